From an optimization exercise on the open Yosys and OpenROAD flow, aimed at small area; shortcuts taken in it are not production practice.
At most, simulation tests tie the RTL to the original design; equivalence was not proved.
Runs are listed by start time; runs that overlapped did not see each other's results, and the first one shown may already differ from the original design.
Some runs may be left out. An edit can pass the tests and still lose a function that they never use.
No functional check of the RTL was part of runs 3 and 4.
Power and IR drop assume default switching activity.

==> design/flow/design.v <==
`timescale 1ns / 1ps
module clk_divider(
    input clk_ht,
    input rst,
    input reset,
    input en,
    output reg clk_di);
    reg [27:0] counter;
    localparam CLK = 28'd2000;
    parameter DIV = 28'd1;
    always @(posedge clk_ht)
    begin
        if (rst == 1'b1 || reset == 1'b1) begin
            clk_di <= 1'b0;
            counter <= 28'd0;
        end
        else if (en == 1'b1) begin
            counter <= counter + 28'd1;
            if(counter >= CLK/DIV - 1)
            begin
                counter <= 28'd0;
            end
            clk_di <= (counter == 28'd0) ? 1'b1 : 1'b0;
        end
        else begin
            clk_di <= 1'b0;
        end
    end
endmodule
`timescale 1ns / 1ps
module button_push(
    input clk_in, rst, button_in,
    output reg button_out
);
reg [27:0] counter;
wire clk_1000hz;
clk_divider #(.DIV(28'd1000)) clk_1ms(clk_in, rst, 1'b0, 1'b1, clk_1000hz);
always @(posedge clk_in) begin
    if (rst) begin
        counter <= 28'd0;
        button_out <= 1'd0;
    end
    else if (clk_1000hz) begin
        if (button_in) begin
            counter <= counter + 28'd1;
            if (counter >= 28'd50) begin
                button_out <= 1'd1;
            end
            if (counter >= 28'd1000) begin
                button_out <= 1'd0;
            end
        end
        else begin
            counter <=28'd0;
            button_out <= 1'd0;
        end
    end
end
endmodule
module button_push_v1(
    input clk_in, rst, button_in,
    output reg button_out
);
reg [27:0] counter;
reg tog;
wire clk_1000hz;
clk_divider #(.DIV(28'd1000)) clk_1ms(clk_in, rst, 1'b0, 1'b1, clk_1000hz);
always @(posedge clk_in) begin
    if (rst) begin
        counter <= 28'd0;
        tog <= 1'b0;
        button_out <= 1'b0;
    end
    else if (clk_1000hz) begin
        if (!button_in && !tog) begin
            button_out <= 1'b1;
        end
        else if (!button_in && tog) begin
            counter <= counter + 1'b1;
            if (counter >= 'd0 && counter <= 'd20) begin
                button_out <= 1'b0;
            end
            else if (counter > 'd20) begin
                tog <= 'b0;
                counter <= 'd0;
            end
        end
        else begin
            tog <= 1'b1;
        end
    end
end
endmodule
module button_press(
    input clk_in, rst, button_in,
    output reg button_out
);
reg [27:0] counter;
wire clk_1000hz;
clk_divider #(.DIV(28'd1000)) clk_1ms(clk_in, rst, 1'b0, 1'b1, clk_1000hz);
always @(posedge clk_in) begin
    if (rst) begin
        counter <= 28'd0;
        button_out <= 1'd0;
    end
    else if (clk_1000hz) begin
        if (button_in) begin
            counter <= counter + 28'd1;
            if (counter >= 28'd3000) begin
                button_out <= 1'd1;
                if (counter > 28'd3020) begin
                    button_out <= 1'd0;
                end
            end
        end
        else begin
            counter <=28'd0;
            button_out <= 1'd0;
        end
    end
end
endmodule
`timescale 1ns / 1ps
module a_checking_pass(
    input [15:0] pw_16bit,
    input [15:0] password,
    input disable_cnt,
    input enough,
    input reset,
    input clk,
    input rst,
    output reg enb_lock,
    output reg gen_rst
);
    always @(posedge clk) begin
        if (rst || reset) begin
            enb_lock <= 1'd0;
            gen_rst <= 1'd0;
        end
        else begin
            if (enough == 1'b1 && !disable_cnt && !enb_lock && !gen_rst) begin
                gen_rst <= 1'b1;
                if(pw_16bit == password)
                    enb_lock <= 1'd1;
                else
                    enb_lock <= 1'd0;
            end
            else begin
                gen_rst <= 1'b0;
            end
        end
    end
endmodule
`timescale 1ns / 1ps
module a_error_processer(
input clk,
input rst,
input gen_rst,
input rst_in,
input rst_out,
output reg gen_stop,
output reg [2:0] error_counter
);
    always @(posedge clk) begin
        if (rst || rst_in) begin
            gen_stop <= 1'd0;
            error_counter <= 'd0;
        end
        else begin
            if (rst_out == 1'b1) begin
                gen_stop <= 1'd0;
            end
            else if (gen_rst == 1'b1) begin
                error_counter <= (error_counter + 1'b1 > 'd7)? 'd7 : (error_counter + 1'b1);
                gen_stop <= 1'd1;
            end
        end
    end
endmodule
`timescale 1ns / 1ps
module a_main(
    input clk,
    input rst,
    input [15:0] pw_16bit,
    input [15:0] password,
    input disable_cnt,
    input enough,
    input reset,
    output enb_lock,
    output gen_stop,
    output [2:0] error_counter,
    output gen_rst
    );
    a_checking_pass cp (
        .pw_16bit(pw_16bit),
        .password(password),
        .disable_cnt(disable_cnt),
        .enough(enough),
        .reset(reset),
        .clk(clk),
        .rst(rst),
        .enb_lock(enb_lock),
        .gen_rst(gen_rst)
    );
    a_error_processer ep (
        .clk(clk),
        .rst(rst),
        .gen_rst(gen_rst),
        .rst_in(enb_lock),
        .rst_out(reset),
        .gen_stop(gen_stop),
        .error_counter(error_counter)
    );
endmodule
`timescale 1ns / 1ps
module d_module_timer(
    input enb_lock,
    input disable_cnt,
    input enb_cnt,
    input ignore,
    input gen_stop,
    input [2:0] error_counter,
    input clk_in,
    input rst,
    output reg enb_set,
    output reg enb_inp,
    output reg reset,
    output reg [9:0] led_cnt,
    output reg [2:0] led_rgb,
    output reg rgb_toggle,
    output reg idle,
    output reg eval
    ,output reg evcp
    ,output reg [2:0] state
    );
    localparam IDLE = 3'b000;
    localparam WAIT = 3'b001;
    localparam OPEN = 3'b010;
    localparam CLOSE = 3'b011;
    localparam NEW = 3'b100;
    localparam EXIT = 3'b101;
    localparam WRONG = 3'b110;
    localparam WARNING = 3'b111;
    localparam OFF = 3'b000;
    localparam RED = 3'b100;
    localparam GREEN = 3'b010;
    localparam YELLOW = 3'b110;
    localparam WHITE = 3'b111;
    localparam BLUE = 3'b001;
    reg evop;
    reg evig;
    reg [4:0] cw10;
    reg [4:0] cl10;
    reg [4:0] co30;
    reg [2:0] exittime;
    reg [2:0] pre_state;
    reg flash;
    reg pulse_count;
    reg [9:0] wrong_timer_minus;
    reg enb_cnt_q;
    reg disable_cnt_q;
    wire ignore_sta;
    wire clk_1hz, clk_1hz_ns;
    button_push B2 (clk_in, rst, ignore, ignore_sta);
    always @(posedge clk_in) begin
        if (rst) begin
            enb_cnt_q <= 1'b0;
            disable_cnt_q <= 1'b0;
        end
        else begin
            enb_cnt_q <= enb_cnt;
            disable_cnt_q <= disable_cnt;
        end
    end
    always @(posedge clk_in) begin
        if (rst || idle) begin
            evop <= 'd0;
        end
        else if (enb_cnt && !enb_cnt_q) begin
            if (enb_lock == 1'b1 && enb_cnt == 1'b1 && disable_cnt == 1'b0 && evop == 1'b0 && evcp == 1'b0 && state == WAIT) evop <= 1'b1;
        end
    end
    always @(posedge clk_in) begin
        if (rst || idle) begin
            evcp <= 'd0;
        end
        else if (disable_cnt && !disable_cnt_q) begin
            if (enb_lock == 1'b1 && enb_cnt == 1'b0 && disable_cnt == 1'b1 && evop == 1'b0 && evcp == 1'b0 && state == WAIT) evcp <= 1'b1;
        end
    end
    always @(posedge clk_in) begin
        if (rst) begin
            state <= IDLE;
            pre_state <= IDLE;
            reset <= 1'b0;
            pulse_count <= 1'b0;
        end
        else begin
            if (idle == 1'b1) begin
                state <= IDLE;
                pre_state <= state;
                reset <= 1'b1;
            end
            else begin
                if (reset) begin
                    reset <=1'b0;
                end
                if (enb_lock == 1'b1) begin
                    if (!evop && !evcp ) begin
                        state <= WAIT;
                        pre_state <= state;
                    end
                    else if (!evop && evcp && !disable_cnt) begin
                        state <= EXIT;
                        pre_state <= state;
                    end
                    else if (!evop && evcp && disable_cnt) begin
                        state <= NEW;
                        pre_state <= state;
                    end
                    else if (evop && !evcp && !disable_cnt) begin
                        if (enb_cnt == 1'b0) begin
                            state <= CLOSE;
                            pre_state <= state;
                        end
                        else begin
                            state <= OPEN;
                            pre_state <= state;
                        end
                    end
                end
                else begin
                    if (gen_stop == 1'b1 && (error_counter == 'd1 || error_counter == 'd2)) begin
                        state <= WARNING;
                        pre_state <= state;
                    end
                    else if (gen_stop == 1'b1 && error_counter > 'd2) begin
                        state <= WRONG;
                        pre_state <= state;
                    end
                end
            end
            if (pulse_count) pulse_count <= 'd0;
            if (pre_state != state) begin
                pulse_count <= 1'b1;
            end
        end
    end
    clk_divider #(.DIV(28'd1)) clock_1hz (clk_in, rst, pulse_count, 1'b1, clk_1hz);
    clk_divider #(.DIV(28'd1)) clock_1hz_ns (clk_in, rst, 1'b0, evop, clk_1hz_ns);
    wire clocked_1hz = clk_1hz_ns & !eval & !evig;
    always @(posedge clk_in) begin
        if (rst || idle == 1'd1) begin
            co30 <= 'd30;
        end
        else if (clocked_1hz) begin
            if (co30 > 'd0 && evop == 'd1) begin
                co30 <= (co30 == 'd0) ? co30 : co30 - 1;
            end
        end
    end
    always @(posedge clk_in) begin
        if (rst) begin
            eval <= 1'b0;
            evig <= 1'b0;
        end
        else if (ignore_sta == 'd1 && eval == 'd1) begin
            eval <= 1'b0;
            evig <= 1'b1;
        end
        else if (co30 == 'd0 && state == OPEN && !eval && !evig) begin
            eval <= 1'b1;
        end
        else if (co30 == 'd0 && state == OPEN && !eval && evig && pre_state == CLOSE) begin
            evig <= 1'b0;
        end
        else if (state == IDLE) begin
            eval <= 1'b0;
            evig <= 1'b0;
        end
    end
    always @(posedge clk_in) begin
        if (rst) begin
            enb_set <= 1'b0;
            enb_inp <= 1'b0;
            led_cnt <= 'd0;
            led_rgb <= OFF;
            rgb_toggle <= 1'b0;
            idle <= 1'b0;
            flash <= 1'b1;
            cw10 <= 'd10;
            cl10 <= 'd10;
            exittime <= 'd2;
            wrong_timer_minus <= 'd0;
        end
        else if (clk_1hz) begin
        case(state)
            IDLE: begin
                enb_set <= 0;
                enb_inp <= 0;
                led_rgb <= OFF;
                rgb_toggle <= 1'b0;
                flash <= 1'b1;
                cw10 <= 'd10;
                cl10 <= 'd10;
                exittime <= 'd2;
                idle <= 1'd0;
                wrong_timer_minus <= 'd0;
            end
            WAIT: begin
                enb_set <= 1'b1;
                enb_inp <= 1'b1;
                led_rgb <= GREEN;
                rgb_toggle <= 1'b0;
                led_cnt <= cw10;
                cw10 <= cw10 - 1'b1;
                if (cw10 == 'd0) begin
                    idle <= 1'b1;
                end
            end
            OPEN: begin
                cl10 <= 5'd10;       
                enb_set <= 0;
                enb_inp <= 1;
                led_rgb <= BLUE;
                rgb_toggle <= 1'b0;
                led_cnt <= co30;
                if (co30 == 'd0 && eval == 1'b1) begin
                    rgb_toggle <= 1'b1;
                end
            end
            CLOSE: begin
                enb_set <= 0;
                enb_inp <= 1;
                led_rgb <= GREEN;
                rgb_toggle <= 1'b1;
                led_cnt <= cl10;
                cl10 <= cl10 - 1'b1;
                if (cl10 == 'd0) begin
                    idle <= 1'b1;
                end
            end
            NEW: begin
                enb_set <= 1;
                enb_inp <= 0;
                led_rgb <= WHITE;
                rgb_toggle <= 1'b0;
            end
            EXIT: begin
                enb_set <= 0;
                enb_inp <= 0;
                exittime <= exittime - 1'b1;
                if (exittime == 'd0) begin
                    idle <= 1'b1;
                    led_rgb <= OFF;
                end
            end
            WRONG: begin
                enb_set <= 0;
                enb_inp <= 1;
                led_rgb <= RED;
                rgb_toggle <= 1'b1;
                led_cnt <= (((error_counter - 'd3)*(error_counter - 'd3) + 1'd1)*'d60) - wrong_timer_minus;
                wrong_timer_minus <= wrong_timer_minus + 1'b1;
                if (wrong_timer_minus == (((error_counter - 'd3)*(error_counter - 'd3) + 1)*'d60)) begin
                    idle <= 1'b1;
                end
            end
            WARNING: begin
                enb_set <= 0;
                enb_inp <= 1;
                led_rgb <= RED;
                rgb_toggle <= 1'b0;
                flash <= flash - 1'b1;
                if (flash == 1'b0) begin
                    idle <= 1'b1;
                end
            end
        endcase
        end
    end
endmodule
`timescale 1ns / 1ps
module d_module_led_rgb(
    input rgb_toggle,
    input [2:0] led_rgb,
    input clk_in,
    input rst,
    input idle,
    output reg [2:0] rgb_out
    );
    localparam OFF = 3'b000;
    localparam RED = 3'b001;
    localparam GREEN = 3'b010;
    localparam YELLOW = 3'b011;
    localparam WHITE = 3'b111;
    localparam BLUE = 3'b100;
    wire clk_1hz;
    clk_divider #(.DIV(28'd4)) clock_1HZ (clk_in, rst, idle, 1'b1, clk_1hz);
    always @(posedge clk_in) begin
        if (rst) begin
            rgb_out <= OFF;
        end
        else if (clk_1hz) begin
            if (rgb_toggle == 1'b1) begin
                if (rgb_out == OFF) begin
                    rgb_out <= led_rgb;
                end
                else begin
                    rgb_out <= OFF;
                end
            end
            else begin
                rgb_out <= led_rgb;
            end
        end
    end
endmodule
`timescale 1ns / 1ps
module d_main(
    input enb_lock,
    input disable_cnt,
    input enb_cnt,
    input ignore,
    input gen_stop,
    input [2:0] error_counter,
    input clk_in,
    input rst,
    output enb_set,
    output enb_inp,
    output reset,
    output [9:0] led_cnt,
    output [2:0] rgb_out,
    output eval
    ,output evcp
    ,output [2:0] state
    );
    wire [2:0] led_rgb;
    wire rgb_toggle, idle;
    d_module_timer D1 (
    .enb_lock(enb_lock)
    ,.disable_cnt(disable_cnt)
    ,.enb_cnt(enb_cnt)
    ,.ignore(ignore)
    ,.gen_stop(gen_stop)
    ,.error_counter(error_counter)
    ,.clk_in(clk_in)
    ,.rst(rst)
    ,.enb_set(enb_set)
    ,.enb_inp(enb_inp)
    ,.reset(reset)
    ,.led_cnt(led_cnt)
    ,.led_rgb(led_rgb)
    ,.rgb_toggle(rgb_toggle)
    ,.idle(idle)
    ,.eval(eval)
    ,.evcp(evcp)
    ,.state(state)
    );
    d_module_led_rgb D2 (
    .rgb_toggle(rgb_toggle)
    ,.led_rgb(led_rgb)
    ,.clk_in(clk_in)
    ,.rst(rst)
    ,.idle(idle)
    ,.rgb_out(rgb_out)
    );
endmodule
`timescale 1ns / 1ps
module h_newlock_v2(
        input   enb_inp,
                enb_set,
                exit_button,
                enough,
        input   [15:0] value_16bit,
        input   confirm_button,
                clk_in,
                rst,
        output  reg disable_cnt,
        output  reg [15:0] password,
        output  reg success
    );
    reg[3:0] three_time_counter;
    wire button_push_confirm, button_push_exit, button_push_3s_exit;
    button_push B0(clk_in, rst, confirm_button, button_push_confirm);
    button_push_v1 B1(clk_in, rst, exit_button,button_push_exit);
    button_press B2(clk_in, rst, exit_button,button_push_3s_exit);
    reg [30:0] counter;
    reg dis_1;
    reg dis_2;
    reg dis_3;
    reg confirm_q, exit_q, exit3s_q;
    always @(posedge clk_in) begin
        if (rst) begin
            confirm_q <= 1'b0;
            exit_q <= 1'b0;
            exit3s_q <= 1'b0;
        end
        else begin
            confirm_q <= button_push_confirm;
            exit_q <= button_push_exit;
            exit3s_q <= button_push_3s_exit;
        end
    end
    always @(posedge clk_in) begin
        if (rst) begin
            success <= 1'b0;
            counter <= 'd0;
        end
        else if (disable_cnt == 1 && enough == 1 && button_push_3s_exit && success == 0) begin
            success <= 1'b1;
            counter <= 'd0;
        end
        else if (success == 1) begin
            counter <= counter + 1'b1;
            if (counter >= 'd4000) begin
                success <= 0;
                counter <= 0;
            end
        end
    end
    always @(posedge clk_in) begin
        if (rst) begin
            three_time_counter <= 4'd0;
            dis_1 <= 1'd0;
        end
        else if (button_push_confirm && !confirm_q) begin
            if (enb_set == 1'd1 && enb_inp == 1'd1) begin
                three_time_counter <= three_time_counter + 4'd1;
                if(three_time_counter >= 4'd2) begin
                    dis_1 <= ~dis_1;
                    three_time_counter <= 4'd0;
                end
            end
        end
    end
    always @(posedge clk_in) begin
        if (rst) begin
            password <= 16'd0;
            dis_2 <= 1'd0;
        end
        else if (button_push_3s_exit && !exit3s_q) begin
            if(enough) begin
                if(disable_cnt == 1'd1) begin
                    password <= value_16bit;
                    dis_2 <= ~dis_2;
                end
                else dis_2<= ~dis_2;
            end
        end
    end
    always @(posedge clk_in) begin
        if (rst) begin
            dis_3 <= 1'd0;
        end
        else if (!button_push_exit && exit_q) begin
            if(disable_cnt == 1'd1) begin
                dis_3 <= ~dis_3;
            end
        end
    end
    always @(posedge clk_in) begin
        if (rst) disable_cnt <= 1'd0;
        else if(dis_1 == 1'd1 && dis_2 == 1'd0 && dis_3 == 1'd0) disable_cnt <= 1'd1;
        else if(dis_1 == 1'd0 && dis_2 == 1'd0 && dis_3 == 1'd1) disable_cnt <= 1'd1;
        else if(dis_1 == 1'd0 && dis_2 == 1'd1 && dis_3 == 1'd0) disable_cnt <= 1'd1;
        else if(dis_1 == 1'd1 && dis_2 == 1'd1 && dis_3 == 1'd1) disable_cnt <= 1'd1;
        else  disable_cnt <= 1'd0;
    end
endmodule
`timescale 1ns / 1ps
module h_un_lock(
    input clk_in,
          rst,
          enb_lock,
          disable_cnt,
          button,
    output reg enb_cnt
    );
    wire d_button;
    reg d_button_q;
    button_push B1 (clk_in, rst, button, d_button);
    always @(posedge clk_in) begin
        if (rst) begin
            d_button_q <= 1'b0;
            enb_cnt <= 1'd0;
        end
        else begin
            d_button_q <= d_button;
            if (d_button && !d_button_q) begin
                if (enb_lock && !disable_cnt) begin
                    enb_cnt <= ~enb_cnt;
                end
            end
        end
    end
endmodule
`timescale 1ns / 1ps
module l_10_to_16bit(
    input [9:0] led_cnt,  
    output reg [15:0] led_cnt16    
);
    reg [3:0] reg0;
    reg [3:0] reg1;   
    reg [3:0] reg2;   
    reg [3:0] reg3;
    integer temp;  
    always @(*) begin
        reg0 = 'd0;
        reg1 = 'd0;   
        reg2 = 'd0;   
        reg3 = 'd0;
        temp = led_cnt;             
        if (temp >= 1000) begin
            reg0 = temp / 1000;     
            temp = temp % 1000;     
        end
        if (temp >= 100) begin      
            reg1 = temp / 100;      
            temp = temp % 100;      
        end
        if (temp >= 10) begin       
            reg2 = temp / 10;       
            temp = temp % 10;       
        end
        reg3 = temp;    
        led_cnt16 = {reg0, reg1, reg2, reg3};
    end
endmodule
`timescale 1ns / 1ps
module l_seg_display(
    input clk_in, rst, confirm, reset, enb_count,
    input [15:0] led_cnt16,
    input [3:0] value_4bit,
    output reg [15:0] led7_out,
    output reg [15:0] pw_16bit,
    output reg enough
);
    reg [27:0] blink_counter;
    reg [3:0] reg0;
    reg [3:0] reg1;
    reg [3:0] reg2;
    reg [3:0] reg3;
    reg toggle_display;
    reg [3:0] count;
    reg button_q;
    wire clk_1000hz, button;
    button_push bt(clk_in, rst, confirm, button);
    clk_divider #(.DIV(28'd1000)) clk_out2(clk_in, rst, 1'b0, 1'b1, clk_1000hz);
    always @(posedge clk_in) begin
        if (rst) begin
            led7_out <= 16'hFFFF;
            reg3 <= 4'b1111;
            blink_counter <= 28'd0;
            toggle_display <= 1'b1;
        end
        else if (clk_1000hz) begin
            if (enb_count) begin
                led7_out <= led_cnt16;
            end else begin
                reg3 <= value_4bit;
                blink_counter <= blink_counter + 1;
                if (blink_counter == 28'd1000) begin
                    toggle_display <= ~toggle_display;
                    blink_counter <= 28'd0;
                end
                if (button == 1'd1) begin
                    led7_out <= {reg0, reg1, reg2, reg3};
                    toggle_display <= 1'd1;
                end
                else if (toggle_display == 1'b0 && count <= 4'd3) begin
                    led7_out <= {reg0, reg1, reg2, 4'b1111};
                end
                else if (toggle_display == 1'b1 && count <= 4'd3)
                    led7_out <= {reg0, reg1, reg2, reg3};
            end
        end
    end
    always @(posedge clk_in) begin
        if (rst) begin
            button_q <= 1'b0;
            pw_16bit <= 16'd0;
        end
        else begin
            button_q <= button;
        end
        if (rst || reset) begin
            reg2 <= 4'b1111;
            reg1 <= 4'b1111;
            reg0 <= 4'b1111;
            count <= 0;
            enough <= 1'b0;
        end
        else if (button && !button_q && !enb_count) begin
            case (count)
                4'd0: begin
                    reg2 <= reg3;
                    reg1 <= 4'b1111;
                    reg0 <= 4'b1111;
                    count <= count + 4'd1;
                end
                4'd1: begin
                    reg2 <= reg3;
                    reg1 <= reg2;
                    reg0 <= 4'b1111;
                    count <= count + 4'd1;
                end
                4'd2: begin
                    reg2 <= reg3;
                    reg1 <= reg2;
                    reg0 <= reg1;
                    count <= count + 4'd1;
                end
                4'd3: begin
                    count <= count + 4'd1;
                    pw_16bit <= {reg0, reg1, reg2, reg3};
                    enough <= 1'b1;
                end
                default: begin end
            endcase
        end
    end
endmodule
`timescale 1ns / 1ps
module matkey(
    input clk,                 
    input rst,
    input [3:0] row,           
    output reg [3:0] col,      
    output reg [3:0] value_4bit  
    );
wire clk_1000hz;
clk_divider #(.DIV(28'd1000)) clk_1ms(clk, rst, 1'b0, 1'b1, clk_1000hz);
always @(posedge clk) begin
  if (rst) begin
    col <= 4'b0001;
    value_4bit <= 4'd0;
  end
  else if (clk_1000hz) begin
    if (col == 4'b0001) begin  
        if (row[0] == 1) value_4bit <= 4'd1;  
        else if (row[1] == 1) value_4bit <= 4'd4;  
        else if (row[2] == 1) value_4bit <= 4'd7;  
        else if (row[3] == 1) value_4bit <= 4'd13;  
        col <= 4'b0010;
    end else if (col == 4'b0010) begin  
        if (row[0] == 1) value_4bit <= 4'd2;  
        else if (row[1] == 1) value_4bit <= 4'd5;  
        else if (row[2] == 1) value_4bit <= 4'd8;  
        else if (row[3] == 1) value_4bit <= 4'd0;  
        col <= 4'b0100;
    end else if (col == 4'b0100) begin  
        if (row[0] == 1) value_4bit <= 4'd3;  
        else if (row[1] == 1) value_4bit <= 4'd6;  
        else if (row[2] == 1) value_4bit <= 4'd9;  
        else if (row[3] == 1) value_4bit <= 4'd14;  
        col <= 4'b1000;
    end else if (col == 4'b1000) begin  
        if (row[0] == 1) value_4bit <= 4'd15;  
        else if (row[1] == 1) value_4bit <= 4'd15;  
        else if (row[2] == 1) value_4bit <= 4'd15;  
        else if (row[3] == 1) value_4bit <= 4'd15;  
        col <= 4'b0001;
    end
  end
end
endmodule
`timescale 1ns / 1ps
module h_gandata(
input [2:0] state,
input eval,
input success,
output reg [127:0] lcd_h0,
output reg [127:0] lcd_h1
    );
localparam IDLE = 3'b000;
localparam WAIT = 3'b001;
localparam OPEN = 3'b010;
localparam CLOSE = 3'b011;
localparam NEW = 3'b100;
localparam EXIT = 3'b101;
localparam WRONG = 3'b110;
localparam WARNING = 3'b111;
always @(*) begin
    if (state == IDLE) begin
        lcd_h0="Enter password  ";
        lcd_h1="    to open     ";
    end
    else if (state == WAIT) begin
        lcd_h0="Correct, press #";
        lcd_h1="open or 3* new  ";
    end
    else if (state == NEW) begin
        lcd_h0="Enter new pass  ";
        lcd_h1="Save press # 3s ";
    end
    else if (state == EXIT && success == 1) begin
        lcd_h0="Successfully sav";
        lcd_h1="e new pass, EXIT";
    end
    else if (state == EXIT && success == 0) begin
        lcd_h0="Fail to save new";
        lcd_h1="pass, EXIT      ";
    end
    else if (state == OPEN && eval == 0) begin
        lcd_h0="Door opening    ";
        lcd_h1="To close press #";
    end
    else if (state == OPEN && eval == 1) begin
        lcd_h0="Open over 30s   ";
        lcd_h1="Please press #,*";
    end
    else if (state == CLOSE) begin
        lcd_h0="Door close in 10";
        lcd_h1="To open press # ";
    end
    else if (state == WARNING) begin
        lcd_h0="Wrong pass!     ";
        lcd_h1="Try again       ";
    end
    else if (state == WRONG) begin
        lcd_h0="Wrong pass!     ";
        lcd_h1="Wait after:     ";
    end
    else begin
        lcd_h0="                ";
        lcd_h1="      ^.^       ";
    end
end
endmodule
`timescale 1ns / 1ps
module h_khoitao_ht(
input clk,
input rst,
input tick,
input [127:0] lcd_h0,
input [127:0] lcd_h1,
output rs,
output e,
output [7:0] data
    );
     parameter [3:0] 
        LCD_INIT = 4'b0000,
        LCD_ADDR_L0 = 4'b0001,
        LCD_DATA_L0 = 4'b0010,
        LCD_ADDR_L1 = 4'b0011,
        LCD_DATA_L1 = 4'b0100,
        LCD_IDLE = 4'b1001,
        LCD_PRE = 4'b1010;
     wire[7:0] lcd_h0b[0:15];
     wire[7:0] lcd_h1b[0:15];
     reg [3:0] state;
     reg [15:0] slx;
     reg [3:0] ptr;
     reg rsr;
     reg er;
     reg [7:0] datar;
     wire [7:0] cmd [0:5];
     assign e = er;
     assign rs = rsr;
     assign data= datar;
     assign cmd[0]=8'h30;  
     assign cmd[1]=8'h38;  
     assign cmd[2]=8'h0C;  
     assign cmd[3]=8'h01;  
     assign cmd[4]=8'h06;  
     assign cmd[5]=8'h0F;  
     generate
     genvar i;
     for(i=1;i<17;i=i+1)
     begin:for_name
        assign lcd_h0b[16-i] = lcd_h0[i*8-1: i*8-8];
        assign lcd_h1b[16-i] = lcd_h1[i*8-1: i*8-8];
    end
    endgenerate
    always@(posedge clk) begin
    if (rst) begin
      state <= LCD_INIT;
      slx <= 15'd0;
      ptr <= 4'd0;
      rsr <= 1'b0;
      er <= 1'b0;
      datar <= 8'd0;
    end
    else if (tick) begin
    case(state)
      LCD_PRE:
      begin  
        slx <= slx + 15'd1;
        if(slx == 15'd2000) begin
        slx <= 15'd0;
        state <= LCD_INIT;
        end
      end
      LCD_INIT:
        begin  
        slx <= slx + 15'd1;
        case (slx)
        15'd16: begin
            rsr <= 1'b0;  
            datar <= cmd[0];  
        end
        15'd20: er <= 1'b1;  
        15'd40: er <= 1'b0;  
        15'd46: begin
            rsr <= 1'b0;
            datar <= cmd[0];  
        end
        15'd50: er <= 1'b1;  
        15'd70: er <= 1'b0;  
        15'd96: begin
            rsr <= 1'b0;
            datar <= cmd[1];  
        end
        15'd100: er <= 1'b1;
        15'd120: er <= 1'b0;
        15'd140: begin
            rsr <= 1'b0;
            datar <= cmd[2];  
        end
        15'd145: er <= 1'b1;
        15'd165: er <= 1'b0;
        15'd185: begin
            rsr <= 1'b0;
            datar <= cmd[3];  
        end
        15'd190: er <= 1'b1;
        15'd195: er <= 1'b0;
        15'd510: begin
            rsr <= 1'b0;
            datar <= cmd[4];  
        end
        15'd515: er <= 1'b1;
        15'd535: er <= 1'b0;
        15'd600: begin
            slx <= 15'd0;
            state <= LCD_ADDR_L0;  
          end
          endcase
          end
        LCD_ADDR_L0:
        begin
            slx <= slx+15'd1;
            datar <= 8'h80;  
            rsr <= 1'b0;
            if(slx==15'd10) er <= 1'b1;  
            else if(slx==15'd11) er <= 1'b0;  
            else if(slx==15'd12) begin
                slx <= 15'd0;
                ptr <= 4'd0;
                state <= LCD_DATA_L0;
            end
        end
        LCD_DATA_L0:
        begin
            slx <= slx+15'd1;
            datar <= lcd_h0b[ptr];
            rsr <= 1'b1;
            if(slx==15'd10) er <= 1'b1;  
            else if(slx==15'd11) er <= 1'b0;  
            else if(slx==15'd12) begin
                slx <= 15'd0;
                if(ptr==4'd15) state <= LCD_ADDR_L1;
                else ptr <= ptr+4'd1;
                end
        end
        LCD_ADDR_L1:
        begin
            slx <= slx+15'd1;
            datar <= 8'hc0;  
            rsr <= 1'b0;
            if(slx==15'd10) er <= 1'b1;  
            else if(slx==15'd11) er <= 1'b0;  
            else if(slx==15'd12) begin
                slx <= 15'd0;
                ptr <= 4'd0;
                state <= LCD_DATA_L1;
            end
        end
        LCD_DATA_L1:
        begin
            slx <= slx+15'd1;
            datar <= lcd_h1b[ptr];
            rsr <= 1'b1;
            if(slx==15'd10) er <= 1'b1;  
            else if(slx==15'd11) er <= 1'b0;  
            else if(slx==15'd12) begin
                slx <= 15'd0;
                if(ptr==4'd15) state <= LCD_IDLE;
                else ptr <= ptr+4'd1;
                end
        end
        LCD_IDLE:
        begin
        slx <= slx+15'd1;
        if(slx == 15'd5) begin
            slx <= 15'd0;
            state <= LCD_ADDR_L0;
            end
        end  
        endcase
    end
    end
endmodule
`timescale 1ns / 1ps
module h_lcd(
input [2:0] state,
input eval,
input success,
input clk_in,
input rst,
output rs,
output e,
output [7:0] data
    );
wire [127:0] lcd_h0;
wire [127:0] lcd_h1;
wire clk;
clk_divider #(.DIV(28'd1000)) clk_1ms(clk_in, rst, 1'b0, 1'b1, clk);
h_gandata IC1 (
        .state(state),
        .eval(eval),
        .success(success),
        .lcd_h0(lcd_h0),
        .lcd_h1(lcd_h1)
        );
h_khoitao_ht IC2(
        .clk(clk_in),
        .rst(rst),
        .tick(clk),
        .lcd_h0(lcd_h0),
        .lcd_h1(lcd_h1),
        .rs(rs),
        .e(e),
        .data(data)
        );
endmodule
`timescale 1ns / 1ps
module mergeALL(
    input btn0,
    input btn1,
    input [3:0] row,
    output [3:0] col,
    input clk,
    input rst,
    output [15:0] led7_out,
    output [2:0] rgb,
    output lock_status,
    output eval,
    output success,
    output [2:0] state
    );
    wire [2:0] error_counter;
    wire [15:0] led_cnt16;
    wire [9:0] led_cnt;
    wire reset;
    wire [15:0] value_16bit;
    wire [15:0] password;
    wire enough;
    wire [3:0] value_4bit;
    wire clear, enb_lock, enb_inp, enb_set, gen_rst, gen_stop, disable_cnt, evcp;
    assign clear = btn1 & !enb_lock & !enb_inp;
     l_seg_display L0(.clk_in (clk)
                    ,.rst(rst)
                    ,.confirm(btn0)
                    ,.reset(gen_rst | reset | clear)
                    ,.enb_count(enb_inp)
                    ,.led_cnt16(led_cnt16)
                    ,.value_4bit(value_4bit)
                    ,.led7_out(led7_out)
                    ,.pw_16bit(value_16bit)
                    ,.enough(enough)
                    );
    a_main M1(
                .clk(clk)
                ,.rst(rst)
                ,.pw_16bit(value_16bit)
                ,.password(password)
                ,.disable_cnt(disable_cnt)
                ,.enough(enough)
                ,.reset(reset)
                ,.enb_lock(enb_lock)
                ,.gen_stop(gen_stop)
                ,.error_counter(error_counter)
                ,.gen_rst(gen_rst)
                );
    d_main M2 (
                .enb_lock(enb_lock)
                ,.disable_cnt(disable_cnt)
                ,.enb_cnt(lock_status)
                ,.ignore(btn0)
                ,.gen_stop(gen_stop)
                ,.error_counter(error_counter)
                ,.clk_in(clk)
                ,.rst(rst)
                ,.enb_set(enb_set)
                ,.enb_inp(enb_inp)
                ,.reset(reset)
                ,.led_cnt(led_cnt)
                ,.rgb_out(rgb)
                ,.eval(eval)
                ,.evcp(evcp)
                ,.state(state)
                );
    l_10_to_16bit L1(.led_cnt(led_cnt)
                    ,.led_cnt16(led_cnt16)
                    );
    h_newlock_v2 H0(.enb_inp(enb_inp)
                    ,.enb_set(enb_set)
                    ,.exit_button(btn1)
                    ,.enough(enough)
                    ,.value_16bit(value_16bit)
                    ,.confirm_button(btn0)
                    ,.clk_in(clk)
                    ,.rst(rst)
                    ,.disable_cnt(disable_cnt)
                    ,.password(password)
                    ,.success(success)
                    );
    h_un_lock H1(.clk_in(clk)
                    ,.rst(rst)
                    ,.enb_lock(enb_lock)
                    ,.disable_cnt(evcp)
                    ,.button(btn1)
                    ,.enb_cnt(lock_status)
                    );
    matkey mat_key (
        .clk(clk),
        .rst(rst),
        .row(row),
        .col(col),
        .value_4bit(value_4bit)
    );
endmodule
`timescale 1ns / 1ps
module lock(
    input clk,
    input rst,
    input btn0,
    input btn1,
    input [3:0] row,
    output [3:0] col,
    output rs,
    output e,
    output [7:0] data,
    output [15:0] led7_out,
    output [2:0] rgb,
    output lock_status,
    output eval
    );
    wire [2:0] state;
    wire success;
    mergeALL M0 (
    .btn0(btn0),
    .btn1(btn1),
    .row(row),
    .col(col),
    .clk(clk),
    .rst(rst),
    .led7_out(led7_out),
     .rgb(rgb),
     .lock_status(lock_status),
     .eval(eval),
     .success(success)
     ,.state(state)
     );
    h_lcd LCD0 (
    .state(state),
    .eval(eval),
    .success(success),
    .clk_in(clk),
    .rst(rst),
    .rs(rs),
    .e(e),
    .data(data));
endmodule
==> design/flow/run.sh <==
#!/bin/bash
# synth_recipe.tcl (not shown) runs the flow's synth.tcl, then flattens the netlist and writes it again
# the make line also repeats each setting of config.mk as NAME=value (left out here)
make -C /OpenROAD-flow-scripts/flow DESIGN_CONFIG=/design/flow/config.mk WORK_HOME=/design/flow/orfs CLKGATE_MAP_FILE= SYNTH_SCRIPT=/design/flow/synth_recipe.tcl finish
==> design/flow/config.mk <==
export PLATFORM = sky130hd
export DESIGN_NAME = lock
export DESIGN_NICKNAME = lock
export VERILOG_FILES = /design/flow/design.v
export SDC_FILE = /design/flow/constraint.sdc
export NUM_CORES = 4
export LEC_CHECK = 0
export CAP_MARGIN = 20
export CORE_MARGIN = 2
export CORE_UTILIZATION = 40
export SLEW_MARGIN = 20
==> design/flow/constraint.sdc <==
create_clock -name core_clock -period 15.0 [get_ports {clk}]
set_input_delay 3.0000 -clock core_clock [delete_from_list [all_inputs] [get_ports {clk}]]
set_output_delay 3.0000 -clock core_clock [all_outputs]
set_load 0.01 [all_outputs]
==> flow_metrics.py, run 1 <==
metrics = {
    "setup_path": {
        "reg2reg_from": "M0.M1.ep.error_counter[0]",
        "max_stage_delay_ns": 1.03,
        "worstSetupPathType": "flop to flop",
        "worst-path-stages": 40,
        "cp_top_family": "adder cells",
        "ff2ff_path_depth": 40,
        "start_kind": "flop",
        "path_buf_inv": 8,
        "crit_slowest_cell": "fa_1",
        "crit_arrival_ns": 12.35,
        "timing.critical_path.mode_cell": "inv_1",
        "cp.required_ns": 15.55,
        "crit_path_end_kind": "flop",
        "rrSetupSlack_ns": 3.20,
        "cp-startpoint": "M0.M1.ep.error_counter[0]",
        "r2r_end": "M0.M2.D1.idle",
        "cp_max_fo": 34,
        "cp-endpoint": "M0.M2.D1.idle",
    },
    "floorplanning": {
        "boundaryPins": 43,
        "fp.dieW_um": 322,
        "die_height_um": 322,
        "rows": 116,
        "start_util_pct": 40.4,
        "dieArea_um2": 104000,
        "coreArea_um2": 100000,
    },
    "timing": {
        "timing_worst_slew_pin_value_ns": 1.11,
        "setup_viol": 0,
        "fin_crit_sh_pct": 78.6,
        "drv_slew": 0,
        "slew_headroom_pct": 25.8,
        "finalHoldViolCount": 0,
        "max_freq_mhz": 84.8,
        "rsz0062_at_grt": "false",
        "fin_crit_ns": 11.80,
        "setup_slack_ns": 3.20,
        "skew_ns": 0.0373,
        "tns_ns": 0,
    },
    "yosys": {
        "ys_seq_elements": 778,
        "synth_seq_area_share_pct": 38.5,
        "syn_area_per_cell_um2": 8.54,
        "syn_inst": 4742,
        "synth_edf_count": 0,
        "synth_cell_types": 122,
        "syn_area_um2": 40500,
        "ys.flop_type": "dfxtp_1",
        "ys_async_sr_fraction_pct": 0,
        "yosys_warnings": 17,
    },
    "drt": {
        "highest_layer": "met5",
        "num_vias": 33077,
        "ant_nets": 0,
        "drt_iter0_drc": 2598,
        "routed_via_density": 5.18,
        "wl_met1_mm": 44.5,
        "wl_met3_mm": 5.24,
        "wire_per_inst_um": 14.9,
        "wl_met2_mm": 42.2,
        "drc_errors": 0,
        "routed_wl_mm": 94.9,
        "drtPass1Iterations": 6,
    },
    "placement": {
        "routabilityCongestion": 0.971,
        "hpwl_mm": 66.5,
        "port_buffers": 42,
        "place_ws_ns": 3.33,
    },
    "clock_tree": {
        "clock_path_buffers": 3,
        "cts_max_level": 3,
        "cts_made_buffers": 85,
        "clk_pin_slew_ns": 0.06,
        "ctsHoldBuffers": 0,
        "cts_sinks": 778,
        "clock_latency_ns": 0.66,
        "root_buffer": "clkbuf_16",
        "cts_setup_buffers": 0,
        "cts_tree": "yes",
        "cts_resized": 0,
    },
    "layout": {
        "drive_gt1_share_pct": 5.29,
        "largest_reg_flops": 31,
        "layout.nets": 5262,
        "largest-register": "M0.H0.counter",
        "diodes": 0,
        "syn2layout_area_growth_pct": 13.6,
    },
    "grt": {
        "grt_first_pass_wirelength_mm": 159,
        "grt_max_degree": 89,
        "antenna_found_initial": 1,
        "gr-usage-all-layers_pct": 18.2,
        "grt_pass1_vias": 31318,
        "overflow": 0,
    },
    "flow_run": {
        "drv_cap": 0,
    },
    "min_path": {
        "min_path_type": "flop to flop",
    },
    "run_status": {
        "status": "no timing/DRC/antenna violations",
    },
}
-- synth_stat cells (16+ instances only) --
master    instances  share of area (%)
clkbuf_1        168                1.6
xor2_1          177                3.8
inv_1           294                2.7
or3_1            44               0.68
fa_1             99                4.9
and3_1           74                1.1
a22oi_1          32               0.59
nor2_1          564                5.2
nor4b_1          29               0.63
a211oi_1         46               0.85
nor2b_1          45               0.70
o21ai_1          16               0.20
ha_1            196                6.1
a21oi_1         259                3.2
nand2_1         432                4.0
nand2b_1         26               0.40
o21bai_1         18               0.33
nor4_1          130                2.0
nand4_1          89                1.4
o22ai_1          41               0.63
o21ai_0         224                2.8
nand3_1         150                1.9
o31ai_1          16               0.30
xnor2_1         142                3.1
or2_2            18               0.28
and2_1           67                1.0
buf_1            23               0.21
mux2i_1          37               0.91
a31oi_1          40               0.62
nor3_1           96                1.2
dfxtp_1         778                 38
a21o_1           36               0.67
o21a_1           20               0.37
o211ai_1         31               0.57
-- area by class of cell --
class	count	area, µm²
Fill cell	9810	54300
Multi-Input combinational cell	3723	24000
Sequential cell	778	15600
Clock buffer	118	2410
Tap cell	1357	1700
Inverter	298	1120
Timing Repair Buffer	73	654
Clock inverter	34	534
-- layout by cell type (no fill, tap or decap), drive strengths merged, types with 16 or more instances in the layout --
| master | synthesis | routed |
|---|---|---|
| xor2 | 177 | 177 |
| a31oi | 41 | 41 |
| fa | 99 | 99 |
| a21o | 38 | 38 |
| and3 | 75 | 75 |
| nand4 | 90 | 90 |
| nand3 | 151 | 151 |
| o21bai | 18 | 18 |
| or3 | 44 | 44 |
| clkinv | 3 | 18 |
| clkbuf | 168 | 118 |
| dfxtp | 778 | 778 |
| or2 | 20 | 20 |
| nand2b | 26 | 26 |
| o21a | 22 | 22 |
| and2 | 68 | 68 |
| nand2 | 435 | 435 |
| o31ai | 19 | 19 |
| xnor2 | 142 | 142 |
| a21oi | 265 | 265 |
| o211ai | 36 | 36 |
| conb | 1 | 265 |
| clkdlybuf4s50 | 0 | 41 |
| inv | 295 | 300 |
| nor4b | 29 | 29 |
| nor2 | 568 | 568 |
| mux2i | 38 | 38 |
| a211oi | 46 | 46 |
| nor4 | 132 | 132 |
| o21ai | 244 | 244 |
| buf | 39 | 32 |
| a221oi | 16 | 16 |
| nor2b | 45 | 45 |
| nor3 | 99 | 99 |
| ha | 196 | 196 |
| a22oi | 35 | 35 |
| o22ai | 41 | 41 |
-- kinds of logic (layout without fill, tap and decap cells) --
logic type | count (synthesis) | in the layout | share of synthesized area [%]
AO/OA/AOI/OAI | 951 | 951 | 15.4
XOR/XNOR | 319 | 319 | 6.90
other | 1 | 265 | 0.00926
adder cells (fa/ha/maj) | 296 | 296 | 11.0
buffers and inverters | 505 | 523 | 4.80
flip-flops | 778 | 778 | 38.5
AND/OR/NAND/NOR | 1849 | 1849 | 22.4
multiplexers | 43 | 43 | 1.11
-- metal layers --
metal	GRT usage, %	up-vias
met5	0	-
met4	6.38	2
met3	3.00	222
met2	29.3	817
met1	24.6	15352
li1	-	16684
-- metrics by stage --
step	utilization (%)	area [µm²]	instances	hold slack, ns
2_1_floorplan	-	41500	5006	0.430
3_3_place_gp	42.9	43000	6228	0.443
3_5_place_dp	42.9	43100	6229	0.446
4_1_cts	45.9	46000	6381	0.463
5_1_grt	45.9	46000	6381	0.473
6_report	45.9	46000	6381	0.459
-- worst min path at each step --
stage                                  from           endpoint  slack [ns]  depth (start not counted)
after floorplan           M0.H0.counter[12]  M0.H0.counter[12]        0.43                          1
after global placement    M0.H0.counter[27]  M0.H0.counter[27]        0.44                          1
after detailed placement  M0.H0.counter[28]  M0.H0.counter[28]        0.45                          1
after CTS                 M0.H0.counter[27]  M0.H0.counter[27]        0.46                          1
after global routing      M0.H0.counter[23]  M0.H0.counter[23]        0.47                          1
final                     M0.H0.counter[23]  M0.H0.counter[23]        0.46                          1
Power of run 1 is not shown: the default activity estimate is doubtful for this run.
==> inputs of run 2 (changes only) <==
==> design/flow/design.v (replaced) <==
`timescale 1ns / 1ps
module lock(
    input clk,
    input rst,
    input btn0,
    input btn1,
    input [3:0] row,
    output [3:0] col,
    output rs,
    output e,
    output [7:0] data,
    output [15:0] led7_out,
    output [2:0] rgb,
    output lock_status,
    output eval
    );
    reg tick;
    always @(posedge clk)
        if (rst) tick <= 1'b0;
        else     tick <= ~tick;
    reg [27:0] c0, c1;
    always @(posedge clk) begin
        if (rst) begin
            c0 <= 28'd0;
            c1 <= 28'd0;
        end
        else if (tick) begin
            c0 <= btn0 ? c0 + 28'd1 : 28'd0;
            c1 <= btn1 ? c1 + 28'd1 : 28'd0;
        end
    end
    wire c0_hi0 = (c0[27:12] == 16'd0);
    wire c1_hi0 = (c1[27:12] == 16'd0);
    wire b0      = c0_hi0 && c0[11:0] >= 12'd51 && c0[11:0] <= 12'd1000;
    wire b0_rise = c0_hi0 && c0[11:0] == 12'd51 && !tick;
    wire b1_rise = c1_hi0 && c1[11:0] == 12'd51 && !tick;
    wire b1l      = c1_hi0 && c1[11:0] >= 12'd3001 && c1[11:0] <= 12'd3021;
    wire b1l_rise = c1_hi0 && c1[11:0] == 12'd3001 && !tick;
    reg       v1_tog, v1_out, v1_q;
    reg [4:0] v1_cnt;
    always @(posedge clk) begin
        if (rst) begin
            v1_cnt <= 5'd0;
            v1_tog <= 1'b0;
            v1_out <= 1'b0;
        end
        else if (tick) begin
            if (!btn1 && !v1_tog)
                v1_out <= 1'b1;
            else if (!btn1 && v1_tog) begin
                if (v1_cnt <= 5'd20) begin
                    v1_cnt <= v1_cnt + 5'd1;
                    v1_out <= 1'b0;
                end
                else begin
                    v1_tog <= 1'b0;
                    v1_cnt <= 5'd0;
                end
            end
            else
                v1_tog <= 1'b1;
        end
    end
    always @(posedge clk)
        if (rst) v1_q <= 1'b0;
        else     v1_q <= v1_out;
    wire v1_fall = !v1_out && v1_q;
    reg [1:0] cidx;
    reg [3:0] value_4bit;
    assign col = {cidx == 2'd3, cidx == 2'd2, cidx == 2'd1, cidx == 2'd0};
    always @(posedge clk) begin
        if (rst) begin
            cidx <= 2'd0;
            value_4bit <= 4'd0;
        end
        else if (tick) begin
            cidx <= cidx + 2'd1;
            if (row != 4'd0) begin
                case (cidx)
                    2'd0: value_4bit <= row[0] ? 4'd1 : row[1] ? 4'd4 : row[2] ? 4'd7 : 4'd13;
                    2'd1: value_4bit <= row[0] ? 4'd2 : row[1] ? 4'd5 : row[2] ? 4'd8 : 4'd0;
                    2'd2: value_4bit <= row[0] ? 4'd3 : row[1] ? 4'd6 : row[2] ? 4'd9 : 4'd14;
                    default: value_4bit <= 4'd15;
                endcase
            end
        end
    end
    reg        enb_lock, gen_rst, gen_stop;
    reg [2:0]  error_counter;
    reg        enb_set, enb_inp, t_reset, idle;
    reg [2:0]  state, pre_state;
    reg        disable_cnt, dis_p;
    reg        success;
    reg [15:0] password;
    reg        enb_cnt;
    reg        eval_r;
    reg        evop, evcp;
    reg [9:0]  led_cnt;
    assign lock_status = enb_cnt;
    assign eval = eval_r;
    reg [15:0] led7_r;
    reg [3:0]  reg0, reg1, reg2, reg3;
    reg [9:0]  blink_counter;
    reg        toggle_display;
    reg [2:0]  count;
    reg        enough;
    reg [3:0]  pw_lo;
    wire [15:0] pw_16bit = {reg0, reg1, reg2, pw_lo};
    wire [15:0] led_cnt16;
    assign led7_out = led7_r;
    wire clear = btn1 & !enb_lock & !enb_inp;
    wire seg_reset = gen_rst | t_reset | clear;
    always @(posedge clk) begin
        if (rst) begin
            led7_r <= 16'hFFFF;
            reg3 <= 4'b1111;
            blink_counter <= 10'd0;
            toggle_display <= 1'b1;
        end
        else if (tick) begin
            if (enb_inp) begin
                led7_r <= led_cnt16;
            end else begin
                reg3 <= value_4bit;
                blink_counter <= blink_counter + 10'd1;
                if (blink_counter == 10'd1000) begin
                    toggle_display <= ~toggle_display;
                    blink_counter <= 10'd0;
                end
                if (b0) begin
                    led7_r <= {reg0, reg1, reg2, reg3};
                    toggle_display <= 1'd1;
                end
                else if (count <= 3'd3)
                    led7_r <= {reg0, reg1, reg2, toggle_display ? reg3 : 4'b1111};
            end
        end
    end
    always @(posedge clk) begin
        if (rst)
            pw_lo <= 4'd0;
        else if (!seg_reset && b0_rise && !enb_inp && count == 3'd3)
            pw_lo <= reg3;
        if (rst || seg_reset) begin
            reg2 <= 4'b1111;
            reg1 <= 4'b1111;
            reg0 <= 4'b1111;
            count <= 3'd0;
            enough <= 1'b0;
        end
        else if (b0_rise && !enb_inp) begin
            case (count)
                3'd0: begin
                    reg2 <= reg3;
                    count <= 3'd1;
                end
                3'd1: begin
                    reg2 <= reg3;
                    reg1 <= reg2;
                    count <= 3'd2;
                end
                3'd2: begin
                    reg2 <= reg3;
                    reg1 <= reg2;
                    reg0 <= reg1;
                    count <= 3'd3;
                end
                3'd3: begin
                    count <= 3'd4;
                    enough <= 1'b1;
                end
                default: begin end
            endcase
        end
    end
    lock_bcd10 bcd (.bin(led_cnt), .bcd(led_cnt16));
    always @(posedge clk) begin
        if (rst || t_reset) begin
            enb_lock <= 1'd0;
            gen_rst <= 1'd0;
        end
        else if (enough && !disable_cnt && !enb_lock && !gen_rst) begin
            gen_rst <= 1'b1;
            enb_lock <= (pw_16bit == password);
        end
        else
            gen_rst <= 1'b0;
    end
    always @(posedge clk) begin
        if (rst || enb_lock) begin
            gen_stop <= 1'd0;
            error_counter <= 3'd0;
        end
        else if (t_reset)
            gen_stop <= 1'd0;
        else if (gen_rst) begin
            if (error_counter != 3'd7) error_counter <= error_counter + 3'd1;
            gen_stop <= 1'd1;
        end
    end
    reg [11:0] succ_cnt;
    reg [1:0]  three_time_counter;
    always @(posedge clk) begin
        if (rst) begin
            success <= 1'b0;
            succ_cnt <= 12'd0;
        end
        else if (disable_cnt && enough && b1l && !success) begin
            success <= 1'b1;
            succ_cnt <= 12'd0;
        end
        else if (success) begin
            if (succ_cnt == 12'd4000) begin
                success <= 1'b0;
                succ_cnt <= 12'd0;
            end
            else
                succ_cnt <= succ_cnt + 12'd1;
        end
    end
    wire ev1 = b0_rise && enb_set && enb_inp && three_time_counter == 2'd2;
    always @(posedge clk) begin
        if (rst)
            three_time_counter <= 2'd0;
        else if (b0_rise && enb_set && enb_inp)
            three_time_counter <= (three_time_counter == 2'd2) ? 2'd0 : three_time_counter + 2'd1;
    end
    wire ev2 = b1l_rise && enough;
    always @(posedge clk) begin
        if (rst)
            password <= 16'd0;
        else if (ev2 && disable_cnt)
            password <= pw_16bit;
    end
    wire ev3 = v1_fall && disable_cnt;
    always @(posedge clk) begin
        if (rst) begin
            dis_p <= 1'b0;
            disable_cnt <= 1'b0;
        end
        else begin
            dis_p <= dis_p ^ ev1 ^ ev2 ^ ev3;
            disable_cnt <= dis_p;
        end
    end
    always @(posedge clk) begin
        if (rst)
            enb_cnt <= 1'd0;
        else if (b1_rise && enb_lock && !evcp)
            enb_cnt <= ~enb_cnt;
    end
    localparam IDLE = 3'b000;
    localparam WAIT = 3'b001;
    localparam OPEN = 3'b010;
    localparam CLOSE = 3'b011;
    localparam NEW = 3'b100;
    localparam EXIT = 3'b101;
    localparam WRONG = 3'b110;
    localparam WARNING = 3'b111;
    localparam OFF = 3'b000;
    localparam RED = 3'b100;
    localparam GREEN = 3'b010;
    localparam WHITE = 3'b111;
    localparam BLUE = 3'b001;
    reg        evig;
    reg [4:0]  cw10, cl10, co30;
    reg [2:0]  exittime;
    reg        flash;
    reg        pulse_count;
    reg [9:0]  wrong_timer_minus;
    reg        enb_cnt_q, disable_cnt_q;
    reg [2:0]  led_rgb;
    reg        rgb_toggle;
    always @(posedge clk) begin
        if (rst) begin
            enb_cnt_q <= 1'b0;
            disable_cnt_q <= 1'b0;
        end
        else begin
            enb_cnt_q <= enb_cnt;
            disable_cnt_q <= disable_cnt;
        end
    end
    always @(posedge clk) begin
        if (rst || idle)
            evop <= 1'b0;
        else if (enb_cnt && !enb_cnt_q && enb_lock && !disable_cnt && !evop && !evcp && state == WAIT)
            evop <= 1'b1;
    end
    always @(posedge clk) begin
        if (rst || idle)
            evcp <= 1'b0;
        else if (disable_cnt && !disable_cnt_q && enb_lock && !enb_cnt && !evop && !evcp && state == WAIT)
            evcp <= 1'b1;
    end
    always @(posedge clk) begin
        if (rst) begin
            state <= IDLE;
            pre_state <= IDLE;
            t_reset <= 1'b0;
            pulse_count <= 1'b0;
        end
        else begin
            if (idle) begin
                state <= IDLE;
                pre_state <= state;
                t_reset <= 1'b1;
            end
            else begin
                if (t_reset)
                    t_reset <= 1'b0;
                if (enb_lock) begin
                    if (!evop && !evcp) begin
                        state <= WAIT;
                        pre_state <= state;
                    end
                    else if (!evop && evcp && !disable_cnt) begin
                        state <= EXIT;
                        pre_state <= state;
                    end
                    else if (!evop && evcp && disable_cnt) begin
                        state <= NEW;
                        pre_state <= state;
                    end
                    else if (evop && !evcp && !disable_cnt) begin
                        state <= enb_cnt ? OPEN : CLOSE;
                        pre_state <= state;
                    end
                end
                else if (gen_stop) begin
                    if (error_counter == 3'd1 || error_counter == 3'd2) begin
                        state <= WARNING;
                        pre_state <= state;
                    end
                    else if (error_counter > 3'd2) begin
                        state <= WRONG;
                        pre_state <= state;
                    end
                end
            end
            pulse_count <= (pre_state != state);
        end
    end
    reg [10:0] hz_cnt;
    reg        clk_1hz;
    always @(posedge clk) begin
        if (rst || pulse_count) begin
            clk_1hz <= 1'b0;
            hz_cnt <= 11'd0;
        end
        else begin
            hz_cnt <= (hz_cnt == 11'd1999) ? 11'd0 : hz_cnt + 11'd1;
            clk_1hz <= (hz_cnt == 11'd0);
        end
    end
    reg [10:0] ns_cnt;
    reg        clk_1hz_ns;
    always @(posedge clk) begin
        if (rst) begin
            clk_1hz_ns <= 1'b0;
            ns_cnt <= 11'd0;
        end
        else if (evop) begin
            ns_cnt <= (ns_cnt == 11'd1999) ? 11'd0 : ns_cnt + 11'd1;
            clk_1hz_ns <= (ns_cnt == 11'd0);
        end
        else
            clk_1hz_ns <= 1'b0;
    end
    always @(posedge clk) begin
        if (rst || idle)
            co30 <= 5'd30;
        else if (clk_1hz_ns && !eval_r && !evig && co30 != 5'd0 && evop)
            co30 <= co30 - 5'd1;
    end
    always @(posedge clk) begin
        if (rst) begin
            eval_r <= 1'b0;
            evig <= 1'b0;
        end
        else if (b0 && eval_r) begin
            eval_r <= 1'b0;
            evig <= 1'b1;
        end
        else if (co30 == 5'd0 && state == OPEN && !eval_r && !evig)
            eval_r <= 1'b1;
        else if (co30 == 5'd0 && state == OPEN && !eval_r && evig && pre_state == CLOSE)
            evig <= 1'b0;
        else if (state == IDLE) begin
            eval_r <= 1'b0;
            evig <= 1'b0;
        end
    end
    reg [9:0] wrong_limit;
    always @(*) begin
        case (error_counter)
            3'd0: wrong_limit = 10'd600;
            3'd1: wrong_limit = 10'd300;
            3'd2: wrong_limit = 10'd120;
            3'd3: wrong_limit = 10'd60;
            3'd4: wrong_limit = 10'd120;
            3'd5: wrong_limit = 10'd300;
            3'd6: wrong_limit = 10'd600;
            default: wrong_limit = 10'd1020;
        endcase
    end
    always @(posedge clk) begin
        if (rst) begin
            enb_set <= 1'b0;
            enb_inp <= 1'b0;
            led_cnt <= 10'd0;
            led_rgb <= OFF;
            rgb_toggle <= 1'b0;
            idle <= 1'b0;
            flash <= 1'b1;
            cw10 <= 5'd10;
            cl10 <= 5'd10;
            exittime <= 3'd2;
            wrong_timer_minus <= 10'd0;
        end
        else if (clk_1hz) begin
        case (state)
            IDLE: begin
                enb_set <= 1'b0;
                enb_inp <= 1'b0;
                led_rgb <= OFF;
                rgb_toggle <= 1'b0;
                flash <= 1'b1;
                cw10 <= 5'd10;
                cl10 <= 5'd10;
                exittime <= 3'd2;
                idle <= 1'd0;
                wrong_timer_minus <= 10'd0;
            end
            WAIT: begin
                enb_set <= 1'b1;
                enb_inp <= 1'b1;
                led_rgb <= GREEN;
                rgb_toggle <= 1'b0;
                led_cnt <= {5'd0, cw10};
                cw10 <= cw10 - 5'd1;
                if (cw10 == 5'd0)
                    idle <= 1'b1;
            end
            OPEN: begin
                cl10 <= 5'd10;
                enb_set <= 1'b0;
                enb_inp <= 1'b1;
                led_rgb <= BLUE;
                rgb_toggle <= (co30 == 5'd0 && eval_r);
                led_cnt <= {5'd0, co30};
            end
            CLOSE: begin
                enb_set <= 1'b0;
                enb_inp <= 1'b1;
                led_rgb <= GREEN;
                rgb_toggle <= 1'b1;
                led_cnt <= {5'd0, cl10};
                cl10 <= cl10 - 5'd1;
                if (cl10 == 5'd0)
                    idle <= 1'b1;
            end
            NEW: begin
                enb_set <= 1'b1;
                enb_inp <= 1'b0;
                led_rgb <= WHITE;
                rgb_toggle <= 1'b0;
            end
            EXIT: begin
                enb_set <= 1'b0;
                enb_inp <= 1'b0;
                exittime <= exittime - 3'd1;
                if (exittime == 3'd0) begin
                    idle <= 1'b1;
                    led_rgb <= OFF;
                end
            end
            WRONG: begin
                enb_set <= 1'b0;
                enb_inp <= 1'b1;
                led_rgb <= RED;
                rgb_toggle <= 1'b1;
                led_cnt <= wrong_limit - wrong_timer_minus;
                wrong_timer_minus <= wrong_timer_minus + 10'd1;
                if (wrong_timer_minus == wrong_limit)
                    idle <= 1'b1;
            end
            WARNING: begin
                enb_set <= 1'b0;
                enb_inp <= 1'b1;
                led_rgb <= RED;
                rgb_toggle <= 1'b0;
                flash <= ~flash;
                if (flash == 1'b0)
                    idle <= 1'b1;
            end
        endcase
        end
    end
    reg [8:0] rgb_cnt;
    reg       rgb_tick;
    reg [2:0] rgb_out;
    assign rgb = rgb_out;
    always @(posedge clk) begin
        if (rst || idle) begin
            rgb_tick <= 1'b0;
            rgb_cnt <= 9'd0;
        end
        else begin
            rgb_cnt <= (rgb_cnt == 9'd499) ? 9'd0 : rgb_cnt + 9'd1;
            rgb_tick <= (rgb_cnt == 9'd0);
        end
    end
    always @(posedge clk) begin
        if (rst)
            rgb_out <= OFF;
        else if (rgb_tick) begin
            if (rgb_toggle)
                rgb_out <= (rgb_out == OFF) ? led_rgb : OFF;
            else
                rgb_out <= led_rgb;
        end
    end
    localparam LCD_INIT    = 3'd0,
               LCD_ADDR_L0 = 3'd1,
               LCD_DATA_L0 = 3'd2,
               LCD_ADDR_L1 = 3'd3,
               LCD_DATA_L1 = 3'd4,
               LCD_IDLE    = 3'd5;
    reg [2:0] lstate;
    reg [9:0] slx;
    reg [3:0] ptr;
    reg       rsr, er;
    reg [7:0] datar;
    assign rs = rsr;
    assign e = er;
    assign data = datar;
    wire [7:0] lcd_char;
    lock_lcd_text txt (.state(state), .eval(eval_r), .success(success),
                       .line(lstate == LCD_DATA_L1), .ptr(ptr), .char(lcd_char));
    always @(posedge clk) begin
        if (rst) begin
            lstate <= LCD_INIT;
            slx <= 10'd0;
            ptr <= 4'd0;
            rsr <= 1'b0;
            er <= 1'b0;
            datar <= 8'd0;
        end
        else if (tick) begin
            slx <= slx + 10'd1;
            case (lstate)
                LCD_INIT: begin
                    case (slx)
                        10'd16, 10'd46: begin rsr <= 1'b0; datar <= 8'h30; end
                        10'd96:  begin rsr <= 1'b0; datar <= 8'h38; end
                        10'd140: begin rsr <= 1'b0; datar <= 8'h0C; end
                        10'd185: begin rsr <= 1'b0; datar <= 8'h01; end
                        10'd510: begin rsr <= 1'b0; datar <= 8'h06; end
                        10'd20, 10'd50, 10'd100, 10'd145, 10'd190, 10'd515: er <= 1'b1;
                        10'd40, 10'd70, 10'd120, 10'd165, 10'd195, 10'd535: er <= 1'b0;
                        10'd600: begin slx <= 10'd0; lstate <= LCD_ADDR_L0; end
                        default: begin end
                    endcase
                end
                LCD_ADDR_L0, LCD_ADDR_L1, LCD_DATA_L0, LCD_DATA_L1: begin
                    rsr <= (lstate == LCD_DATA_L0 || lstate == LCD_DATA_L1);
                    datar <= (lstate == LCD_ADDR_L0) ? 8'h80 :
                             (lstate == LCD_ADDR_L1) ? 8'hC0 : lcd_char;
                    if (slx == 10'd10) er <= 1'b1;
                    else if (slx == 10'd11) er <= 1'b0;
                    else if (slx == 10'd12) begin
                        slx <= 10'd0;
                        case (lstate)
                            LCD_ADDR_L0: begin ptr <= 4'd0; lstate <= LCD_DATA_L0; end
                            LCD_DATA_L0: if (ptr == 4'd15) lstate <= LCD_ADDR_L1; else ptr <= ptr + 4'd1;
                            LCD_ADDR_L1: begin ptr <= 4'd0; lstate <= LCD_DATA_L1; end
                            default:     if (ptr == 4'd15) lstate <= LCD_IDLE; else ptr <= ptr + 4'd1;
                        endcase
                    end
                end
                default: begin  
                    if (slx == 10'd5) begin
                        slx <= 10'd0;
                        lstate <= LCD_ADDR_L0;
                    end
                end
            endcase
        end
    end
endmodule
module lock_bcd10(
    input [9:0] bin,
    output [15:0] bcd
    );
    reg [3:0] d0, d1, d2, d3;
    integer temp;
    always @(*) begin
        d0 = 4'd0;
        d1 = 4'd0;
        d2 = 4'd0;
        temp = bin;
        if (temp >= 1000) begin
            d0 = temp / 1000;
            temp = temp % 1000;
        end
        if (temp >= 100) begin
            d1 = temp / 100;
            temp = temp % 100;
        end
        if (temp >= 10) begin
            d2 = temp / 10;
            temp = temp % 10;
        end
        d3 = temp;
    end
    assign bcd = {d0, d1, d2, d3};
endmodule
module lock_lcd_text(
    input [2:0] state,
    input eval,
    input success,
    input line,
    input [3:0] ptr,
    output [7:0] char
    );
    reg [127:0] h0, h1;
    always @(*) begin
        case (state)
            3'b000: begin h0 = "Enter password  "; h1 = "    to open     "; end
            3'b001: begin h0 = "Correct, press #"; h1 = "open or 3* new  "; end
            3'b100: begin h0 = "Enter new pass  "; h1 = "Save press # 3s "; end
            3'b101: if (success) begin h0 = "Successfully sav"; h1 = "e new pass, EXIT"; end
                    else         begin h0 = "Fail to save new"; h1 = "pass, EXIT      "; end
            3'b010: if (!eval) begin h0 = "Door opening    "; h1 = "To close press #"; end
                    else       begin h0 = "Open over 30s   "; h1 = "Please press #,*"; end
            3'b011: begin h0 = "Door close in 10"; h1 = "To open press # "; end
            3'b111: begin h0 = "Wrong pass!     "; h1 = "Try again       "; end
            default: begin h0 = "Wrong pass!     "; h1 = "Wait after:     "; end
        endcase
    end
    wire [127:0] h = line ? h1 : h0;
    assign char = h[(15 - ptr) * 8 +: 8];
endmodule
--- a/design/flow/config.mk
+++ b/design/flow/config.mk
@@ -6,6 +6,7 @@
 export NUM_CORES = 4
 export LEC_CHECK = 0
+export ABC_AREA = 1
 export CAP_MARGIN = 20
 export CORE_MARGIN = 2
-export CORE_UTILIZATION = 40
+export CORE_UTILIZATION = 60
 export SLEW_MARGIN = 20
==> run 2 against run 1 <==
Critical endpoint is now col[2]. Worst setup slack improved by 7.0 ns. Synthesized area decreased by 58%. Still clean. Worst hold slack got worse by 0.030 ns. Cell area decreased by 59%. Clock skew decreased by 0.0016 ns.
==> flow_metrics.py, run 2 <==
metrics = {
    "run_status": {
        "status": "no timing/DRC/antenna violations",
    },
    "drt": {
        "drc_errors": 0,
        "drt_iter0_drc": 1746,
        "routed_wl_mm": 47.8,
        "routed_via_density": 5.90,
        "ant_nets": 0,
        "num_vias": 17504,
        "drtPass1Iterations": 6,
        "wire_per_inst_um": 16.1,
    },
    "grt": {
        "grt_first_pass_wirelength_mm": 77.2,
        "grt_pass1_vias": 16105,
        "gr-usage-all-layers_pct": 31.6,
        "overflow": 0,
        "antenna_found_initial": 0,
        "grt_max_degree": 66,
    },
    "yosys": {
        "syn_area_um2": 16900,
        "synth_cell_types": 61,
        "synth_common_cells": "nand2_1, inv_1, nor2_1",
        "post-synth-top-count-cell": "nand2_1",
        "ys_seq_elements": 286,
        "yosys_warnings": 3,
        "ys_async_sr_fraction_pct": 0,
        "yosys-top-cells-area": "dfxtp_1, nand2_1, inv_1, nor2_1, o21ai_0",
        "syn_area_per_cell_um2": 6.67,
        "synth_edf_count": 0,
        "syn_inst": 2539,
        "ys.flop_type": "dfxtp_1",
        "yosysTopAreaCell": "dfxtp_1",
        "synth_top_area_share_pct": 33.8,
        "synth_seq_area_share_pct": 33.8,
    },
    "power_and_ir_drop": {
        "vdd_ir_drop_max_v": 0.000104,
        "power_leakage_nw": 7.43,
        "p_per_area_nw_per_um2": 87.9,
    },
    "layout": {
        "final_common_cell": "nand2_1",
        "num-fill-cells": 2474,
        "drive_gt1_share_pct": 5.60,
        "layout_common_cells": "nand2_1, inv_1, nor2_1",
        "layout.nets": 2625,
        "layout.cells.non_filler": 2967,
        "reg_top3": "c0 x28, c1 x28",
        "syn2layout_area_growth_pct": 10.3,
        "diodes": 0,
    },
    "clock_tree": {
        "clk_pin_slew_ns": 0.06,
        "clock_path_buffers": 3,
        "root_buffer": "clkbuf_16",
        "cts_max_level": 1,
        "clock_latency_ns": 0.58,
        "cts_tree": "yes",
        "ctsHoldBuffers": 0,
        "cts_made_buffers": 30,
        "cts_sinks": 286,
        "cts_resized": 0,
        "cts_setup_buffers": 0,
    },
    "min_path": {
        "min-delay-start": "exittime[0]",
        "min_path_cells": 1,
        "hold_end": "exittime[0]",
        "min_path_type": "flop to flop",
    },
    "floorplanning": {
        "fp.dieW_um": 172,
        "die_height_um": 172,
        "start_util_pct": 60.9,
        "coreArea_um2": 27800,
        "dieArea_um2": 29600,
        "rows": 61,
        "boundaryPins": 43,
    },
    "placement": {
        "placedCellCount": 2913,
        "routabilityCongestion": 1.02,
        "port_buffers": 42,
        "hpwl_mm": 35.2,
    },
    "setup_path": {
        "start_kind": "flop",
        "crit_path_end_kind": "output pin",
        "cp_max_fo": 5,
        "r2r_end": "led7_r[1]",
        "rrSetupSlack_ns": 10.38,
        "crit_arrival_ns": 1.81,
        "path_buf_inv": 2,
        "cp.required_ns": 12.00,
        "crit_slowest_cell": "clkdlybuf4s50_1",
        "cp_top_family": "buffers and inverters",
        "max_stage_delay_ns": 0.57,
        "ff2ff_path_depth": 36,
        "worstSetupPathType": "flop to output pin",
        "reg2reg_from": "led_cnt[5]",
        "path_cells": "inv_1 > ha_1 > clkdlybuf4s50_1",
    },
    "timing": {
        "setup_viol": 0,
        "skew_ns": 0.0356,
        "timing_worst_slew_pin_value_ns": 0.820,
        "tns_ns": 0,
        "fin_crit_ns": 4.81,
        "slew_headroom_pct": 45.1,
        "drv_slew": 0,
        "fin_crit_sh_pct": 32.0,
        "max_freq_mhz": 208,
        "rsz0062_at_grt": "false",
        "finalHoldViolCount": 0,
    },
    "flow_run": {
        "drv_cap": 0,
    },
}
run 2: cell types whose count changed in the layout (fill, tap and decap cells not counted), sizes merged, moves of 128 or more:
cell,change
conb,-265
dfxtp,-492
ha,-146
nor2,-218
xnor2,-128
xor2,-144
run 2: stage by stage:
step / power, mW / area, µm² / setup slack [ns] / hold WS, ns / utilization, %
floorplan: 0.895 / 16900 / 10.78 / 0.407 / -
global placement: 0.936 / 17700 / 9.74 / 0.416 / 63.7
detailed placement: 0.941 / 17700 / 9.69 / 0.420 / 63.7
CTS: 1.65 / 18700 / 10.18 / 0.428 / 67.2
global route: 1.70 / 18700 / 9.86 / 0.456 / 67.2
finish: 1.64 / 18700 / 10.19 / 0.429 / 67.2
run 2: power breakdown:
| group | leakage [nW] | internal (mW) | total [mW] | switching [mW] |
|---|---|---|---|---|
| sequential | 2.32 | 0.782 | 0.799 | 0.0173 |
| clock | 0.472 | 0.402 | 0.715 | 0.314 |
| combinational | 4.65 | 0.0439 | 0.128 | 0.0837 |
run 2: logic make-up (layout without fill, tap and decap cells):
| group | after synthesis | after routing | synth area share, % |
|---|---|---|---|
| adder cells (fa/ha/maj) | 50 | 50 | 3.70 |
| flip-flops | 286 | 286 | 33.8 |
| buffers and inverters | 462 | 512 | 10.3 |
| XOR/XNOR | 47 | 47 | 2.43 |
| AND/OR/NAND/NOR | 1119 | 1119 | 29.6 |
| AO/OA/AOI/OAI | 575 | 575 | 20.2 |
run 2: area by class of cell:
class	count	area, µm²	share of cell area, %
multi-input combinational	1791	9490	50.8
sequential	286	5730	30.7
inverter	404	1520	8.12
clock buffer	38	851	4.56
timing repair buffer	54	505	2.71
tap	378	473	2.53
clock inverter	16	118	0.630
run 2: worst max-delay path by stage:
stage,from,end,slack (ns),depth (start not counted)
after floorplan,rst,rgb_cnt[8],10.78,7
final,cidx[0],col[2],10.19,3
after global placement,rst,c0[9],9.74,7
after global routing,led_cnt[5],led7_r[2],9.86,45
after CTS,cidx[0],col[2],10.18,3
after detailed placement,rst,c0[9],9.69,7
run 2: layer usage:
layer / wire length, µm / track usage, %
met3: 3240 / 4.44
met5: 0 / 0
met1: 20800 / 40.8
met2: 21900 / 53.7
met4: 1830 / 12.1
==> inputs of run 3 (changes only) <==
--- a/design/flow/design.v
+++ b/design/flow/design.v
@@ -15,4 +15,53 @@
     output eval
     );
+    function [27:0] inc;
+        input [27:0] x;
+        integer i;
+        reg c;
+        begin
+            c = 1'b1;
+            for (i = 0; i < 28; i = i + 1) begin
+                inc[i] = x[i] ^ c;
+                c = c & x[i];
+            end
+        end
+    endfunction
+    function [27:0] dec;
+        input [27:0] x;
+        integer i;
+        reg b;
+        begin
+            b = 1'b1;
+            for (i = 0; i < 28; i = i + 1) begin
+                dec[i] = x[i] ^ b;
+                b = b & ~x[i];
+            end
+        end
+    endfunction
+    function [9:0] sub10;
+        input [9:0] a;
+        input [9:0] b;
+        integer i;
+        reg c;
+        begin
+            c = 1'b1;
+            for (i = 0; i < 10; i = i + 1) begin
+                sub10[i] = a[i] ^ ~b[i] ^ c;
+                c = (a[i] & ~b[i]) | (a[i] & c) | (~b[i] & c);
+            end
+        end
+    endfunction
+    function ge;
+        input [27:0] x;
+        input [27:0] k;
+        integer i;
+        reg r;
+        begin
+            r = 1'b1;
+            for (i = 0; i < 28; i = i + 1)
+                r = k[i] ? (x[i] & r) : (x[i] | r);
+            ge = r;
+        end
+    endfunction
     reg tick;
     always @(posedge clk)
@@ -26,14 +75,14 @@
         end
         else if (tick) begin
-            c0 <= btn0 ? c0 + 28'd1 : 28'd0;
-            c1 <= btn1 ? c1 + 28'd1 : 28'd0;
+            c0 <= btn0 ? inc(c0) : 28'd0;
+            c1 <= btn1 ? inc(c1) : 28'd0;
         end
     end
     wire c0_hi0 = (c0[27:12] == 16'd0);
     wire c1_hi0 = (c1[27:12] == 16'd0);
-    wire b0      = c0_hi0 && c0[11:0] >= 12'd51 && c0[11:0] <= 12'd1000;
+    wire b0      = c0_hi0 && ge(c0[11:0], 51) && !ge(c0[11:0], 1001);
     wire b0_rise = c0_hi0 && c0[11:0] == 12'd51 && !tick;
     wire b1_rise = c1_hi0 && c1[11:0] == 12'd51 && !tick;
-    wire b1l      = c1_hi0 && c1[11:0] >= 12'd3001 && c1[11:0] <= 12'd3021;
+    wire b1l      = c1_hi0 && ge(c1[11:0], 3001) && !ge(c1[11:0], 3022);
     wire b1l_rise = c1_hi0 && c1[11:0] == 12'd3001 && !tick;
     reg       v1_tog, v1_out, v1_q;
@@ -49,6 +98,6 @@
                 v1_out <= 1'b1;
             else if (!btn1 && v1_tog) begin
-                if (v1_cnt <= 5'd20) begin
-                    v1_cnt <= v1_cnt + 5'd1;
+                if (!ge(v1_cnt, 21)) begin
+                    v1_cnt <= inc(v1_cnt);
                     v1_out <= 1'b0;
                 end
@@ -75,5 +124,5 @@
         end
         else if (tick) begin
-            cidx <= cidx + 2'd1;
+            cidx <= inc(cidx);
             if (row != 4'd0) begin
                 case (cidx)
@@ -123,5 +172,5 @@
             end else begin
                 reg3 <= value_4bit;
-                blink_counter <= blink_counter + 10'd1;
+                blink_counter <= inc(blink_counter);
                 if (blink_counter == 10'd1000) begin
                     toggle_display <= ~toggle_display;
@@ -132,5 +181,5 @@
                     toggle_display <= 1'd1;
                 end
-                else if (count <= 3'd3)
+                else if (!count[2])
                     led7_r <= {reg0, reg1, reg2, toggle_display ? reg3 : 4'b1111};
             end
@@ -195,5 +244,5 @@
             gen_stop <= 1'd0;
         else if (gen_rst) begin
-            if (error_counter != 3'd7) error_counter <= error_counter + 3'd1;
+            if (error_counter != 3'd7) error_counter <= inc(error_counter);
             gen_stop <= 1'd1;
         end
@@ -216,5 +265,5 @@
             end
             else
-                succ_cnt <= succ_cnt + 12'd1;
+                succ_cnt <= inc(succ_cnt);
         end
     end
@@ -224,5 +273,5 @@
             three_time_counter <= 2'd0;
         else if (b0_rise && enb_set && enb_inp)
-            three_time_counter <= (three_time_counter == 2'd2) ? 2'd0 : three_time_counter + 2'd1;
+            three_time_counter <= {three_time_counter[0], ~three_time_counter[1] & ~three_time_counter[0]};
     end
     wire ev2 = b1l_rise && enough;
@@ -333,5 +382,5 @@
                         pre_state <= state;
                     end
-                    else if (error_counter > 3'd2) begin
+                    else if (error_counter[2] || error_counter[1:0] == 2'd3) begin
                         state <= WRONG;
                         pre_state <= state;
@@ -350,5 +399,5 @@
         end
         else begin
-            hz_cnt <= (hz_cnt == 11'd1999) ? 11'd0 : hz_cnt + 11'd1;
+            hz_cnt <= (hz_cnt == 11'd1999) ? 11'd0 : inc(hz_cnt);
             clk_1hz <= (hz_cnt == 11'd0);
         end
@@ -362,5 +411,5 @@
         end
         else if (evop) begin
-            ns_cnt <= (ns_cnt == 11'd1999) ? 11'd0 : ns_cnt + 11'd1;
+            ns_cnt <= (ns_cnt == 11'd1999) ? 11'd0 : inc(ns_cnt);
             clk_1hz_ns <= (ns_cnt == 11'd0);
         end
@@ -372,5 +421,5 @@
             co30 <= 5'd30;
         else if (clk_1hz_ns && !eval_r && !evig && co30 != 5'd0 && evop)
-            co30 <= co30 - 5'd1;
+            co30 <= dec(co30);
     end
     always @(posedge clk) begin
@@ -439,5 +488,5 @@
                 rgb_toggle <= 1'b0;
                 led_cnt <= {5'd0, cw10};
-                cw10 <= cw10 - 5'd1;
+                cw10 <= dec(cw10);
                 if (cw10 == 5'd0)
                     idle <= 1'b1;
@@ -457,5 +506,5 @@
                 rgb_toggle <= 1'b1;
                 led_cnt <= {5'd0, cl10};
-                cl10 <= cl10 - 5'd1;
+                cl10 <= dec(cl10);
                 if (cl10 == 5'd0)
                     idle <= 1'b1;
@@ -470,5 +519,5 @@
                 enb_set <= 1'b0;
                 enb_inp <= 1'b0;
-                exittime <= exittime - 3'd1;
+                exittime <= dec(exittime);
                 if (exittime == 3'd0) begin
                     idle <= 1'b1;
@@ -481,6 +530,6 @@
                 led_rgb <= RED;
                 rgb_toggle <= 1'b1;
-                led_cnt <= wrong_limit - wrong_timer_minus;
-                wrong_timer_minus <= wrong_timer_minus + 10'd1;
+                led_cnt <= sub10(wrong_limit, wrong_timer_minus);
+                wrong_timer_minus <= inc(wrong_timer_minus);
                 if (wrong_timer_minus == wrong_limit)
                     idle <= 1'b1;
@@ -508,5 +557,5 @@
         end
         else begin
-            rgb_cnt <= (rgb_cnt == 9'd499) ? 9'd0 : rgb_cnt + 9'd1;
+            rgb_cnt <= (rgb_cnt == 9'd499) ? 9'd0 : inc(rgb_cnt);
             rgb_tick <= (rgb_cnt == 9'd0);
         end
@@ -549,5 +598,5 @@
         end
         else if (tick) begin
-            slx <= slx + 10'd1;
+            slx <= inc(slx);
             case (lstate)
                 LCD_INIT: begin
@@ -574,7 +623,7 @@
                         case (lstate)
                             LCD_ADDR_L0: begin ptr <= 4'd0; lstate <= LCD_DATA_L0; end
-                            LCD_DATA_L0: if (ptr == 4'd15) lstate <= LCD_ADDR_L1; else ptr <= ptr + 4'd1;
+                            LCD_DATA_L0: if (ptr == 4'd15) lstate <= LCD_ADDR_L1; else ptr <= inc(ptr);
                             LCD_ADDR_L1: begin ptr <= 4'd0; lstate <= LCD_DATA_L1; end
-                            default:     if (ptr == 4'd15) lstate <= LCD_IDLE; else ptr <= ptr + 4'd1;
+                            default:     if (ptr == 4'd15) lstate <= LCD_IDLE; else ptr <= inc(ptr);
                         endcase
                     end
@@ -594,26 +643,27 @@
     output [15:0] bcd
     );
-    reg [3:0] d0, d1, d2, d3;
-    integer temp;
+    function [3:0] add3;
+        input [3:0] d;
+        case (d)
+            4'd5: add3 = 4'd8;
+            4'd6: add3 = 4'd9;
+            4'd7: add3 = 4'd10;
+            4'd8: add3 = 4'd11;
+            4'd9: add3 = 4'd12;
+            default: add3 = d;
+        endcase
+    endfunction
+    reg [23:0] s;
+    integer i;
     always @(*) begin
-        d0 = 4'd0;
-        d1 = 4'd0;
-        d2 = 4'd0;
-        temp = bin;
-        if (temp >= 1000) begin
-            d0 = temp / 1000;
-            temp = temp % 1000;
-        end
-        if (temp >= 100) begin
-            d1 = temp / 100;
-            temp = temp % 100;
-        end
-        if (temp >= 10) begin
-            d2 = temp / 10;
-            temp = temp % 10;
+        s = {14'd0, bin};
+        for (i = 0; i < 10; i = i + 1) begin
+            s[13:10] = add3(s[13:10]);
+            s[17:14] = add3(s[17:14]);
+            s[21:18] = add3(s[21:18]);
+            s = s << 1;
         end
-        d3 = temp;
     end
-    assign bcd = {d0, d1, d2, d3};
+    assign bcd = {2'b00, s[23:10]};
 endmodule
 module lock_lcd_text(
--- a/design/flow/config.mk
+++ b/design/flow/config.mk
@@ -9,4 +9,5 @@
 export CAP_MARGIN = 20
 export CORE_MARGIN = 2
-export CORE_UTILIZATION = 60
+export CORE_UTILIZATION = 70
+export CTS_BUF_LIST = sky130_fd_sc_hd__clkbuf_2
 export SLEW_MARGIN = 20
==> run 3 against run 2 <==
Still clean. Die area decreased by 16%. Clock-buffer cell count increased by 61. Worst hold slack improved by 0.024 ns. Clock skew increased by 0.076 ns. First-iteration DRC count increased by 8.1%. Final cell count decreased by 9.7%. Synthesized cell count decreased by 11%. Synthesized area decreased by 2.2%. Critical path type is now flop to flop. Critical endpoint is now c1[26]. Largest cell class unchanged. Largest power group unchanged. Highest routed layer unchanged.
==> flow_metrics.py, run 3 <==
metrics = {
    "run_status": {
        "status": "no timing/DRC/antenna violations",
    },
    "setup_path": {
        "crit_path_end_kind": "flop",
        "max_stage_delay_ns": 0.37,
        "ff2ff_path_depth": 27,
        "crit_arrival_ns": 6.43,
        "r2r_end": "c1[26]",
        "crit_slowest_cell": "dfxtp_1",
        "start_kind": "flop",
        "reg2reg_from": "c1[0]",
        "worstSetupPathType": "flop to flop",
        "cp_max_fo": 5,
        "timing.critical_path.mode_cell": "ha_1",
        "cp-endpoint": "c1[26]",
        "cp-startpoint": "c1[0]",
        "cp.required_ns": 15.78,
        "rrSetupSlack_ns": 9.35,
    },
    "placement": {
        "hpwl_mm": 32.4,
        "port_buffers": 42,
        "place_ws_ns": 9.41,
        "routabilityCongestion": 1.05,
    },
    "timing": {
        "finalHoldViolCount": 0,
        "skew_ns": 0.112,
        "max_freq_mhz": 177,
        "drv_slew": 0,
        "timing_worst_slew_pin_value_ns": 1.05,
        "rsz0062_at_grt": "false",
        "setup_viol": 0,
        "setup_slack_ns": 9.35,
        "tns_ns": 0,
        "fin_crit_sh_pct": 37.7,
        "fin_crit_ns": 5.65,
        "slew_headroom_pct": 30.0,
    },
    "floorplanning": {
        "die_height_um": 158,
        "rows": 56,
        "start_util_pct": 71.0,
        "boundaryPins": 43,
        "dieArea_um2": 24900,
        "fp.dieW_um": 158,
        "coreArea_um2": 23300,
    },
    "clock_tree": {
        "cts_sinks": 286,
        "clock_path_buffers": 3,
        "clk_pin_slew_ns": 0.11,
        "cts_setup_buffers": 0,
        "cts_tree": "yes",
        "cts_made_buffers": 74,
        "clock_latency_ns": 0.88,
        "cts_max_level": 3,
        "root_buffer": "clkbuf_2",
        "cts_resized": 0,
        "ctsHoldBuffers": 0,
    },
    "yosys": {
        "synthMuxAreaShare_pct": 0,
        "post-synth-top-count-cell": "nand2_1",
        "synth_cell_types": 53,
        "synth_top_area_share_pct": 34.6,
        "yosys-top-cells-area": "dfxtp_1, ha_1, nand2_1, inv_1, nor2_1",
        "ys.flop_type": "dfxtp_1",
        "synth_seq_area_share_pct": 34.6,
        "syn_area_um2": 16600,
        "yosysTopAreaCell": "dfxtp_1",
        "synth_common_cells": "nand2_1, dfxtp_1, inv_1",
        "syn_area_per_cell_um2": 7.33,
        "ys_async_sr_fraction_pct": 0,
        "synth_top_family_by_area": "simple AND/OR/NAND/NOR gates",
        "synth_xor_area_share_pct": 1.32,
        "ys_seq_elements": 286,
        "yosys_warnings": 3,
        "syn_inst": 2259,
        "synth_fa_ha_area_share_pct": 12.7,
        "yosys.area_share.simple_pct": 23.2,
        "synth_edf_count": 0,
        "synth_compound_area_share_pct": 19.5,
    },
    "drt": {
        "ant_nets": 0,
        "num_vias": 16481,
        "drtPass1Iterations": 9,
        "drt_iter0_drc": 1888,
        "routed_wl_mm": 45.8,
        "drc_errors": 0,
        "routed_via_density": 6.15,
        "wire_per_inst_um": 17.1,
    },
    "layout": {
        "layout_common_cells": "nand2_1, dfxtp_1, inv_1",
        "num-fill-cells": 1779,
        "reg_top3": "c0 x28, c1 x28",
        "final_common_cell": "nand2_1",
        "layout.nets": 2477,
        "drive_gt1_share_pct": 7.72,
        "syn2layout_area_growth_pct": 7.63,
    },
    "grt": {
        "grt_first_pass_wirelength_mm": 74.2,
        "met2_usage_pct": 61.3,
        "grt_pass1_vias": 15472,
        "overflow": 0,
        "grt_max_degree": 95,
        "grt.busiest_layer": "met2",
        "met1_usage_pct": 45.5,
        "antenna_found_initial": 1,
        "gr-usage-all-layers_pct": 36.6,
        "globalRouteMet3Util_pct": 6.95,
    },
    "min_path": {
        "min_path_type": "flop to flop",
    },
    "flow_run": {
        "drv_cap": 0,
    },
    "power_and_ir_drop": {
        "p_per_area_nw_per_um2": 86.3,
        "vdd_ir_drop_max_v": 0.0000817,
        "power_leakage_nw": 8.20,
        "power_mw": 1.54,
    },
}
==> run 3: per-stage QoR <==
| stage | utilization [%] | hold WS [ns] | cells | area (µm²) |
|---|---|---|---|---|
| after global placement | 73.5 | 0.412 | 2547 | 17100 |
| after global routing | 76.4 | 0.470 | 2679 | 17800 |
| after CTS | 76.4 | 0.431 | 2678 | 17800 |
| after floorplan | - | 0.403 | 2259 | 16600 |
| final | 76.4 | 0.453 | 2679 | 17800 |
| after detailed placement | 73.5 | 0.438 | 2547 | 17200 |
==> run 3: cells by family (layout without fill, tap and decap cells) <==
family,count (synthesis),in the layout
and+or+nand+nor,878,878
AOI/OAI and AO/OA,526,526
buffers and inverters,379,479
DFF,286,286
adders and majority gates,165,165
xor gates and xnor gates,25,25
other,0,1
==> run 3: worst max-delay path, delay by kind of cell (launching register included) <==
| kind | cells | cell delay, ns |
|---|---|---|
| flops | 1 | 0.37 |
| compound gates | 1 | 0.24 |
| fa+ha+maj | 26 | 4.95 |
==> run 3: metal layers <==
layer	share of wire, %	vias to the layer above
li1	-	7903
met3	8.5	188
met1	40	7562
met5	0	-
met4	4.3	0
met2	47	828
==> run 3: how the worst min path moves through the flow <==
| stage | from | to | slack [ns] | depth (start not counted) |
|---|---|---|---|---|
| final | dis_p | disable_cnt | 0.45 | 2 |
| after global routing | dis_p | disable_cnt | 0.47 | 2 |
| after CTS | idle | t_reset | 0.43 | 2 |
| after detailed placement | hz_cnt[0] | hz_cnt[0] | 0.44 | 1 |
| after global placement | exittime[0] | exittime[0] | 0.41 | 1 |
| after floorplan | exittime[0] | exittime[0] | 0.40 | 1 |
==> run 3: final cells by class <==
type | instances | area (µm²) | area share, %
Multi-Input combinational cell | 1594 | 9420 | 52.8
Sequential cell | 286 | 5730 | 32.1
Inverter | 293 | 1100 | 6.17
Timing Repair Buffer | 55 | 513 | 2.88
Clock buffer | 99 | 495 | 2.78
Tap cell | 319 | 399 | 2.24
Clock inverter | 32 | 169 | 0.948
Antenna cell | 1 | 2.50 | 0.0140
==> run 3: power breakdown <==
group	internal [mW]	switching, mW
combinational	0.0644	0.123
sequential	0.788	0.0253
clock	0.202	0.336
total	1.05	0.484
==> inputs of run 4 (changes only) <==
--- a/design/flow/config.mk
+++ b/design/flow/config.mk
@@ -10,4 +10,5 @@
 export CORE_MARGIN = 2
 export CORE_UTILIZATION = 70
-export CTS_BUF_LIST = sky130_fd_sc_hd__clkbuf_2
+export CTS_BUF_LIST = sky130_fd_sc_hd__clkbuf_4
+export CTS_CLUSTER_SIZE = 20
 export SLEW_MARGIN = 20
==> run 4 against run 3 <==
Clock skew is 0.050 ns lower. Global-route usage grew 0.43 points. Sequential share of layout area fell by 0.44 points. Highest routed layer unchanged. Still clean. Utilization increased by 1.1 points. Combinational power hardly changed.
==> flow_metrics.py, run 4 <==
metrics = {
    "drt": {
        "drt_iter0_drc": 1954,
        "num_vias": 16579,
        "ant_nets": 0,
        "routed_wl_mm": 46.3,
        "routed_via_density": 6.19,
        "drc_errors": 0,
        "wire_per_inst_um": 17.3,
        "drtPass1Iterations": 7,
    },
    "setup_path": {
        "cp-startpoint": "c1[0]",
        "worstSetupPathType": "flop to flop",
        "cp_max_fo": 5,
        "crit_arrival_ns": 6.21,
        "reg2reg_from": "c1[0]",
        "crit_slowest_cell": "dfxtp_1",
        "cp_top_family": "adder cells",
        "timing.critical_path.mode_cell": "ha_1",
        "crit_path_end_kind": "flop",
        "start_kind": "flop",
        "max_stage_delay_ns": 0.35,
        "cp.required_ns": 15.59,
        "path_buf_inv": 0,
    },
    "grt": {
        "gr-usage-all-layers_pct": 37.0,
        "grt_pass1_vias": 15763,
        "overflow": 0,
        "antenna_found_initial": 1,
        "grt_first_pass_wirelength_mm": 75.1,
        "grt_max_degree": 95,
    },
    "min_path": {
        "min_path_type": "flop to flop",
        "min-delay-start": "dis_p",
    },
    "timing": {
        "fin_crit_sh_pct": 37.5,
        "fin_crit_ns": 5.62,
        "tns_ns": 0,
        "skew_ns": 0.0617,
        "timing_worst_slew_pin_value_ns": 1.09,
        "rsz0062_at_grt": "false",
        "max_freq_mhz": 178,
        "setup_viol": 0,
        "drv_slew": 0,
        "finalHoldViolCount": 0,
        "slew_headroom_pct": 27.2,
    },
    "placement": {
        "routabilityCongestion": 1.05,
        "port_buffers": 42,
        "place_area_um2": 17200,
        "hpwl_mm": 32.4,
        "placedCellCount": 2547,
    },
    "yosys": {
        "synth_edf_count": 0,
        "synth_seq_area_share_pct": 34.6,
        "syn_area_um2": 16600,
        "yosysTopAreaCell": "dfxtp_1",
        "syn_inst": 2259,
        "synth_cell_types": 53,
        "yosys-top-cells-area": "dfxtp_1, ha_1, nand2_1, inv_1, nor2_1",
        "ys.flop_type": "dfxtp_1",
        "ys_async_sr_fraction_pct": 0,
        "yosys_warnings": 3,
        "syn_area_per_cell_um2": 7.33,
        "synth_common_cells": "nand2_1, dfxtp_1, inv_1",
        "post-synth-top-count-cell": "nand2_1",
        "ys_seq_elements": 286,
        "synth_top_area_share_pct": 34.6,
    },
    "layout": {
        "final_util_pct": 77.5,
        "syn2layout_area_growth_pct": 9.13,
        "layout.cells.non_filler": 2680,
        "drive_gt1_share_pct": 7.88,
        "reg_top3": "c0 x28, c1 x28",
        "layout_common_cells": "nand2_1, dfxtp_1, inv_1",
        "fin_area_um2": 18100,
        "num-fill-cells": 1710,
        "final_common_cell": "nand2_1",
        "layout.nets": 2477,
    },
    "clock_tree": {
        "cts_setup_buffers": 0,
        "ctsHoldBuffers": 0,
        "cts_made_buffers": 74,
        "cts_sinks": 286,
        "clock_latency_ns": 0.73,
        "clock_path_buffers": 3,
        "clk_pin_slew_ns": 0.07,
        "cts_tree": "yes",
        "root_buffer": "clkbuf_4",
        "cts_max_level": 3,
        "cts_resized": 0,
    },
    "flow_run": {
        "drv_cap": 0,
    },
    "power_and_ir_drop": {
        "vdd_ir_drop_max_v": 0.0000875,
        "power_leakage_nw": 8.24,
        "p_per_area_nw_per_um2": 92.0,
    },
    "floorplanning": {
        "die_height_um": 158,
        "dieArea_um2": 24900,
        "fp.dieW_um": 158,
        "boundaryPins": 43,
        "rows": 56,
        "coreArea_um2": 23300,
        "start_util_pct": 71.0,
    },
    "run_status": {
        "status": "no timing/DRC/antenna violations",
    },
}
[run 4: cell count changes in the layout (fill, tap and decap cells not counted)]
cell and delta:
clkbuf_4 +104, clkbuf_2 -99, clkinvlp_4 +1, inv_2 -1, clkinv_1 -3, bufinv_16 -1
[run 4: cell type report]
class	instances	area [µm²]	area share (%)
Multi-Input combinational cell	1594	9420	52.1
Sequential cell	286	5730	31.7
Tap cell	319	399	2.21
Clock buffer	104	781	4.32
Clock inverter	28	131	0.727
Timing Repair Buffer	55	513	2.84
Inverter	293	1100	6.09
Antenna cell	1	2.50	0.0138
[run 4: logic make-up after synthesis]
logic type      share of synthesized area, %
buf+inv                                 8.68
compound gates                          19.5
xor+xnor                                1.32
flops                                   34.6
simple gates                            23.2
fa+ha+maj                               12.7
[run 4: tightest hold or removal path, delay by kind of cell (launching register included)]
kind | cells | cell delay [ns]
DFF | 1 | 0.30
buffers and inverters | 1 | 0.07
and+or+nand+nor | 1 | 0.04
[run 4: routing by layer]
layer / share of wire [%] / vias to the layer above / routed length [µm] / GRT usage [%]
li1: - / 7895 / - / -
met1: 40 / 7630 / 18400 / 45.8
met2: 47 / 849 / 21700 / 61.8
met3: 8.5 / 205 / 3930 / 6.84
met4: 4.8 / 0 / 2230 / 18.7
met5: 0 / - / 0 / 0
[run 4: metrics by stage]
step	power (mW)	hold WS (ns)	setup slack (ns)
after floorplan	0.949	0.403	9.75
after global placement	1.00	0.412	9.62
after detailed placement	1.01	0.438	9.41
after CTS	1.66	0.415	9.36
after global routing	1.73	0.434	9.13
final	1.66	0.418	9.38
[run 4: where the power goes]
part	switching, mW	internal [mW]	leakage, nW
registers	0.0254	0.789	2.32
logic	0.124	0.0646	5.38
clock network	0.336	0.325	0.538
total	0.486	1.18	8.24
[run 4: final timing paths]
path | end | slack [ns] | depth (start not counted)
min reg2reg | disable_cnt | 0.42 | 2
max reg2reg | c1[26] | 9.38 | 27
max | c1[26] | 9.38 | 27
min | disable_cnt | 0.42 | 2
==> inputs of run 5 (changes only) <==
--- a/design/flow/design.v
+++ b/design/flow/design.v
@@ -138,5 +138,5 @@
     reg [2:0]  error_counter;
     reg        enb_set, enb_inp, t_reset, idle;
-    reg [2:0]  state, pre_state;
+    reg [2:0]  state;
     reg        disable_cnt, dis_p;
     reg        success;
@@ -313,6 +313,7 @@
     localparam BLUE = 3'b001;
     reg        evig;
-    reg [4:0]  cw10, cl10, co30;
-    reg [2:0]  exittime;
+    reg [3:0]  cw10, cl10;
+    reg [4:0]  co30;
+    reg [1:0]  exittime;
     reg        flash;
     reg        pulse_count;
@@ -343,64 +344,68 @@
             evcp <= 1'b1;
     end
+    reg [2:0] st_next;
+    reg       st_load;
+    always @(*) begin
+        st_next = state;
+        st_load = 1'b0;
+        if (idle) begin
+            st_next = IDLE;
+            st_load = 1'b1;
+        end
+        else if (enb_lock) begin
+            if (!evop && !evcp) begin
+                st_next = WAIT;
+                st_load = 1'b1;
+            end
+            else if (!evop && evcp) begin
+                st_next = disable_cnt ? NEW : EXIT;
+                st_load = 1'b1;
+            end
+            else if (evop && !evcp && !disable_cnt) begin
+                st_next = enb_cnt ? OPEN : CLOSE;
+                st_load = 1'b1;
+            end
+        end
+        else if (gen_stop) begin
+            if (error_counter == 3'd1 || error_counter == 3'd2) begin
+                st_next = WARNING;
+                st_load = 1'b1;
+            end
+            else if (error_counter[2] || error_counter[1:0] == 2'd3) begin
+                st_next = WRONG;
+                st_load = 1'b1;
+            end
+        end
+    end
+    reg st_changed, pre_close;
     always @(posedge clk) begin
         if (rst) begin
             state <= IDLE;
-            pre_state <= IDLE;
+            st_changed <= 1'b0;
+            pre_close <= 1'b0;
             t_reset <= 1'b0;
             pulse_count <= 1'b0;
         end
         else begin
-            if (idle) begin
-                state <= IDLE;
-                pre_state <= state;
-                t_reset <= 1'b1;
-            end
-            else begin
-                if (t_reset)
-                    t_reset <= 1'b0;
-                if (enb_lock) begin
-                    if (!evop && !evcp) begin
-                        state <= WAIT;
-                        pre_state <= state;
-                    end
-                    else if (!evop && evcp && !disable_cnt) begin
-                        state <= EXIT;
-                        pre_state <= state;
-                    end
-                    else if (!evop && evcp && disable_cnt) begin
-                        state <= NEW;
-                        pre_state <= state;
-                    end
-                    else if (evop && !evcp && !disable_cnt) begin
-                        state <= enb_cnt ? OPEN : CLOSE;
-                        pre_state <= state;
-                    end
-                end
-                else if (gen_stop) begin
-                    if (error_counter == 3'd1 || error_counter == 3'd2) begin
-                        state <= WARNING;
-                        pre_state <= state;
-                    end
-                    else if (error_counter[2] || error_counter[1:0] == 2'd3) begin
-                        state <= WRONG;
-                        pre_state <= state;
-                    end
-                end
+            if (st_load) begin
+                state <= st_next;
+                st_changed <= (st_next != state);
+                pre_close <= (state == CLOSE);
             end
-            pulse_count <= (pre_state != state);
+            if (idle)
+                t_reset <= 1'b1;
+            else if (t_reset)
+                t_reset <= 1'b0;
+            pulse_count <= st_changed;
         end
     end
     reg [10:0] hz_cnt;
-    reg        clk_1hz;
     always @(posedge clk) begin
-        if (rst || pulse_count) begin
-            clk_1hz <= 1'b0;
+        if (rst || pulse_count || hz_cnt == 11'd1491)
             hz_cnt <= 11'd0;
-        end
-        else begin
-            hz_cnt <= (hz_cnt == 11'd1999) ? 11'd0 : inc(hz_cnt);
-            clk_1hz <= (hz_cnt == 11'd0);
-        end
+        else
+            hz_cnt <= {hz_cnt[9:0], ~(hz_cnt[10] ^ hz_cnt[8])};
     end
+    wire clk_1hz = (hz_cnt == 11'd1);
     reg [10:0] ns_cnt;
     reg        clk_1hz_ns;
@@ -434,5 +439,5 @@
         else if (co30 == 5'd0 && state == OPEN && !eval_r && !evig)
             eval_r <= 1'b1;
-        else if (co30 == 5'd0 && state == OPEN && !eval_r && evig && pre_state == CLOSE)
+        else if (co30 == 5'd0 && state == OPEN && !eval_r && evig && pre_close)
             evig <= 1'b0;
         else if (state == IDLE) begin
@@ -463,7 +468,7 @@
             idle <= 1'b0;
             flash <= 1'b1;
-            cw10 <= 5'd10;
-            cl10 <= 5'd10;
-            exittime <= 3'd2;
+            cw10 <= 4'd10;
+            cl10 <= 4'd10;
+            exittime <= 2'd2;
             wrong_timer_minus <= 10'd0;
         end
@@ -476,7 +481,7 @@
                 rgb_toggle <= 1'b0;
                 flash <= 1'b1;
-                cw10 <= 5'd10;
-                cl10 <= 5'd10;
-                exittime <= 3'd2;
+                cw10 <= 4'd10;
+                cl10 <= 4'd10;
+                exittime <= 2'd2;
                 idle <= 1'd0;
                 wrong_timer_minus <= 10'd0;
@@ -487,11 +492,11 @@
                 led_rgb <= GREEN;
                 rgb_toggle <= 1'b0;
-                led_cnt <= {5'd0, cw10};
+                led_cnt <= {6'd0, cw10};
                 cw10 <= dec(cw10);
-                if (cw10 == 5'd0)
+                if (cw10 == 4'd0)
                     idle <= 1'b1;
             end
             OPEN: begin
-                cl10 <= 5'd10;
+                cl10 <= 4'd10;
                 enb_set <= 1'b0;
                 enb_inp <= 1'b1;
@@ -505,7 +510,7 @@
                 led_rgb <= GREEN;
                 rgb_toggle <= 1'b1;
-                led_cnt <= {5'd0, cl10};
+                led_cnt <= {6'd0, cl10};
                 cl10 <= dec(cl10);
-                if (cl10 == 5'd0)
+                if (cl10 == 4'd0)
                     idle <= 1'b1;
             end
@@ -520,5 +525,5 @@
                 enb_inp <= 1'b0;
                 exittime <= dec(exittime);
-                if (exittime == 3'd0) begin
+                if (exittime == 2'd0) begin
                     idle <= 1'b1;
                     led_rgb <= OFF;
@@ -548,17 +553,13 @@
     end
     reg [8:0] rgb_cnt;
-    reg       rgb_tick;
     reg [2:0] rgb_out;
     assign rgb = rgb_out;
     always @(posedge clk) begin
-        if (rst || idle) begin
-            rgb_tick <= 1'b0;
+        if (rst || idle || rgb_cnt == 9'd33)
             rgb_cnt <= 9'd0;
-        end
-        else begin
-            rgb_cnt <= (rgb_cnt == 9'd499) ? 9'd0 : inc(rgb_cnt);
-            rgb_tick <= (rgb_cnt == 9'd0);
-        end
+        else
+            rgb_cnt <= {rgb_cnt[7:0], ~(rgb_cnt[8] ^ rgb_cnt[4])};
     end
+    wire rgb_tick = (rgb_cnt == 9'd1);
     always @(posedge clk) begin
         if (rst)
@@ -578,6 +579,7 @@
                LCD_IDLE    = 3'd5;
     reg [2:0] lstate;
-    reg [9:0] slx;
-    reg [3:0] ptr;
+    reg [3:0] slx;       
+    reg [3:0] ptr;       
+    reg [1:0] ihi;       
     reg       rsr, er;
     reg [7:0] datar;
@@ -588,9 +590,15 @@
     lock_lcd_text txt (.state(state), .eval(eval_r), .success(success),
                        .line(lstate == LCD_DATA_L1), .ptr(ptr), .char(lcd_char));
+    wire [9:0] icnt = {ihi, ptr, slx};
+    wire [3:0] slx_inc = inc(slx);
+    wire [3:0] ptr_inc = inc(ptr);
+    wire       slx_all1 = &slx;
+    wire       ptr_all1 = &ptr;
     always @(posedge clk) begin
         if (rst) begin
             lstate <= LCD_INIT;
-            slx <= 10'd0;
+            slx <= 4'd0;
             ptr <= 4'd0;
+            ihi <= 2'd0;
             rsr <= 1'b0;
             er <= 1'b0;
@@ -598,8 +606,12 @@
         end
         else if (tick) begin
-            slx <= inc(slx);
             case (lstate)
                 LCD_INIT: begin
-                    case (slx)
+                    slx <= slx_inc;
+                    if (slx_all1) begin
+                        ptr <= ptr_inc;
+                        if (ptr_all1) ihi <= inc(ihi);
+                    end
+                    case (icnt)
                         10'd16, 10'd46: begin rsr <= 1'b0; datar <= 8'h30; end
                         10'd96:  begin rsr <= 1'b0; datar <= 8'h38; end
@@ -609,27 +621,34 @@
                         10'd20, 10'd50, 10'd100, 10'd145, 10'd190, 10'd515: er <= 1'b1;
                         10'd40, 10'd70, 10'd120, 10'd165, 10'd195, 10'd535: er <= 1'b0;
-                        10'd600: begin slx <= 10'd0; lstate <= LCD_ADDR_L0; end
+                        10'd600: begin
+                            slx <= 4'd0;
+                            ptr <= 4'd0;
+                            ihi <= 2'd0;
+                            lstate <= LCD_ADDR_L0;
+                        end
                         default: begin end
                     endcase
                 end
                 LCD_ADDR_L0, LCD_ADDR_L1, LCD_DATA_L0, LCD_DATA_L1: begin
+                    slx <= slx_inc;
                     rsr <= (lstate == LCD_DATA_L0 || lstate == LCD_DATA_L1);
                     datar <= (lstate == LCD_ADDR_L0) ? 8'h80 :
                              (lstate == LCD_ADDR_L1) ? 8'hC0 : lcd_char;
-                    if (slx == 10'd10) er <= 1'b1;
-                    else if (slx == 10'd11) er <= 1'b0;
-                    else if (slx == 10'd12) begin
-                        slx <= 10'd0;
+                    if (slx == 4'd10) er <= 1'b1;
+                    else if (slx == 4'd11) er <= 1'b0;
+                    else if (slx == 4'd12) begin
+                        slx <= 4'd0;
                         case (lstate)
                             LCD_ADDR_L0: begin ptr <= 4'd0; lstate <= LCD_DATA_L0; end
-                            LCD_DATA_L0: if (ptr == 4'd15) lstate <= LCD_ADDR_L1; else ptr <= inc(ptr);
+                            LCD_DATA_L0: if (ptr_all1) lstate <= LCD_ADDR_L1; else ptr <= ptr_inc;
                             LCD_ADDR_L1: begin ptr <= 4'd0; lstate <= LCD_DATA_L1; end
-                            default:     if (ptr == 4'd15) lstate <= LCD_IDLE; else ptr <= inc(ptr);
+                            default:     if (ptr_all1) lstate <= LCD_IDLE; else ptr <= ptr_inc;
                         endcase
                     end
                 end
                 default: begin  
-                    if (slx == 10'd5) begin
-                        slx <= 10'd0;
+                    slx <= slx_inc;
+                    if (slx == 4'd5) begin
+                        slx <= 4'd0;
                         lstate <= LCD_ADDR_L0;
                     end
==> design/flow/flow/run.sh (new file) <==
#!/bin/bash
# Layout flow: the standard synthesis, then its combinational logic
# re-mapped by Yosys/ABC with a stronger area script (registers, their
# names and cell types untouched), then the standard layout from floorplan
# to finish.
set -euo pipefail
W=$(pwd)
R=$W/orfs/results/$FLOW_PLATFORM/lock/base
YOSYS=$FLOW_HOME/../tools/install/yosys/bin/yosys
[ -x "$YOSYS" ] || YOSYS=yosys
LIB=$FLOW_HOME/platforms/$FLOW_PLATFORM/lib/sky130_fd_sc_hd__tt_025C_1v80.lib

# 1. standard synthesis
bash standard.sh synth > $W/1_standard_synth.log 2>&1

# 2. re-map the combinational logic
cp $R/1_2_yosys.v $W/1_2_yosys_standard.v
sed -e "s#@LIB@#$LIB#g" -e "s#@IN@#$W/1_2_yosys_standard.v#g" \
    -e "s#@OUT@#$W/1_2_yosys_remapped.v#g" -e "s#@ABC@#$W/flow/remap.abc#g" \
    $W/flow/remap.ys > $W/remap.ys
"$YOSYS" -s $W/remap.ys > $W/2_remap_yosys.log 2>&1
cp $W/1_2_yosys_remapped.v $R/1_2_yosys.v
rm -f $R/1_synth.odb $R/1_synth.sdc

# 3. standard layout from the re-mapped netlist
# clock tree: small buffers, no dummy loads
# port buffers: the smallest buffer
export BUFFER_PORTS_ARGS="-inputs -outputs -buffer_cell sky130_fd_sc_hd__buf_1"
export CTS_ARGS="-sink_clustering_enable -repair_clock_nets -dont_use_dummy_load -buf_list sky130_fd_sc_hd__clkbuf_4"
bash standard.sh > $W/3_standard_layout.log 2>&1
test -f $W/out/final.def
==> design/flow/flow/remap.abc (new file) <==
strash; &get -n; &deepsyn -T 300; &put; dch; map -a
==> design/flow/flow/remap.ys (new file) <==
# Re-map the combinational cells of the standard synthesis netlist.
# Flip-flops and tie cells stay as they are (same instances, names, types).
read_liberty -ignore_miss_func @LIB@
read_verilog @IN@
hierarchy -top lock
setattr -mod -set keep_hierarchy 1 sky130_fd_sc_hd__dfxtp_1 sky130_fd_sc_hd__conb_1
flatten
rename -hide w:*.*
opt_clean
tee -o stat_before.txt stat -liberty @LIB@
abc -script @ABC@ -liberty @LIB@ -dont_use sky130_fd_sc_hd__probe_p_8 -dont_use sky130_fd_sc_hd__probec_p_8 -dont_use sky130_fd_sc_hd__lpflow_bleeder_1 -dont_use sky130_fd_sc_hd__lpflow_clkbufkapwr_1 -dont_use sky130_fd_sc_hd__lpflow_clkbufkapwr_16 -dont_use sky130_fd_sc_hd__lpflow_clkbufkapwr_2 -dont_use sky130_fd_sc_hd__lpflow_clkbufkapwr_4 -dont_use sky130_fd_sc_hd__lpflow_clkbufkapwr_8 -dont_use sky130_fd_sc_hd__lpflow_clkinvkapwr_1 -dont_use sky130_fd_sc_hd__lpflow_clkinvkapwr_16 -dont_use sky130_fd_sc_hd__lpflow_clkinvkapwr_2 -dont_use sky130_fd_sc_hd__lpflow_clkinvkapwr_4 -dont_use sky130_fd_sc_hd__lpflow_clkinvkapwr_8 -dont_use sky130_fd_sc_hd__lpflow_decapkapwr_12 -dont_use sky130_fd_sc_hd__lpflow_decapkapwr_3 -dont_use sky130_fd_sc_hd__lpflow_decapkapwr_4 -dont_use sky130_fd_sc_hd__lpflow_decapkapwr_6 -dont_use sky130_fd_sc_hd__lpflow_decapkapwr_8 -dont_use sky130_fd_sc_hd__lpflow_inputiso0n_1 -dont_use sky130_fd_sc_hd__lpflow_inputiso0p_1 -dont_use sky130_fd_sc_hd__lpflow_inputiso1n_1 -dont_use sky130_fd_sc_hd__lpflow_inputiso1p_1 -dont_use sky130_fd_sc_hd__lpflow_inputisolatch_1 -dont_use sky130_fd_sc_hd__lpflow_isobufsrc_1 -dont_use sky130_fd_sc_hd__lpflow_isobufsrc_16 -dont_use sky130_fd_sc_hd__lpflow_isobufsrc_2 -dont_use sky130_fd_sc_hd__lpflow_isobufsrc_4 -dont_use sky130_fd_sc_hd__lpflow_isobufsrc_8 -dont_use sky130_fd_sc_hd__lpflow_isobufsrckapwr_16 -dont_use sky130_fd_sc_hd__lpflow_lsbuf_lh_hl_isowell_tap_1 -dont_use sky130_fd_sc_hd__lpflow_lsbuf_lh_hl_isowell_tap_2 -dont_use sky130_fd_sc_hd__lpflow_lsbuf_lh_hl_isowell_tap_4 -dont_use sky130_fd_sc_hd__lpflow_lsbuf_lh_isowell_4 -dont_use sky130_fd_sc_hd__lpflow_lsbuf_lh_isowell_tap_1 -dont_use sky130_fd_sc_hd__lpflow_lsbuf_lh_isowell_tap_2 -dont_use sky130_fd_sc_hd__lpflow_lsbuf_lh_isowell_tap_4 
opt_clean -purge
hilomap -singleton -hicell sky130_fd_sc_hd__conb_1 HI -locell sky130_fd_sc_hd__conb_1 LO
splitnets
opt_clean -purge
insbuf -buf sky130_fd_sc_hd__buf_1 A X
tee -o stat_after.txt stat -liberty @LIB@
select -module lock
write_verilog -noattr -noexpr -nohex -nodec -selected @OUT@
==> design/flow/standard.sh (new file) <==
#!/bin/bash
# synth_recipe.tcl (not shown) runs the flow's synth.tcl, then flattens the netlist and writes it again
# the make line also repeats each setting of config.mk as NAME=value (left out here)
make -C /OpenROAD-flow-scripts/flow DESIGN_CONFIG=/design/flow/config.mk WORK_HOME=/design/flow/orfs CLKGATE_MAP_FILE= SYNTH_SCRIPT=/design/flow/synth_recipe.tcl "${@:-finish}"
--- a/design/flow/config.mk
+++ b/design/flow/config.mk
@@ -10,5 +10,3 @@
 export CORE_MARGIN = 2
 export CORE_UTILIZATION = 70
-export CTS_BUF_LIST = sky130_fd_sc_hd__clkbuf_4
-export CTS_CLUSTER_SIZE = 20
 export SLEW_MARGIN = 20
removed: design/flow/run.sh
==> run 5 against run 4 <==
Still clean. Synthesized area decreased by 16%. Final cell count shrank 7.6%. Cell area is 17% lower. Via count shrank 6.1%. Clock power is 25% lower. Die area down 16%. Clock skew is 0.041 ns higher. Critical endpoint is now c1[27].
==> flow_metrics.py, run 5 <==
metrics = {
    "run_status": {
        "status": "no timing/DRC/antenna violations",
    },
    "timing": {
        "tns_ns": 0,
        "slew_headroom_pct": 38.8,
        "finalHoldViolCount": 0,
        "rsz0062_at_grt": "false",
        "setup_viol": 0,
        "skew_ns": 0.102,
        "drv_slew": 0,
        "fin_crit_sh_pct": 35.5,
        "fin_crit_ns": 5.32,
        "timing_worst_slew_pin_value_ns": 0.915,
        "max_freq_mhz": 188,
    },
    "yosys": {
        "syn_area_um2": 13800,
        "syn_inst": 2087,
        "yosys_warnings": 3,
        "syn_area_per_cell_um2": 6.63,
    },
    "setup_path": {
        "crit_arrival_ns": 5.86,
        "path_buf_inv": 8,
        "ff2ff_path_depth": 28,
        "start_kind": "flop",
        "crit_slowest_cell": "clkinv_1",
        "cp_max_fo": 16,
        "rrSetupSlack_ns": 9.68,
        "cp_top_family": "simple AND/OR/NAND/NOR gates",
        "cp.required_ns": 15.54,
        "reg2reg_from": "tick",
        "crit_path_end_kind": "flop",
        "r2r_end": "c1[27]",
        "timing.critical_path.mode_cell": "nor2_1",
        "max_stage_delay_ns": 0.63,
        "worstSetupPathType": "flop to flop",
    },
    "clock_tree": {
        "cts_tree": "yes",
        "cts_made_buffers": 71,
        "clk_pin_slew_ns": 0.06,
        "cts_sinks": 276,
        "cts_resized": 0,
        "cts_max_level": 3,
        "clock_latency_ns": 0.70,
        "root_buffer": "clkbuf_4",
        "ctsHoldBuffers": 0,
        "cts_setup_buffers": 0,
        "clock_path_buffers": 3,
    },
    "layout": {
        "layout.cells.non_filler": 2477,
        "syn2layout_area_growth_pct": 8.07,
        "drive_gt1_share_pct": 4.39,
        "final_common_cell": "nor2_1",
        "layout.nets": 2221,
        "layout_common_cells": "nor2_1, clkinv_1, dfxtp_1",
        "reg_top3": "c0 x28, c1 x28",
        "fin_area_um2": 14900,
    },
    "grt": {
        "gr-usage-all-layers_pct": 41.4,
        "antenna_found_initial": 1,
        "overflow": 0,
        "grt_pass1_vias": 14580,
        "grt_first_pass_wirelength_mm": 69.0,
        "grt_max_degree": 45,
    },
    "drt": {
        "routed_wl_mm": 43.7,
        "ant_nets": 0,
        "wire_per_inst_um": 17.6,
        "num_vias": 15560,
        "drt_iter0_drc": 1752,
        "drc_errors": 0,
        "routed_via_density": 6.28,
        "drtPass1Iterations": 8,
    },
    "power_and_ir_drop": {
        "p_per_area_nw_per_um2": 87.1,
        "sw_frac_of_total_pct": 25.3,
        "comb_power_share_pct": 4.4,
        "p_seq_share_pct": 57.6,
        "power_leakage_nw": 5.18,
        "p_sw_mw": 0.329,
        "p_clk_share_pct": 38.0,
        "vdd_ir_drop_max_v": 0.0000788,
        "p_int_mw": 0.973,
    },
    "floorplanning": {
        "die_height_um": 145,
        "fp.dieW_um": 145,
        "boundaryPins": 43,
        "dieArea_um2": 20900,
        "coreArea_um2": 19400,
        "start_util_pct": 71.3,
        "rows": 51,
    },
    "min_path": {
        "min-delay-start": "hz_cnt[7]",
        "hold_end": "hz_cnt[8]",
        "min_path_cells": 2,
        "min_path_type": "flop to flop",
    },
    "flow_run": {
        "drv_cap": 0,
    },
    "placement": {
        "port_buffers": 42,
        "place_area_um2": 14400,
        "routabilityCongestion": 1.14,
        "hpwl_mm": 31.6,
        "placedCellCount": 2405,
    },
}
## run 5: final cells by class
class,instances,area [µm²]
Multi-Input combinational cell,1431,6890
Sequential cell,276,5530
Timing Repair Buffer,53,241
Tap cell,265,332
Fill cell,1500,4450
Clock buffer,71,533
Inverter,380,1430
Antenna cell,1,2.50
## run 5: worst reg2reg max path, delay by kind of cell, from the launching register on
family / cells / cell delay (ns)
and+or+nand+nor: 20 / 3.17
buffers and inverters: 8 / 1.39
DFF: 1 / 0.61
## run 5: worst max path at each step
stage | startpoint | endpoint | cells after the start
CTS | tick | c1[27] | 28
global route | tick | c1[27] | 28
global placement | rst | c0[24] | 14
floorplan | rst | reg1[0] | 11
finish | tick | c1[27] | 28
detailed placement | rst | c0[24] | 14
## run 5: metrics by stage
step | worst slack (ns) | total power [mW] | hold WS, ns | utilization, %
CTS | 9.71 | 1.30 | 0.408 | 77.0
floorplan | 9.75 | 0.800 | 0.397 | -
detailed placement | 9.24 | 0.821 | 0.414 | 74.2
finish | 9.68 | 1.30 | 0.398 | 77.0
global placement | 9.38 | 0.819 | 0.403 | 74.2
global route | 9.00 | 1.34 | 0.390 | 77.0
## run 5: routing by layer
metal | vias up | global-route usage, % | wire [µm]
met5 | - | 0 | 0
met1 | 6984 | 50.5 | 16800
met2 | 1041 | 67.1 | 19600
met3 | 242 | 11.5 | 5080
met4 | 0 | 20.8 | 2190
li1 | 7293 | - | -
## run 5: power by group through the flow
stage	Combinational, mW	Sequential [mW]	Clock, mW
floorplan	0.0350	0.765	0
global placement	0.0532	0.766	0
detailed placement	0.0549	0.766	0
CTS	0.0557	0.750	0.494
global route	0.0629	0.751	0.530
finish	0.0574	0.750	0.494
==> inputs of run 6 (changes only) <==
==> design/flow/flow/remap.abc (replaced) <==
strash; &get -n; &deepsyn -T 600; &put; strash; &get -n; &dch -f; &nf -a -R 1000; &put
==> run 6 against run 5 <==
Clock skew fell by 0.030 ns. Worst setup slack improved by 0.31 ns. Sequential power up 2%. Clock-buffer cell count decreased by 2. Die area is 3.9% lower. Clock power fell by 4%.
==> flow_metrics.py, run 6 <==
metrics = {
    "grt": {
        "grt_first_pass_wirelength_mm": 67.3,
        "overflow": 0,
        "grt_pass1_vias": 13671,
        "grt_max_degree": 52,
        "gr-usage-all-layers_pct": 41.1,
        "antenna_found_initial": 1,
    },
    "yosys": {
        "syn_inst": 1671,
        "yosys_warnings": 3,
        "syn_area_per_cell_um2": 7.95,
        "syn_area_um2": 13300,
    },
    "timing": {
        "fin_crit_sh_pct": 33.4,
        "tns_ns": 0,
        "finalHoldViolCount": 0,
        "setup_viol": 0,
        "fin_crit_ns": 5.01,
        "max_freq_mhz": 200,
        "rsz0062_at_grt": "false",
        "timing_worst_slew_pin_value_ns": 1.05,
        "slew_headroom_pct": 30.0,
        "drv_slew": 0,
        "skew_ns": 0.0721,
    },
    "layout": {
        "multiInputGateArea_um2": 7600,
        "num-fill-cells": 1254,
        "syn2layout_area_growth_pct": 8.32,
        "layout.nets": 1809,
        "reg_top3": "c0 x28, c1 x28",
        "final_common_cell": "dfxtp_1",
        "layout_common_cells": "dfxtp_1, nor2_1, nand2_1",
        "seqCellArea_um2": 5530,
        "drive_gt1_share_pct": 4.89,
        "layout.cells.non_filler": 2034,
    },
    "floorplanning": {
        "start_util_pct": 71.2,
        "rows": 50,
        "fp.dieW_um": 142,
        "coreArea_um2": 18600,
        "die_height_um": 142,
        "boundaryPins": 43,
        "dieArea_um2": 20100,
    },
    "clock_tree": {
        "clock_path_buffers": 3,
        "clock_latency_ns": 0.69,
        "cts_made_buffers": 69,
        "cts_resized": 0,
        "root_buffer": "clkbuf_4",
        "ctsHoldBuffers": 0,
        "cts_sinks": 276,
        "cts_max_level": 3,
        "clk_pin_slew_ns": 0.06,
        "cts_tree": "yes",
        "cts_setup_buffers": 0,
    },
    "power_and_ir_drop": {
        "vdd_ir_drop_max_v": 0.0000744,
        "power_leakage_nw": 5.26,
        "p_per_area_nw_per_um2": 91.6,
        "power_mw": 1.32,
    },
    "setup_path": {
        "path_buf_inv": 1,
        "cp_top_family": "simple AND/OR/NAND/NOR gates",
        "worstSetupPathType": "input port to flop",
        "ff2ff_path_depth": 18,
        "cp.required_ns": 15.58,
        "crit_slowest_cell": "or2_0",
        "rrSetupSlack_ns": 10.50,
        "crit_path_end_kind": "flop",
        "crit_arrival_ns": 5.59,
        "start_kind": "input port",
        "worst-path-stages": 12,
        "max_stage_delay_ns": 0.29,
        "path_cells": "clkbuf_2 > or2_0 > and3_1 > and2_0 > and3_1 > nand3_1 > nor2_1 > and4_1 > and3_1 > and4_1 > a21oi_1 > nor3b_1",
        "cp_max_fo": 10,
        "timing.critical_path.mode_cell": "and3_1",
    },
    "drt": {
        "num_vias": 14302,
        "drtPass1Iterations": 8,
        "drt_iter0_drc": 1848,
        "routed_via_density": 7.03,
        "drc_errors": 0,
        "routed_wl_mm": 41.7,
        "wire_per_inst_um": 20.5,
        "ant_nets": 0,
    },
    "min_path": {
        "min_path_type": "flop to flop",
        "min_path_cells": 1,
    },
    "placement": {
        "placedCellCount": 1964,
        "port_buffers": 42,
        "routabilityCongestion": 1.13,
        "hpwl_mm": 28.5,
    },
    "flow_run": {
        "drv_cap": 0,
    },
    "run_status": {
        "status": "no timing/DRC/antenna violations",
    },
}
==> run 6: worst reg2reg max path, stage by stage (launching register included) <==
cell	delay (ns)
dfxtp_1	0.46
and3_1	0.29
and3_1	0.23
and2_0	0.26
and3_1	0.32
nor2b_1	0.23
and3_1	0.25
and4_1	0.27
and2_0	0.21
and3_1	0.22
and2_0	0.20
and3_1	0.26
and3_1	0.21
and2_0	0.25
and3_1	0.24
and2_0	0.20
nand2_1	0.10
xor2_1	0.16
nor2_1	0.06
==> run 6: final cells by class <==
type	count	area share (%)
Clock buffer	69	3.60
Antenna cell	1	0.0174
Timing Repair Buffer	59	1.99
Sequential cell	276	38.4
Inverter	42	1.10
Multi-Input combinational cell	1353	52.8
Tap cell	234	2.04
==> run 6: per-layer routing <==
metal	vias up	wire [µm]	share of wire [%]	global-route usage [%]
met3	248	4310	10	9.28
met5	-	0	0	0
li1	6504	-	-	-
met1	6559	16100	39	50.3
met4	0	2390	5.7	22.3
met2	991	18900	45	67.5
==> run 6: final timing paths <==
check | from | endpoint
worst min-delay path | pulse_count | hz_cnt[10]
worst max-delay path | rst | c0[23]
worst min register to register | pulse_count | hz_cnt[10]
worst max register to register | c1[0] | c1[27]
==> run 6: power by group <==
part | leakage, nW | switching [mW] | internal (mW)
Combinational | 2.71 | 0.0526 | 0.0251
Sequential | 2.23 | 0.0170 | 0.748
Clock | 0.317 | 0.266 | 0.210
Total | 5.26 | 0.335 | 0.983
==> run 6: stage by stage <==
step | setup WS, ns | utilization (%) | instance area, µm² | hold slack, ns
4_1_cts | 10.07 | 77.1 | 14400 | 0.433
3_5_place_dp | 9.41 | 74.4 | 13900 | 0.425
6_report | 9.99 | 77.2 | 14400 | 0.433
5_1_grt | 9.83 | 77.2 | 14400 | 0.443
3_3_place_gp | 9.52 | 74.4 | 13900 | 0.405
2_1_floorplan | 10.01 | - | 13300 | 0.397
==> inputs of run 7 (changes only) <==
--- a/design/flow/flow/run.sh
+++ b/design/flow/flow/run.sh
@@ -27,5 +27,5 @@
 # port buffers: the smallest buffer
 export BUFFER_PORTS_ARGS="-inputs -outputs -buffer_cell sky130_fd_sc_hd__buf_1"
-export CTS_ARGS="-sink_clustering_enable -repair_clock_nets -dont_use_dummy_load -buf_list sky130_fd_sc_hd__clkbuf_4"
+export CTS_ARGS="-sink_clustering_enable -repair_clock_nets -dont_use_dummy_load -buf_list sky130_fd_sc_hd__clkbuf_8 -sink_clustering_size 16 -sink_clustering_max_diameter 80"
 bash standard.sh > $W/3_standard_layout.log 2>&1
 test -f $W/out/final.def
==> run 7 against run 6 <==
Power fell by 9.9%. Synthesized cell count did not move. Sequential power about the same. Still clean. Fmax decreased by 1.9%. Register-to-register slack improved by 0.09 ns. Worst setup slack lost 0.096 ns. Non-clock buffer count unchanged. Critical path type unchanged. Sequential share of layout area grew 0.63 points. Final cell count decreased by 2.4%. Critical path depth is the same. Routed wire length decreased by 3.2%. Via count shrank 2.4%.
==> flow_metrics.py, run 7 <==
metrics = {
    "timing": {
        "fin_crit_ns": 5.10,
        "max_freq_mhz": 196,
        "setup_viol": 0,
        "hold_slack_ns": 0.442,
        "skew_ns": 0.0714,
        "drv_slew": 0,
        "timing_worst_slew_pin_value_ns": 1.02,
        "setup_slack_ns": 9.90,
        "fin_crit_sh_pct": 34.0,
        "rsz0062_at_grt": "false",
        "finalHoldViolCount": 0,
        "tns_ns": 0,
        "slew_headroom_pct": 31.8,
    },
    "setup_path": {
        "cp_top_family": "simple AND/OR/NAND/NOR gates",
        "cp_max_fo": 10,
        "ff2ff_path_depth": 18,
        "worst-path-stages": 12,
        "cp-startpoint": "rst",
        "path_buf_inv": 1,
        "crit_path_end_kind": "flop",
        "timing.critical_path.mode_cell": "and3_1",
        "max_stage_delay_ns": 0.27,
        "path_cells": "clkbuf_2 > or2_0 > and3_1 > and2_0 > and3_1 > nand3_1 > nor2_1 > and4_1 > and3_1 > and4_1 > a21oi_1 > nor3b_1",
        "worstSetupPathType": "input port to flop",
        "start_kind": "input port",
        "crit_arrival_ns": 5.55,
        "reg2reg_from": "c1[0]",
        "crit_slowest_cell": "or2_0",
        "cp-endpoint": "c0[23]",
        "cp.required_ns": 15.45,
        "r2r_end": "c1[27]",
        "rrSetupSlack_ns": 10.59,
    },
    "clock_tree": {
        "cts_resized": 0,
        "root_buffer": "clkbuf_8",
        "clock_path_buffers": 3,
        "cts_tree": "yes",
        "cts_setup_buffers": 0,
        "clock_latency_ns": 0.55,
        "ctsHoldBuffers": 0,
        "cts_sinks": 276,
        "cts_made_buffers": 21,
        "cts_max_level": 1,
        "clk_pin_slew_ns": 0.10,
    },
    "drt": {
        "ant_nets": 0,
        "drtPass1Iterations": 8,
        "num_vias": 13964,
        "drt_iter0_drc": 1900,
        "drc_errors": 0,
        "wire_per_inst_um": 20.3,
        "routed_wl_mm": 40.3,
        "routed_via_density": 7.03,
    },
    "layout": {
        "layout.cells.non_filler": 1985,
        "multiInputGateArea_um2": 7600,
        "final_util_pct": 75.9,
        "seqCellArea_um2": 5530,
        "final_common_cell": "dfxtp_1",
        "layout.nets": 1761,
        "fin_area_um2": 14200,
        "layout_common_cells": "dfxtp_1, nor2_1, nand2_1",
        "diodes": 0,
        "drive_gt1_share_pct": 2.28,
        "num-fill-cells": 1294,
        "reg_top3": "c0 x28, c1 x28",
        "syn2layout_area_growth_pct": 6.58,
    },
    "floorplanning": {
        "rows": 50,
        "coreArea_um2": 18600,
        "start_util_pct": 71.2,
        "fp.dieW_um": 142,
        "dieArea_um2": 20100,
        "boundaryPins": 43,
        "die_height_um": 142,
    },
    "yosys": {
        "yosys_warnings": 3,
        "syn_inst": 1671,
        "syn_area_per_cell_um2": 7.95,
        "syn_area_um2": 13300,
    },
    "placement": {
        "hpwl_mm": 28.5,
        "port_buffers": 42,
        "place_area_um2": 13900,
        "placedCellCount": 1964,
        "routabilityCongestion": 1.13,
        "place_ws_ns": 9.41,
    },
    "power_and_ir_drop": {
        "power_leakage_nw": 5.09,
        "p_per_area_nw_per_um2": 83.9,
        "vdd_ir_drop_max_v": 0.0000792,
        "power_mw": 1.19,
    },
    "grt": {
        "overflow": 0,
        "grt_max_degree": 52,
        "antenna_found_initial": 1,
        "gr-usage-all-layers_pct": 39.5,
        "grt_first_pass_wirelength_mm": 65.3,
        "grt_pass1_vias": 13083,
    },
    "run_status": {
        "status": "no timing/DRC/antenna violations",
    },
    "flow_run": {
        "drv_cap": 0,
    },
    "min_path": {
        "min_path_type": "flop to flop",
    },
}
==> run 7: routing by layer <==
layer	GRT usage [%]	share of wire [%]
met5	0	0.032
met1	49.9	38
met4	17.6	5.4
met3	7.53	10
met2	65.9	46
==> run 7: worst min-delay path by stage <==
stage | to | startpoint | cells past startpoint | slack, ns
finish | hz_cnt[10] | pulse_count | 1 | 0.44
global route | hz_cnt[10] | pulse_count | 1 | 0.47
CTS | hz_cnt[10] | pulse_count | 1 | 0.44
detailed placement | hz_cnt[10] | pulse_count | 1 | 0.42
global placement | hz_cnt[10] | pulse_count | 1 | 0.41
floorplan | hz_cnt[10] | pulse_count | 1 | 0.40
==> run 7: final cells by class <==
cell class | count | share of cell area (%)
sequential | 276 | 39.0
multi-input combinational | 1353 | 53.7
tap | 234 | 2.07
clock buffer | 21 | 2.04
inverter | 42 | 1.11
timing repair buffer | 59 | 2.02
==> run 7: where the power goes <==
| group | total (mW) | internal (mW) | switching, mW |
|---|---|---|---|
| clock network | 0.347 | 0.126 | 0.221 |
| logic | 0.0768 | 0.0251 | 0.0517 |
| registers | 0.764 | 0.747 | 0.0168 |
| total | 1.19 | 0.898 | 0.289 |
==> inputs of run 8 (changes only) <==
--- a/design/flow/design.v
+++ b/design/flow/design.v
@@ -582,13 +582,23 @@
     reg [3:0] ptr;       
     reg [1:0] ihi;       
-    reg       rsr, er;
-    reg [7:0] datar;
+    reg [6:0] datar;
+    wire [9:0] icnt = {ihi, ptr, slx};
+    wire lcd_addr = (lstate == LCD_ADDR_L0 || lstate == LCD_ADDR_L1);
+    wire lcd_data = (lstate == LCD_DATA_L0 || lstate == LCD_DATA_L1);
+    wire lcd_fresh = (slx == 4'd0 && ptr == 4'd0);
+    wire er = (lstate == LCD_INIT) ?
+              ((icnt >= 10'd21 && icnt <= 10'd40) || (icnt >= 10'd51 && icnt <= 10'd70) ||
+               (icnt >= 10'd101 && icnt <= 10'd120) || (icnt >= 10'd146 && icnt <= 10'd165) ||
+               (icnt >= 10'd191 && icnt <= 10'd195) || (icnt >= 10'd516 && icnt <= 10'd535)) :
+              (slx == 4'd11);
+    wire rsr = (lcd_data && !lcd_fresh) || (lstate == LCD_IDLE) ||
+               (lcd_addr && slx == 4'd0 && ptr == 4'd15);
+    wire d7 = (lcd_addr && slx != 4'd0) || (lcd_data && lcd_fresh);
     assign rs = rsr;
     assign e = er;
-    assign data = datar;
+    assign data = {d7, datar};
     wire [7:0] lcd_char;
     lock_lcd_text txt (.state(state), .eval(eval_r), .success(success),
                        .line(lstate == LCD_DATA_L1), .ptr(ptr), .char(lcd_char));
-    wire [9:0] icnt = {ihi, ptr, slx};
     wire [3:0] slx_inc = inc(slx);
     wire [3:0] ptr_inc = inc(ptr);
@@ -601,7 +611,5 @@
             ptr <= 4'd0;
             ihi <= 2'd0;
-            rsr <= 1'b0;
-            er <= 1'b0;
-            datar <= 8'd0;
+            datar <= 7'd0;
         end
         else if (tick) begin
@@ -614,11 +622,9 @@
                     end
                     case (icnt)
-                        10'd16, 10'd46: begin rsr <= 1'b0; datar <= 8'h30; end
-                        10'd96:  begin rsr <= 1'b0; datar <= 8'h38; end
-                        10'd140: begin rsr <= 1'b0; datar <= 8'h0C; end
-                        10'd185: begin rsr <= 1'b0; datar <= 8'h01; end
-                        10'd510: begin rsr <= 1'b0; datar <= 8'h06; end
-                        10'd20, 10'd50, 10'd100, 10'd145, 10'd190, 10'd515: er <= 1'b1;
-                        10'd40, 10'd70, 10'd120, 10'd165, 10'd195, 10'd535: er <= 1'b0;
+                        10'd16, 10'd46: datar <= 7'h30;
+                        10'd96:  datar <= 7'h38;
+                        10'd140: datar <= 7'h0C;
+                        10'd185: datar <= 7'h01;
+                        10'd510: datar <= 7'h06;
                         10'd600: begin
                             slx <= 4'd0;
@@ -632,10 +638,7 @@
                 LCD_ADDR_L0, LCD_ADDR_L1, LCD_DATA_L0, LCD_DATA_L1: begin
                     slx <= slx_inc;
-                    rsr <= (lstate == LCD_DATA_L0 || lstate == LCD_DATA_L1);
-                    datar <= (lstate == LCD_ADDR_L0) ? 8'h80 :
-                             (lstate == LCD_ADDR_L1) ? 8'hC0 : lcd_char;
-                    if (slx == 4'd10) er <= 1'b1;
-                    else if (slx == 4'd11) er <= 1'b0;
-                    else if (slx == 4'd12) begin
+                    datar <= (lstate == LCD_ADDR_L0) ? 7'h00 :
+                             (lstate == LCD_ADDR_L1) ? 7'h40 : lcd_char[6:0];
+                    if (slx == 4'd12) begin
                         slx <= 4'd0;
                         case (lstate)
==> run 8 against run 7 <==
Critical path depth up 9. Worst hold slack better by 0.019 ns. Via count down 2.3%. Critical endpoint is now c0[27].
==> flow_metrics.py, run 8 <==
metrics = {
    "run_status": {
        "status": "no timing/DRC/antenna violations",
    },
    "placement": {
        "port_buffers": 42,
        "routabilityCongestion": 1.04,
        "place_ws_ns": 7.49,
        "hpwl_mm": 28.1,
    },
    "clock_tree": {
        "cts_resized": 0,
        "clk_pin_slew_ns": 0.10,
        "cts_made_buffers": 21,
        "cts_tree": "yes",
        "cts_max_level": 1,
        "cts_sinks": 273,
        "root_buffer": "clkbuf_8",
        "clock_latency_ns": 0.56,
        "clock_path_buffers": 3,
        "cts_setup_buffers": 0,
        "ctsHoldBuffers": 0,
    },
    "timing": {
        "timing_worst_slew_pin_value_ns": 1.14,
        "slew_headroom_pct": 23.5,
        "setup_slack_ns": 7.98,
        "tns_ns": 0,
        "drv_slew": 0,
        "max_freq_mhz": 142,
        "setup_viol": 0,
        "fin_crit_ns": 7.02,
        "hold_slack_ns": 0.461,
        "finalHoldViolCount": 0,
        "skew_ns": 0.0713,
        "rsz0062_at_grt": "false",
        "fin_crit_sh_pct": 46.8,
    },
    "setup_path": {
        "cp-endpoint": "c0[27]",
        "ff2ff_path_depth": 20,
        "crit_arrival_ns": 7.43,
        "crit_slowest_cell": "nor2_1",
        "reg2reg_from": "c0[0]",
        "rrSetupSlack_ns": 10.23,
        "worstSetupPathType": "input port to flop",
        "cp.required_ns": 15.40,
        "path_buf_inv": 1,
        "worst-path-stages": 21,
        "cp_top_family": "simple AND/OR/NAND/NOR gates",
        "crit_path_end_kind": "flop",
        "max_stage_delay_ns": 0.36,
        "timing.critical_path.mode_cell": "and3_1",
        "r2r_end": "c0[27]",
        "cp_max_fo": 5,
        "start_kind": "input port",
        "cp-startpoint": "rst",
        "path_cells": "clkbuf_2 > nor2_1 > nor2_1 > and3_1 > and3_1 > and3_1 > and3_1 > and2_0 > and3_1 > and2_0 > and3_1 > and2_0 > and3_1 > and2_0 > and3_1 > and2_0 > and3_1 > and2_0 > nand2_1 > xor2_1 > nor2_1",
    },
    "floorplanning": {
        "start_util_pct": 72.1,
        "dieArea_um2": 19800,
        "coreArea_um2": 18100,
        "fp.dieW_um": 141,
        "die_height_um": 141,
        "boundaryPins": 43,
        "rows": 49,
    },
    "layout": {
        "reg_top3": "c0 x28, c1 x28",
        "layout.nets": 1730,
        "syn2layout_area_growth_pct": 6.64,
        "final_common_cell": "dfxtp_1",
        "layout_common_cells": "dfxtp_1, nor2_1, nand2_1",
        "diodes": 0,
        "drive_gt1_share_pct": 2.33,
    },
    "min_path": {
        "min_path_type": "flop to flop",
        "min_path_cells": 2,
    },
    "drt": {
        "routed_wl_mm": 40.0,
        "routed_via_density": 7.00,
        "wire_per_inst_um": 20.5,
        "drtPass1Iterations": 7,
        "ant_nets": 0,
        "drc_errors": 0,
        "drt_iter0_drc": 1964,
        "num_vias": 13643,
    },
    "power_and_ir_drop": {
        "power_mw": 1.18,
        "p_per_area_nw_per_um2": 84.9,
        "power_leakage_nw": 5.16,
        "vdd_ir_drop_max_v": 0.0000935,
    },
    "grt": {
        "grt_max_degree": 56,
        "overflow": 0,
        "antenna_found_initial": 0,
        "grt_first_pass_wirelength_mm": 65.2,
        "gr-usage-all-layers_pct": 39.8,
        "grt_pass1_vias": 12966,
    },
    "yosys": {
        "syn_area_um2": 13100,
        "syn_area_per_cell_um2": 7.97,
        "yosys_warnings": 3,
        "syn_inst": 1641,
    },
    "flow_run": {
        "drv_cap": 0,
    },
}
[run 8: worst min path at each step]
stage | end | slack, ns | startpoint
finish | value_4bit[0] | 0.46 | value_4bit[0]
global route | value_4bit[0] | 0.47 | value_4bit[0]
CTS | value_4bit[0] | 0.45 | value_4bit[0]
detailed placement | value_4bit[0] | 0.44 | value_4bit[0]
global placement | hz_cnt[6] | 0.43 | hz_cnt[5]
floorplan | value_4bit[0] | 0.42 | value_4bit[0]
[run 8: tightest hold or removal path, stage by stage, from the launching register on]
cell and delay (ns):
dfxtp_1 0.33, nand2_1 0.06, nand2_1 0.04
[run 8: layer usage]
| layer | wire, µm | up-vias | GRT usage, % |
|---|---|---|---|
| li1 | - | 6256 | - |
| met2 | 17900 | 854 | 64.2 |
| met3 | 3900 | 204 | 6.90 |
| met5 | 0 | - | 0 |
| met1 | 15700 | 6329 | 51.4 |
| met4 | 2550 | 0 | 20.8 |
[run 8: power by group]
group          switching, mW  total [mW]  internal [mW]  leakage (nW)
Combinational         0.0509      0.0758         0.0249          2.80
Clock                  0.225       0.351          0.126         0.151
Sequential            0.0177       0.758          0.740          2.21
[run 8: per-stage QoR]
step                instances  utilization, %  area, µm²
floorplan                1641               -      13100
CTS                      1949            76.8      13900
global route             1949            76.9      13900
finish                   1949            76.9      13900
global placement         1928            75.2      13600
detailed placement       1928            75.2      13600
[run 8: cell type report]
class | instances | area [µm²]
multi-input cells | 1331 | 7490
clock buffers | 21 | 289
inverters | 37 | 139
fillers | 1285 | 4200
well taps | 229 | 287
flip-flops and latches | 273 | 5470
repair buffers | 58 | 279
==> inputs of run 9 (changes only) <==
==> design/flow/flow/remap.abc (replaced) <==
strash; &get -n; &deepsyn -T 1200; &put; strash; &get -n; &dch -f; &nf -a -R 1000; &put
--- a/design/flow/config.mk
+++ b/design/flow/config.mk
@@ -10,3 +10,4 @@
 export CORE_MARGIN = 2
 export CORE_UTILIZATION = 70
+export GPL_TIMING_DRIVEN = 0
 export SLEW_MARGIN = 20
==> run 9 against run 8 <==
Still clean. Clock power about the same. Highest routed layer unchanged. Synthesized cell count did not move. Clock skew down 0.039 ns. Critical endpoint unchanged.
==> flow_metrics.py, run 9 <==
metrics = {
    "run_status": {
        "status": "no timing/DRC/antenna violations",
    },
    "placement": {
        "port_buffers": 42,
        "place_area_um2": 13600,
        "routabilityCongestion": 1.04,
        "hpwl_mm": 27.8,
    },
    "setup_path": {
        "rrSetupSlack_ns": 9.26,
        "crit_arrival_ns": 7.95,
        "timing.critical_path.mode_cell": "and3_1",
        "cp-startpoint": "rst",
        "ff2ff_path_depth": 20,
        "crit_path_end_kind": "flop",
        "cp.required_ns": 15.44,
        "path_buf_inv": 1,
        "r2r_end": "c0[27]",
        "cp_top_family": "simple AND/OR/NAND/NOR gates",
        "cp-endpoint": "c0[27]",
        "worst-path-stages": 21,
        "worstSetupPathType": "input port to flop",
        "crit_slowest_cell": "buf_2",
        "max_stage_delay_ns": 0.45,
        "reg2reg_from": "tick",
        "start_kind": "input port",
        "path_cells": "buf_2 > nor2_1 > nor2_1 > and3_1 > and3_1 > and3_1 > and3_1 > and2_0 > and3_1 > and2_0 > and3_1 > and2_0 > and3_1 > and2_0 > and3_1 > and2_0 > and3_1 > and2_0 > nand2_1 > xor2_1 > nor2_1",
        "cp_max_fo": 20,
    },
    "drt": {
        "drc_errors": 0,
        "routed_via_density": 6.95,
        "routed_wl_mm": 39.4,
        "wire_per_inst_um": 20.4,
        "ant_nets": 0,
        "drtPass1Iterations": 7,
        "num_vias": 13445,
        "drt_iter0_drc": 1513,
    },
    "clock_tree": {
        "clock_latency_ns": 0.57,
        "root_buffer": "clkbuf_8",
        "cts_tree": "yes",
        "cts_resized": 0,
        "cts_setup_buffers": 0,
        "ctsHoldBuffers": 0,
        "cts_made_buffers": 21,
        "clock_path_buffers": 3,
        "cts_sinks": 273,
        "cts_max_level": 1,
        "clk_pin_slew_ns": 0.09,
    },
    "floorplanning": {
        "dieArea_um2": 19800,
        "start_util_pct": 72.1,
        "coreArea_um2": 18100,
        "fp.dieW_um": 141,
        "rows": 49,
        "boundaryPins": 43,
        "die_height_um": 141,
    },
    "timing": {
        "drv_slew": 0,
        "fin_crit_sh_pct": 50.1,
        "finalHoldViolCount": 0,
        "fin_crit_ns": 7.51,
        "setup_viol": 0,
        "skew_ns": 0.0319,
        "slew_headroom_pct": 15.7,
        "max_freq_mhz": 133,
        "timing_worst_slew_pin_value_ns": 1.25,
        "rsz0062_at_grt": "false",
        "tns_ns": 0,
        "hold_slack_ns": 0.460,
    },
    "grt": {
        "overflow": 0,
        "antenna_found_initial": 0,
        "grt_pass1_vias": 12721,
        "grt_first_pass_wirelength_mm": 63.7,
        "grt_max_degree": 43,
        "gr-usage-all-layers_pct": 39.0,
    },
    "power_and_ir_drop": {
        "p_sw_mw": 0.294,
        "p_per_area_nw_per_um2": 85.5,
        "sw_frac_of_total_pct": 24.8,
        "p_seq_share_pct": 64.0,
        "p_clk_share_pct": 29.8,
        "p_int_mw": 0.891,
        "power_leakage_nw": 5.09,
        "comb_power_share_pct": 6.2,
        "vdd_ir_drop_max_v": 0.0000915,
    },
    "layout": {
        "layout_common_cells": "dfxtp_1, nor2_1, nand2_1",
        "fin_area_um2": 13900,
        "drive_gt1_share_pct": 1.88,
        "syn2layout_area_growth_pct": 6.00,
        "num-fill-cells": 1293,
        "final_common_cell": "dfxtp_1",
        "diodes": 0,
        "reg_top3": "c0 x28, c1 x28",
        "layout.nets": 1716,
    },
    "yosys": {
        "syn_area_per_cell_um2": 7.97,
        "yosys_warnings": 3,
        "syn_area_um2": 13100,
        "syn_inst": 1641,
    },
    "flow_run": {
        "drv_cap": 0,
    },
    "min_path": {
        "min_path_type": "flop to flop",
    },
}
## run 9: metrics by stage
step / utilization, % / worst slack, ns / instances / power (mW)
floorplan: - / 8.20 / 1641 / 0.816
global placement: 74.5 / 5.41 / 1912 / 0.840
detailed placement: 74.8 / 6.98 / 1914 / 0.845
CTS: 76.4 / 7.54 / 1935 / 1.18
global route: 76.4 / 7.05 / 1935 / 1.22
finish: 76.4 / 7.49 / 1935 / 1.18
## run 9: power by group through the flow
| stage | Sequential, mW | Clock, mW | Combinational, mW |
|---|---|---|---|
| 6_report | 0.759 | 0.353 | 0.0730 |
| 5_1_grt | 0.760 | 0.380 | 0.0799 |
| 4_1_cts | 0.758 | 0.350 | 0.0717 |
| 3_5_place_dp | 0.774 | 0 | 0.0711 |
| 3_3_place_gp | 0.773 | 0 | 0.0668 |
| 2_1_floorplan | 0.770 | 0 | 0.0457 |
## run 9: worst min-delay path by stage
stage	from	to	slack, ns	depth (start not counted)
6_report	value_4bit[0]	value_4bit[0]	0.46	2
3_3_place_gp	value_4bit[0]	value_4bit[0]	0.43	2
4_1_cts	value_4bit[0]	value_4bit[0]	0.46	2
5_1_grt	value_4bit[0]	value_4bit[0]	0.47	2
3_5_place_dp	value_4bit[0]	value_4bit[0]	0.45	2
2_1_floorplan	value_4bit[0]	value_4bit[0]	0.42	2
## run 9: worst reg2reg max path: cells and delay by family (launching register included)
| family | cells | cell delay (ns) |
|---|---|---|
| DFF | 1 | 1.05 |
| and+or+nand+nor | 19 | 4.43 |
| xor gates and xnor gates | 1 | 0.14 |
## run 9: area by class of cell
cell class              instances  area, µm²  share of cell area (%)
flip-flops and latches        273       5470                    39.5
multi-input cells            1331       7490                    54.0
well taps                     229        287                    2.07
clock buffers                  21        289                    2.08
inverters                      37        139                    1.00
repair buffers                 44        190                    1.37
## run 9: routing by layer
metal  vias up  track usage (%)  routed length, µm
li1       6232                -                  -
met1      6215             50.2              15500
met2       801             63.3              17700
met3       197             6.69               3800
met4         0             20.5               2340
met5         -                0                  0

port drivers added, routing unchanged:
How much do the figures lean on ideal ports? The routed layouts below were timed once more, with nothing changed but the port constraints.
Step 1: set_driving_cell puts a clkbuf_16 on clk and a buf_2 on each other input, an assumption about the parent block.
Step 2 also shifts input and output timing later by t, the mid clock arrival at the registers, as if the neighbouring blocks saw the same clock.
Three values: no drivers, after step 1, after step 2; two values: the first two.
| run | t, ns | setup WS [ns] | latest minus earliest clock arrival (ns) | slew at the worst register clock pin (ns) |
|---|---|---|---|---|
| run 1 | 0.710 | 3.203 / 3.203 / 3.203 | 0.041 / 0.041 | 0.07 / 0.07 |
| run 2 | 0.608 | 10.194 / 10.144 / 9.633 | 0.036 / 0.036 | 0.07 / 0.07 |
| run 3 | 0.879 | 9.352 / 9.352 / 9.352 | 0.127 / 0.127 | 0.12 / 0.12 |
| run 4 | 0.752 | 9.380 / 9.380 / 9.380 | 0.069 / 0.069 | 0.08 / 0.08 |
| run 5 | 0.693 | 9.679 / 9.679 / 9.147 | 0.107 / 0.107 | 0.08 / 0.08 |
| run 6 | 0.691 | 9.993 / 10.012 / 9.321 | 0.073 / 0.072 | 0.07 / 0.07 |
| run 7 | 0.558 | 9.897 / 9.920 / 9.362 | 0.074 / 0.074 | 0.10 / 0.10 |
| run 8 | 0.572 | 7.976 / 7.992 / 7.420 | 0.076 / 0.077 | 0.11 / 0.11 |
| run 9 | 0.595 | 7.486 / 7.509 / 6.913 | 0.035 / 0.035 | 0.11 / 0.11 |
After both steps setup and hold are still met in every run listed. The setup slack of run 6, which loses most, moves by +0.019 ns with the drivers and by -0.672 ns with both steps.
